From an optimization exercise on the open Yosys and OpenROAD flow, aimed at small area; shortcuts taken in it are not production practice. At most, simulation tests tie the RTL to the original design; equivalence was not proved. Order is by start time. A run may have started before the one above it ended, and the first run may already hold edits. Some runs may be left out. An edit can pass the tests and still lose a function that they never use. Only the layout flow was run in runs 6 to 9; the RTL was not checked for function there. No driver is modelled on the clock port, so clocking that relies on it looks cheaper here than on a real chip.

===== flow/run.sh =====
#!/bin/bash
# synth_recipe.tcl (not shown) runs the flow's synth.tcl, then flattens the netlist and writes it again
# the make line also repeats each setting of config.mk as NAME=value (left out here)
make -C /OpenROAD-flow-scripts/flow DESIGN_CONFIG=/design/flow/config.mk WORK_HOME=/design/flow/orfs CLKGATE_MAP_FILE= SYNTH_SCRIPT=/design/flow/synth_recipe.tcl finish

===== flow/config.mk =====
export PLATFORM = sky130hd
export DESIGN_NAME = usb
export DESIGN_NICKNAME = usb
export VERILOG_FILES = /design/flow/design.v
export SDC_FILE = /design/flow/constraint.sdc
export NUM_CORES = 4
export LEC_CHECK = 0
export CAP_MARGIN = 20
export CORE_MARGIN = 2
export CORE_UTILIZATION = 40
export PLACE_DENSITY = 0.6
export SLEW_MARGIN = 20

===== flow/constraint.sdc =====
create_clock -name core_clock -period 20.8 [get_ports {clk_48}]
set_input_delay 4.1600 -clock core_clock [delete_from_list [all_inputs] [get_ports {clk_48}]]
set_output_delay 4.1600 -clock core_clock [all_outputs]
set_load 0.01 [all_outputs]

===== flow/design.v =====
module usb_crc5(
    input rst_n,
    input clk,
    input clken,
    input d,
    output valid
    );
reg[4:0] r;
reg[4:0] next;
wire top = r[4];
assign valid = (next == 5'b01100);
always @(*) begin
    if (top == d)
        next = { r[3], r[2], r[1], r[0], 1'b0 };
    else
        next = { r[3], r[2], !r[1], r[0], 1'b1 };
end
always @(posedge clk or negedge rst_n) begin
    if (!rst_n) begin
        r <= 5'b11111;
    end else if (clken) begin
        r <= next;
    end
end
endmodule
module usb_crc16(
    input rst_n,
    input clk,
    input clken,
    input d,
    input dump,
    output out,
    output valid
    );
reg[15:0] r;
reg[15:0] next;
assign out = r[15];
assign valid = (next == 16'b1000000000001101);
always @(*) begin
    if (dump || out == d)
        next = { r[14:0], 1'b0 };
    else
        next = { !r[14], r[13:2], !r[1], r[0], 1'b1 };
end
always @(posedge clk or negedge rst_n) begin
    if (!rst_n) begin
        r <= 16'hffff;
    end else if (clken) begin
        r <= next;
    end
end
endmodule
module usb_clk_recovery(
    input rst_n,
    input clk,
    input i,
    output strobe
    );
reg[1:0] cntr;
reg prev_i;
assign strobe = cntr == 2'b0;
always @(posedge clk or negedge rst_n) begin
    if (!rst_n) begin
        cntr <= 2'b0;
        prev_i <= 1'b0;
    end else begin
        if (i == prev_i) begin
            cntr <= cntr - 1'b1;
        end else begin
            cntr <= 2'b1;
        end
        prev_i <= i;
    end
end
endmodule
module usb_bit_destuff(
    input rst_n,
    input clk,
    input clken,
    input d,
    output strobe);
reg[6:0] data;
assign strobe = clken && (data != 7'b0111111);
always @(posedge clk or negedge rst_n) begin
    if (!rst_n) begin
        data <= 7'b0000000;
    end else if (clken) begin
        data <= { data[5:0], d };
    end
end
endmodule
module usb_sync_detect(
    input rst_n,
    input clk,
    input clken,
    input j,
    input se0,
    output sync);
reg[6:0] data;
assign sync = (data == 7'b0101010 && !j && !se0);
always @(posedge clk or negedge rst_n) begin
    if (!rst_n) begin
        data <= 7'd0;
    end else if (clken) begin
        data <= { data[5:0], j || se0 };
    end
end
endmodule
module usb_reset_detect(
    input rst_n,
    input clk,
    input se0,
    output usb_rst);
localparam cntr_rst_val = 19'd480000;
reg[18:0] cntr;
assign usb_rst = cntr == 19'b0;
always @(posedge clk or negedge rst_n) begin
    if (!rst_n) begin
        cntr <= cntr_rst_val;
    end else begin
        if (se0) begin
            if (!usb_rst)
                cntr <= cntr - 1'b1;
        end else begin
            cntr <= cntr_rst_val;
        end
    end
end
endmodule
module multisample3(
    input clk,
    input in,
    output reg out
    );
reg[2:0] r;
always @(r) begin
    case (r)
        3'b000: out = 1'b0;
        3'b001: out = 1'b0;
        3'b010: out = 1'b0;
        3'b011: out = 1'b1;
        3'b100: out = 1'b0;
        3'b101: out = 1'b1;
        3'b110: out = 1'b1;
        3'b111: out = 1'b1;
    endcase
end
always @(posedge clk) begin
    r <= { r[1:0], in };
end
endmodule
module multisample5(
    input clk,
    input in,
    output reg out
    );
reg[4:0] r;
always @(r) begin
    case (r)
        5'b00000: out = 1'b0;
        5'b00001: out = 1'b0;
        5'b00010: out = 1'b0;
        5'b00011: out = 1'b0;
        5'b00100: out = 1'b0;
        5'b00101: out = 1'b0;
        5'b00110: out = 1'b0;
        5'b00111: out = 1'b1;
        5'b01000: out = 1'b0;
        5'b01001: out = 1'b0;
        5'b01010: out = 1'b0;
        5'b01011: out = 1'b1;
        5'b01100: out = 1'b0;
        5'b01101: out = 1'b1;
        5'b01110: out = 1'b1;
        5'b01111: out = 1'b1;
        5'b10000: out = 1'b0;
        5'b10001: out = 1'b0;
        5'b10010: out = 1'b0;
        5'b10011: out = 1'b1;
        5'b10100: out = 1'b0;
        5'b10101: out = 1'b1;
        5'b10110: out = 1'b1;
        5'b10111: out = 1'b1;
        5'b11000: out = 1'b0;
        5'b11001: out = 1'b1;
        5'b11010: out = 1'b1;
        5'b11011: out = 1'b1;
        5'b11100: out = 1'b1;
        5'b11101: out = 1'b1;
        5'b11110: out = 1'b1;
        5'b11111: out = 1'b1;
    endcase
end
always @(posedge clk) begin
    r <= { r[3:0], in };
end
endmodule
module nrzi_decode(
    input clk,
    input clken,
    input i,
    output o
    );
reg prev_i;
assign o = (prev_i == i);
always @(posedge clk) begin
    if (clken) begin
        prev_i <= i;
    end
end
endmodule
module usb_recv_sm(
    input rst_n,
    input clk,
    input strobe,
    input din,
    input sync,
    input se0,
    output reg[3:0] xpid,
    output reg[7:0] xdata,
    output xpacket,
    output reg xdatastrobe,
    output reg xcrc5_ok,
    output reg xcrc16_ok
    );
reg clear_shift;
reg[7:0] shift_reg;
reg[8:0] next_shift;
always @(*) begin
    if (clear_shift)
        next_shift = { 8'b1, din };
    else
        next_shift = { shift_reg[7:0], din };
end
always @(posedge clk) begin
    if (strobe) begin
        shift_reg <= next_shift[7:0];
    end
end
localparam
    st_idle = 2'b00,
    st_done = 2'b10,
    st_pid = 2'b01,
    st_data = 2'b11;
reg[1:0] state;
wire crc5_valid;
usb_crc5 crc5(
    .rst_n(rst_n && xpacket),
    .clk(clk),
    .clken(strobe),
    .d(din),
    .valid(crc5_valid)
    );
wire crc16_valid;
usb_crc16 crc16(
    .rst_n(rst_n && xpacket),
    .clk(clk),
    .clken(strobe),
    .d(din),
    .dump(1'b0),
    .out(),
    .valid(crc16_valid)
    );
assign xpacket = (state == st_data);
always @(posedge clk or negedge rst_n) begin
    if (!rst_n) begin
        state <= st_idle;
        clear_shift <= 1'b0;
        xpid <= 4'b0;
        xdata <= 8'b0;
        xdatastrobe <= 1'b0;
        xcrc5_ok <= 1'b0;
        xcrc16_ok <= 1'b0;
    end else if (strobe) begin
        clear_shift <= 1'b0;
        xdatastrobe <= 1'b0;
        case (state)
            st_idle: begin
                if (sync && !se0) begin
                    state <= st_pid;
                    clear_shift <= 1'b1;
                end
            end
            st_pid: begin
                if (se0) begin
                    state <= st_idle;
                end else begin
                    if (next_shift[8]) begin
                        if (next_shift[7:4] == ~next_shift[3:0]) begin
                            clear_shift <= 1'b1;
                            xpid <= { next_shift[4], next_shift[5], next_shift[6], next_shift[7] };
                            state <= st_data;
                            xcrc5_ok <= 1'b0;
                            xcrc16_ok <= 1'b0;
                        end else begin
                            state <= st_done;
                        end
                    end else begin
                        clear_shift <= 1'b0;
                    end
                end
            end
            st_data: begin
                if (se0) begin
                    state <= st_idle;
                end else begin
                    clear_shift <= 1'b0;
                    if (next_shift[8]) begin
                        clear_shift <= 1'b1;
                        xdata <= {
                            next_shift[0], next_shift[1], next_shift[2], next_shift[3],
                            next_shift[4], next_shift[5], next_shift[6], next_shift[7] };
                        xdatastrobe <= 1'b1;
                        xcrc5_ok <= crc5_valid;
                        xcrc16_ok <= crc16_valid;
                    end
                end
            end
            default: begin
                if (se0)
                    state <= st_idle;
            end
        endcase
    end
end
endmodule
module usb_recv(
    input rst_n,
    input clk_48,
    input rx_j,
    input rx_se0,
    output short_idle,
    output usb_rst,
    output[3:0] xpid,
    output[7:0] xdata,
    output xpacket,
    output xdatastrobe,
    output xcrc5_ok,
    output xcrc16_ok
    );
wire j;
multisample3 d_filter(
    .clk(clk_48),
    .in(rx_j),
    .out(j));
wire se0;
multisample5 se0_filter(
    .clk(clk_48),
    .in(rx_se0),
    .out(se0));
reg[2:0] short_idle_counter;
assign short_idle = short_idle_counter == 3'b0;
always @(posedge clk_48) begin
    if (se0 || !j || xpacket)
        short_idle_counter <= 3'b111;
    else if (short_idle_counter != 3'b0)
        short_idle_counter <= short_idle_counter - 1'b1;
end
wire nrzi_strobe;
usb_clk_recovery clk_rcvr(
    .rst_n(rst_n),
    .clk(clk_48),
    .i(j),
    .strobe(nrzi_strobe)
    );
wire d;
nrzi_decode nrzi_decoder(
    .clk(clk_48),
    .clken(nrzi_strobe),
    .i(j),
    .o(d));
wire strobe;
usb_bit_destuff destuffer(
    .rst_n(rst_n),
    .clk(clk_48),
    .clken(nrzi_strobe),
    .d(d),
    .strobe(strobe)
    );
usb_reset_detect reset_detect(
    .rst_n(rst_n),
    .clk(clk_48),
    .se0(se0),
    .usb_rst(usb_rst));
wire sync_seq;
usb_sync_detect sync_detect(
    .rst_n(rst_n),
    .clk(clk_48),
    .clken(nrzi_strobe),
    .j(j),
    .se0(se0),
    .sync(sync_seq));
wire strobed_xdatastrobe;
assign xdatastrobe = strobed_xdatastrobe && strobe;
usb_recv_sm sm(
    .rst_n(rst_n),
    .clk(clk_48),
    .strobe(strobe),
    .din(d),
    .sync(sync_seq),
    .se0(se0),
    .xpid(xpid),
    .xdata(xdata),
    .xpacket(xpacket),
    .xdatastrobe(strobed_xdatastrobe),
    .xcrc5_ok(xcrc5_ok),
    .xcrc16_ok(xcrc16_ok)
    );
endmodule
module usb_tx(
    input rst_n,
    input clk_48,
    output tx_en,
    output tx_j,
    output tx_se0,
    input transmit,
    input[7:0] data,
    input update_crc16,
    input send_crc16,
    output data_strobe
    );
reg[1:0] tx_clock;
wire bit_strobe = tx_clock == 2'b00;
always @(posedge clk_48 or negedge rst_n) begin
    if (!rst_n) begin
        tx_clock <= 2'b00;
    end else begin
        tx_clock <= tx_clock + 1'b1;
    end
end
wire bit_stuff;
wire tx_strobe = bit_strobe && !bit_stuff;
reg[2:0] state;
localparam
    st_idle = 3'b000,
    st_sync = 3'b101,
    st_run  = 3'b001,
    st_eop1 = 3'b010,
    st_eop2 = 3'b011,
    st_eop3 = 3'b100,
    st_crc1 = 3'b110,
    st_crc2 = 3'b111;
assign tx_en = (state != st_idle);
reg[8:0] tx_data;
reg crc_enabled;
wire dump_crc = state == st_crc1 || state == st_crc2;
wire crc_out;
wire d = dump_crc? !crc_out: tx_data[0];
wire se0 = !bit_stuff && (state == st_eop1 || state == st_eop2);
wire tx_data_empty = (tx_data[8:2] == 7'b0);
assign data_strobe = transmit && tx_data_empty && tx_strobe;
always @(posedge clk_48 or negedge rst_n) begin
    if (!rst_n) begin
        state <= st_idle;
    end else if (tx_strobe) begin
        case (state)
            st_idle: begin
                if (transmit)
                    state <= st_run;
            end
            st_sync: begin
                if (tx_data_empty)
                    state <= st_run;
            end
            st_run: begin
                if (tx_data_empty && !transmit) begin
                    if (send_crc16)
                        state <= st_crc1;
                    else
                        state <= st_eop1;
                end
            end
            st_crc1: begin
                if (tx_data_empty)
                    state <= st_crc2;
            end
            st_crc2: begin
                if (tx_data_empty)
                    state <= st_eop1;
            end
            st_eop1: begin
                state <= st_eop2;
            end
            st_eop2: begin
                state <= st_eop3;
            end
            st_eop3: begin
                state <= st_idle;
            end
        endcase
    end
end
always @(posedge clk_48) begin
    if (tx_strobe) begin
        if (!tx_en) begin
            tx_data <= 9'b110000000;  
            crc_enabled <= 1'b0;
        end else if (tx_data_empty) begin
            tx_data <= { 1'b1, data };
            crc_enabled <= update_crc16;
        end else begin
            tx_data <= { 1'b0, tx_data[8:1] };
        end
    end
end
reg[2:0] bit_stuff_counter;
assign bit_stuff = bit_stuff_counter == 3'd6;
always @(posedge clk_48 or negedge rst_n) begin
    if (!rst_n) begin
        bit_stuff_counter <= 3'b0;
    end else if (bit_strobe) begin
        if (state == st_idle || !d || bit_stuff || se0)
            bit_stuff_counter <= 3'b0;
        else
            bit_stuff_counter <= bit_stuff_counter + 1'b1;
    end
end
reg last_j;
wire j = state == st_idle || state == st_eop3? 1'b1: ((bit_stuff || !d)? !last_j: last_j);
always @(posedge clk_48) begin
    if (bit_strobe)
        last_j <= tx_en? j: 1'b1;
end
assign tx_j = j;
assign tx_se0 = se0;
usb_crc16 tx_crc(
    .rst_n(rst_n && state != st_idle),
    .clk(clk_48),
    .clken(tx_strobe && (dump_crc || crc_enabled)),
    .d(d),
    .dump(dump_crc),
    .out(crc_out),
    .valid()
    );
endmodule
module usb(
    input rst_n,
    input clk_48,
    input rx_j,
    input rx_se0,
    output tx_en,
    output tx_j,
    output tx_se0,
    input[6:0] usb_address,
    output usb_rst,
    output reg transaction_active,
    output reg[3:0] endpoint,
    output reg direction_in,
    output reg setup,
    input data_toggle,
    input[1:0] handshake,
    output reg[7:0] data_out,
    input[7:0] data_in,
    input data_in_valid,
    output reg data_strobe,
    output reg success
    );
localparam
    hs_ack = 2'b00,
    hs_none = 2'b01,
    hs_nak = 2'b10,
    hs_stall = 2'b11;
wire[3:0] recv_pid;
wire[7:0] recv_data;
wire recv_packet;
wire recv_datastrobe;
wire recv_crc5_ok;
wire recv_crc16_ok;
wire recv_short_idle;
usb_recv recv(
    .rst_n(rst_n),
    .clk_48(clk_48),
    .rx_j(rx_j),
    .rx_se0(rx_se0),
    .short_idle(recv_short_idle),
    .usb_rst(usb_rst),
    .xpid(recv_pid),
    .xdata(recv_data),
    .xpacket(recv_packet),
    .xdatastrobe(recv_datastrobe),
    .xcrc5_ok(recv_crc5_ok),
    .xcrc16_ok(recv_crc16_ok)
    );
reg tx_transmit;
reg[7:0] tx_data;
wire tx_data_strobe;
reg tx_enable_crc16;
wire tx_send_crc16;
usb_tx tx(
    .rst_n(rst_n),
    .clk_48(clk_48),
    .tx_en(tx_en),
    .tx_j(tx_j),
    .tx_se0(tx_se0),
    .transmit(tx_transmit),
    .data(tx_data),
    .data_strobe(tx_data_strobe),
    .update_crc16(tx_enable_crc16),
    .send_crc16(tx_send_crc16)
    );
reg[7:0] recv_queue_0;
reg[7:0] recv_queue_1;
reg recv_queue_0_valid;
reg recv_queue_1_valid;
always @(posedge clk_48) begin
    if (!recv_packet) begin
        recv_queue_1_valid <= 1'b0;
        recv_queue_0_valid <= 1'b0;
    end else if (recv_datastrobe) begin
        data_out <= recv_queue_1;
        recv_queue_1 <= recv_queue_0;
        recv_queue_0 <= recv_data;
        recv_queue_1_valid <= recv_queue_0_valid;
        recv_queue_0_valid <= 1'b1;
    end
end
localparam
    st_idle = 3'b000,
    st_data = 3'b001,
    st_err = 3'b010,
    st_send_handshake = 3'b011,
    st_in = 3'b100,
    st_prep_recv_ack = 3'b101,
    st_recv_ack = 3'b110,
    st_send_ack = 3'b111;
reg[2:0] state;
assign tx_send_crc16 = state == st_prep_recv_ack;
localparam
    pt_special   = 2'b00,
    pt_token     = 2'b01,
    pt_handshake = 2'b10,
    pt_data      = 2'b11;
localparam
    tok_out   = 2'b00,
    tok_sof   = 2'b01,
    tok_in    = 2'b10,
    tok_setup = 2'b11;
reg[6:0] token_timeout;
wire token_active = token_timeout != 7'b0;
reg[1:0] handshake_latch;
always @(posedge clk_48 or negedge rst_n) begin
    if (!rst_n) begin
        success <= 1'b0;
        state <= st_idle;
        data_strobe <= 1'b0;
        endpoint <= 4'b0;
        direction_in <= 1'b0;
        setup <= 1'b0;
        transaction_active <= 1'b0;
        token_timeout <= 7'b0;
        tx_transmit <= 1'b0;
        tx_enable_crc16 <= 1'b0;
        handshake_latch <= 2'b00;
    end else begin
        if (token_timeout != 7'b0)
            token_timeout <= token_timeout - 1'b1;
        if (!transaction_active) begin
            endpoint <= 4'b0;
            direction_in <= 1'b0;
            setup <= 1'b0;
            handshake_latch <= 2'b00;
        end
        success <= 1'b0;
        data_strobe <= 1'b0;
        tx_transmit <= 1'b0;
        case (state)
            st_idle: begin
                if (!token_active)
                    transaction_active <= 1'b0;
                if (recv_packet) begin
                    if (recv_pid[1:0] == pt_token) begin
                        state <= st_data;
                    end else begin
                        if (recv_pid[1:0] == pt_data && !recv_pid[2] && token_active) begin
                            handshake_latch <= handshake;
                            state <= recv_pid[3] == data_toggle? st_data: st_send_ack;
                        end else begin
                            state <= st_err;
                        end
                    end
                end
            end
            st_data: begin
                if (!recv_packet) begin
                    state <= st_idle;
                    case (recv_pid[1:0])
                        pt_token: begin
                            if (recv_queue_1_valid && recv_crc5_ok && recv_queue_1[6:0] == usb_address && recv_pid[3:2] != tok_sof) begin
                                token_timeout <= 7'h7f;
                                transaction_active <= 1'b1;
                                endpoint <= { recv_queue_0[2:0], recv_queue_1[7] };
                                case (recv_pid[3:2])
                                    tok_in: begin
                                        direction_in <= 1'b1;
                                        setup <= 1'b0;
                                        state <= st_in;
                                    end
                                    tok_out: begin
                                        direction_in <= 1'b0;
                                        setup <= 1'b0;
                                    end
                                    tok_setup: begin
                                        direction_in <= 1'b0;
                                        setup <= 1'b1;
                                    end
                                endcase
                            end else begin
                                transaction_active <= 1'b0;
                                endpoint <= 4'b0;
                                direction_in <= 1'b0;
                                setup <= 1'b0;
                            end
                        end
                        pt_data: begin
                            if (recv_queue_1_valid && recv_crc16_ok) begin
                                if (handshake_latch == hs_ack || handshake_latch == hs_none)
                                    success <= 1'b1;
                                state <= st_send_handshake;
                            end
                        end
                        default: begin
                            endpoint <= 4'b0;
                            direction_in <= 1'b0;
                            setup <= 1'b0;
                        end
                    endcase
                end else if (recv_datastrobe) begin
                    case (recv_pid[1:0])
                        pt_token: begin
                            if (recv_queue_1_valid)
                                state <= st_err;
                        end
                        pt_data: begin
                            if (recv_queue_1_valid && (handshake_latch == hs_ack || handshake_latch == hs_none))
                                data_strobe <= 1'b1;
                        end
                        default: begin
                            state <= st_err;
                        end
                    endcase
                end
            end
            st_in: begin
                tx_transmit <= tx_transmit;
                if (!tx_transmit && recv_short_idle) begin
                    if (handshake != hs_ack && handshake != hs_none) begin
                        handshake_latch <= handshake;
                        state <= st_send_handshake;
                    end else begin
                        tx_data <= { !data_toggle, 3'b100, data_toggle, 3'b011 };
                        tx_transmit <= 1'b1;
                    end
                end
                if (tx_transmit && tx_data_strobe) begin
                    if (!data_in_valid) begin
                        if (handshake == hs_ack) begin
                            state <= st_prep_recv_ack;
                        end else begin
                            state <= st_err;
                            success <= 1'b1;
                            transaction_active <= 1'b0;
                        end
                        tx_enable_crc16 <= 1'b0;
                        tx_transmit <= 1'b0;
                    end else begin
                        tx_data <= data_in;
                        data_strobe <= 1'b1;
                        tx_enable_crc16 <= 1'b1;
                    end
                end
            end
            st_prep_recv_ack: begin
                token_timeout <= 7'h7f;
                if (!tx_en && !recv_packet)
                    state <= st_recv_ack;
            end
            st_recv_ack: begin
                if (recv_packet) begin
                    state <= st_err;
                    if (recv_pid == 4'b0010) begin
                        success <= 1'b1;
                        transaction_active <= 1'b0;
                    end
                end
                if (!token_active && !recv_packet)
                    state <= st_idle;
            end
            st_send_ack: begin
                tx_transmit <= tx_transmit;
                if (!tx_transmit && recv_short_idle) begin
                    tx_data <= 8'b11010010;  
                    tx_transmit <= 1'b1;
                end
                if (tx_transmit && tx_data_strobe) begin
                    tx_transmit <= 1'b0;
                    state <= st_err;
                end
            end
            st_send_handshake: begin
                tx_transmit <= tx_transmit;
                if (!tx_transmit && recv_short_idle) begin
                    case (handshake_latch)
                        hs_none: begin
                            state <= st_idle;
                        end
                        hs_ack: begin
                            tx_data <= 8'b11010010;
                            tx_transmit <= 1'b1;
                        end
                        hs_nak: begin
                            tx_data <= 8'b01011010;
                            tx_transmit <= 1'b1;
                        end
                        hs_stall: begin
                            tx_data <= 8'b00011110;
                            tx_transmit <= 1'b1;
                        end
                    endcase
                end
                if (tx_transmit && tx_data_strobe) begin
                    tx_transmit <= 1'b0;
                    state <= st_err;
                end
            end
            default: begin
                transaction_active <= 1'b0;
                if (!tx_en && !recv_packet)
                    state <= st_idle;
            end
        endcase
    end
end
endmodule

==> summary.txt, run 1 <==
Timing
  • Worst Clk Skew: about 14 ps
  • RSZ-0062 raised after global routing: no
  • Max-Slew Margin vs Limit: 0.3453
  • Least-Margin Pin Slew: between 900 and 1000 ps
  • Pins Over Slew Limit: 0
  • Setup TNS: 0 ps
  • Count of final hold-check violations: 0
  • Tmin final: just under 7000 ps
  • Final Worst Setup Slack: roughly 14000 ps
  • Fin crit share: 0.3288
  • Final setup fails: 0
  • FMAX: between 0.1 and 0.15 GHz

Die
  • Site row count: 52
  • Ports: 44
  • Core ar.: 20360 sq um
  • Die Wd: 148.6 um
  • Die area: approximately 22000 sq um
  • Die Ht: about 150 um
  • Starting density of the core: 0.4107

Synth
  • Mapped Nets: ~790
  • Mapped Cells: 750
  • Synthesized area: ~8400 sq um
  • Yosys Warn Count: 13
  • Post-synth top flop: dfrtp_1
  • #FFs+latches synth: 187
  • Fraction of registers with async set/reset: 0.6524
  • Mean area per synthesized cell: roughly 11 sq um
  • Yosys cell types: 67
  • Post-synthesis sequential area ratio: 0.5894
  • Post-synth EDFFs: between 50 and 60

Clock tree
  • CTS Buf Count: 17
  • Clock Latency Late Sink: roughly 430 ps
  • Cts-stage hold buffer count: 0
  • CTS tree: built
  • Depth of the CTS H-tree: 4
  • Root buffer cell: clkbuf_16
  • CTS Buffer Depth: 2
  • Post-CTS Resized: 0
  • CTS sink cnt: between 150 and 200
  • Clock slew at reported path FFs: ~70 ps
  • Post-CTS Setup Inserts: 0

Placed design
  • GPL Wtd Cong: about 0.85
  • I/O Buffers: 43
  • DP Worst Slack: 14440 ps
  • Post-detail-place hpwl: around 12000 um
  • Placed Area: slightly above 9000 sq um

Route
  • WL/cell: around 15 um
  • Post-Route WL: between 15000 and 20000 um
  • Via Count: between 5k and 6k
  • Drc violations: 0
  • 1st-pass router iterations: 5
  • Initial DRC Count: ~310
  • Antenna Nets Post-Route: 0
  • Vias per Instance: between 5 and 6

Cells and area
  • ANT cells: 0
  • Fraction of layout cells with a size suffix above 1: 0.1743
  • Biggest regs: recv.reset_detect.cntr x19, recv.sm.crc16.r x16, tx.tx_crc.r x16
  • Largest register FFs: 19
  • Area grow syn2layout: 14.99%
  • Final instance area: slightly below 10000 sq um
  • Nets: a little over 800
  • Most flop-heavy register: recv.reset_detect.cntr

Worst hold path
  • Worst hold path class: reg -> reg
  • Hold worst-path end: recv.d_filter.r[1]
  • Worst Hold Depth: 0
  • Hold Path Origin: recv.d_filter.r[0]

Setup path
  • CP Launch Point: recv.reset_detect.cntr[15]
  • CP Launch Type: flop
  • Data required time of the worst path: approximately 17000 ps
  • Worst path arrival time: ~2700 ps
  • R2R cell count: 7
  • Slack of the worst reg-to-reg path: 17300 ps
  • Worst R2R Start: recv.clk_rcvr.cntr[0]
  • Worst Setup End Kind: output pin
  • Highest net fanout along the worst path: 3
  • CP Class: reg -> out
  • Reg2reg end: recv.sm.xdata[1]

Global route
  • Number of global-route vias before repair: 5608
  • First-pass GRT wire length: 27980 um
  • GRT overflow: 0
  • Antenna violations before repair: 0
  • GRT Resource Usage Total: 0.1597
  • Largest net degree at the start of global routing: 47

Status
  • Outcome: finished clean

Run
  • Number of max-cap violations: 0
-- cells in the mapped netlist, drive strengths merged, types with 20 or more instances --
| cell type | number | area share |
|---|---|---|
| o21ai | 41 | 0.025 |
| xnor2 | 22 | 0.024 |
| clkbuf | 20 | 0.0090 |
| nand2 | 104 | 0.047 |
| dfstp | 44 | 0.14 |
| inv | 30 | 0.013 |
| nor3 | 28 | 0.017 |
| nor2 | 61 | 0.027 |
| edfxtp | 52 | 0.19 |
| xor2 | 24 | 0.025 |
| dfrtp | 78 | 0.23 |
| mux2 | 41 | 0.055 |
| a21oi | 30 | 0.018 |
-- per-layer routing --
layer  wire length (um)  global-route usage
met4                238             0.04905
met5                  0                   0
met1               7474              0.2128
met2               8084              0.2611
met3                661             0.03712
-- cells by family after synthesis --
family          synth area share
simple gates              0.1686
compound gates           0.08377
mux                      0.06118
buf+inv                  0.02618
fa+ha+maj                0.02184
flops                     0.5894
xor+xnor                 0.04907
-- through the flow --
step / utilization / cells / hold WS (ps)
final: 0.4723 / 1073 / 358.6
after detailed placement: 0.4451 / 1041 / 347.4
after global placement: 0.4451 / 1041 / 338.0
after global routing: 0.4723 / 1073 / 375.9
after floorplan: - / 750 / 331.5
after CTS: 0.4723 / 1073 / 360.1
-- layout by cell type (no fill, tap or decap), types with 5 or more instances in the layout --
cell type / count
dfxtp_1: 13
a21oi_1: 30
xor2_1: 24
clkbuf_16: 17
nand2b_1: 8
nand3_1: 13
nand2_1: 104
clkdlybuf4s50_1: 42
mux2i_1: 5
o21ai_0: 40
buf_4: 6
nor2_1: 60
or3_1: 10
dfstp_2: 44
nor4_1: 7
mux2_2: 41
dfrtp_1: 78
nor3_1: 27
edfxtp_1: 52
nand4_1: 5
ha_1: 13
nor2b_1: 13
nand3b_1: 5
inv_1: 29
xnor2_1: 21
-- layout make-up --
| class | instances | area, sq um |
|---|---|---|
| inverter | 30 | 112.6 |
| tap | 270 | 337.8 |
| clock inverter | 13 | 111.4 |
| sequential | 187 | 4930 |
| multi-input combinational | 506 | 3218 |
| fill | 1832 | 10750 |
| timing repair buffer | 48 | 465.4 |
| clock buffer | 19 | 442.9 |
-- worst max-delay path by stage --
stage / to / slack, ps / cells after the start
4_1_cts: usb_rst / 13950 / 4
2_1_floorplan: usb_rst / 15030 / 3
3_3_place_gp: usb_rst / 14460 / 4
3_5_place_dp: usb_rst / 14440 / 4
6_report: usb_rst / 13960 / 4
5_1_grt: usb_rst / 13840 / 4
-- critical path: stages, from the launching register on --
cell	delay (ps)
dfrtp_1	410
or4_1	590
or3_1	390
nor3_2	280
clkdlybuf4s50_1	580
Power of run 1 is not shown: the default activity estimate is doubtful for this run.
==> inputs of run 2 (changes only) <==
==> flow/design.v (replaced) <==
module usb(
    input rst_n,
    input clk_48,
    input rx_j,
    input rx_se0,
    output tx_en,
    output tx_j,
    output tx_se0,
    input[6:0] usb_address,
    output usb_rst,
    output reg transaction_active,
    output reg[3:0] endpoint,
    output reg direction_in,
    output reg setup,
    input data_toggle,
    input[1:0] handshake,
    output reg[7:0] data_out,
    input[7:0] data_in,
    input data_in_valid,
    output reg data_strobe,
    output reg success
    );
localparam
    hs_ack = 2'b00,
    hs_none = 2'b01,
    hs_nak = 2'b10,
    hs_stall = 2'b11;
reg[2:0] j_samples;
reg[4:0] se0_samples;
always @(posedge clk_48) begin
    j_samples <= { j_samples[1:0], rx_j };
    se0_samples <= { se0_samples[3:0], rx_se0 };
end
wire j = (j_samples[0] & j_samples[1]) | (j_samples[0] & j_samples[2]) | (j_samples[1] & j_samples[2]);
wire se0 = ({ 2'b0, se0_samples[0] } + se0_samples[1] + se0_samples[2] + se0_samples[3] + se0_samples[4]) >= 3'd3;
wire rx_packet;
reg[2:0] short_idle_counter;
wire short_idle = short_idle_counter == 3'b0;
always @(posedge clk_48) begin
    if (se0 || !j || rx_packet)
        short_idle_counter <= 3'b111;
    else if (short_idle_counter != 3'b0)
        short_idle_counter <= short_idle_counter - 1'b1;
end
reg[1:0] rcv_cntr;
reg rcv_prev;
wire nrzi_strobe = rcv_cntr == 2'b0;
always @(posedge clk_48 or negedge rst_n) begin
    if (!rst_n) begin
        rcv_cntr <= 2'b0;
        rcv_prev <= 1'b0;
    end else begin
        if (j == rcv_prev)
            rcv_cntr <= rcv_cntr - 1'b1;
        else
            rcv_cntr <= 2'b1;
        rcv_prev <= j;
    end
end
reg nrzi_prev;
always @(posedge clk_48) begin
    if (nrzi_strobe)
        nrzi_prev <= j;
end
wire d = (nrzi_prev == j);
reg[2:0] ones;
always @(posedge clk_48 or negedge rst_n) begin
    if (!rst_n)
        ones <= 3'd0;
    else if (nrzi_strobe)
        ones <= !d? 3'd0: (ones == 3'd7)? 3'd7: ones + 1'b1;
end
wire strobe = nrzi_strobe && (ones != 3'd6);
reg[2:0] sync_st;
wire sync_in = j || se0;
always @(posedge clk_48 or negedge rst_n) begin
    if (!rst_n)
        sync_st <= 3'd1;
    else if (nrzi_strobe) begin
        if (!sync_in)
            sync_st <= sync_st[0]? 3'd1: sync_st + 1'b1;
        else
            sync_st <= !sync_st[0]? 3'd0: (sync_st == 3'd7)? 3'd6: sync_st + 1'b1;
    end
end
wire sync = (sync_st == 3'd7) && !j && !se0;
localparam[18:0] reset_lfsr_start = 19'h2afdd;
reg[18:0] reset_lfsr;
wire reset_lfsr_low = &reset_lfsr[17:0];
assign usb_rst = reset_lfsr_low && reset_lfsr[18];
wire reset_lfsr_fb = !(reset_lfsr[18] ^ reset_lfsr[17] ^ reset_lfsr[16] ^ reset_lfsr[13]) || reset_lfsr_low;
always @(posedge clk_48 or negedge rst_n) begin
    if (!rst_n)
        reset_lfsr <= reset_lfsr_start;
    else if (!se0)
        reset_lfsr <= reset_lfsr_start;
    else
        reset_lfsr <= { reset_lfsr[17:0], reset_lfsr_fb };
end
localparam
    rs_idle = 2'b00,
    rs_done = 2'b10,
    rs_pid = 2'b01,
    rs_data = 2'b11;
reg[1:0] rx_state;
assign rx_packet = (rx_state == rs_data);
reg[3:0] rx_pid;
reg rx_crc_ok;
reg rx_byte_done;      
reg rx_byte_done2;     
reg rx_first_bit;      
reg[7:0] recv_queue_0;
reg[7:0] recv_queue_1;
reg recv_queue_0_valid;
reg recv_queue_1_valid;
wire rx_datastrobe = rx_byte_done && strobe;
wire[8:0] next_shift = { data_out, d };
reg[15:0] crc;
wire rx_token = (rx_pid[1:0] == 2'b01);
wire rx_crc_fb = (rx_token? crc[4]: crc[15]) ^ d;
wire[15:0] rx_crc_next = { crc[14] ^ rx_crc_fb, crc[13:2], crc[1] ^ rx_crc_fb, crc[0], rx_crc_fb };
wire rx_crc_valid = rx_token? (rx_crc_next[4:0] == 5'b01100): (rx_crc_next == 16'b1000000000001101);
always @(posedge clk_48 or negedge rst_n) begin
    if (!rst_n) begin
        rx_state <= rs_idle;
        rx_byte_done <= 1'b0;
        rx_byte_done2 <= 1'b0;
    end else if (strobe) begin
        rx_byte_done <= 1'b0;
        rx_byte_done2 <= rx_byte_done;
        case (rx_state)
            rs_idle: begin
                if (sync)
                    rx_state <= rs_pid;
            end
            rs_pid: begin
                if (se0) begin
                    rx_state <= rs_idle;
                end else if (next_shift[8]) begin
                    if (next_shift[7:4] == ~next_shift[3:0])
                        rx_state <= rs_data;
                    else
                        rx_state <= rs_done;
                end
            end
            rs_data: begin
                if (se0)
                    rx_state <= rs_idle;
                else if (!rx_byte_done && !rx_byte_done2 && next_shift[8])
                    rx_byte_done <= 1'b1;
            end
            default: begin
                if (se0)
                    rx_state <= rs_idle;
            end
        endcase
    end
end
always @(posedge clk_48) begin
    if (strobe) begin
        case (rx_state)
            rs_idle: begin
                if (sync)
                    data_out <= 8'b00000001;
            end
            rs_pid: begin
                if (!se0) begin
                    if (next_shift[8]) begin
                        rx_pid <= { next_shift[4], next_shift[5], next_shift[6], next_shift[7] };
                        rx_crc_ok <= 1'b0;
                        data_out <= 8'b00000001;
                    end else begin
                        data_out <= next_shift[7:0];
                    end
                end
            end
            rs_data: begin
                if (!se0) begin
                    if (rx_byte_done) begin
                        rx_first_bit <= d;
                    end else if (rx_byte_done2) begin
                        data_out <= { 6'b000001, rx_first_bit, d };
                    end else if (next_shift[8]) begin
                        recv_queue_0 <= {
                            next_shift[0], next_shift[1], next_shift[2], next_shift[3],
                            next_shift[4], next_shift[5], next_shift[6], next_shift[7] };
                        recv_queue_1 <= recv_queue_0;
                        data_out <= recv_queue_1;
                        rx_crc_ok <= rx_crc_valid;
                    end else begin
                        data_out <= next_shift[7:0];
                    end
                end
            end
            default: begin
            end
        endcase
    end
end
always @(posedge clk_48) begin
    if (!rx_packet) begin
        recv_queue_1_valid <= 1'b0;
        recv_queue_0_valid <= 1'b0;
    end else if (rx_datastrobe) begin
        recv_queue_1_valid <= recv_queue_0_valid;
        recv_queue_0_valid <= 1'b1;
    end
end
reg tx_transmit;
reg[7:0] tx_data;
reg tx_enable_crc16;
wire tx_send_crc16;
reg[1:0] tx_clock;
wire bit_strobe = tx_clock == 2'b00;
always @(posedge clk_48 or negedge rst_n) begin
    if (!rst_n)
        tx_clock <= 2'b00;
    else
        tx_clock <= tx_clock + 1'b1;
end
reg[2:0] bit_stuff_counter;
wire bit_stuff = bit_stuff_counter == 3'd6;
wire tx_strobe = bit_strobe && !bit_stuff;
reg[2:0] tx_state;
localparam
    ts_idle = 3'b000,
    ts_run  = 3'b001,
    ts_eop1 = 3'b010,
    ts_eop2 = 3'b011,
    ts_eop3 = 3'b100,
    ts_crc1 = 3'b110,
    ts_crc2 = 3'b111;
assign tx_en = (tx_state != ts_idle);
reg[8:0] tx_shift;
reg tx_crc_enabled;
wire dump_crc = tx_state == ts_crc1 || tx_state == ts_crc2;
wire txd = dump_crc? !crc[15]: tx_shift[0];
wire txse0 = !bit_stuff && (tx_state == ts_eop1 || tx_state == ts_eop2);
wire tx_shift_empty = (tx_shift[8:2] == 7'b0);
wire tx_data_strobe = tx_transmit && tx_shift_empty && tx_strobe;
always @(posedge clk_48 or negedge rst_n) begin
    if (!rst_n) begin
        tx_state <= ts_idle;
    end else if (tx_strobe) begin
        case (tx_state)
            ts_idle: begin
                if (tx_transmit)
                    tx_state <= ts_run;
            end
            ts_run: begin
                if (tx_shift_empty && !tx_transmit) begin
                    if (tx_send_crc16)
                        tx_state <= ts_crc1;
                    else
                        tx_state <= ts_eop1;
                end
            end
            ts_crc1: begin
                if (tx_shift_empty)
                    tx_state <= ts_crc2;
            end
            ts_crc2: begin
                if (tx_shift_empty)
                    tx_state <= ts_eop1;
            end
            ts_eop1: begin
                tx_state <= ts_eop2;
            end
            ts_eop2: begin
                tx_state <= ts_eop3;
            end
            ts_eop3: begin
                tx_state <= ts_idle;
            end
            default: begin
            end
        endcase
    end
end
always @(posedge clk_48) begin
    if (tx_strobe) begin
        if (!tx_en) begin
            tx_shift <= 9'b110000000;  
            tx_crc_enabled <= 1'b0;
        end else if (tx_shift_empty) begin
            tx_shift <= { 1'b1, tx_data };
            tx_crc_enabled <= tx_enable_crc16;
        end else begin
            tx_shift <= { 1'b0, tx_shift[8:1] };
        end
    end
end
always @(posedge clk_48 or negedge rst_n) begin
    if (!rst_n) begin
        bit_stuff_counter <= 3'b0;
    end else if (bit_strobe) begin
        if (tx_state == ts_idle || !txd || bit_stuff || txse0)
            bit_stuff_counter <= 3'b0;
        else
            bit_stuff_counter <= bit_stuff_counter + 1'b1;
    end
end
reg last_j;
wire txj = tx_state == ts_idle || tx_state == ts_eop3? 1'b1: ((bit_stuff || !txd)? !last_j: last_j);
always @(posedge clk_48) begin
    if (bit_strobe)
        last_j <= tx_en? txj: 1'b1;
end
assign tx_j = txj;
assign tx_se0 = txse0;
wire tx_crc_fb = !dump_crc && (crc[15] ^ txd);
wire[15:0] tx_crc_next = { crc[14] ^ tx_crc_fb, crc[13:2], crc[1] ^ tx_crc_fb, crc[0], tx_crc_fb };
always @(posedge clk_48 or negedge rst_n) begin
    if (!rst_n) begin
        crc <= 16'hffff;
    end else if (tx_en) begin
        if (!(dump_crc || tx_crc_enabled))
            crc <= 16'hffff;
        else if (tx_strobe)
            crc <= tx_crc_next;
    end else begin
        if (!rx_packet)
            crc <= 16'hffff;
        else if (strobe)
            crc <= rx_crc_next;
    end
end
localparam
    st_idle = 3'b000,
    st_data = 3'b001,
    st_err = 3'b010,
    st_send_handshake = 3'b011,
    st_in = 3'b100,
    st_prep_recv_ack = 3'b101,
    st_recv_ack = 3'b110,
    st_send_ack = 3'b111;
reg[2:0] state;
assign tx_send_crc16 = state == st_prep_recv_ack;
localparam
    pt_special   = 2'b00,
    pt_token     = 2'b01,
    pt_handshake = 2'b10,
    pt_data      = 2'b11;
localparam
    tok_out   = 2'b00,
    tok_sof   = 2'b01,
    tok_in    = 2'b10,
    tok_setup = 2'b11;
reg[6:0] token_timeout;
wire token_active = token_timeout != 7'b0;
wire token_fb = token_timeout[6]? (!token_timeout[5] && token_timeout[4:0] != 5'b0): token_timeout[5];
wire[6:0] token_next = { token_timeout[5:0], token_fb };
reg[1:0] handshake_latch;
always @(posedge clk_48 or negedge rst_n) begin
    if (!rst_n) begin
        success <= 1'b0;
        state <= st_idle;
        data_strobe <= 1'b0;
        endpoint <= 4'b0;
        direction_in <= 1'b0;
        setup <= 1'b0;
        transaction_active <= 1'b0;
        token_timeout <= 7'b0;
        tx_transmit <= 1'b0;
        tx_enable_crc16 <= 1'b0;
        handshake_latch <= 2'b00;
    end else begin
        token_timeout <= token_next;
        if (!transaction_active) begin
            endpoint <= 4'b0;
            direction_in <= 1'b0;
            setup <= 1'b0;
            handshake_latch <= 2'b00;
        end
        success <= 1'b0;
        data_strobe <= 1'b0;
        tx_transmit <= 1'b0;
        case (state)
            st_idle: begin
                if (!token_active)
                    transaction_active <= 1'b0;
                if (rx_packet) begin
                    if (rx_pid[1:0] == pt_token) begin
                        state <= st_data;
                    end else begin
                        if (rx_pid[1:0] == pt_data && !rx_pid[2] && token_active) begin
                            handshake_latch <= handshake;
                            state <= rx_pid[3] == data_toggle? st_data: st_send_ack;
                        end else begin
                            state <= st_err;
                        end
                    end
                end
            end
            st_data: begin
                if (!rx_packet) begin
                    state <= st_idle;
                    case (rx_pid[1:0])
                        pt_token: begin
                            if (recv_queue_1_valid && rx_crc_ok && recv_queue_1[6:0] == usb_address && rx_pid[3:2] != tok_sof) begin
                                token_timeout <= 7'b0000001;
                                transaction_active <= 1'b1;
                                endpoint <= { recv_queue_0[2:0], recv_queue_1[7] };
                                case (rx_pid[3:2])
                                    tok_in: begin
                                        direction_in <= 1'b1;
                                        setup <= 1'b0;
                                        state <= st_in;
                                    end
                                    tok_out: begin
                                        direction_in <= 1'b0;
                                        setup <= 1'b0;
                                    end
                                    tok_setup: begin
                                        direction_in <= 1'b0;
                                        setup <= 1'b1;
                                    end
                                    default: begin
                                    end
                                endcase
                            end else begin
                                transaction_active <= 1'b0;
                                endpoint <= 4'b0;
                                direction_in <= 1'b0;
                                setup <= 1'b0;
                            end
                        end
                        pt_data: begin
                            if (recv_queue_1_valid && rx_crc_ok) begin
                                if (handshake_latch == hs_ack || handshake_latch == hs_none)
                                    success <= 1'b1;
                                state <= st_send_handshake;
                            end
                        end
                        default: begin
                            endpoint <= 4'b0;
                            direction_in <= 1'b0;
                            setup <= 1'b0;
                        end
                    endcase
                end else if (rx_datastrobe) begin
                    case (rx_pid[1:0])
                        pt_token: begin
                            if (recv_queue_1_valid)
                                state <= st_err;
                        end
                        pt_data: begin
                            if (recv_queue_1_valid && (handshake_latch == hs_ack || handshake_latch == hs_none))
                                data_strobe <= 1'b1;
                        end
                        default: begin
                            state <= st_err;
                        end
                    endcase
                end
            end
            st_in: begin
                tx_transmit <= tx_transmit;
                if (!tx_transmit && short_idle) begin
                    if (handshake != hs_ack && handshake != hs_none) begin
                        handshake_latch <= handshake;
                        state <= st_send_handshake;
                    end else begin
                        tx_data <= { !data_toggle, 3'b100, data_toggle, 3'b011 };
                        tx_transmit <= 1'b1;
                    end
                end
                if (tx_transmit && tx_data_strobe) begin
                    if (!data_in_valid) begin
                        if (handshake == hs_ack) begin
                            state <= st_prep_recv_ack;
                        end else begin
                            state <= st_err;
                            success <= 1'b1;
                            transaction_active <= 1'b0;
                        end
                        tx_enable_crc16 <= 1'b0;
                        tx_transmit <= 1'b0;
                    end else begin
                        tx_data <= data_in;
                        data_strobe <= 1'b1;
                        tx_enable_crc16 <= 1'b1;
                    end
                end
            end
            st_prep_recv_ack: begin
                token_timeout <= 7'b0000001;
                if (!tx_en && !rx_packet)
                    state <= st_recv_ack;
            end
            st_recv_ack: begin
                if (rx_packet) begin
                    state <= st_err;
                    if (rx_pid == 4'b0010) begin
                        success <= 1'b1;
                        transaction_active <= 1'b0;
                    end
                end
                if (!token_active && !rx_packet)
                    state <= st_idle;
            end
            st_send_ack: begin
                tx_transmit <= tx_transmit;
                if (!tx_transmit && short_idle) begin
                    tx_data <= 8'b11010010;  
                    tx_transmit <= 1'b1;
                end
                if (tx_transmit && tx_data_strobe) begin
                    tx_transmit <= 1'b0;
                    state <= st_err;
                end
            end
            st_send_handshake: begin
                tx_transmit <= tx_transmit;
                if (!tx_transmit && short_idle) begin
                    case (handshake_latch)
                        hs_none: begin
                            state <= st_idle;
                        end
                        hs_ack: begin
                            tx_data <= 8'b11010010;
                            tx_transmit <= 1'b1;
                        end
                        hs_nak: begin
                            tx_data <= 8'b01011010;
                            tx_transmit <= 1'b1;
                        end
                        hs_stall: begin
                            tx_data <= 8'b00011110;
                            tx_transmit <= 1'b1;
                        end
                    endcase
                end
                if (tx_transmit && tx_data_strobe) begin
                    tx_transmit <= 1'b0;
                    state <= st_err;
                end
            end
            default: begin
                transaction_active <= 1'b0;
                if (!tx_en && !rx_packet)
                    state <= st_idle;
            end
        endcase
    end
end
endmodule
==> summary.txt, run 2 <==
Status
  • Outcome: finished clean

Clock tree
  • CTS Buffer Depth: 2 (unchanged)
  • Post-CTS Resized: 0 (unchanged)
  • Cts-stage hold buffer count: 0 (unchanged)
  • Clock Latency Late Sink: 420 ps (about the same)
  • Root buffer cell: clkbuf_16
  • Depth of the CTS H-tree: 4 (unchanged)
  • CTS Buf Count: 17 (unchanged)
  • Post-CTS Setup Inserts: 0 (unchanged)
  • CTS tree: built
  • Clock slew at reported path FFs: 60 ps (about the same)
  • CTS sink cnt: 142 (-24%)

Die
  • Die Ht: 134.6 um (-9.4%)
  • Site row count: 47 (-9.6%)
  • Core ar.: 16640 sq um (-18%)
  • Die Wd: 134.6 um (-9.4%)
  • Starting density of the core: 0.4100 (-0.0006831)
  • Die area: 18120 sq um (-18%)
  • Ports: 44 (unchanged)

Cells and area
  • Nets: 747 (-9.6%)
  • Register area: 3776 sq um (-23%)
  • Area grow syn2layout: 18.13%
  • Biggest regs: reset_lfsr x19, crc x16, tx_shift x9
  • Largest register FFs: 19 (unchanged)
  • Multi-input gate area: 2811 sq um (-13%)
  • ANT cells: 0 (unchanged)
  • Fraction of layout cells with a size suffix above 1: 0.1201 (-0.05423)
  • Most common cell after layout, fill and taps aside: nand2_1
  • Final core utilization: 0.4844 (+0.01211)
  • Final instance area: 8061 sq um (-16%)
  • Leading cell types in the layout, fill and taps excluded: nand2_1, nor2_1, edfxtp_1
  • Fill count: 1511 (-18%)
  • Most flop-heavy register: reset_lfsr

Synth
  • Synthesized area: 6824 sq um (-18%)
  • Most common cell in the netlist: nand2_1
  • Mapped Cells: 664 (-11%)
  • Mean area per synthesized cell: 10.28 sq um (-7.8%)
  • #FFs+latches synth: 142 (-24%)
  • Most area-hungry cell type in the Yosys netlist: edfxtp_1
  • Post-synth top flop: edfxtp_1
  • Top-area cell type share of the netlist area: 0.2200 (-0.01334)
  • Area contributors post-synth: edfxtp_1, dfrtp_1, dfstp_2, nand2_1, dfxtp_1
  • Post-synth top cells: nand2_1, nor2_1, edfxtp_1
  • Post-synth EDFFs: 50 (-3.8%)
  • Fraction of registers with async set/reset: 0.5563 (-0.09607)
  • Yosys Warn Count: 1 (-12)
  • Mapped Nets: 708 (-9.9%)
  • Yosys cell types: 72 (+7.5%)
  • Post-synthesis sequential area ratio: 0.5534 (-0.03602)

Setup path
  • Crit path buffers/inverters: 1 (unchanged)
  • Slowest CP cell: dfstp_2
  • CP peak stage delay: 540 ps (-50 ps)
  • R2R cell count: 7 (unchanged)
  • Data required time of the worst path: 16640 ps (about the same)
  • Worst Setup End Kind: output pin
  • Critical path, cell by cell: and4_1, nand3_1, or4_1, nor2_1, clkdlybuf4s50_1
  • Worst path depth: 5 (+1)
  • Highest net fanout along the worst path: 3 (unchanged)
  • CP Launch Type: flop
  • Crit path max-delay family: simple AND/OR/NAND/NOR gates
  • Slack of the worst reg-to-reg path: 17370 ps (+70 ps)
  • CP Class: reg -> out
  • Worst path arrival time: 2410 ps (-270 ps)

Timing
  • Least-Margin Pin Slew: 1075 ps (+92.96 ps)
  • Final setup fails: 0 (unchanged)
  • Count of final hold-check violations: 0 (unchanged)
  • Fin crit share: 0.3159 (-0.01296)
  • FMAX: 0.1522 GHz (+4.1%)
  • Max-Slew Margin vs Limit: 0.2819 (-0.06336)
  • RSZ-0062 raised after global routing: no
  • Worst Clk Skew: 6.690 ps (-7.541 ps)
  • Tmin final: 6570 ps (-269.5 ps)
  • Final Worst Setup Slack: 14230 ps (+269.5 ps)
  • Setup TNS: 0 ps (unchanged)
  • Pins Over Slew Limit: 0 (unchanged)

Global route
  • Antenna violations before repair: 0 (unchanged)
  • GRT Resource Usage Total: 0.1742 (+0.01448)
  • Largest net degree at the start of global routing: 61 (+30%)
  • GRT overflow: 0 (unchanged)
  • Number of global-route vias before repair: 4986 (-11%)
  • First-pass GRT wire length: 24820 um (-11%)

Placed design
  • I/O Buffers: 43 (unchanged)
  • Placed Area: 7481 sq um (-17%)
  • Post-detail-place hpwl: 10490 um (-10%)
  • GPL Wtd Cong: 0.8651 (+1.8%)
  • DP Worst Slack: 14350 ps (-88.60 ps)

Route
  • 1st-pass router iterations: 4 (-1)
  • Wire length on met1: 7136 um (-4.5%)
  • Via Count: 4978 (-11%)
  • Vias per Instance: 5.318 (+1.9%)
  • WL met2: 6875 um (-15%)
  • Antenna Nets Post-Route: 0 (unchanged)
  • Post-Route WL: 14920 um (-9.4%)
  • WL/cell: 15.94 um (+3.9%)
  • Initial DRC Count: 285 (-7.2%)
  • Met3 WL: 606 um (-8.3%)
  • Drc violations: 0 (unchanged)
  • Max layer used: met4

Worst hold path
  • Worst Hold Depth: 0 (unchanged)
  • Worst hold path class: reg -> reg

Run
  • Number of max-cap violations: 0 (unchanged)
## run 2: area by class of cell
| type | instances | share of cell area |
|---|---|---|
| inverters | 40 | 0.01862 |
| flip-flops and latches | 142 | 0.4684 |
| clock inverters | 15 | 0.01862 |
| well taps | 220 | 0.03415 |
| multi-input cells | 453 | 0.3488 |
| clock buffers | 17 | 0.05277 |
| repair buffers | 49 | 0.05867 |
## run 2: cells by family (layout without fill, tap and decap cells)
kind of cell               after synthesis  count (layout)  synth area share
buffers and inverters                   69             121           0.03832
and+or+nand+nor                        252             252            0.1848
muxes                                    9               9           0.01357
adders and majority gates               22              22           0.04217
xor gates and xnor gates                21              21           0.02695
DFF                                    142             142            0.5534
AOI/OAI and AO/OA                      149             149            0.1408
## run 2: per-layer routing
layer	vias up	GRT usage
li1	2434	-
met1	2428	0.2311
met2	97	0.2803
met3	19	0.03866
met4	0	0.06667
met5	-	0
## run 2: worst paths after layout
path,start,endpoint
max in group asynchronous,rst_n,data_strobe
worst max-delay path,reset_lfsr[13],usb_rst
min in group asynchronous,rst_n,reset_lfsr[5]
worst min register to register,se0_samples[1],se0_samples[2]
worst max register to register,se0_samples[0],data_out[2]
worst min-delay path,se0_samples[1],se0_samples[2]
## run 2: through the flow
step                instances  hold slack, ps
CTS                       936           351.5
global route              936           356.1
detailed placement        904           340.4
finish                    936           349.7
global placement          904           334.9
floorplan                 664           330.8
Power of run 2 is not shown: the default activity estimate is doubtful for this run.
==> inputs of run 3 (changes only) <==
--- a/flow/config.mk
+++ b/flow/config.mk
@@ -5,6 +5,7 @@
 export SDC_FILE = /design/flow/constraint.sdc
 export NUM_CORES = 4
 export LEC_CHECK = 0
+export ABC_AREA = 1
 export CAP_MARGIN = 20
 export CORE_MARGIN = 2
 export CORE_UTILIZATION = 40
==> summary.txt, run 3 <==
Cells and area
  • Final instance area: 8572 sq um (+6.3%)
  • Fraction of layout cells with a size suffix above 1: 0.1122 (-0.007932)
  • ANT cells: 0 (unchanged)
  • Nets: 967 (+29%)
  • Biggest regs: reset_lfsr x19, crc x16, tx_shift x9
  • Largest register FFs: 19 (unchanged)
  • Most common cell after layout, fill and taps aside: nand2_1
  • Most flop-heavy register: reset_lfsr
  • Area grow syn2layout: 16.67%
  • Leading cell types in the layout, fill and taps excluded: nand2_1, inv_1, nor2_1

Die
  • Starting density of the core: 0.4090 (-0.001045)
  • Ports: 44 (unchanged)
  • Die area: 19470 sq um (+7.4%)
  • Core ar.: 17960 sq um (+7.9%)
  • Die Wd: 139.5 um (+3.6%)
  • Site row count: 49 (+4.3%)
  • Die Ht: 139.5 um (+3.6%)

Clock tree
  • Clock Latency Late Sink: 430 ps (about the same)
  • Cts-stage hold buffer count: 0 (unchanged)
  • Depth of the CTS H-tree: 4 (unchanged)
  • CTS Buffer Depth: 2 (unchanged)
  • Root buffer cell: clkbuf_16
  • CTS Buf Count: 17 (unchanged)
  • Post-CTS Resized: 0 (unchanged)
  • Post-CTS Setup Inserts: 0 (unchanged)
  • CTS sink cnt: 142 (unchanged)
  • CTS tree: built
  • Clock slew at reported path FFs: 60 ps (about the same)

Synth
  • Fraction of registers with async set/reset: 0.5563 (unchanged)
  • Most area-hungry cell type in the Yosys netlist: edfxtp_1
  • XOR/XNOR Fraction of Synth Area: 0.01073 (-0.01622)
  • Mapped Cells: 872 (+31%)
  • Post-synth top flop: edfxtp_1
  • Post-synthesis mux area share: 0 (-0.01357)
  • Most common cell in the netlist: nand2_1
  • Post-synth EDFFs: 50 (unchanged)
  • Synth Area in Simple Gates: 0.2379 (+0.05309)
  • Largest family of logic cells by synthesized area: simple AND/OR/NAND/NOR gates
  • Top-area cell type share of the netlist area: 0.2044 (-0.01566)
  • Post-synthesis compound-gate area fraction: 0.1063 (-0.03455)
  • Mapped Nets: 916 (+29%)
  • Yosys cell types: 56 (-22%)
  • Area contributors post-synth: edfxtp_1, dfrtp_1, nand2_1, dfstp_2, inv_1
  • Post-synthesis adder-cell area fraction: 0.03781 (-0.004364)
  • Synthesized area: 7347 sq um (+7.7%)
  • Post-synthesis sequential area ratio: 0.5140 (-0.03939)
  • Mean area per synthesized cell: 8.426 sq um (-18%)
  • Post-synth top cells: nand2_1, inv_1, nor2_1
  • Yosys Warn Count: 1 (unchanged)
  • #FFs+latches synth: 142 (unchanged)

Route
  • Antenna Nets Post-Route: 0 (unchanged)
  • Drc violations: 0 (unchanged)
  • Initial DRC Count: 501 (+76%)
  • Vias per Instance: 4.848 (-8.8%)
  • 1st-pass router iterations: 5 (+1)
  • Post-Route WL: 15670 um (+5.0%)
  • Via Count: 5648 (+13%)
  • WL/cell: 13.45 um (-16%)

Worst hold path
  • Worst hold path class: reg -> reg

Setup path
  • CP Class: reg -> out
  • Data required time of the worst path: 16640 ps (about the same)
  • Highest net fanout along the worst path: 8 (+5)
  • CP Launch Type: flop
  • Worst Setup End Kind: output pin
  • Worst path arrival time: 2200 ps (-210 ps)

Placed design
  • DP Worst Slack: 14620 ps (+266.7 ps)
  • I/O Buffers: 43 (unchanged)
  • Placed Area: 7984 sq um (+6.7%)
  • GPL Wtd Cong: 0.8802 (+1.7%)
  • Post-detail-place hpwl: 11390 um (+8.5%)

Status
  • Outcome: finished clean

Timing
  • Hold WS: 350.2 ps (+0.5150 ps)
  • Fin crit share: 0.3058 (-0.01011)
  • Final setup fails: 0 (unchanged)
  • Max-Slew Margin vs Limit: 0.6035 (+0.3215)
  • Least-Margin Pin Slew: 579.8 ps (-495.2 ps)
  • Tmin final: 6360 ps (-210.3 ps)
  • RSZ-0062 raised after global routing: no
  • Final Worst Setup Slack: 14440 ps (+210.3 ps)
  • FMAX: 0.1572 GHz (+3.3%)
  • Count of final hold-check violations: 0 (unchanged)
  • Worst Clk Skew: 8.287 ps (+1.597 ps)
  • Pins Over Slew Limit: 0 (unchanged)
  • Setup TNS: 0 ps (unchanged)

Global route
  • GRT overflow: 0 (unchanged)
  • First-pass GRT wire length: 26280 um (+5.9%)
  • Antenna violations before repair: 0 (unchanged)
  • Largest net degree at the start of global routing: 43 (-30%)
  • Number of global-route vias before repair: 5491 (+10%)
  • GRT Resource Usage Total: 0.1686 (-0.005546)

Run
  • Number of max-cap violations: 0 (unchanged)
-- run 3: changes by cell type in the layout (fill, tap and decap cells not counted), sizes merged, moves of 6 or more --
| cell | change |
|---|---|
| nand3 | +25 |
| a21oi | -18 |
| inv | +110 |
| clkinv | +6 |
| o21ai | +42 |
| nor2 | +36 |
| nand2 | +150 |
| or2 | +6 |
| xnor2 | -13 |
| nand2b | -19 |
| mux2i | -7 |
| and2 | -19 |
| a22oi | -7 |
| nor2b | -11 |
-- run 3: final cells by class --
type / instances / area, sq um
multi-input cells: 561 / 2892
well taps: 229 / 286.5
inverters: 155 / 586.8
repair buffers: 46 / 447.9
clock inverters: 13 / 107.6
clock buffers: 19 / 475.5
flip-flops and latches: 142 / 3776
fillers: 1724 / 9392
-- run 3: final timing paths --
kind,startpoint,end,slack (ps),cells after the start
setup / recovery,tx_state[1],tx_j,14440,7
hold / removal,se0_samples[1],se0_samples[2],350,0
setup reg to reg,se0_samples[0],rx_pid[1],17380,12
hold reg to reg,se0_samples[1],se0_samples[2],350,0
max in group asynchronous,rst_n,reset_lfsr[7],16140,2
min in group asynchronous,rst_n,endpoint[2],3710,1
-- run 3: worst max-delay path, cell delays in order, from the launching register on --
cell	delay, ps
dfrtp_1	580
nand2_2	140
o21ai_0	180
nand2_1	70
inv_1	90
a21oi_1	80
o21ai_0	80
clkdlybuf4s50_1	550
-- run 3: logic make-up after synthesis --
group / count (synthesis)
buffers and inverters: 169
flip-flops: 142
adder cells (fa/ha/maj): 21
XOR/XNOR: 9
AND/OR/NAND/NOR: 398
AO/OA/AOI/OAI: 133
-- run 3: per-layer routing --
metal | share of wire | wire [um] | track usage
met2 | 0.46 | 7132 | 0.2642
met1 | 0.48 | 7533 | 0.2238
met4 | 0.021 | 329 | 0.06805
met3 | 0.043 | 670 | 0.04405
met5 | 0 | 0 | 0
-- run 3: through the flow --
| step | cells | utilization |
|---|---|---|
| 3_5_place_dp | 1132 | 0.4445 |
| 2_1_floorplan | 872 | - |
| 6_report | 1165 | 0.4772 |
| 3_3_place_gp | 1132 | 0.4445 |
| 4_1_cts | 1164 | 0.4769 |
| 5_1_grt | 1165 | 0.4772 |
Power of run 3 is not shown: the default activity estimate is doubtful for this run.
==> inputs of run 4 (changes only) <==
--- a/flow/design.v
+++ b/flow/design.v
@@ -181,10 +181,6 @@
                     end else if (rx_byte_done2) begin
                         data_out <= { 6'b000001, rx_first_bit, d };
                     end else if (next_shift[8]) begin
-                        recv_queue_0 <= {
-                            next_shift[0], next_shift[1], next_shift[2], next_shift[3],
-                            next_shift[4], next_shift[5], next_shift[6], next_shift[7] };
-                        recv_queue_1 <= recv_queue_0;
                         data_out <= recv_queue_1;
                         rx_crc_ok <= rx_crc_valid;
                     end else begin
@@ -207,7 +203,6 @@
     end
 end
 reg tx_transmit;
-reg[7:0] tx_data;
 reg tx_enable_crc16;
 wire tx_send_crc16;
 reg[1:0] tx_clock;
@@ -231,13 +226,14 @@
     ts_crc1 = 3'b110,
     ts_crc2 = 3'b111;
 assign tx_en = (tx_state != ts_idle);
-reg[8:0] tx_shift;
+reg tx_mark;
+wire[8:0] tx_shift = { tx_mark, recv_queue_1 };
 reg tx_crc_enabled;
 wire dump_crc = tx_state == ts_crc1 || tx_state == ts_crc2;
-wire txd = dump_crc? !crc[15]: tx_shift[0];
+wire txd = dump_crc? !crc[15]: recv_queue_1[0];
 wire txse0 = !bit_stuff && (tx_state == ts_eop1 || tx_state == ts_eop2);
 wire tx_shift_empty = (tx_shift[8:2] == 7'b0);
-wire tx_data_strobe = tx_transmit && tx_shift_empty && tx_strobe;
+wire tx_data_strobe = tx_transmit && tx_shift_empty && tx_strobe && tx_en;
 always @(posedge clk_48 or negedge rst_n) begin
     if (!rst_n) begin
         tx_state <= ts_idle;
@@ -280,16 +276,39 @@
 always @(posedge clk_48) begin
     if (tx_strobe) begin
         if (!tx_en) begin
-            tx_shift <= 9'b110000000;  
+            tx_mark <= 1'b1;
             tx_crc_enabled <= 1'b0;
         end else if (tx_shift_empty) begin
-            tx_shift <= { 1'b1, tx_data };
+            tx_mark <= 1'b1;
             tx_crc_enabled <= tx_enable_crc16;
         end else begin
-            tx_shift <= { 1'b0, tx_shift[8:1] };
+            tx_mark <= 1'b0;
         end
     end
 end
+wire rx_complete = strobe && rx_state == rs_data && !se0 && !rx_byte_done && !rx_byte_done2 && next_shift[8];
+reg tx_data_load;
+reg[7:0] tx_data_value;
+always @(posedge clk_48) begin
+    if (tx_data_load)
+        recv_queue_0 <= tx_data_value;
+    else if (rx_complete && !tx_en)
+        recv_queue_0 <= {
+            next_shift[0], next_shift[1], next_shift[2], next_shift[3],
+            next_shift[4], next_shift[5], next_shift[6], next_shift[7] };
+end
+always @(posedge clk_48) begin
+    if (tx_strobe && (tx_en || tx_transmit)) begin
+        if (!tx_en)
+            recv_queue_1 <= 8'b10000000;  
+        else if (tx_shift_empty)
+            recv_queue_1 <= recv_queue_0;
+        else
+            recv_queue_1 <= { tx_mark, recv_queue_1[7:1] };
+    end else if (rx_complete && !tx_en) begin
+        recv_queue_1 <= recv_queue_0;
+    end
+end
 always @(posedge clk_48 or negedge rst_n) begin
     if (!rst_n) begin
         bit_stuff_counter <= 3'b0;
@@ -351,6 +370,38 @@
 wire token_fb = token_timeout[6]? (!token_timeout[5] && token_timeout[4:0] != 5'b0): token_timeout[5];
 wire[6:0] token_next = { token_timeout[5:0], token_fb };
 reg[1:0] handshake_latch;
+always @(*) begin
+    tx_data_load = 1'b0;
+    tx_data_value = data_in;
+    case (state)
+        st_in: begin
+            if (!tx_transmit && short_idle && (handshake == hs_ack || handshake == hs_none)) begin
+                tx_data_load = 1'b1;
+                tx_data_value = { !data_toggle, 3'b100, data_toggle, 3'b011 };
+            end else if (tx_transmit && tx_data_strobe && data_in_valid) begin
+                tx_data_load = 1'b1;
+            end
+        end
+        st_send_ack: begin
+            if (!tx_transmit && short_idle) begin
+                tx_data_load = 1'b1;
+                tx_data_value = 8'b11010010;  
+            end
+        end
+        st_send_handshake: begin
+            if (!tx_transmit && short_idle && handshake_latch != hs_none) begin
+                tx_data_load = 1'b1;
+                case (handshake_latch)
+                    hs_nak: tx_data_value = 8'b01011010;
+                    hs_stall: tx_data_value = 8'b00011110;
+                    default: tx_data_value = 8'b11010010;
+                endcase
+            end
+        end
+        default: begin
+        end
+    endcase
+end
 always @(posedge clk_48 or negedge rst_n) begin
     if (!rst_n) begin
         success <= 1'b0;
@@ -461,7 +512,6 @@
                         handshake_latch <= handshake;
                         state <= st_send_handshake;
                     end else begin
-                        tx_data <= { !data_toggle, 3'b100, data_toggle, 3'b011 };
                         tx_transmit <= 1'b1;
                     end
                 end
@@ -477,7 +527,6 @@
                         tx_enable_crc16 <= 1'b0;
                         tx_transmit <= 1'b0;
                     end else begin
-                        tx_data <= data_in;
                         data_strobe <= 1'b1;
                         tx_enable_crc16 <= 1'b1;
                     end
@@ -502,7 +551,6 @@
             st_send_ack: begin
                 tx_transmit <= tx_transmit;
                 if (!tx_transmit && short_idle) begin
-                    tx_data <= 8'b11010010;  
                     tx_transmit <= 1'b1;
                 end
                 if (tx_transmit && tx_data_strobe) begin
@@ -518,15 +566,12 @@
                             state <= st_idle;
                         end
                         hs_ack: begin
-                            tx_data <= 8'b11010010;
                             tx_transmit <= 1'b1;
                         end
                         hs_nak: begin
-                            tx_data <= 8'b01011010;
                             tx_transmit <= 1'b1;
                         end
                         hs_stall: begin
-                            tx_data <= 8'b00011110;
                             tx_transmit <= 1'b1;
                         end
                     endcase
--- a/flow/config.mk
+++ b/flow/config.mk
@@ -5,7 +5,6 @@
 export SDC_FILE = /design/flow/constraint.sdc
 export NUM_CORES = 4
 export LEC_CHECK = 0
-export ABC_AREA = 1
 export CAP_MARGIN = 20
 export CORE_MARGIN = 2
 export CORE_UTILIZATION = 40
==> summary.txt, run 4 <==
Synth
  • Most area-hungry cell type in the Yosys netlist: dfrtp_1
  • Yosys Warn Count: 1 (unchanged)
  • Post-synth top flop: dfrtp_1
  • Synthesized area: 6565 sq um (-11%)
  • Area contributors post-synth: dfrtp_1, edfxtp_1, dfstp_2, nor2_1, dfxtp_1
  • Mean area per synthesized cell: 10.07 sq um (+20%)
  • Post-synth EDFFs: 34 (-32%)
  • Post-synth top cells: nor2_1, dfrtp_1, nand2_1
  • Mapped Nets: 691 (-25%)
  • Mapped Cells: 652 (-25%)
  • Post-synthesis sequential area ratio: 0.5020 (-0.01196)
  • #FFs+latches synth: 126 (-11%)
  • Most common cell in the netlist: nor2_1
  • Fraction of registers with async set/reset: 0.6270 (+0.07065)
  • Yosys cell types: 85 (+52%)
  • Top-area cell type share of the netlist area: 0.1868 (-0.01759)

Setup path
  • Worst Setup End Kind: output pin
  • Highest net fanout along the worst path: 2 (-6)
  • Data required time of the worst path: 16640 ps (about the same)
  • CP Launch Type: flop
  • Worst path arrival time: 2390 ps (+190 ps)
  • Slowest CP cell: clkdlybuf4s50_1
  • CP peak stage delay: 540 ps (-40 ps)
  • Critical path, cell by cell: and4_1, nand3_1, or4_1, nor2_1, clkdlybuf4s50_1
  • CP Class: reg -> out

Route
  • Antenna Nets Post-Route: 0 (unchanged)
  • WL/cell: 18.86 um (+40%)
  • Via Count: 5187 (-8.2%)
  • Initial DRC Count: 551 (+10%)
  • Vias per Instance: 5.638 (+16%)
  • 1st-pass router iterations: 5 (unchanged)
  • Drc violations: 0 (unchanged)
  • Post-Route WL: 17350 um (+11%)

Timing
  • Least-Margin Pin Slew: 955.5 ps (+375.7 ps)
  • Count of final hold-check violations: 0 (unchanged)
  • Final setup fails: 0 (unchanged)
  • Tmin final: 6547 ps (+187.3 ps)
  • Max-Slew Margin vs Limit: 0.3630 (-0.2405)
  • Worst Clk Skew: 5.789 ps (-2.497 ps)
  • RSZ-0062 raised after global routing: no
  • Fin crit share: 0.3148 (+0.009005)
  • Hold WS: 351.9 ps (+1.671 ps)
  • Setup TNS: 0 ps (unchanged)
  • FMAX: 0.1527 GHz (-2.9%)
  • Pins Over Slew Limit: 0 (unchanged)

Placed design
  • Cell Count Post-Placement: 888 (-22%)
  • GPL Wtd Cong: 0.9163 (+4.1%)
  • I/O Buffers: 43 (unchanged)
  • Post-detail-place hpwl: 12330 um (+8.3%)
  • Placed Area: 7156 sq um (-10%)

Die
  • Die area: 17450 sq um (-10%)
  • Site row count: 46 (-6.1%)
  • Die Wd: 132.1 um (-5.3%)
  • Starting density of the core: 0.4118 (+0.002789)
  • Ports: 44 (unchanged)
  • Core ar.: 15940 sq um (-11%)
  • Die Ht: 132.1 um (-5.3%)

Cells and area
  • Fraction of layout cells with a size suffix above 1: 0.1307 (+0.01850)
  • Biggest regs: reset_lfsr x19, crc x16
  • Largest register FFs: 19 (unchanged)
  • Most flop-heavy register: reset_lfsr
  • Post-Layout Cell Count: 920 (-21%)
  • Most common cell after layout, fill and taps aside: nor2_1
  • Area grow syn2layout: 18.60%
  • Final instance area: 7786 sq um (-9.2%)
  • ANT cells: 0 (unchanged)
  • Leading cell types in the layout, fill and taps excluded: nor2_1, dfrtp_1, nand2_1
  • Nets: 730 (-25%)

Worst hold path
  • Worst hold path class: reg -> reg

Global route
  • First-pass GRT wire length: 27620 um (+5.1%)
  • GRT overflow: 0 (unchanged)
  • Largest net degree at the start of global routing: 80 (+86%)
  • Antenna violations before repair: 0 (unchanged)
  • Number of global-route vias before repair: 4930 (-10%)
  • GRT Resource Usage Total: 0.2029 (+0.03427)

Clock tree
  • Depth of the CTS H-tree: 4 (unchanged)
  • CTS Buf Count: 17 (unchanged)
  • Clock Latency Late Sink: 420 ps (about the same)
  • CTS sink cnt: 126 (-11%)
  • Post-CTS Setup Inserts: 0 (unchanged)
  • Cts-stage hold buffer count: 0 (unchanged)
  • Root buffer cell: clkbuf_16
  • CTS Buffer Depth: 2 (unchanged)
  • CTS tree: built
  • Post-CTS Resized: 0 (unchanged)
  • Clock slew at reported path FFs: 50 ps (about the same)

Status
  • Outcome: finished clean

Run
  • Number of max-cap violations: 0 (unchanged)
-- run 4: changes by cell type in the layout (fill, tap and decap cells not counted), moves of 10 or more --
cell      before  now
a21oi_1       21   43
nand2_1      219   47
inv_1        148   30
and2_1         0   10
mux2i_1        0   15
nor2b_1        0   17
nand2b_1       0   21
nor2_1        80   70
o21ai_1       20    1
o21ai_0       59   26
nand3_1       45   23
edfxtp_1      50   34
-- run 4: worst max-delay path: cells and delay by family, from the launching register on --
family                 cells  cell delay (ps)
buffers and inverters      1              540
DFF                        1              530
and+or+nand+nor            4              900
-- run 4: metrics by stage --
stage | worst slack (ps) | util
after CTS | 14220 | 0.4881
after global placement | 14600 | 0.4488
after floorplan | 15190 | -
after detailed placement | 14520 | 0.4488
final | 14250 | 0.4884
after global routing | 14100 | 0.4884
-- run 4: final timing paths --
kind	start	to	slack, ps	cells after the start
worst min-delay path	se0_samples[3]	se0_samples[4]	350	0
worst max-delay path	reset_lfsr[8]	usb_rst	14250	5
max in group asynchronous	rst_n	bit_stuff_counter[1]	16490	1
worst max register to register	se0_samples[0]	data_out[5]	17350	9
min in group asynchronous	rst_n	token_timeout[2]	3770	1
worst min register to register	se0_samples[3]	se0_samples[4]	350	0
-- run 4: cells by family (layout without fill, tap and decap cells) --
group	after synthesis	after routing	share of synthesized area
mux	24	24	0.03888
flops	126	126	0.5020
buf+inv	60	112	0.04040
fa+ha+maj	17	17	0.03450
simple gates	261	261	0.2093
compound gates	140	140	0.1418
xor+xnor	24	24	0.03316
-- run 4: final cells by class --
class	count	area (sq um)
clock inverter	14	197.7
multi-input combinational	466	3004
fill	1500	8157
sequential	126	3296
timing repair buffer	48	469.2
tap	216	270.3
inverter	32	120.1
clock buffer	18	429.2
-- run 4: routing by layer --
layer  global-route usage  wire length (um)  up-vias
li1                     -                 -     2426
met1               0.2728              7769     2557
met2               0.3261              8261      178
met3              0.04460               973       26
met4              0.06703               345        0
met5                    0                 0        -
Power of run 4 is not shown: the default activity estimate is doubtful for this run.
==> inputs of run 5 (changes only) <==
--- a/flow/config.mk
+++ b/flow/config.mk
@@ -8,5 +8,8 @@
 export CAP_MARGIN = 20
 export CORE_MARGIN = 2
 export CORE_UTILIZATION = 40
+export CTS_BUF_LIST = sky130_fd_sc_hd__clkbuf_8
+export CTS_CLUSTER_DIAMETER = 100
+export CTS_CLUSTER_SIZE = 30
 export PLACE_DENSITY = 0.6
 export SLEW_MARGIN = 20
==> summary.txt, run 5 <==
Route
  • WL/cell: 18.79 um (-0.39%)
  • Vias per Instance: 5.683 (+0.79%)
  • Via Count: 5228 (+0.79%)
  • Drc violations: 0 (unchanged)
  • Initial DRC Count: 460 (-17%)
  • Antenna Nets Post-Route: 0 (unchanged)
  • Post-Route WL: 17280 um (-0.39%)
  • 1st-pass router iterations: 9 (+4)

Die
  • Core ar.: 15940 sq um (unchanged)
  • Starting density of the core: 0.4118 (unchanged)
  • Ports: 44 (unchanged)
  • Die Ht: 132.1 um (unchanged)
  • Die Wd: 132.1 um (unchanged)
  • Die area: 17450 sq um (unchanged)
  • Site row count: 46 (unchanged)

Setup path
  • Critical path, cell by cell: and4_1, nand3_1, or4_1, nor2_1, clkdlybuf4s50_1
  • CP Launch Type: flop
  • Crit path max-delay family: simple AND/OR/NAND/NOR gates
  • CP Class: reg -> out
  • Highest net fanout along the worst path: 2 (unchanged)
  • Slowest CP cell: dfstp_2
  • Worst Setup End Kind: output pin
  • Data required time of the worst path: 16640 ps (about the same)
  • Crit path buffers/inverters: 1 (unchanged)
  • CP peak stage delay: 540 ps (about the same)
  • Worst path arrival time: 2430 ps (+40 ps)

Cells and area
  • Nets: 730 (unchanged)
  • Biggest regs: reset_lfsr x19, crc x16
  • Largest register FFs: 19 (unchanged)
  • ANT cells: 0 (unchanged)
  • Leading cell types in the layout, fill and taps excluded: nor2_1, dfrtp_1, nand2_1
  • Fill count: 1522 (+1.5%)
  • Multi-input gate area: 3004 sq um (unchanged)
  • Area grow syn2layout: 15.69%
  • Most flop-heavy register: reset_lfsr
  • Fraction of layout cells with a size suffix above 1: 0.1307 (unchanged)
  • Register area: 3296 sq um (unchanged)
  • Most common cell after layout, fill and taps aside: nor2_1

Timing
  • Setup TNS: 0 ps (unchanged)
  • Count of final hold-check violations: 0 (unchanged)
  • Least-Margin Pin Slew: 954.8 ps (-0.7812 ps)
  • Final setup fails: 0 (unchanged)
  • FMAX: 0.1518 GHz (-0.58%)
  • Pins Over Slew Limit: 0 (unchanged)
  • RSZ-0062 raised after global routing: no
  • Tmin final: 6586 ps (+38.40 ps)
  • Worst Clk Skew: 10.07 ps (+4.280 ps)
  • Max-Slew Margin vs Limit: 0.3635 (+0.0005210)
  • Fin crit share: 0.3166 (+0.001846)

Clock tree
  • CTS Buffer Depth: 2 (unchanged)
  • Post-CTS Setup Inserts: 0 (unchanged)
  • Clock slew at reported path FFs: 70 ps (+20 ps)
  • Cts-stage hold buffer count: 0 (unchanged)
  • Root buffer cell: clkbuf_8
  • CTS tree: built
  • Clock Latency Late Sink: 440 ps (+20 ps)
  • Depth of the CTS H-tree: 4 (unchanged)
  • Post-CTS Resized: 0 (unchanged)
  • CTS sink cnt: 126 (unchanged)
  • CTS Buf Count: 17 (unchanged)

Status
  • Outcome: finished clean

Placed design
  • GPL Wtd Cong: 0.9163 (unchanged)
  • Post-detail-place hpwl: 12330 um (unchanged)
  • I/O Buffers: 43 (unchanged)

Synth
  • Yosys Warn Count: 1 (unchanged)
  • Post-synth top flop: dfrtp_1
  • Post-synth top cells: nor2_1, dfrtp_1, nand2_1
  • Most area-hungry cell type in the Yosys netlist: dfrtp_1
  • Mean area per synthesized cell: 10.07 sq um (unchanged)
  • Fraction of registers with async set/reset: 0.6270 (unchanged)
  • Mapped Cells: 652 (unchanged)
  • Post-synth EDFFs: 34 (unchanged)
  • Synthesized area: 6565 sq um (unchanged)
  • Yosys cell types: 85 (unchanged)
  • Top-area cell type share of the netlist area: 0.1868 (unchanged)
  • Area contributors post-synth: dfrtp_1, edfxtp_1, dfstp_2, nor2_1, dfxtp_1
  • Post-synthesis sequential area ratio: 0.5020 (unchanged)
  • Most common cell in the netlist: nor2_1
  • #FFs+latches synth: 126 (unchanged)
  • Mapped Nets: 691 (unchanged)

Global route
  • GRT Resource Usage Total: 0.2009 (-0.002010)
  • Largest net degree at the start of global routing: 80 (unchanged)
  • GRT overflow: 0 (unchanged)
  • Number of global-route vias before repair: 4909 (-0.43%)
  • First-pass GRT wire length: 27380 um (-0.87%)
  • Antenna violations before repair: 0 (unchanged)

Run
  • Number of max-cap violations: 0 (unchanged)

Worst hold path
  • Worst hold path class: reg -> reg
run 5: logic make-up (layout without fill, tap and decap cells):
logic type / Yosys count / count (layout) / synth area share
buffers and inverters: 60 / 112 / 0.04040
and+or+nand+nor: 261 / 261 / 0.2093
AOI/OAI and AO/OA: 140 / 140 / 0.1418
muxes: 24 / 24 / 0.03888
DFF: 126 / 126 / 0.5020
adders and majority gates: 17 / 17 / 0.03450
xor gates and xnor gates: 24 / 24 / 0.03316
run 5: cell type report:
type,instances,share of cell area
repair buffers,48,0.06178
clock buffers,17,0.03081
flip-flops and latches,126,0.4339
clock inverters,15,0.02652
multi-input cells,466,0.3956
inverters,32,0.01582
well taps,216,0.03558
run 5: layer usage:
metal | track usage | wire length, um
met1 | 0.2702 | 7616
met2 | 0.3247 | 8234
met3 | 0.04152 | 1089
met4 | 0.06643 | 343
met5 | 0 | 0
run 5: path summary, 6_finish.rpt:
path / startpoint / endpoint / slack [ps] / cells past startpoint
max reg2reg: se0_samples[0] / data_out[5] / 17360 / 9
min reg2reg: j_samples[1] / j_samples[2] / 350 / 0
min in group asynchronous: rst_n / token_timeout[2] / 3750 / 1
max: reset_lfsr[8] / usb_rst / 14210 / 5
max in group asynchronous: rst_n / tx_clock[0] / 16530 / 1
min: j_samples[1] / j_samples[2] / 350 / 0
run 5: per-stage QoR:
| step | cell area, sq um | setup WS (ps) | hold slack [ps] | instances | util |
|---|---|---|---|---|---|
| 5_1_grt | 7595 | 14060 | 358.9 | 920 | 0.4764 |
| 3_5_place_dp | 7156 | 14520 | 344.5 | 888 | 0.4488 |
| 3_3_place_gp | 7156 | 14600 | 334.8 | 888 | 0.4488 |
| 2_1_floorplan | 6565 | 15190 | 330.8 | 652 | - |
| 4_1_cts | 7591 | 14180 | 356.0 | 920 | 0.4761 |
| 6_report | 7595 | 14210 | 352.4 | 920 | 0.4764 |
Power of run 5 is not shown: the default activity estimate is doubtful for this run.
==> inputs of run 6 (changes only) <==
--- a/flow/design.v
+++ b/flow/design.v
@@ -32,28 +32,34 @@
     se0_samples <= { se0_samples[3:0], rx_se0 };
 end
 wire j = (j_samples[0] & j_samples[1]) | (j_samples[0] & j_samples[2]) | (j_samples[1] & j_samples[2]);
-wire se0 = ({ 2'b0, se0_samples[0] } + se0_samples[1] + se0_samples[2] + se0_samples[3] + se0_samples[4]) >= 3'd3;
+wire[4:0] ss = se0_samples;
+wire se0 = (ss[0] & ss[1] & ss[2]) | (ss[0] & ss[1] & ss[3]) | (ss[0] & ss[1] & ss[4]) | (ss[0] & ss[2] & ss[3]) |
+    (ss[0] & ss[2] & ss[4]) | (ss[0] & ss[3] & ss[4]) | (ss[1] & ss[2] & ss[3]) | (ss[1] & ss[2] & ss[4]) |
+    (ss[1] & ss[3] & ss[4]) | (ss[2] & ss[3] & ss[4]);
 wire rx_packet;
+function[2:0] seq_step(input[2:0] c);
+    seq_step = { c[1], c[0], c[1]? !c[2]: (c[2] && c[0]) };
+endfunction
 reg[2:0] short_idle_counter;
-wire short_idle = short_idle_counter == 3'b0;
+wire short_idle = short_idle_counter == 3'b000;
 always @(posedge clk_48) begin
     if (se0 || !j || rx_packet)
-        short_idle_counter <= 3'b111;
-    else if (short_idle_counter != 3'b0)
-        short_idle_counter <= short_idle_counter - 1'b1;
+        short_idle_counter <= 3'b001;
+    else
+        short_idle_counter <= seq_step(short_idle_counter);
 end
 reg[1:0] rcv_cntr;
 reg rcv_prev;
-wire nrzi_strobe = rcv_cntr == 2'b0;
+wire nrzi_strobe = rcv_cntr == 2'b00;
 always @(posedge clk_48 or negedge rst_n) begin
     if (!rst_n) begin
-        rcv_cntr <= 2'b0;
+        rcv_cntr <= 2'b00;
         rcv_prev <= 1'b0;
     end else begin
         if (j == rcv_prev)
-            rcv_cntr <= rcv_cntr - 1'b1;
+            rcv_cntr <= { !rcv_cntr[0], rcv_cntr[1] };
         else
-            rcv_cntr <= 2'b1;
+            rcv_cntr <= 2'b01;
         rcv_prev <= j;
     end
 end
@@ -66,24 +72,27 @@
 reg[2:0] ones;
 always @(posedge clk_48 or negedge rst_n) begin
     if (!rst_n)
-        ones <= 3'd0;
+        ones <= 3'b001;
     else if (nrzi_strobe)
-        ones <= !d? 3'd0: (ones == 3'd7)? 3'd7: ones + 1'b1;
+        ones <= !d? 3'b001: seq_step(ones);
 end
-wire strobe = nrzi_strobe && (ones != 3'd6);
-reg[2:0] sync_st;
+wire strobe = nrzi_strobe && (ones != 3'b100);
+reg[1:0] sync_m;
+reg sync_p;
 wire sync_in = j || se0;
 always @(posedge clk_48 or negedge rst_n) begin
-    if (!rst_n)
-        sync_st <= 3'd1;
-    else if (nrzi_strobe) begin
-        if (!sync_in)
-            sync_st <= sync_st[0]? 3'd1: sync_st + 1'b1;
-        else
-            sync_st <= !sync_st[0]? 3'd0: (sync_st == 3'd7)? 3'd6: sync_st + 1'b1;
+    if (!rst_n) begin
+        sync_m <= 2'b10;
+        sync_p <= 1'b1;
+    end else if (nrzi_strobe) begin
+        sync_p <= !sync_in;
+        if (sync_in)
+            sync_m <= sync_p? { sync_m[0], !sync_m[1] || sync_m[0] }: 2'b10;
+        else if (sync_p)
+            sync_m <= 2'b10;
     end
 end
-wire sync = (sync_st == 3'd7) && !j && !se0;
+wire sync = (sync_m == 2'b11) && sync_p && !j && !se0;
 localparam[18:0] reset_lfsr_start = 19'h2afdd;
 reg[18:0] reset_lfsr;
 wire reset_lfsr_low = &reset_lfsr[17:0];
@@ -211,10 +220,10 @@
     if (!rst_n)
         tx_clock <= 2'b00;
     else
-        tx_clock <= tx_clock + 1'b1;
+        tx_clock <= { tx_clock[0], !tx_clock[1] };
 end
 reg[2:0] bit_stuff_counter;
-wire bit_stuff = bit_stuff_counter == 3'd6;
+wire bit_stuff = bit_stuff_counter == 3'b100;
 wire tx_strobe = bit_strobe && !bit_stuff;
 reg[2:0] tx_state;
 localparam
@@ -311,12 +320,12 @@
 end
 always @(posedge clk_48 or negedge rst_n) begin
     if (!rst_n) begin
-        bit_stuff_counter <= 3'b0;
+        bit_stuff_counter <= 3'b001;
     end else if (bit_strobe) begin
         if (tx_state == ts_idle || !txd || bit_stuff || txse0)
-            bit_stuff_counter <= 3'b0;
+            bit_stuff_counter <= 3'b001;
         else
-            bit_stuff_counter <= bit_stuff_counter + 1'b1;
+            bit_stuff_counter <= seq_step(bit_stuff_counter);
     end
 end
 reg last_j;
==> flow/flow/run.sh (new file) <==
#!/bin/bash
set -euo pipefail
export BUFFER_PORTS_ARGS="-buffer_cell sky130_fd_sc_hd__buf_1"
export CTS_ARGS="-sink_clustering_enable -repair_clock_nets -dont_use_dummy_load -buf_list sky130_fd_sc_hd__clkbuf_8"
bash standard.sh > standard.log 2>&1
==> flow/standard.sh (new file) <==
#!/bin/bash
# synth_recipe.tcl (not shown) runs the flow's synth.tcl, then flattens the netlist and writes it again
# the make line also repeats each setting of config.mk as NAME=value (left out here)
make -C /OpenROAD-flow-scripts/flow DESIGN_CONFIG=/design/flow/config.mk WORK_HOME=/design/flow/orfs CLKGATE_MAP_FILE= SYNTH_SCRIPT=/design/flow/synth_recipe.tcl "${@:-finish}"
--- a/flow/config.mk
+++ b/flow/config.mk
@@ -8,8 +8,5 @@
 export CAP_MARGIN = 20
 export CORE_MARGIN = 2
 export CORE_UTILIZATION = 40
-export CTS_BUF_LIST = sky130_fd_sc_hd__clkbuf_8
-export CTS_CLUSTER_DIAMETER = 100
-export CTS_CLUSTER_SIZE = 30
 export PLACE_DENSITY = 0.6
 export SLEW_MARGIN = 20
removed: flow/run.sh
==> summary.txt, run 6 <==
Setup path
  • Data required time of the worst path: 16640 ps (about the same)
  • CP Launch Type: flop
  • CP peak stage delay: 550 ps (about the same)
  • Worst Setup End Kind: output pin
  • Critical path, cell by cell: and4_1, nand3_1, or4_1, nor2_1, buf_1
  • CP Class: reg -> out
  • Slowest CP cell: dfstp_2
  • Worst path arrival time: 2050 ps (-380 ps)
  • Highest net fanout along the worst path: 3 (+1)

Clock tree
  • CTS sink cnt: 126 (unchanged)
  • Post-CTS Resized: 0 (unchanged)
  • Cts-stage hold buffer count: 0 (unchanged)
  • Post-CTS Setup Inserts: 0 (unchanged)
  • Root buffer cell: clkbuf_8
  • CTS Buf Count: 17 (unchanged)
  • CTS Buffer Depth: 2 (unchanged)
  • Clock slew at reported path FFs: 60 ps (about the same)
  • Depth of the CTS H-tree: 4 (unchanged)
  • CTS tree: built
  • Clock Latency Late Sink: 440 ps (about the same)

Synth
  • Yosys Warn Count: 1 (unchanged)
  • Post-synthesis sequential area ratio: 0.5311 (+0.02912)
  • Mean area per synthesized cell: 9.737 sq um (-3.3%)
  • Top-area cell type share of the netlist area: 0.1853 (-0.001476)
  • Yosys cell types: 75 (-12%)
  • Post-synth top flop: dfrtp_1
  • Post-synth top cells: nand2_1, nor2_1, o21ai_0
  • Post-synth EDFFs: 34 (unchanged)
  • Mapped Nets: 661 (-4.3%)
  • Most area-hungry cell type in the Yosys netlist: dfrtp_1
  • Synthesized area: 6212 sq um (-5.4%)
  • Mapped Cells: 638 (-2.1%)
  • Most common cell in the netlist: nand2_1
  • Area contributors post-synth: dfrtp_1, edfxtp_1, dfstp_2, o21ai_0, dfxtp_1
  • Fraction of registers with async set/reset: 0.6270 (unchanged)
  • #FFs+latches synth: 126 (unchanged)

Route
  • Via Count: 4915 (-6.0%)
  • 1st-pass router iterations: 5 (-4)
  • Met3 WL: 1028 um (-5.6%)
  • Antenna Nets Post-Route: 0 (unchanged)
  • Post-Route WL: 15400 um (-11%)
  • Drc violations: 0 (unchanged)
  • Vias per Instance: 5.755 (+1.3%)
  • WL/cell: 18.04 um (-4.0%)
  • Max layer used: met4
  • Initial DRC Count: 355 (-23%)
  • Wire length on met1: 7184 um (-5.7%)
  • WL met2: 6963 um (-15%)

Placed design
  • I/O Buffers: 43 (unchanged)
  • Placed Area: 6471 sq um (-9.6%)
  • GPL Wtd Cong: 0.9183 (+0.22%)
  • Post-detail-place hpwl: 11130 um (-9.7%)
  • Cell Count Post-Placement: 836 (-5.9%)

Global route
  • Largest net degree at the start of global routing: 80 (unchanged)
  • Antenna violations before repair: 1 (+1)
  • GRT overflow: 0 (unchanged)
  • GRT Resource Usage Total: 0.1945 (-0.006380)
  • Number of global-route vias before repair: 4614 (-6.0%)
  • First-pass GRT wire length: 24510 um (-10%)

Timing
  • Pins Over Slew Limit: 0 (unchanged)
  • Count of final hold-check violations: 0 (unchanged)
  • Hold WS: 356.1 ps (+3.732 ps)
  • Fin crit share: 0.2984 (-0.01825)
  • Max-Slew Margin vs Limit: 0.3354 (-0.02814)
  • Final setup fails: 0 (unchanged)
  • FMAX: 0.1611 GHz (+6.1%)
  • Setup TNS: 0 ps (unchanged)
  • Worst Clk Skew: 19.73 ps (+9.657 ps)
  • RSZ-0062 raised after global routing: no
  • Least-Margin Pin Slew: 997.0 ps (+42.21 ps)
  • Tmin final: 6206 ps (-379.7 ps)

Cells and area
  • Leading cell types in the layout, fill and taps excluded: nand2_1, nor2_1, o21ai_0
  • Nets: 690 (-5.5%)
  • Biggest regs: reset_lfsr x19, crc x16
  • Largest register FFs: 19 (unchanged)
  • Area grow syn2layout: 7.976%
  • Final instance area: 6708 sq um (-12%)
  • Fraction of layout cells with a size suffix above 1: 0.1128 (-0.01790)
  • Most flop-heavy register: reset_lfsr
  • Post-Layout Cell Count: 854 (-7.2%)
  • Most common cell after layout, fill and taps aside: nand2_1

Die
  • Starting density of the core: 0.4086 (-0.003146)
  • Site row count: 45 (-2.2%)
  • Die area: 16540 sq um (-5.2%)
  • Die Ht: 128.6 um (-2.6%)
  • Die Wd: 128.6 um (-2.6%)
  • Core ar.: 15200 sq um (-4.6%)
  • Ports: 44 (unchanged)

Run
  • Number of max-cap violations: 0 (unchanged)

Status
  • Outcome: finished clean

Worst hold path
  • Worst hold path class: reg -> reg
==> run 6: worst paths after layout <==
check	start	endpoint	slack [ps]	cells past startpoint
worst max-delay path	reset_lfsr[13]	usb_rst	14590	5
worst min-delay path	j_samples[0]	j_samples[1]	360	0
worst max register to register	tx_state[2]	crc[2]	17500	7
worst min register to register	j_samples[0]	j_samples[1]	360	0
max in group asynchronous	rst_n	sync_m[0]	16160	2
min in group asynchronous	rst_n	bit_stuff_counter[2]	3970	2
==> run 6: area by class of cell <==
| cell class | instances | area (sq um) |
|---|---|---|
| clock buffer | 17 | 234.0 |
| multi-input combinational | 453 | 2666 |
| timing repair buffer | 45 | 180.2 |
| fill | 1460 | 8494 |
| inverter | 24 | 90.09 |
| antenna | 1 | 2.502 |
| tap | 188 | 235.2 |
| sequential | 126 | 3299 |
==> run 6: per-stage QoR <==
step | setup WS [ps] | utilization
final | 14590 | 0.4412
after global routing | 14490 | 0.4412
after CTS | 14560 | 0.4411
after detailed placement | 14540 | 0.4257
after global placement | 14680 | 0.4257
after floorplan | 14980 | -
==> run 6: kinds of logic after synthesis <==
group | synth area share
compound gates | 0.1736
xor+xnor | 0.02941
fa+ha+maj | 0.001611
buf+inv | 0.03968
flops | 0.5311
mux | 0.01148
simple gates | 0.2131
==> run 6: metal layers <==
| layer | vias up | GRT usage |
|---|---|---|
| li1 | 2347 | - |
| met1 | 2378 | 0.2737 |
| met2 | 169 | 0.2932 |
| met3 | 21 | 0.04782 |
| met4 | 0 | 0.07097 |
| met5 | - | 0 |
==> run 6: critical path, delay by kind of cell (launching register included) <==
family,cells,cell delay (ps)
AND/OR/NAND/NOR,4,910
flip-flops,1,550
buffers and inverters,1,150
Power of run 6 is not shown: the default activity estimate is doubtful for this run.
==> inputs of run 7 (changes only) <==
==> flow/run.sh (new file) <==
#!/bin/bash
# synth_recipe.tcl (not shown) runs the flow's synth.tcl, then flattens the netlist and writes it again
# the make line also repeats each setting of config.mk as NAME=value (left out here)
make -C /OpenROAD-flow-scripts/flow DESIGN_CONFIG=/design/flow/config.mk WORK_HOME=/design/flow/orfs CLKGATE_MAP_FILE= SYNTH_SCRIPT=/design/flow/synth_recipe.tcl finish
--- a/flow/config.mk
+++ b/flow/config.mk
@@ -8,5 +8,8 @@
 export CAP_MARGIN = 20
 export CORE_MARGIN = 2
 export CORE_UTILIZATION = 40
+export CTS_BUF_LIST = sky130_fd_sc_hd__clkbuf_8
+export CTS_CLUSTER_DIAMETER = 100
+export CTS_CLUSTER_SIZE = 30
 export PLACE_DENSITY = 0.6
 export SLEW_MARGIN = 20
removed: flow/flow/run.sh
removed: flow/standard.sh
==> summary.txt, run 7 <==
Cells and area
  • Leading cell types in the layout, fill and taps excluded: nand2_1, nor2_1, o21ai_0
  • Final instance area: 7056 sq um (+5.2%)
  • Post-Layout Cell Count: 867 (+1.5%)
  • Area grow syn2layout: 13.58%
  • ANT cells: 0 (-1)
  • Biggest regs: reset_lfsr x19, crc x16
  • Largest register FFs: 19 (unchanged)
  • Fraction of layout cells with a size suffix above 1: 0.1208 (+0.007984)
  • Fill count: 1456 (-0.27%)
  • Nets: 689 (-0.14%)
  • Most flop-heavy register: reset_lfsr
  • Most common cell after layout, fill and taps aside: nand2_1

Timing
  • Pins Over Slew Limit: 0 (unchanged)
  • Final setup fails: 0 (unchanged)
  • Count of final hold-check violations: 0 (unchanged)
  • RSZ-0062 raised after global routing: no
  • FMAX: 0.1519 GHz (-5.7%)
  • Tmin final: 6584 ps (+378.0 ps)
  • Worst Clk Skew: 15.60 ps (-4.127 ps)
  • Max-Slew Margin vs Limit: 0.3354 (about the same)
  • Least-Margin Pin Slew: 988.6 ps (-8.373 ps)
  • Setup TNS: 0 ps (unchanged)
  • Fin crit share: 0.3165 (+0.01817)

Synth
  • Post-synth top flop: dfrtp_1
  • Yosys cell types: 75 (unchanged)
  • Post-synthesis adder-cell area fraction: 0.001611 (unchanged)
  • Mean area per synthesized cell: 9.737 sq um (unchanged)
  • Post-synth EDFFs: 34 (unchanged)
  • Most area-hungry cell type in the Yosys netlist: dfrtp_1
  • Fraction of registers with async set/reset: 0.6270 (unchanged)
  • Post-synthesis sequential area ratio: 0.5311 (unchanged)
  • Synthesized area: 6212 sq um (unchanged)
  • Area contributors post-synth: dfrtp_1, edfxtp_1, dfstp_2, o21ai_0, dfxtp_1
  • Post-synthesis compound-gate area fraction: 0.1736 (unchanged)
  • Most common cell in the netlist: nand2_1
  • XOR/XNOR Fraction of Synth Area: 0.02941 (unchanged)
  • Post-synth top cells: nand2_1, nor2_1, o21ai_0
  • Mapped Cells: 638 (unchanged)
  • Yosys Warn Count: 1 (unchanged)
  • #FFs+latches synth: 126 (unchanged)
  • Top-area cell type share of the netlist area: 0.1853 (unchanged)
  • Largest family of logic cells by synthesized area: simple AND/OR/NAND/NOR gates
  • Synth Area in Simple Gates: 0.2131 (unchanged)
  • Mapped Nets: 661 (unchanged)
  • Post-synthesis mux area share: 0.01148 (unchanged)

Die
  • Die Ht: 128.6 um (unchanged)
  • Core ar.: 15200 sq um (unchanged)
  • Starting density of the core: 0.4086 (unchanged)
  • Ports: 44 (unchanged)
  • Die Wd: 128.6 um (unchanged)
  • Die area: 16540 sq um (unchanged)
  • Site row count: 45 (unchanged)

Run
  • Number of max-cap violations: 0 (unchanged)

Global route
  • GRT Resource Usage Total: 0.2000 (+0.005474)
  • GR Util met1: 0.2895 (+0.01573)
  • Antenna violations before repair: 0 (-1)
  • Number of global-route vias before repair: 4730 (+2.5%)
  • First-pass GRT wire length: 25340 um (+3.4%)
  • Largest net degree at the start of global routing: 80 (unchanged)
  • Global Route met3 Usage: 0.04449 (-0.003326)
  • Gr busiest metal: met2
  • Met2 GRT Util: 0.3004 (+0.007196)
  • GRT overflow: 0 (unchanged)

Placed design
  • GPL Wtd Cong: 0.9382 (+2.2%)
  • I/O Buffers: 43 (unchanged)
  • Post-detail-place hpwl: 11220 um (+0.79%)
  • Cell Count Post-Placement: 835 (-0.12%)
  • Placed Area: 6726 sq um (+3.9%)

Route
  • 1st-pass router iterations: 4 (-1)
  • WL/cell: 18.16 um (+0.67%)
  • Antenna Nets Post-Route: 0 (unchanged)
  • Via Count: 4966 (+1.0%)
  • Post-Route WL: 15740 um (+2.2%)
  • Initial DRC Count: 273 (-23%)
  • Vias per Instance: 5.728 (-0.48%)
  • Drc violations: 0 (unchanged)

Setup path
  • Crit path max-delay family: simple AND/OR/NAND/NOR gates
  • Crit path buffers/inverters: 1 (unchanged)
  • Critical path capture point: usb_rst
  • Data required time of the worst path: 16640 ps (about the same)
  • Worst R2R Start: tx_state[2]
  • Slack of the worst reg-to-reg path: 17530 ps (+30 ps)
  • Worst path arrival time: 2420 ps (+370 ps)
  • Reg2reg end: crc[15]
  • CP Launch Point: reset_lfsr[13]
  • Worst Setup End Kind: output pin
  • CP Class: reg -> out
  • CP Launch Type: flop
  • Highest net fanout along the worst path: 3 (unchanged)
  • Critical path, cell by cell: and4_1, nand3_1, or4_1, nor2_1, clkdlybuf4s50_1
  • R2R cell count: 7 (unchanged)
  • Worst path depth: 5 (unchanged)
  • Slowest CP cell: or4_1
  • CP peak stage delay: 550 ps (about the same)

Status
  • Outcome: finished clean

Worst hold path
  • Worst hold path class: reg -> reg

Clock tree
  • Cts-stage hold buffer count: 0 (unchanged)
  • Depth of the CTS H-tree: 4 (unchanged)
  • CTS sink cnt: 126 (unchanged)
  • CTS tree: built
  • Post-CTS Setup Inserts: 0 (unchanged)
  • Post-CTS Resized: 0 (unchanged)
  • Clock slew at reported path FFs: 70 ps (about the same)
  • CTS Buf Count: 17 (unchanged)
  • Root buffer cell: clkbuf_8
  • Clock Latency Late Sink: 440 ps (about the same)
  • CTS Buffer Depth: 2 (unchanged)
run 7: cell types whose count changed in the layout (fill, tap and decap cells not counted):
cell	delta
bufinv_16	+1
clkbuf_4	-1
clkinv_2	+5
clkinvlp_4	+1
diode_2	-1
clkdlybuf4s50_1	+42
inv_4	+1
inv_1	+7
buf_1	-42
run 7: worst min path at each step:
stage / startpoint / to / slack [ps] / cells past startpoint
2_1_floorplan: se0_samples[1] / se0_samples[2] / 330 / 0
3_3_place_gp: se0_samples[1] / se0_samples[2] / 340 / 0
3_5_place_dp: j_samples[0] / j_samples[1] / 350 / 0
4_1_cts: j_samples[1] / j_samples[2] / 360 / 0
5_1_grt: j_samples[0] / j_samples[1] / 370 / 0
6_report: j_samples[1] / j_samples[2] / 350 / 0
run 7: area by class of cell:
type,instances,area (sq um),share of cell area
inverter,24,90.09,0.01277
multi-input combinational,453,2666,0.3779
sequential,126,3299,0.4676
tap,188,235.2,0.03334
clock buffer,17,234.0,0.03316
clock inverter,15,95.09,0.01348
timing repair buffer,44,435.4,0.06171
run 7: logic make-up after synthesis:
group	after synthesis
AND/OR/NAND/NOR	260
AO/OA/AOI/OAI	166
flip-flops	126
buffers and inverters	59
XOR/XNOR	20
multiplexers	6
adder cells (fa/ha/maj)	1
run 7: metrics by stage:
| step | setup WS, ps | hold WS (ps) | utilization |
|---|---|---|---|
| after floorplan | 14980 | 331.4 | - |
| after global placement | 14310 | 338.4 | 0.4425 |
| after detailed placement | 14230 | 346.7 | 0.4425 |
| after CTS | 14170 | 356.7 | 0.4641 |
| after global routing | 14070 | 369.5 | 0.4641 |
| final | 14220 | 354.0 | 0.4641 |
run 7: metal layers:
metal / up-vias / part of all wire
met5: - / 0
met2: 163 / 0.44
li1: 2369 / -
met4: 0 / 0.016
met3: 18 / 0.059
met1: 2416 / 0.48
Power of run 7 is not shown: the default activity estimate is doubtful for this run.
==> inputs of run 8 (changes only) <==
--- a/flow/design.v
+++ b/flow/design.v
@@ -70,11 +70,11 @@
 end
 wire d = (nrzi_prev == j);
 reg[2:0] ones;
-always @(posedge clk_48 or negedge rst_n) begin
-    if (!rst_n)
+always @(posedge clk_48) begin
+    if (!rst_n || (nrzi_strobe && !d))
         ones <= 3'b001;
     else if (nrzi_strobe)
-        ones <= !d? 3'b001: seq_step(ones);
+        ones <= seq_step(ones);
 end
 wire strobe = nrzi_strobe && (ones != 3'b100);
 reg[1:0] sync_m;
@@ -96,12 +96,10 @@
 localparam[18:0] reset_lfsr_start = 19'h2afdd;
 reg[18:0] reset_lfsr;
 wire reset_lfsr_low = &reset_lfsr[17:0];
-assign usb_rst = reset_lfsr_low && reset_lfsr[18];
+assign usb_rst = reset_lfsr_low && reset_lfsr[18] && rst_n;
 wire reset_lfsr_fb = !(reset_lfsr[18] ^ reset_lfsr[17] ^ reset_lfsr[16] ^ reset_lfsr[13]) || reset_lfsr_low;
-always @(posedge clk_48 or negedge rst_n) begin
-    if (!rst_n)
-        reset_lfsr <= reset_lfsr_start;
-    else if (!se0)
+always @(posedge clk_48) begin
+    if (!se0 || !rst_n)
         reset_lfsr <= reset_lfsr_start;
     else
         reset_lfsr <= { reset_lfsr[17:0], reset_lfsr_fb };
@@ -123,20 +121,23 @@
 reg recv_queue_0_valid;
 reg recv_queue_1_valid;
 wire rx_datastrobe = rx_byte_done && strobe;
+wire rx_complete = strobe && rx_state == rs_data && !se0 && !rx_byte_done && !rx_byte_done2 && next_shift[8];
 wire[8:0] next_shift = { data_out, d };
 reg[15:0] crc;
 wire rx_token = (rx_pid[1:0] == 2'b01);
 wire rx_crc_fb = (rx_token? crc[4]: crc[15]) ^ d;
 wire[15:0] rx_crc_next = { crc[14] ^ rx_crc_fb, crc[13:2], crc[1] ^ rx_crc_fb, crc[0], rx_crc_fb };
 wire rx_crc_valid = rx_token? (rx_crc_next[4:0] == 5'b01100): (rx_crc_next == 16'b1000000000001101);
+always @(posedge clk_48) begin
+    if (strobe) begin
+        rx_byte_done <= rx_complete;
+        rx_byte_done2 <= rx_byte_done;
+    end
+end
 always @(posedge clk_48 or negedge rst_n) begin
     if (!rst_n) begin
         rx_state <= rs_idle;
-        rx_byte_done <= 1'b0;
-        rx_byte_done2 <= 1'b0;
     end else if (strobe) begin
-        rx_byte_done <= 1'b0;
-        rx_byte_done2 <= rx_byte_done;
         case (rx_state)
             rs_idle: begin
                 if (sync)
@@ -155,8 +156,6 @@
             rs_data: begin
                 if (se0)
                     rx_state <= rs_idle;
-                else if (!rx_byte_done && !rx_byte_done2 && next_shift[8])
-                    rx_byte_done <= 1'b1;
             end
             default: begin
                 if (se0)
@@ -295,7 +294,6 @@
         end
     end
 end
-wire rx_complete = strobe && rx_state == rs_data && !se0 && !rx_byte_done && !rx_byte_done2 && next_shift[8];
 reg tx_data_load;
 reg[7:0] tx_data_value;
 always @(posedge clk_48) begin
@@ -318,10 +316,8 @@
         recv_queue_1 <= recv_queue_0;
     end
 end
-always @(posedge clk_48 or negedge rst_n) begin
-    if (!rst_n) begin
-        bit_stuff_counter <= 3'b001;
-    end else if (bit_strobe) begin
+always @(posedge clk_48) begin
+    if (bit_strobe) begin
         if (tx_state == ts_idle || !txd || bit_stuff || txse0)
             bit_stuff_counter <= 3'b001;
         else
@@ -338,10 +334,8 @@
 assign tx_se0 = txse0;
 wire tx_crc_fb = !dump_crc && (crc[15] ^ txd);
 wire[15:0] tx_crc_next = { crc[14] ^ tx_crc_fb, crc[13:2], crc[1] ^ tx_crc_fb, crc[0], tx_crc_fb };
-always @(posedge clk_48 or negedge rst_n) begin
-    if (!rst_n) begin
-        crc <= 16'hffff;
-    end else if (tx_en) begin
+always @(posedge clk_48) begin
+    if (tx_en) begin
         if (!(dump_crc || tx_crc_enabled))
             crc <= 16'hffff;
         else if (tx_strobe)
==> flow/flow/run.sh (new file) <==
#!/bin/bash
set -euo pipefail
export BUFFER_PORTS_ARGS="-buffer_cell sky130_fd_sc_hd__buf_1"
export CTS_ARGS="-sink_clustering_enable -repair_clock_nets -dont_use_dummy_load -buf_list sky130_fd_sc_hd__clkbuf_8 -sink_clustering_size 40 -sink_clustering_max_diameter 200"
bash standard.sh > standard.log 2>&1
==> flow/standard.sh (new file) <==
#!/bin/bash
# synth_recipe.tcl (not shown) runs the flow's synth.tcl, then flattens the netlist and writes it again
# the make line also repeats each setting of config.mk as NAME=value (left out here)
make -C /OpenROAD-flow-scripts/flow DESIGN_CONFIG=/design/flow/config.mk WORK_HOME=/design/flow/orfs CLKGATE_MAP_FILE= SYNTH_SCRIPT=/design/flow/synth_recipe.tcl "${@:-finish}"
--- a/flow/config.mk
+++ b/flow/config.mk
@@ -8,8 +8,5 @@
 export CAP_MARGIN = 20
 export CORE_MARGIN = 2
 export CORE_UTILIZATION = 40
-export CTS_BUF_LIST = sky130_fd_sc_hd__clkbuf_8
-export CTS_CLUSTER_DIAMETER = 100
-export CTS_CLUSTER_SIZE = 30
 export PLACE_DENSITY = 0.6
 export SLEW_MARGIN = 20
removed: flow/run.sh
==> summary.txt, run 8 <==
Status
  • Outcome: finished clean

Timing
  • FMAX: 0.1080 GHz (-29%)
  • Fin crit share: 0.4451 (+0.1285)
  • Least-Margin Pin Slew: 876.2 ps (-112.4 ps)
  • Tmin final: 9258 ps (+2674 ps)
  • Setup TNS: 0 ps (unchanged)
  • Final setup fails: 0 (unchanged)
  • Count of final hold-check violations: 0 (unchanged)
  • RSZ-0062 raised after global routing: no
  • Pins Over Slew Limit: 0 (unchanged)
  • Max-Slew Margin vs Limit: 0.4127 (+0.07722)
  • Worst Clk Skew: 29.18 ps (+13.58 ps)

Synth
  • Mean area per synthesized cell: 10.09 sq um (+3.6%)
  • Yosys cell types: 76 (+1.3%)
  • Top-area cell type share of the netlist area: 0.2751 (+0.08976)
  • Post-synthesis adder-cell area fraction: 0.003542 (+0.001931)
  • Area contributors post-synth: edfxtp_1, dfrtp_1, dfxtp_1, nand2_1, o21ai_0
  • Synth Area in Simple Gates: 0.2136 (+0.0004945)
  • Post-synthesis mux area share: 0.01209 (+0.0006055)
  • Mapped Nets: 618 (-6.5%)
  • Most common cell in the netlist: nand2_1
  • Largest family of logic cells by synthesized area: simple AND/OR/NAND/NOR gates
  • XOR/XNOR Fraction of Synth Area: 0.02917 (-0.0002331)
  • Post-synthesis sequential area ratio: 0.5422 (+0.01108)
  • Mapped Cells: 595 (-6.7%)
  • Post-synthesis compound-gate area fraction: 0.1621 (-0.01150)
  • Post-synth top flop: edfxtp_1
  • Yosys Warn Count: 1 (unchanged)
  • Most area-hungry cell type in the Yosys netlist: edfxtp_1
  • Post-synth top cells: nand2_1, edfxtp_1, nor2_1, o21ai_0, dfxtp_1
  • Fraction of registers with async set/reset: 0.2857 (-0.3413)
  • #FFs+latches synth: 126 (unchanged)
  • Synthesized area: 6005 sq um (-3.3%)
  • Post-synth EDFFs: 55 (+62%)

Cells and area
  • Largest register FFs: 19 (unchanged)
  • Biggest regs: reset_lfsr x19, crc x16
  • Fraction of layout cells with a size suffix above 1: 0.08531 (-0.03546)
  • Most flop-heavy register: reset_lfsr
  • Fill count: 1360 (-6.6%)
  • Area grow syn2layout: 8.856%
  • Leading cell types in the layout, fill and taps excluded: nand2_1, edfxtp_1, nor2_1, o21ai_0, buf_1
  • ANT cells: 0 (unchanged)
  • Nets: 658 (-4.5%)
  • Most common cell after layout, fill and taps aside: nand2_1

Setup path
  • CP peak stage delay: 460 ps (-90 ps)
  • Slack of the worst reg-to-reg path: 17430 ps (-100 ps)
  • CP Class: in -> out
  • Highest net fanout along the worst path: 47 (+44)
  • Slowest CP cell: buf_4
  • Crit path buffers/inverters: 3 (+2)
  • Reg2reg end: recv_queue_0[0]
  • Worst Setup End Kind: output pin
  • Data required time of the worst path: 16640 ps (about the same)
  • Critical path, cell by cell: clkbuf_2, buf_4, nand2_1, nor2_1, buf_1
  • Crit path max-delay family: buffers and inverters
  • R2R cell count: 6 (-1)
  • CP Launch Type: input port
  • Worst path arrival time: 5100 ps (+2680 ps)
  • Worst R2R Start: tx_state[1]

Global route
  • GRT overflow: 0 (unchanged)
  • GRT Resource Usage Total: 0.1903 (-0.009691)
  • Number of global-route vias before repair: 4568 (-3.4%)
  • Antenna violations before repair: 0 (unchanged)
  • Largest net degree at the start of global routing: 48 (-40%)
  • First-pass GRT wire length: 24020 um (-5.2%)

Worst hold path
  • Hold Path Origin: j_samples[1]
  • Worst hold path class: reg -> reg
  • Hold worst-path end: j_samples[2]
  • Worst Hold Depth: 0 (unchanged)

Placed design
  • I/O Buffers: 43 (unchanged)
  • GPL Wtd Cong: 0.8747 (-6.8%)
  • Post-detail-place hpwl: 10490 um (-6.5%)

Route
  • Via Count: 4634 (-6.7%)
  • Initial DRC Count: 437 (+60%)
  • Drc violations: 0 (unchanged)
  • Vias per Instance: 5.672 (-0.97%)
  • Post-Route WL: 14640 um (-7.0%)
  • Antenna Nets Post-Route: 0 (unchanged)
  • WL/cell: 17.92 um (-1.3%)
  • 1st-pass router iterations: 5 (+1)

Clock tree
  • CTS Buf Count: 17 (unchanged)
  • CTS tree: built
  • Post-CTS Setup Inserts: 0 (unchanged)
  • Post-CTS Resized: 0 (unchanged)
  • Clock slew at reported path FFs: 70 ps (about the same)
  • CTS sink cnt: 126 (unchanged)
  • CTS Buffer Depth: 2 (unchanged)
  • Depth of the CTS H-tree: 4 (unchanged)
  • Cts-stage hold buffer count: 0 (unchanged)
  • Root buffer cell: clkbuf_8
  • Clock Latency Late Sink: 440 ps (about the same)

Die
  • Die Wd: 126.5 um (-1.6%)
  • Die area: 16010 sq um (-3.2%)
  • Site row count: 44 (-2.2%)
  • Die Ht: 126.5 um (-1.6%)
  • Starting density of the core: 0.4116 (+0.002936)
  • Core ar.: 14590 sq um (-4.0%)
  • Ports: 44 (unchanged)

Run
  • Number of max-cap violations: 0 (unchanged)
run 8: changes by cell type after synthesis, sizes merged, moves of 8 or more:
cell    before  now
dfstp       33    2
nor2        63   45
clkbuf      31   14
and3         2   10
edfxtp      34   55
or2          5   15
dfxtp       13   35
o21ai       58   47
dfrtp       46   34
run 8: metrics by stage:
step	setup slack [ps]	std cells	instance area (sq um)	utilization	hold slack [ps]
2_1_floorplan	12050	595	6005	-	331.5
3_3_place_gp	11530	800	6302	0.4320	336.1
3_5_place_dp	11490	800	6302	0.4320	337.3
4_1_cts	11490	817	6536	0.4480	341.1
5_1_grt	11390	817	6536	0.4480	355.6
6_report	11540	817	6536	0.4480	345.1
run 8: worst register-to-register path, cell delays in order, from the launching register on:
cell	delay, ps
dfrtp_1	550
nor3_2	780
inv_2	250
nand4b_2	250
nor2_1	150
a31oi_2	650
nand2_1	400
run 8: layout make-up:
class                   instances  area, sq um  area share
flip-flops and latches        126         3256      0.4981
multi-input cells             419         2525      0.3863
well taps                     184        230.2     0.03522
inverters                      25        106.4     0.01627
repair buffers                 46        185.2     0.02833
clock buffers                  17        234.0     0.03580
run 8: worst max-delay path by stage:
stage          cells after the start  startpoint       to  slack, ps
6_report                           5       rst_n  usb_rst      11540
5_1_grt                            5       rst_n  usb_rst      11390
4_1_cts                            5       rst_n  usb_rst      11490
3_5_place_dp                       5       rst_n  usb_rst      11490
3_3_place_gp                       5       rst_n  usb_rst      11530
2_1_floorplan                      3       rst_n  usb_rst      12050
run 8: kinds of logic after synthesis:
kind of cell | after synthesis
compound gates | 144
buf+inv | 50
fa+ha+maj | 2
simple gates | 246
xor+xnor | 20
mux | 7
flops | 126
run 8: layer usage:
metal	vias to the layer above	wire length [um]	share of wire	global-route usage
met5	-	0	0	0
met4	0	227	0.016	0.06464
met3	15	804	0.055	0.05061
met2	121	6914	0.47	0.2985
met1	2275	6694	0.46	0.2563
li1	2223	-	-	-
Power of run 8 is not shown: the default activity estimate is doubtful for this run.
==> inputs of run 9 (changes only) <==
==> flow/flow/run.sh (replaced) <==
#!/bin/bash
set -euo pipefail
export BUFFER_PORTS_ARGS="-buffer_cell sky130_fd_sc_hd__buf_1"
export CTS_ARGS="-sink_clustering_enable -repair_clock_nets -dont_use_dummy_load -buf_list sky130_fd_sc_hd__clkbuf_4 -sink_clustering_size 25 -sink_clustering_max_diameter 150"
bash standard.sh > standard.log 2>&1
==> summary.txt, run 9 <==
Die
  • Die Wd: 126.5 um (unchanged)
  • Die Ht: 126.5 um (unchanged)
  • Core ar.: 14590 sq um (unchanged)
  • Ports: 44 (unchanged)
  • Starting density of the core: 0.4116 (unchanged)
  • Site row count: 44 (unchanged)
  • Die area: 16010 sq um (unchanged)

Cells and area
  • Area grow syn2layout: 7.085%
  • Leading cell types in the layout, fill and taps excluded: nand2_1, edfxtp_1, nor2_1, o21ai_0, buf_1
  • Largest register FFs: 19 (unchanged)
  • Most common cell after layout, fill and taps aside: nand2_1
  • Post-Layout Cell Count: 817 (unchanged)
  • ANT cells: 0 (unchanged)
  • Most flop-heavy register: reset_lfsr
  • Fraction of layout cells with a size suffix above 1: 0.08531 (unchanged)
  • Nets: 658 (unchanged)
  • Biggest regs: reset_lfsr x19, crc x16

Synth
  • Post-synth top flop: edfxtp_1
  • Synthesized area: 6005 sq um (unchanged)
  • Post-synth top cells: nand2_1, edfxtp_1, nor2_1, o21ai_0, dfxtp_1
  • Mapped Cells: 595 (unchanged)
  • Area contributors post-synth: edfxtp_1, dfrtp_1, dfxtp_1, nand2_1, o21ai_0
  • Post-synthesis sequential area ratio: 0.5422 (unchanged)
  • Top-area cell type share of the netlist area: 0.2751 (unchanged)
  • Fraction of registers with async set/reset: 0.2857 (unchanged)
  • Most area-hungry cell type in the Yosys netlist: edfxtp_1
  • Mean area per synthesized cell: 10.09 sq um (unchanged)
  • Most common cell in the netlist: nand2_1
  • Post-synth EDFFs: 55 (unchanged)
  • #FFs+latches synth: 126 (unchanged)
  • Mapped Nets: 618 (unchanged)
  • Yosys cell types: 76 (unchanged)
  • Yosys Warn Count: 1 (unchanged)

Clock tree
  • CTS Buffer Depth: 2 (unchanged)
  • Post-CTS Setup Inserts: 0 (unchanged)
  • Clock Latency Late Sink: 530 ps (+90 ps)
  • Cts-stage hold buffer count: 0 (unchanged)
  • CTS tree: built
  • Root buffer cell: clkbuf_4
  • CTS Buf Count: 17 (unchanged)
  • Post-CTS Resized: 0 (unchanged)
  • Clock slew at reported path FFs: 110 ps (+40 ps)
  • CTS sink cnt: 126 (unchanged)
  • Depth of the CTS H-tree: 4 (unchanged)

Timing
  • Pins Over Slew Limit: 0 (unchanged)
  • Least-Margin Pin Slew: 882.9 ps (+6.630 ps)
  • Tmin final: 9260 ps (+2.500 ps)
  • Hold WS: 338.9 ps (-6.150 ps)
  • Worst Clk Skew: 45.27 ps (+16.09 ps)
  • Count of final hold-check violations: 0 (unchanged)
  • Max-Slew Margin vs Limit: 0.4082 (-0.004444)
  • Final Worst Setup Slack: 11540 ps (-2.500 ps)
  • Setup TNS: 0 ps (unchanged)
  • FMAX: 0.1080 GHz (about the same)
  • Final setup fails: 0 (unchanged)
  • RSZ-0062 raised after global routing: no
  • Fin crit share: 0.4452 (about the same)

Placed design
  • Post-detail-place hpwl: 10490 um (unchanged)
  • I/O Buffers: 43 (unchanged)
  • GPL Wtd Cong: 0.8747 (unchanged)
  • Cell Count Post-Placement: 800 (unchanged)
  • DP Worst Slack: 11490 ps (unchanged)

Global route
  • First-pass GRT wire length: 23960 um (-0.23%)
  • GR Util met1: 0.2560 (-0.0002715)
  • GRT overflow: 0 (unchanged)
  • Gr busiest metal: met2
  • Global Route met3 Usage: 0.05188 (+0.001265)
  • Number of global-route vias before repair: 4558 (-0.22%)
  • GRT Resource Usage Total: 0.1899 (-0.0004503)
  • Met2 GRT Util: 0.2973 (-0.001258)
  • Largest net degree at the start of global routing: 48 (unchanged)
  • Antenna violations before repair: 0 (unchanged)

Setup path
  • Worst Setup End Kind: output pin
  • Worst path arrival time: 5100 ps (about the same)
  • CP Class: in -> out
  • CP Launch Type: input port
  • Highest net fanout along the worst path: 47 (unchanged)
  • Data required time of the worst path: 16640 ps (about the same)

Run
  • Number of max-cap violations: 0 (unchanged)

Route
  • Antenna Nets Post-Route: 0 (unchanged)
  • Drc violations: 0 (unchanged)
  • Via Count: 4613 (-0.45%)
  • 1st-pass router iterations: 5 (unchanged)
  • Vias per Instance: 5.646 (-0.45%)
  • Post-Route WL: 14590 um (-0.38%)
  • Initial DRC Count: 475 (+8.7%)
  • WL/cell: 17.85 um (-0.38%)

Status
  • Outcome: finished clean

Worst hold path
  • Worst hold path class: reg -> reg
[run 9: changes by cell type in the layout (fill, tap and decap cells not counted)]
| cell | previous run | this run |
|---|---|---|
| clkbuf_4 | 0 | 17 |
| clkbuf_8 | 17 | 0 |
[run 9: path summary, 6_finish.rpt]
kind | cells after the start | to | slack, ps | startpoint
worst max register to register | 6 | recv_queue_0[0] | 17410 | tx_state[1]
min in group asynchronous | 2 | rx_state[0] | 3700 | rst_n
worst max-delay path | 5 | usb_rst | 11540 | rst_n
worst min-delay path | 0 | j_samples[2] | 340 | j_samples[1]
worst min register to register | 0 | j_samples[2] | 340 | j_samples[1]
max in group asynchronous | 2 | tx_enable_crc16 | 16670 | rst_n
[run 9: critical path, cell delays in order]
cell and delay [ps]:
clkbuf_2 70, buf_4 460, nand2_1 110, nor2_1 110, buf_1 160
[run 9: stage by stage]
stage	utilization	instance area [sq um]
2_1_floorplan	-	6005
3_3_place_gp	0.4320	6302
3_5_place_dp	0.4320	6302
4_1_cts	0.4407	6430
5_1_grt	0.4407	6430
6_report	0.4407	6430
[run 9: metal layers]
layer  up-vias  share of wire
met1      2225           0.45
li1       2229              -
met5         -              0
met3        21          0.062
met4         0          0.019
met2       138           0.47
[run 9: logic make-up after synthesis]
logic type,synth area share
AO/OA/AOI/OAI,0.1621
XOR/XNOR,0.02917
adder cells (fa/ha/maj),0.003542
buffers and inverters,0.03730
flip-flops,0.5422
multiplexers,0.01209
AND/OR/NAND/NOR,0.2136
[run 9: area by class of cell]
class,instances,area (sq um)
inverter,25,106.4
clock buffer,17,127.6
timing repair buffer,46,185.2
multi-input combinational,419,2525
fill,1379,8159
tap,184,230.2
sequential,126,3256
Power of run 9 is not shown: the default activity estimate is doubtful for this run.
==> inputs of run 10 (changes only) <==
--- a/flow/design.v
+++ b/flow/design.v
@@ -373,38 +373,33 @@
 wire token_fb = token_timeout[6]? (!token_timeout[5] && token_timeout[4:0] != 5'b0): token_timeout[5];
 wire[6:0] token_next = { token_timeout[5:0], token_fb };
 reg[1:0] handshake_latch;
+wire tx_pid_load = (state == st_in || state == st_send_ack || state == st_send_handshake) && !tx_transmit;
+wire[3:0] tx_pid = {
+    (state == st_in)? data_toggle: (state == st_send_handshake && handshake_latch[1]),
+    state == st_send_handshake && handshake_latch == hs_stall,
+    1'b1,
+    state == st_in };
+wire tx_byte_load = tx_data_strobe && state == st_in && data_in_valid;
 always @(*) begin
-    tx_data_load = 1'b0;
-    tx_data_value = data_in;
+    tx_data_load = tx_byte_load || tx_pid_load;
+    tx_data_value = tx_byte_load? data_in: { ~tx_pid, tx_pid };
+end
+always @(posedge clk_48) begin
     case (state)
-        st_in: begin
-            if (!tx_transmit && short_idle && (handshake == hs_ack || handshake == hs_none)) begin
-                tx_data_load = 1'b1;
-                tx_data_value = { !data_toggle, 3'b100, data_toggle, 3'b011 };
-            end else if (tx_transmit && tx_data_strobe && data_in_valid) begin
-                tx_data_load = 1'b1;
-            end
-        end
-        st_send_ack: begin
-            if (!tx_transmit && short_idle) begin
-                tx_data_load = 1'b1;
-                tx_data_value = 8'b11010010;  
-            end
-        end
-        st_send_handshake: begin
-            if (!tx_transmit && short_idle && handshake_latch != hs_none) begin
-                tx_data_load = 1'b1;
-                case (handshake_latch)
-                    hs_nak: tx_data_value = 8'b01011010;
-                    hs_stall: tx_data_value = 8'b00011110;
-                    default: tx_data_value = 8'b11010010;
-                endcase
-            end
-        end
-        default: begin
-        end
+        st_in: tx_transmit <= tx_transmit? !(tx_data_strobe && !data_in_valid): (short_idle && (handshake == hs_ack || handshake == hs_none));
+        st_send_ack: tx_transmit <= tx_transmit? !tx_data_strobe: short_idle;
+        st_send_handshake: tx_transmit <= tx_transmit? !tx_data_strobe: (short_idle && handshake_latch != hs_none);
+        default: tx_transmit <= 1'b0;
     endcase
 end
+always @(posedge clk_48) begin
+    if (state == st_idle && rx_packet && rx_pid[1:0] == pt_data && !rx_pid[2] && token_active)
+        handshake_latch <= handshake;
+    else if (state == st_in && !tx_transmit && short_idle && handshake != hs_ack && handshake != hs_none)
+        handshake_latch <= handshake;
+    else if (!transaction_active)
+        handshake_latch <= 2'b00;
+end
 always @(posedge clk_48 or negedge rst_n) begin
     if (!rst_n) begin
         success <= 1'b0;
@@ -415,20 +410,16 @@
         setup <= 1'b0;
         transaction_active <= 1'b0;
         token_timeout <= 7'b0;
-        tx_transmit <= 1'b0;
         tx_enable_crc16 <= 1'b0;
-        handshake_latch <= 2'b00;
     end else begin
         token_timeout <= token_next;
         if (!transaction_active) begin
             endpoint <= 4'b0;
             direction_in <= 1'b0;
             setup <= 1'b0;
-            handshake_latch <= 2'b00;
         end
         success <= 1'b0;
         data_strobe <= 1'b0;
-        tx_transmit <= 1'b0;
         case (state)
             st_idle: begin
                 if (!token_active)
@@ -438,7 +429,6 @@
                         state <= st_data;
                     end else begin
                         if (rx_pid[1:0] == pt_data && !rx_pid[2] && token_active) begin
-                            handshake_latch <= handshake;
                             state <= rx_pid[3] == data_toggle? st_data: st_send_ack;
                         end else begin
                             state <= st_err;
@@ -509,13 +499,10 @@
                 end
             end
             st_in: begin
-                tx_transmit <= tx_transmit;
                 if (!tx_transmit && short_idle) begin
                     if (handshake != hs_ack && handshake != hs_none) begin
-                        handshake_latch <= handshake;
                         state <= st_send_handshake;
                     end else begin
-                        tx_transmit <= 1'b1;
                     end
                 end
                 if (tx_transmit && tx_data_strobe) begin
@@ -528,7 +515,6 @@
                             transaction_active <= 1'b0;
                         end
                         tx_enable_crc16 <= 1'b0;
-                        tx_transmit <= 1'b0;
                     end else begin
                         data_strobe <= 1'b1;
                         tx_enable_crc16 <= 1'b1;
@@ -552,35 +538,27 @@
                     state <= st_idle;
             end
             st_send_ack: begin
-                tx_transmit <= tx_transmit;
                 if (!tx_transmit && short_idle) begin
-                    tx_transmit <= 1'b1;
                 end
                 if (tx_transmit && tx_data_strobe) begin
-                    tx_transmit <= 1'b0;
                     state <= st_err;
                 end
             end
             st_send_handshake: begin
-                tx_transmit <= tx_transmit;
                 if (!tx_transmit && short_idle) begin
                     case (handshake_latch)
                         hs_none: begin
                             state <= st_idle;
                         end
                         hs_ack: begin
-                            tx_transmit <= 1'b1;
                         end
                         hs_nak: begin
-                            tx_transmit <= 1'b1;
                         end
                         hs_stall: begin
-                            tx_transmit <= 1'b1;
                         end
                     endcase
                 end
                 if (tx_transmit && tx_data_strobe) begin
-                    tx_transmit <= 1'b0;
                     state <= st_err;
                 end
             end
==> flow/flow/run.sh (replaced) <==
#!/bin/bash
set -euo pipefail
export BUFFER_PORTS_ARGS="-buffer_cell sky130_fd_sc_hd__buf_1"
export CTS_ARGS="-sink_clustering_enable -repair_clock_nets -dont_use_dummy_load -buf_list sky130_fd_sc_hd__clkbuf_8 -sink_clustering_size 40 -sink_clustering_max_diameter 200"
bash standard.sh > standard.log 2>&1
==> summary.txt, run 10 <==
Synth
  • Post-synth EDFFs: 57 (+3.6%)
  • Area contributors post-synth: edfxtp_1, dfrtp_1, dfxtp_1, nand2_1, nand2b_1
  • Post-synthesis adder-cell area fraction: 0.01404 (+0.01050)
  • Synthesized area: 5969 sq um (-0.58%)
  • Yosys Warn Count: 1 (unchanged)
  • XOR/XNOR Fraction of Synth Area: 0.03249 (+0.003315)
  • #FFs+latches synth: 126 (unchanged)
  • Yosys cell types: 80 (+5.3%)
  • Fraction of registers with async set/reset: 0.2619 (-0.02381)
  • Mapped Nets: 596 (-3.6%)
  • Top-area cell type share of the netlist area: 0.2867 (+0.01168)
  • Most area-hungry cell type in the Yosys netlist: edfxtp_1
  • Most common cell in the netlist: nand2_1
  • Post-synth top cells: nand2_1, edfxtp_1, dfxtp_1
  • Mapped Cells: 568 (-4.5%)
  • Synth Area in Simple Gates: 0.2123 (-0.001262)
  • Largest family of logic cells by synthesized area: simple AND/OR/NAND/NOR gates
  • Post-synthesis mux area share: 0.01530 (+0.003215)
  • Post-synthesis sequential area ratio: 0.5462 (+0.004020)
  • Post-synth top flop: edfxtp_1
  • Post-synthesis compound-gate area fraction: 0.1455 (-0.01665)
  • Mean area per synthesized cell: 10.51 sq um (+4.1%)

Route
  • Drc violations: 0 (unchanged)
  • Vias per Instance: 5.686 (+0.71%)
  • 1st-pass router iterations: 5 (unchanged)
  • Antenna Nets Post-Route: 0 (unchanged)
  • Post-Route WL: 13780 um (-5.5%)
  • Initial DRC Count: 301 (-37%)
  • WL/cell: 17.45 um (-2.3%)
  • Via Count: 4492 (-2.6%)

Timing
  • Final setup fails: 0 (unchanged)
  • Worst Clk Skew: 21.27 ps (-24.00 ps)
  • Tmin final: 9393 ps (+132.7 ps)
  • Least-Margin Pin Slew: 1038 ps (+155.6 ps)
  • Count of final hold-check violations: 0 (unchanged)
  • Setup TNS: 0 ps (unchanged)
  • Fin crit share: 0.4516 (+0.006380)
  • Pins Over Slew Limit: 0 (unchanged)
  • Final Worst Setup Slack: 11410 ps (-132.7 ps)
  • Max-Slew Margin vs Limit: 0.3045 (-0.1038)
  • FMAX: 0.1065 GHz (-1.4%)
  • RSZ-0062 raised after global routing: no

Setup path
  • Slack of the worst reg-to-reg path: 17910 ps (+500 ps)
  • Data required time of the worst path: 16640 ps (about the same)
  • Critical path capture point: usb_rst
  • Worst path arrival time: 5230 ps (+130 ps)
  • R2R cell count: 6 (unchanged)
  • Highest net fanout along the worst path: 41 (-13%)
  • CP Launch Type: input port
  • Worst Setup End Kind: output pin
  • CP Class: in -> out
  • CP Launch Point: rst_n
  • Worst R2R Start: se0_samples[2]
  • Reg2reg end: data_out[0]

Global route
  • Gr busiest metal: met2
  • First-pass GRT wire length: 22360 um (-6.7%)
  • Met2 GRT Util: 0.2802 (-0.01706)
  • Number of global-route vias before repair: 4412 (-3.2%)
  • Antenna violations before repair: 0 (unchanged)
  • GRT Resource Usage Total: 0.1802 (-0.009696)
  • GR Util met1: 0.2365 (-0.01959)
  • GRT overflow: 0 (unchanged)
  • Largest net degree at the start of global routing: 42 (-13%)
  • Global Route met3 Usage: 0.05225 (+0.0003746)

Die
  • Site row count: 44 (unchanged)
  • Core ar.: 14530 sq um (-0.38%)
  • Die Ht: 126.2 um (-0.28%)
  • Die Wd: 126.2 um (-0.28%)
  • Ports: 44 (unchanged)
  • Die area: 15920 sq um (-0.57%)
  • Starting density of the core: 0.4107 (-0.0008515)

Cells and area
  • ANT cells: 0 (unchanged)
  • Nets: 636 (-3.3%)
  • Fill count: 1432 (+3.8%)
  • Biggest regs: reset_lfsr x19, crc x16
  • Most flop-heavy register: reset_lfsr
  • Largest register FFs: 19 (unchanged)
  • Most common cell after layout, fill and taps aside: nand2_1
  • Multi-input gate area: 2505 sq um (-0.79%)
  • Area grow syn2layout: 8.887%
  • Leading cell types in the layout, fill and taps excluded: nand2_1, edfxtp_1, buf_1
  • Fraction of layout cells with a size suffix above 1: 0.08911 (+0.003801)
  • Register area: 3261 sq um (+0.15%)

Worst hold path
  • Worst hold path class: reg -> reg

Run
  • Number of max-cap violations: 0 (unchanged)

Clock tree
  • Depth of the CTS H-tree: 4 (unchanged)
  • Clock slew at reported path FFs: 70 ps (-40 ps)
  • Cts-stage hold buffer count: 0 (unchanged)
  • CTS tree: built
  • CTS sink cnt: 126 (unchanged)
  • Post-CTS Setup Inserts: 0 (unchanged)
  • Clock Latency Late Sink: 440 ps (-90 ps)
  • Root buffer cell: clkbuf_8
  • Post-CTS Resized: 0 (unchanged)
  • CTS Buffer Depth: 2 (unchanged)
  • CTS Buf Count: 17 (unchanged)

Placed design
  • I/O Buffers: 43 (unchanged)
  • GPL Wtd Cong: 0.8620 (-1.5%)
  • Post-detail-place hpwl: 10090 um (-3.9%)
  • DP Worst Slack: 11280 ps (-214.9 ps)

Status
  • Outcome: finished clean
## run 10: worst min-delay path by stage
stage | slack [ps] | cells after the start | end | start
after CTS | 360 | 0 | se0_samples[2] | se0_samples[1]
after detailed placement | 340 | 0 | se0_samples[2] | se0_samples[1]
final | 350 | 0 | se0_samples[2] | se0_samples[1]
after floorplan | 330 | 0 | se0_samples[2] | se0_samples[1]
after global placement | 340 | 0 | se0_samples[2] | se0_samples[1]
after global routing | 360 | 0 | se0_samples[2] | se0_samples[1]
## run 10: cell families after synthesis
| family | Yosys count |
|---|---|
| simple gates | 230 |
| buf+inv | 48 |
| xor+xnor | 20 |
| mux | 9 |
| compound gates | 128 |
| flops | 126 |
| fa+ha+maj | 7 |
## run 10: final cells by class
| class | instances | share of cell area |
|---|---|---|
| flip-flops and latches | 126 | 0.5016 |
| multi-input cells | 394 | 0.3854 |
| clock buffers | 17 | 0.03600 |
| well taps | 184 | 0.03542 |
| repair buffers | 45 | 0.02733 |
| inverters | 24 | 0.01424 |
## run 10: worst max-delay path: stages
cell,delay [ps]
buf_2,680
nand2_1,110
nor2_1,110
buf_1,160
## run 10: metal layers
metal	part of all wire	vias to the layer above
li1	-	2141
met1	0.45	2182
met2	0.46	138
met3	0.063	31
met4	0.025	0
met5	0	-
## run 10: through the flow
stage | util | instances | instance area, sq um | hold slack (ps)
2_1_floorplan | - | 568 | 5969 | 327.6
3_3_place_gp | 0.4311 | 773 | 6266 | 335.2
3_5_place_dp | 0.4311 | 773 | 6266 | 337.7
4_1_cts | 0.4472 | 790 | 6500 | 355.0
5_1_grt | 0.4472 | 790 | 6500 | 358.1
6_report | 0.4472 | 790 | 6500 | 353.8
Power of run 10 is not shown: the default activity estimate is doubtful for this run.
==> inputs of run 11 (changes only) <==
==> flow/flow/run.sh (replaced) <==
#!/bin/bash
set -euo pipefail
export BUFFER_PORTS_ARGS="-buffer_cell sky130_fd_sc_hd__buf_1"
export CTS_ARGS="-sink_clustering_enable -repair_clock_nets -dont_use_dummy_load -buf_list sky130_fd_sc_hd__clkbuf_4"
bash standard.sh > standard.log 2>&1
--- a/flow/config.mk
+++ b/flow/config.mk
@@ -7,6 +7,6 @@
 export LEC_CHECK = 0
 export CAP_MARGIN = 20
 export CORE_MARGIN = 2
-export CORE_UTILIZATION = 40
-export PLACE_DENSITY = 0.6
+export CORE_UTILIZATION = 65
+export PLACE_DENSITY = 0.75
 export SLEW_MARGIN = 20
==> summary.txt, run 11 <==
Status
  • Outcome: finished clean

Worst hold path
  • Hold worst-path end: se0_samples[2]
  • Worst Hold Depth: 0 (unchanged)
  • Hold Path Origin: se0_samples[1]
  • Worst hold path class: reg -> reg

Setup path
  • CP Launch Type: input port
  • Worst path arrival time: 4990 ps (-240 ps)
  • CP Class: in -> out
  • Slowest CP cell: buf_4
  • Critical path, cell by cell: clkbuf_2, buf_4, nand2_1, nor2_1, buf_1
  • Data required time of the worst path: 16640 ps (about the same)
  • Slack of the worst reg-to-reg path: 17890 ps (-20 ps)
  • Worst Setup End Kind: output pin
  • Highest net fanout along the worst path: 41 (unchanged)
  • Crit path buffers/inverters: 3 (+1)
  • Reg2reg end: data_out[3]
  • Crit path max-delay family: buffers and inverters
  • Worst R2R Start: se0_samples[2]
  • CP peak stage delay: 400 ps (-280 ps)
  • R2R cell count: 6 (unchanged)

Die
  • Die Ht: 99.83 um (-21%)
  • Die area: 9966 sq um (-37%)
  • Core ar.: 8806 sq um (-39%)
  • Starting density of the core: 0.6779 (+0.2672)
  • Die Wd: 99.83 um (-21%)
  • Ports: 44 (unchanged)
  • Site row count: 34 (-23%)

Clock tree
  • Root buffer cell: clkbuf_4
  • CTS Buffer Depth: 2 (unchanged)
  • CTS tree: built
  • CTS sink cnt: 126 (unchanged)
  • Depth of the CTS H-tree: 4 (unchanged)
  • Post-CTS Setup Inserts: 0 (unchanged)
  • Cts-stage hold buffer count: 0 (unchanged)
  • Clock slew at reported path FFs: 110 ps (+40 ps)
  • Clock Latency Late Sink: 490 ps (+50 ps)
  • CTS Buf Count: 17 (unchanged)
  • Post-CTS Resized: 0 (unchanged)

Cells and area
  • Register area: 3261 sq um (unchanged)
  • Biggest regs: reset_lfsr x19, crc x16
  • Multi-input gate area: 2511 sq um (+0.25%)
  • Fill count: 673 (-53%)
  • Largest register FFs: 19 (unchanged)
  • ANT cells: 0 (unchanged)
  • Most flop-heavy register: reset_lfsr
  • Nets: 637 (+0.16%)
  • Most common cell after layout, fill and taps aside: nand2_1
  • Area grow syn2layout: 5.743%
  • Fraction of layout cells with a size suffix above 1: 0.09226 (+0.003148)
  • Leading cell types in the layout, fill and taps excluded: nand2_1, edfxtp_1, buf_1

Synth
  • Most area-hungry cell type in the Yosys netlist: edfxtp_1
  • Post-synth top cells: nand2_1, edfxtp_1, dfxtp_1
  • Post-synthesis sequential area ratio: 0.5462 (unchanged)
  • Synthesized area: 5969 sq um (unchanged)
  • Mapped Nets: 596 (unchanged)
  • Post-synth top flop: edfxtp_1
  • Top-area cell type share of the netlist area: 0.2867 (unchanged)
  • Mapped Cells: 568 (unchanged)
  • Area contributors post-synth: edfxtp_1, dfrtp_1, dfxtp_1, nand2_1, nand2b_1
  • Most common cell in the netlist: nand2_1
  • Mean area per synthesized cell: 10.51 sq um (unchanged)
  • Yosys Warn Count: 1 (unchanged)
  • #FFs+latches synth: 126 (unchanged)
  • Fraction of registers with async set/reset: 0.2619 (unchanged)
  • Yosys cell types: 80 (unchanged)
  • Post-synth EDFFs: 57 (unchanged)

Run
  • Number of max-cap violations: 0 (unchanged)

Timing
  • Setup TNS: 0 ps (unchanged)
  • Final setup fails: 0 (unchanged)
  • RSZ-0062 raised after global routing: no
  • Max-Slew Margin vs Limit: 0.3271 (+0.02266)
  • Least-Margin Pin Slew: 1000 ps (-38.36 ps)
  • Tmin final: 9148 ps (-244.7 ps)
  • Fin crit share: 0.4398 (-0.01176)
  • FMAX: 0.1093 GHz (+2.7%)
  • Worst Clk Skew: 42.05 ps (+20.77 ps)
  • Hold WS: 359.4 ps (+5.563 ps)
  • Count of final hold-check violations: 0 (unchanged)
  • Pins Over Slew Limit: 0 (unchanged)

Route
  • Initial DRC Count: 343 (+14%)
  • Antenna Nets Post-Route: 0 (unchanged)
  • 1st-pass router iterations: 5 (unchanged)
  • WL/cell: 18.57 um (+6.4%)
  • Post-Route WL: 13280 um (-3.7%)
  • Drc violations: 0 (unchanged)
  • Vias per Instance: 6.350 (+12%)
  • Via Count: 4540 (+1.1%)

Global route
  • First-pass GRT wire length: 21840 um (-2.3%)
  • Antenna violations before repair: 0 (unchanged)
  • Largest net degree at the start of global routing: 42 (unchanged)
  • Number of global-route vias before repair: 4448 (+0.82%)
  • GRT overflow: 0 (unchanged)
  • GRT Resource Usage Total: 0.2832 (+0.1030)

Placed design
  • Post-detail-place hpwl: 9707 um (-3.8%)
  • GPL Wtd Cong: 0.9117 (+5.8%)
  • I/O Buffers: 43 (unchanged)
-- run 11: cell counts after synthesis --
No cell type changed its count.
-- run 11: layout make-up --
type,count,area share
well taps,108,0.02141
inverters,24,0.01467
flip-flops and latches,126,0.5166
repair buffers,46,0.02934
clock buffers,17,0.02022
multi-input cells,394,0.3978
-- run 11: worst max path at each step --
stage,start,to,slack (ps),cells after the start
2_1_floorplan,rst_n,usb_rst,12280,2
3_3_place_gp,rst_n,usb_rst,11620,5
3_5_place_dp,rst_n,usb_rst,11620,5
4_1_cts,rst_n,usb_rst,11610,5
5_1_grt,rst_n,usb_rst,11470,5
6_report,rst_n,usb_rst,11650,5
-- run 11: per-stage QoR --
stage / std cells / utilization / worst slack [ps] / instance area [sq um]
4_1_cts: 715 / 0.7161 / 11610 / 6306
2_1_floorplan: 568 / - / 12280 / 5969
3_3_place_gp: 698 / 0.7016 / 11620 / 6178
6_report: 715 / 0.7168 / 11650 / 6312
5_1_grt: 715 / 0.7168 / 11470 / 6312
3_5_place_dp: 698 / 0.7016 / 11620 / 6178
-- run 11: logic make-up after synthesis --
logic type | synth area share
xor gates and xnor gates | 0.03249
adders and majority gates | 0.01404
AOI/OAI and AO/OA | 0.1455
and+or+nand+nor | 0.2123
muxes | 0.01530
DFF | 0.5462
buffers and inverters | 0.03417
-- run 11: layer usage --
metal | vias to the layer above | global-route usage | wire, um
met1 | 2161 | 0.3832 | 5717
met3 | 36 | 0.07591 | 960
li1 | 2144 | - | -
met2 | 199 | 0.4465 | 6221
met5 | - | 0 | 0
met4 | 0 | 0.1001 | 376
Power of run 11 is not shown: the default activity estimate is doubtful for this run.
==> inputs of run 12 (changes only) <==
--- a/flow/design.v
+++ b/flow/design.v
@@ -93,16 +93,18 @@
     end
 end
 wire sync = (sync_m == 2'b11) && sync_p && !j && !se0;
-localparam[18:0] reset_lfsr_start = 19'h2afdd;
-reg[18:0] reset_lfsr;
-wire reset_lfsr_low = &reset_lfsr[17:0];
-assign usb_rst = reset_lfsr_low && reset_lfsr[18] && rst_n;
-wire reset_lfsr_fb = !(reset_lfsr[18] ^ reset_lfsr[17] ^ reset_lfsr[16] ^ reset_lfsr[13]) || reset_lfsr_low;
+reg[3:0] reset_pre;
+reg reset_long;
+wire reset_wrap = se0 && reset_pre == 4'b1000;
+wire reset_count = se0 && (reset_long || reset_wrap);
+wire reset_end;
+assign usb_rst = reset_long && reset_end && rst_n;
 always @(posedge clk_48) begin
     if (!se0 || !rst_n)
-        reset_lfsr <= reset_lfsr_start;
+        reset_pre <= 4'b0001;
     else
-        reset_lfsr <= { reset_lfsr[17:0], reset_lfsr_fb };
+        reset_pre <= { reset_pre[2:0], reset_pre[3] ^ reset_pre[2] };
+    reset_long <= rst_n && reset_count;
 end
 localparam
     rs_idle = 2'b00,
@@ -334,8 +336,15 @@
 assign tx_se0 = txse0;
 wire tx_crc_fb = !dump_crc && (crc[15] ^ txd);
 wire[15:0] tx_crc_next = { crc[14] ^ tx_crc_fb, crc[13:2], crc[1] ^ tx_crc_fb, crc[0], tx_crc_fb };
+assign reset_end = crc == 16'hb973;
+wire[15:0] reset_crc_next = { crc[14] ^ crc[15], crc[13:2], crc[1] ^ crc[15], crc[0], crc[15] };
 always @(posedge clk_48) begin
-    if (tx_en) begin
+    if (reset_count) begin
+        if (!reset_long)
+            crc <= 16'hffff;
+        else if (reset_wrap && !reset_end)
+            crc <= reset_crc_next;
+    end else if (tx_en) begin
         if (!(dump_crc || tx_crc_enabled))
             crc <= 16'hffff;
         else if (tx_strobe)
@@ -439,8 +448,8 @@
             st_data: begin
                 if (!rx_packet) begin
                     state <= st_idle;
-                    case (rx_pid[1:0])
-                        pt_token: begin
+                    case (rx_pid[1])
+                        1'b0: begin
                             if (recv_queue_1_valid && rx_crc_ok && recv_queue_1[6:0] == usb_address && rx_pid[3:2] != tok_sof) begin
                                 token_timeout <= 7'b0000001;
                                 transaction_active <= 1'b1;
@@ -469,33 +478,19 @@
                                 setup <= 1'b0;
                             end
                         end
-                        pt_data: begin
+                        default: begin
                             if (recv_queue_1_valid && rx_crc_ok) begin
-                                if (handshake_latch == hs_ack || handshake_latch == hs_none)
+                                if (!handshake_latch[1])
                                     success <= 1'b1;
                                 state <= st_send_handshake;
                             end
                         end
-                        default: begin
-                            endpoint <= 4'b0;
-                            direction_in <= 1'b0;
-                            setup <= 1'b0;
-                        end
-                    endcase
-                end else if (rx_datastrobe) begin
-                    case (rx_pid[1:0])
-                        pt_token: begin
-                            if (recv_queue_1_valid)
-                                state <= st_err;
-                        end
-                        pt_data: begin
-                            if (recv_queue_1_valid && (handshake_latch == hs_ack || handshake_latch == hs_none))
-                                data_strobe <= 1'b1;
-                        end
-                        default: begin
-                            state <= st_err;
-                        end
                     endcase
+                end else if (rx_datastrobe && recv_queue_1_valid) begin
+                    if (!rx_pid[1])
+                        state <= st_err;
+                    else if (!handshake_latch[1])
+                        data_strobe <= 1'b1;
                 end
             end
             st_in: begin
==> flow/flow/run.sh (replaced) <==
#!/bin/bash
set -euo pipefail
export BUFFER_PORTS_ARGS="-buffer_cell sky130_fd_sc_hd__buf_1"
export CTS_ARGS="-sink_clustering_enable -repair_clock_nets -dont_use_dummy_load -buf_list sky130_fd_sc_hd__clkbuf_8 -sink_clustering_size 40 -sink_clustering_max_diameter 200"
bash standard.sh > standard.log 2>&1
--- a/flow/config.mk
+++ b/flow/config.mk
@@ -7,6 +7,6 @@
 export LEC_CHECK = 0
 export CAP_MARGIN = 20
 export CORE_MARGIN = 2
-export CORE_UTILIZATION = 65
-export PLACE_DENSITY = 0.75
+export CORE_UTILIZATION = 40
+export PLACE_DENSITY = 0.6
 export SLEW_MARGIN = 20
==> summary.txt, run 12 <==
Timing
  • Worst Clk Skew: 32.16 ps (-9.886 ps)
  • Least-Margin Pin Slew: 1072 ps (+71.58 ps)
  • Fin crit share: 0.4459 (+0.006029)
  • Setup TNS: 0 ps (unchanged)
  • Pins Over Slew Limit: 0 (unchanged)
  • FMAX: 0.1078 GHz (-1.4%)
  • Final setup fails: 0 (unchanged)
  • Tmin final: 9274 ps (+125.4 ps)
  • Count of final hold-check violations: 0 (unchanged)
  • Final Worst Setup Slack: 11530 ps (-125.4 ps)
  • RSZ-0062 raised after global routing: no
  • Max-Slew Margin vs Limit: 0.2780 (-0.04912)

Setup path
  • Worst Setup End Kind: output pin
  • Worst path arrival time: 5110 ps (+120 ps)
  • Highest net fanout along the worst path: 42 (+2.4%)
  • CP Class: in -> out
  • CP Launch Type: input port
  • Data required time of the worst path: 16640 ps (about the same)

Placed design
  • I/O Buffers: 43 (unchanged)
  • Post-detail-place hpwl: 9801 um (+0.97%)
  • DP Worst Slack: 11470 ps (-149.7 ps)
  • GPL Wtd Cong: 0.8803 (-3.4%)
  • Placed Area: 5966 sq um (-3.4%)

Synth
  • Yosys Warn Count: 1 (unchanged)
  • Post-synth EDFFs: 57 (unchanged)
  • Mapped Cells: 554 (-2.5%)
  • Yosys cell types: 75 (-6.3%)
  • Synthesized area: 5674 sq um (-4.9%)
  • #FFs+latches synth: 112 (-11%)
  • Most area-hungry cell type in the Yosys netlist: edfxtp_1
  • Mean area per synthesized cell: 10.24 sq um (-2.5%)
  • Fraction of registers with async set/reset: 0.2946 (+0.03274)
  • Top-area cell type share of the netlist area: 0.3017 (+0.01492)
  • Mapped Nets: 584 (-2.0%)
  • Most common cell in the netlist: edfxtp_1
  • Post-synth top flop: edfxtp_1
  • Post-synthesis sequential area ratio: 0.5252 (-0.02097)
  • Post-synth top cells: edfxtp_1, nor2_1, nand2_1
  • Area contributors post-synth: edfxtp_1, dfrtp_1, dfxtp_1, nor2_1, o21ai_0

Cells and area
  • ANT cells: 0 (unchanged)
  • Largest register FFs: 16 (-3)
  • Area grow syn2layout: 7.321%
  • Most flop-heavy register: crc
  • Most common cell after layout, fill and taps aside: edfxtp_1
  • Fraction of layout cells with a size suffix above 1: 0.06003 (-0.03222)
  • Final instance area: 6090 sq um (-3.5%)
  • Nets: 615 (-3.5%)
  • Leading cell types in the layout, fill and taps excluded: edfxtp_1, nor2_1, nand2_1, buf_1, o21ai_0

Clock tree
  • CTS tree: built
  • Clock slew at reported path FFs: 90 ps (-20 ps)
  • Clock Latency Late Sink: 390 ps (-100 ps)
  • Root buffer cell: clkbuf_8
  • Post-CTS Resized: 0 (unchanged)
  • CTS sink cnt: 112 (-11%)
  • CTS Buf Count: 9 (-8)
  • Depth of the CTS H-tree: 3 (-1)
  • Post-CTS Setup Inserts: 0 (unchanged)
  • CTS Buffer Depth: 2 (unchanged)
  • Cts-stage hold buffer count: 0 (unchanged)

Die
  • Ports: 44 (unchanged)
  • Die Ht: 123.1 um (+23%)
  • Die area: 15150 sq um (+52%)
  • Site row count: 43 (+26%)
  • Core ar.: 13880 sq um (+58%)
  • Die Wd: 123.1 um (+23%)
  • Starting density of the core: 0.4088 (-0.2691)

Global route
  • Number of global-route vias before repair: 4128 (-7.2%)
  • GRT overflow: 0 (unchanged)
  • GRT Resource Usage Total: 0.1851 (-0.09813)
  • Gr busiest metal: met2
  • Antenna violations before repair: 0 (unchanged)
  • Global Route met3 Usage: 0.04935 (-0.02655)
  • Met2 GRT Util: 0.2852 (-0.1612)
  • GR Util met1: 0.2559 (-0.1273)
  • First-pass GRT wire length: 21290 um (-2.5%)
  • Largest net degree at the start of global routing: 43 (+2.4%)

Route
  • Post-Route WL: 13560 um (+2.1%)
  • Vias per Instance: 5.847 (-7.9%)
  • Initial DRC Count: 356 (+3.8%)
  • Drc violations: 0 (unchanged)
  • WL/cell: 17.77 um (-4.3%)
  • Via Count: 4461 (-1.7%)
  • Antenna Nets Post-Route: 0 (unchanged)
  • 1st-pass router iterations: 5 (unchanged)

Worst hold path
  • Worst hold path class: reg -> reg

Run
  • Number of max-cap violations: 0 (unchanged)

Status
  • Outcome: finished clean
run 12: changes by cell type after synthesis, sizes merged, moves of 5 or more:
| cell | change |
|---|---|
| or2 | -14 |
| nor2b | +8 |
| dfxtp | -14 |
| a21oi | +10 |
| a211oi | -6 |
| xnor2 | -11 |
| nor2 | +15 |
| xor2 | +9 |
| o21ai | -5 |
| nand2 | -18 |
| nand3 | +7 |
run 12: cell type report:
type                       count  area (sq um)
clock buffer                   9         123.9
fill                        1337          7791
inverter                      23         86.33
multi-input combinational    394          2496
sequential                   112          2980
tap                          180         225.2
timing repair buffer          45         177.7
run 12: final timing paths:
path | startpoint | endpoint | slack [ps] | cells past startpoint
min reg2reg | se0_samples[1] | se0_samples[2] | 360 | 0
max in group asynchronous | rst_n | tx_state[0] | 16560 | 2
min in group asynchronous | rst_n | rx_state[1] | 3810 | 2
min | se0_samples[1] | se0_samples[2] | 360 | 0
max reg2reg | se0_samples[2] | recv_queue_0[1] | 17720 | 7
max | rst_n | usb_rst | 11530 | 4
run 12: cells by family (layout without fill, tap and decap cells):
family / Yosys count / count (layout) / share of synthesized area
and+or+nand+nor: 223 / 223 / 0.2132
adders and majority gates: 9 / 9 / 0.01962
buffers and inverters: 48 / 77 / 0.03638
AOI/OAI and AO/OA: 138 / 138 / 0.1621
muxes: 6 / 6 / 0.01103
xor gates and xnor gates: 18 / 18 / 0.03242
DFF: 112 / 112 / 0.5252
run 12: stage by stage:
step | instances | utilization | hold slack, ps
after CTS | 763 | 0.4387 | 357.1
after global placement | 754 | 0.4298 | 333.4
final | 763 | 0.4387 | 355.4
after global routing | 763 | 0.4387 | 368.4
after detailed placement | 754 | 0.4298 | 340.1
after floorplan | 554 | - | 331.5
run 12: worst max-delay path, stage by stage:
cell and delay, ps:
clkbuf_2 70, buf_4 440, and3_1 260, buf_1 160
run 12: layer usage:
layer / up-vias / wire, um
li1: 2093 / -
met1: 2191 / 6261
met2: 161 / 6238
met3: 16 / 878
met4: 0 / 179
met5: - / 0
Power of run 12 is not shown: the default activity estimate is doubtful for this run.
==> inputs of run 13 (changes only) <==
--- a/flow/design.v
+++ b/flow/design.v
@@ -129,7 +129,7 @@
 wire rx_token = (rx_pid[1:0] == 2'b01);
 wire rx_crc_fb = (rx_token? crc[4]: crc[15]) ^ d;
 wire[15:0] rx_crc_next = { crc[14] ^ rx_crc_fb, crc[13:2], crc[1] ^ rx_crc_fb, crc[0], rx_crc_fb };
-wire rx_crc_valid = rx_token? (rx_crc_next[4:0] == 5'b01100): (rx_crc_next == 16'b1000000000001101);
+wire rx_crc_match = rx_token? (crc[4:0] == 5'b01100): (crc == 16'b1000000000001101);
 always @(posedge clk_48) begin
     if (strobe) begin
         rx_byte_done <= rx_complete;
@@ -170,8 +170,7 @@
     if (strobe) begin
         case (rx_state)
             rs_idle: begin
-                if (sync)
-                    data_out <= 8'b00000001;
+                data_out <= 8'b00000001;
             end
             rs_pid: begin
                 if (!se0) begin
@@ -192,7 +191,6 @@
                         data_out <= { 6'b000001, rx_first_bit, d };
                     end else if (next_shift[8]) begin
                         data_out <= recv_queue_1;
-                        rx_crc_ok <= rx_crc_valid;
                     end else begin
                         data_out <= next_shift[7:0];
                     end
@@ -201,6 +199,8 @@
             default: begin
             end
         endcase
+        if (rx_byte_done)
+            rx_crc_ok <= rx_crc_match;
     end
 end
 always @(posedge clk_48) begin
@@ -299,26 +299,6 @@
 reg tx_data_load;
 reg[7:0] tx_data_value;
 always @(posedge clk_48) begin
-    if (tx_data_load)
-        recv_queue_0 <= tx_data_value;
-    else if (rx_complete && !tx_en)
-        recv_queue_0 <= {
-            next_shift[0], next_shift[1], next_shift[2], next_shift[3],
-            next_shift[4], next_shift[5], next_shift[6], next_shift[7] };
-end
-always @(posedge clk_48) begin
-    if (tx_strobe && (tx_en || tx_transmit)) begin
-        if (!tx_en)
-            recv_queue_1 <= 8'b10000000;  
-        else if (tx_shift_empty)
-            recv_queue_1 <= recv_queue_0;
-        else
-            recv_queue_1 <= { tx_mark, recv_queue_1[7:1] };
-    end else if (rx_complete && !tx_en) begin
-        recv_queue_1 <= recv_queue_0;
-    end
-end
-always @(posedge clk_48) begin
     if (bit_strobe) begin
         if (tx_state == ts_idle || !txd || bit_stuff || txse0)
             bit_stuff_counter <= 3'b001;
@@ -565,4 +545,24 @@
         endcase
     end
 end
+always @(posedge clk_48) begin
+    if (tx_data_load)
+        recv_queue_0 <= tx_data_value;
+    else if (rx_complete && !tx_en)
+        recv_queue_0 <= {
+            next_shift[0], next_shift[1], next_shift[2], next_shift[3],
+            next_shift[4], next_shift[5], next_shift[6], next_shift[7] };
+end
+always @(posedge clk_48) begin
+    if (tx_pid_load) begin
+        recv_queue_1 <= 8'b10000000;  
+    end else if (tx_strobe && tx_en) begin
+        if (tx_shift_empty)
+            recv_queue_1 <= recv_queue_0;
+        else
+            recv_queue_1 <= { tx_mark, recv_queue_1[7:1] };
+    end else if (rx_complete && !tx_en) begin
+        recv_queue_1 <= recv_queue_0;
+    end
+end
 endmodule
==> flow/flow/run.sh (replaced) <==
#!/bin/bash
# The standard layout (standard.sh), with
#  - synthesis mapped by an area-oriented ABC script (flow/synth.tcl),
#  - one buf_1 per port instead of the default port buffer,
#  - a clock tree of clkbuf_8 without dummy loads.
# Each tool's output goes to a log file in this folder.
set -euo pipefail
W=$(pwd)
export OWN_ABC_SCRIPT="$W/flow/abc_area.script"
export FLOW_SYNTH_TCL="$W/synth_recipe.tcl"
export BUFFER_PORTS_ARGS="-buffer_cell sky130_fd_sc_hd__buf_1"
export CTS_ARGS="-sink_clustering_enable -repair_clock_nets -dont_use_dummy_load -buf_list sky130_fd_sc_hd__clkbuf_8"
sed "s#SYNTH_SCRIPT=[^ ]*synth_recipe.tcl#SYNTH_SCRIPT=$W/flow/synth.tcl#" standard.sh > own_standard.sh
grep -q "SYNTH_SCRIPT=$W/flow/synth.tcl" own_standard.sh
bash own_standard.sh > standard.log 2>&1
==> flow/flow/abc_area.script (new file) <==
strash
&get -n
&fraig -x
&put
dc2
strash
&get -n
&dch -f
&nf
&put
==> flow/flow/synth.tcl (new file) <==
# The standard synthesis script, with the technology mapping done by an
# area-oriented ABC script (flow/abc_area.script) instead of ORFS's speed
# script. Everything else, the flip-flop mapping included, is unchanged.
proc abc {args} {
  set out {}
  for {set i 0} {$i < [llength $args]} {incr i} {
    set a [lindex $args $i]
    if {$a eq "-script"} {
      incr i
      lappend out -script $::env(OWN_ABC_SCRIPT)
      continue
    }
    lappend out $a
  }
  yosys abc {*}$out
}
source $::env(FLOW_SYNTH_TCL)
==> summary.txt, run 13 <==
Setup path
  • Highest net fanout along the worst path: 40 (-4.8%)
  • R2R cell count: 6 (-1)
  • CP Launch Type: input port
  • Worst path arrival time: 5050 ps (-60 ps)
  • Worst Setup End Kind: output pin
  • Crit path max-delay family: buffers and inverters
  • Worst R2R Start: tx_transmit
  • CP peak stage delay: 420 ps (-20 ps)
  • Crit path buffers/inverters: 3 (unchanged)
  • Critical path, cell by cell: clkbuf_2, buf_4, nand2_1, nor2_1, buf_1
  • Slowest CP cell: buf_4
  • CP Class: in -> out
  • Data required time of the worst path: 16640 ps (about the same)
  • Reg2reg end: state[2]
  • Slack of the worst reg-to-reg path: 17850 ps (+130 ps)

Timing
  • Fin crit share: 0.4426 (-0.003216)
  • Setup TNS: 0 ps (unchanged)
  • Count of final hold-check violations: 0 (unchanged)
  • Tmin final: 9207 ps (-66.90 ps)
  • Worst Clk Skew: 34.26 ps (+2.098 ps)
  • Least-Margin Pin Slew: 987.0 ps (-84.68 ps)
  • FMAX: 0.1086 GHz (+0.73%)
  • RSZ-0062 raised after global routing: no
  • Final setup fails: 0 (unchanged)
  • Max-Slew Margin vs Limit: 0.3359 (+0.05794)
  • Pins Over Slew Limit: 0 (unchanged)

Clock tree
  • CTS sink cnt: 112 (unchanged)
  • Clock Latency Late Sink: 400 ps (about the same)
  • CTS Buf Count: 9 (unchanged)
  • Post-CTS Resized: 0 (unchanged)
  • CTS Buffer Depth: 2 (unchanged)
  • Post-CTS Setup Inserts: 0 (unchanged)
  • Root buffer cell: clkbuf_8
  • Cts-stage hold buffer count: 0 (unchanged)
  • Depth of the CTS H-tree: 3 (unchanged)
  • Clock slew at reported path FFs: 90 ps (about the same)
  • CTS tree: built

Synth
  • Area contributors post-synth: edfxtp_1, dfrtp_1, dfxtp_1, nand2_1, a21oi_1
  • Yosys Warn Count: 1 (unchanged)
  • #FFs+latches synth: 112 (unchanged)
  • Most area-hungry cell type in the Yosys netlist: edfxtp_1
  • Synthesized area: 5284 sq um (-6.9%)
  • Post-synthesis sequential area ratio: 0.5489 (+0.02365)
  • Post-synth EDFFs: 49 (-14%)
  • Post-synth top flop: edfxtp_1
  • Top-area cell type share of the netlist area: 0.2785 (-0.02318)
  • Fraction of registers with async set/reset: 0.2946 (unchanged)
  • Mapped Nets: 542 (-7.2%)
  • Most common cell in the netlist: nand2_1
  • Post-synth top cells: nand2_1, edfxtp_1, nor2_1
  • Yosys cell types: 57 (-24%)
  • Mean area per synthesized cell: 10.32 sq um (+0.76%)
  • Mapped Cells: 512 (-7.6%)

Die
  • Core ar.: 12770 sq um (-8.0%)
  • Die area: 14140 sq um (-6.7%)
  • Site row count: 41 (-4.7%)
  • Ports: 44 (unchanged)
  • Starting density of the core: 0.4137 (+0.004875)
  • Die Ht: 118.9 um (-3.4%)
  • Die Wd: 118.9 um (-3.4%)

Placed design
  • Post-detail-place hpwl: 9661 um (-1.4%)
  • Cell Count Post-Placement: 733 (-2.8%)
  • GPL Wtd Cong: 0.9485 (+7.7%)
  • Placed Area: 5710 sq um (-4.3%)
  • I/O Buffers: 43 (unchanged)

Route
  • Vias per Instance: 5.689 (-2.7%)
  • Antenna Nets Post-Route: 0 (unchanged)
  • Post-Route WL: 13100 um (-3.4%)
  • WL/cell: 17.65 um (-0.66%)
  • Drc violations: 0 (unchanged)
  • Via Count: 4221 (-5.4%)
  • Initial DRC Count: 295 (-17%)
  • 1st-pass router iterations: 5 (unchanged)

Cells and area
  • Most flop-heavy register: crc
  • Area grow syn2layout: 10.68%
  • Register area: 2900 sq um (-2.7%)
  • Leading cell types in the layout, fill and taps excluded: nand2_1, edfxtp_1, buf_1
  • Largest register FFs: 16 (unchanged)
  • ANT cells: 0 (unchanged)
  • Nets: 602 (-2.1%)
  • Most common cell after layout, fill and taps aside: nand2_1
  • Final instance area: 5848 sq um (-4.0%)
  • Fraction of layout cells with a size suffix above 1: 0.03684 (-0.02319)
  • Fill count: 1252 (-6.4%)
  • Multi-input gate area: 2332 sq um (-6.6%)
  • Post-Layout Cell Count: 742 (-2.8%)

Run
  • Number of max-cap violations: 0 (unchanged)

Worst hold path
  • Hold Path Origin: j_samples[1]
  • Hold worst-path end: j_samples[2]
  • Worst hold path class: reg -> reg
  • Worst Hold Depth: 0 (unchanged)

Global route
  • First-pass GRT wire length: 21250 um (-0.16%)
  • GRT Resource Usage Total: 0.1906 (+0.005513)
  • Antenna violations before repair: 0 (unchanged)
  • Largest net degree at the start of global routing: 41 (-4.7%)
  • GRT overflow: 0 (unchanged)
  • Number of global-route vias before repair: 4180 (+1.3%)

Status
  • Outcome: finished clean
[run 13: layout make-up]
cell class	count	area share
clock buffers	9	0.02118
well taps	172	0.03680
flip-flops and latches	112	0.4959
inverters	19	0.01220
multi-input cells	381	0.3988
repair buffers	49	0.03509
[run 13: routing by layer]
layer,global-route usage,up-vias,part of all wire,wire length [um]
met5,0,-,0,0
met4,0.06696,0,0.024,310
met3,0.04310,25,0.055,716
met2,0.3103,132,0.47,6159
met1,0.2498,2049,0.45,5912
li1,-,2015,-,-
[run 13: stage by stage]
stage | util | hold WS, ps | worst slack (ps)
2_1_floorplan | - | 333.0 | 12280
3_5_place_dp | 0.4471 | 340.2 | 11550
3_3_place_gp | 0.4467 | 342.7 | 11580
5_1_grt | 0.4578 | 361.1 | 11430
4_1_cts | 0.4568 | 358.0 | 11540
6_report | 0.4578 | 355.3 | 11590
[run 13: kinds of logic (layout without fill, tap and decap cells)]
| logic type | after synthesis | in the layout | synth area share |
|---|---|---|---|
| simple gates | 225 | 225 | 0.2202 |
| compound gates | 121 | 121 | 0.1518 |
| flops | 112 | 112 | 0.5489 |
| buf+inv | 19 | 77 | 0.01350 |
| xor+xnor | 18 | 18 | 0.02984 |
| fa+ha+maj | 9 | 9 | 0.02036 |
| mux | 8 | 8 | 0.01539 |
[run 13: worst register-to-register path, delay by kind of cell, from the launching register on]
family          cells  cell delay (ps)
simple gates        3             1730
compound gates      3              640
flops               1              460
[run 13: worst max path at each step]
stage               slack (ps)   from       to  depth (start not counted)
floorplan                12280  rst_n  usb_rst                          2
global placement         11580  rst_n  usb_rst                          5
detailed placement       11550  rst_n  usb_rst                          5
CTS                      11540  rst_n  usb_rst                          5
global route             11430  rst_n  usb_rst                          5
finish                   11590  rst_n  usb_rst                          5
Power of run 13 is not shown: the default activity estimate is doubtful for this run.
==> inputs of run 14 (changes only) <==
==> flow/flow/abc_area.script (replaced) <==
strash
&get -n
&fraig -x
&put
dc2
strash
&get -n
&dch -f
&nf -R 1000
&put
strash
&get -n
&dch -f
&nf -R 1000
&put
==> summary.txt, run 14 <==
Timing
  • Fin crit share: 0.4425 (about the same)
  • Max-Slew Margin vs Limit: 0.3179 (-0.01799)
  • Pins Over Slew Limit: 0 (unchanged)
  • Worst Clk Skew: 29.59 ps (-4.674 ps)
  • FMAX: 0.1087 GHz (about the same)
  • Final Worst Setup Slack: 11600 ps (+3.700 ps)
  • Final setup fails: 0 (unchanged)
  • Setup TNS: 0 ps (unchanged)
  • Tmin final: 9203 ps (-3.700 ps)
  • Count of final hold-check violations: 0 (unchanged)
  • Least-Margin Pin Slew: 1015 ps (+28.28 ps)
  • RSZ-0062 raised after global routing: no

Route
  • Antenna Nets Post-Route: 0 (unchanged)
  • WL met2: 5758 um (-6.5%)
  • Met3 WL: 736 um (+2.8%)
  • Wire length on met1: 5754 um (-2.7%)
  • Post-Route WL: 12540 um (-4.3%)
  • Via Count: 4133 (-2.1%)
  • Initial DRC Count: 410 (+39%)
  • Drc violations: 0 (unchanged)
  • Max layer used: met4
  • Vias per Instance: 5.570 (-2.1%)
  • 1st-pass router iterations: 5 (unchanged)
  • WL/cell: 16.89 um (-4.3%)

Die
  • Ports: 44 (unchanged)
  • Die area: 13850 sq um (-2.1%)
  • Core ar.: 12620 sq um (-1.2%)
  • Die Ht: 117.7 um (-1.0%)
  • Starting density of the core: 0.4098 (-0.003879)
  • Die Wd: 117.7 um (-1.0%)
  • Site row count: 41 (unchanged)

Placed design
  • GPL Wtd Cong: 0.8685 (-8.4%)
  • DP Worst Slack: 11550 ps (+7.000 ps)
  • Post-detail-place hpwl: 9195 um (-4.8%)
  • I/O Buffers: 43 (unchanged)
  • Placed Area: 5564 sq um (-2.6%)

Cells and area
  • ANT cells: 0 (unchanged)
  • Most flop-heavy register: crc
  • Final core utilization: 0.4507 (-0.007107)
  • Leading cell types in the layout, fill and taps excluded: nand2_1, nor2_1, edfxtp_1
  • Multi-input gate area: 2196 sq um (-5.8%)
  • Final instance area: 5688 sq um (-2.7%)
  • Nets: 602 (unchanged)
  • Fraction of layout cells with a size suffix above 1: 0.02456 (-0.01228)
  • Largest register FFs: 16 (unchanged)
  • Fill count: 1222 (-2.4%)
  • Area grow syn2layout: 9.993%
  • Register area: 2900 sq um (unchanged)

Synth
  • Mapped Cells: 516 (+0.78%)
  • Synthesized area: 5171 sq um (-2.1%)
  • Mapped Nets: 546 (+0.74%)
  • Largest family of logic cells by synthesized area: simple AND/OR/NAND/NOR gates
  • Synth Area in Simple Gates: 0.2149 (-0.005367)
  • XOR/XNOR Fraction of Synth Area: 0.02710 (-0.002738)
  • Area contributors post-synth: edfxtp_1, dfrtp_1, dfxtp_1, o21ai_0, nand2_1
  • Fraction of registers with async set/reset: 0.2946 (unchanged)
  • Mean area per synthesized cell: 10.02 sq um (-2.9%)
  • Post-synthesis mux area share: 0.01161 (-0.003778)
  • Post-synth top cells: nand2_1, nor2_1, edfxtp_1
  • Post-synthesis compound-gate area fraction: 0.1503 (-0.001534)
  • Most area-hungry cell type in the Yosys netlist: edfxtp_1
  • Yosys Warn Count: 1 (unchanged)
  • Post-synth top flop: edfxtp_1
  • Yosys cell types: 45 (-21%)
  • Top-area cell type share of the netlist area: 0.2845 (+0.006064)
  • Post-synth EDFFs: 49 (unchanged)
  • Post-synthesis sequential area ratio: 0.5609 (+0.01195)
  • Post-synthesis adder-cell area fraction: 0.02081 (+0.0004435)
  • #FFs+latches synth: 112 (unchanged)

Setup path
  • CP peak stage delay: 420 ps (about the same)
  • Critical path, cell by cell: clkbuf_2, buf_4, and3_1, buf_1
  • Worst path arrival time: 5040 ps (about the same)
  • Slowest CP cell: buf_4
  • CP Class: in -> out
  • Data required time of the worst path: 16640 ps (about the same)
  • CP Launch Type: input port
  • CP Launch Point: rst_n
  • Worst R2R Start: recv_queue_1[2]
  • Highest net fanout along the worst path: 40 (unchanged)
  • Worst Setup End Kind: output pin

Clock tree
  • CTS Buf Count: 9 (unchanged)
  • CTS tree: built
  • Root buffer cell: clkbuf_8
  • Cts-stage hold buffer count: 0 (unchanged)
  • Depth of the CTS H-tree: 3 (unchanged)
  • Clock slew at reported path FFs: 100 ps (about the same)
  • Clock Latency Late Sink: 390 ps (about the same)
  • Post-CTS Setup Inserts: 0 (unchanged)
  • Post-CTS Resized: 0 (unchanged)
  • CTS Buffer Depth: 2 (unchanged)
  • CTS sink cnt: 112 (unchanged)

Global route
  • First-pass GRT wire length: 20240 um (-4.7%)
  • GRT overflow: 0 (unchanged)
  • Number of global-route vias before repair: 3843 (-8.1%)
  • Largest net degree at the start of global routing: 41 (unchanged)
  • Antenna violations before repair: 0 (unchanged)
  • GRT Resource Usage Total: 0.1859 (-0.004665)

Worst hold path
  • Worst hold path class: reg -> reg
  • Hold Path Origin: j_samples[1]

Status
  • Outcome: finished clean

Run
  • Number of max-cap violations: 0 (unchanged)
## run 14: cell count changes after synthesis, moves of 4 or more
cell,before,now
nand3b_1,7,1
o22a_1,1,8
o2111ai_1,1,5
nand2_1,52,56
xnor2_1,13,8
nor2_1,38,56
a31oi_1,8,2
a21o_1,4,0
nand2b_1,24,18
o21ai_0,25,43
## run 14: critical path, delay by kind of cell
family	cells	cell delay, ps
buffers and inverters	3	640
and+or+nand+nor	1	230
## run 14: metrics by stage
stage	cells	hold slack, ps
floorplan	516	333.0
global route	742	373.1
detailed placement	733	348.2
global placement	733	340.3
CTS	742	364.7
finish	742	359.7
## run 14: cell families after synthesis
| logic type | after synthesis |
|---|---|
| mux | 6 |
| fa+ha+maj | 9 |
| simple gates | 229 |
| xor+xnor | 16 |
| buf+inv | 20 |
| compound gates | 124 |
| flops | 112 |
## run 14: layout make-up
class | instances | share of cell area
sequential | 112 | 0.5099
multi-input combinational | 384 | 0.3861
tap | 172 | 0.03784
timing repair buffer | 45 | 0.03124
clock buffer | 9 | 0.02178
inverter | 20 | 0.01320
## run 14: layer usage
| metal | GRT usage | vias up |
|---|---|---|
| met1 | 0.2572 | 1972 |
| met3 | 0.03634 | 21 |
| met2 | 0.2856 | 148 |
| met5 | 0 | - |
| li1 | - | 1992 |
| met4 | 0.07756 | 0 |
## run 14: worst paths after layout
kind / slack (ps) / to / cells after the start
max in group asynchronous: 16600 / endpoint[1] / 2
hold reg to reg: 360 / j_samples[2] / 0
min in group asynchronous: 3800 / tx_state[0] / 2
setup / recovery: 11600 / usb_rst / 4
setup reg to reg: 17470 / state[2] / 7
hold / removal: 360 / j_samples[2] / 0
Power of run 14 is not shown: the default activity estimate is doubtful for this run.
==> inputs of run 15 (changes only) <==
--- a/flow/design.v
+++ b/flow/design.v
@@ -338,13 +338,13 @@
 end
 localparam
     st_idle = 3'b000,
-    st_data = 3'b001,
-    st_err = 3'b010,
-    st_send_handshake = 3'b011,
-    st_in = 3'b100,
-    st_prep_recv_ack = 3'b101,
-    st_recv_ack = 3'b110,
-    st_send_ack = 3'b111;
+    st_data = 3'b101,
+    st_err = 3'b001,
+    st_send_handshake = 3'b111,
+    st_in = 3'b010,
+    st_prep_recv_ack = 3'b110,
+    st_recv_ack = 3'b011,
+    st_send_ack = 3'b100;
 reg[2:0] state;
 assign tx_send_crc16 = state == st_prep_recv_ack;
 localparam
==> flow/flow/run.sh (replaced) <==
#!/bin/bash
# The standard layout (standard.sh), with
#  - synthesis mapped by an area-oriented ABC script (flow/synth.tcl),
#  - one buf_1 per port instead of the default port buffer,
#  - a clock tree of clkbuf_8 without dummy loads, whose buffers are upsized
#    where the clock slew is high (flow/post_cts.tcl).
# Each tool's output goes to a log file in this folder.
set -euo pipefail
W=$(pwd)
export OWN_ABC_SCRIPT="$W/flow/abc_area.script"
export FLOW_SYNTH_TCL="$W/synth_recipe.tcl"
export BUFFER_PORTS_ARGS="-buffer_cell sky130_fd_sc_hd__buf_1"
export POST_CTS_TCL="$W/flow/post_cts.tcl"
export CTS_ARGS="-sink_clustering_enable -repair_clock_nets -dont_use_dummy_load -buf_list sky130_fd_sc_hd__clkbuf_8"
sed "s#SYNTH_SCRIPT=[^ ]*synth_recipe.tcl#SYNTH_SCRIPT=$W/flow/synth.tcl#" standard.sh > own_standard.sh
grep -q "SYNTH_SCRIPT=$W/flow/synth.tcl" own_standard.sh
bash own_standard.sh > standard.log 2>&1
==> flow/flow/post_cts.tcl (new file) <==
# After clock tree synthesis: upsize clock buffers (clkbuf_8 -> clkbuf_16)
# whose flip-flop clock pins see an estimated slew above 95 ps, one step per
# pass, then legalize the placement again.
proc upsize_clock_buffers {limit} {
  set order {sky130_fd_sc_hd__clkbuf_4 sky130_fd_sc_hd__clkbuf_8 sky130_fd_sc_hd__clkbuf_16}
  for {set pass 0} {$pass < 4} {incr pass} {
    estimate_parasitics -placement
    set todo [dict create]
    foreach pin [get_pins -hierarchical */CLK] {
      if {[get_property $pin slew_max] <= $limit} continue
      set net [get_nets -of_objects $pin]
      foreach drv [get_pins -of_objects $net -filter "direction == output"] {
        set inst [get_cells -of_objects $drv]
        dict set todo [get_full_name $inst] $inst
      }
    }
    set changed 0
    dict for {name inst} $todo {
      set m [get_property $inst ref_name]
      set k [lsearch $order $m]
      if {$k >= 0 && $k < [llength $order] - 1} {
        puts "upsize_clock_buffers: $name $m -> [lindex $order [expr {$k + 1}]]"
        replace_cell $inst [lindex $order [expr {$k + 1}]]
        incr changed
      }
    }
    puts "upsize_clock_buffers: pass $pass changed $changed"
    if {$changed == 0} break
  }
}
upsize_clock_buffers 0.095
detailed_placement
check_placement -verbose
estimate_parasitics -placement
==> summary.txt, run 15 <==
Die
  • Die Ht: 116.1 um (-1.4%)
  • Die area: 13480 sq um (-2.7%)
  • Ports: 44 (unchanged)
  • Site row count: 40 (-2.4%)
  • Core ar.: 12160 sq um (-3.6%)
  • Die Wd: 116.1 um (-1.4%)
  • Starting density of the core: 0.4133 (+0.003496)

Global route
  • GR Util met1: 0.2468 (-0.01042)
  • GRT Resource Usage Total: 0.1868 (+0.0008983)
  • Antenna violations before repair: 0 (unchanged)
  • Largest net degree at the start of global routing: 41 (unchanged)
  • Global Route met3 Usage: 0.05241 (+0.01608)
  • Gr busiest metal: met2
  • First-pass GRT wire length: 19270 um (-4.8%)
  • GRT overflow: 0 (unchanged)
  • Met2 GRT Util: 0.2963 (+0.01069)
  • Number of global-route vias before repair: 3846 (+0.078%)

Status
  • Outcome: finished clean

Setup path
  • Data required time of the worst path: 16640 ps (about the same)
  • CP Launch Type: input port
  • Slowest CP cell: buf_4
  • Critical path, cell by cell: clkbuf_2, buf_4, and3_1, buf_1
  • CP Class: in -> out
  • Slack of the worst reg-to-reg path: 17460 ps (about the same)
  • Highest net fanout along the worst path: 40 (unchanged)
  • Worst path arrival time: 5040 ps (about the same)
  • Worst Setup End Kind: output pin
  • CP peak stage delay: 410 ps (about the same)

Synth
  • #FFs+latches synth: 112 (unchanged)
  • Top-area cell type share of the netlist area: 0.2928 (+0.008217)
  • Area contributors post-synth: edfxtp_1, dfrtp_1, dfxtp_1, nor2_1, nand2_1
  • Post-synthesis sequential area ratio: 0.5770 (+0.01620)
  • Post-synth top flop: edfxtp_1
  • Mapped Cells: 492 (-4.7%)
  • Mapped Nets: 517 (-5.3%)
  • Fraction of registers with async set/reset: 0.2946 (unchanged)
  • Post-synth EDFFs: 49 (unchanged)
  • Yosys Warn Count: 1 (unchanged)
  • Most common cell in the netlist: nor2_1
  • Synthesized area: 5026 sq um (-2.8%)
  • Mean area per synthesized cell: 10.22 sq um (+1.9%)
  • Yosys cell types: 46 (+2.2%)
  • Most area-hungry cell type in the Yosys netlist: edfxtp_1
  • Post-synth top cells: nor2_1, nand2_1, edfxtp_1

Cells and area
  • Leading cell types in the layout, fill and taps excluded: nor2_1, nand2_1, edfxtp_1
  • Most flop-heavy register: crc
  • Fraction of layout cells with a size suffix above 1: 0.02920 (+0.004636)
  • Largest register FFs: 16 (unchanged)
  • Nets: 575 (-4.5%)
  • Area grow syn2layout: 11.33%
  • ANT cells: 0 (unchanged)
  • Fill count: 1164 (-4.7%)
  • Most common cell after layout, fill and taps aside: nor2_1

Timing
  • Count of final hold-check violations: 0 (unchanged)
  • FMAX: 0.1087 GHz (about the same)
  • Final setup fails: 0 (unchanged)
  • Tmin final: 9200 ps (-3.600 ps)
  • Least-Margin Pin Slew: 815.9 ps (-199.4 ps)
  • Fin crit share: 0.4423 (about the same)
  • Max-Slew Margin vs Limit: 0.4561 (+0.1381)
  • Pins Over Slew Limit: 0 (unchanged)
  • Worst Clk Skew: 11.45 ps (-18.13 ps)
  • RSZ-0062 raised after global routing: no
  • Setup TNS: 0 ps (unchanged)

Route
  • Vias per Instance: 5.447 (-2.2%)
  • 1st-pass router iterations: 5 (unchanged)
  • Via Count: 3900 (-5.6%)
  • Post-Route WL: 11820 um (-5.7%)
  • WL/cell: 16.51 um (-2.3%)
  • Antenna Nets Post-Route: 0 (unchanged)
  • Initial DRC Count: 373 (-9.0%)
  • Drc violations: 0 (unchanged)

Run
  • Number of max-cap violations: 0 (unchanged)

Clock tree
  • CTS sink cnt: 112 (unchanged)
  • CTS tree: built
  • Clock slew at reported path FFs: 70 ps (-30 ps)
  • Clock Latency Late Sink: 400 ps (about the same)

Placed design
  • Post-detail-place hpwl: 8752 um (-4.8%)
  • I/O Buffers: 43 (unchanged)
  • GPL Wtd Cong: 0.9258 (+6.6%)

Worst hold path
  • Worst hold path class: reg -> reg
## run 15: final timing paths
kind / startpoint / cells past startpoint / to
hold reg to reg: j_samples[1] / 0 / j_samples[2]
setup / recovery: rst_n / 4 / usb_rst
max in group asynchronous: rst_n / 2 / sync_p
min in group asynchronous: rst_n / 2 / token_timeout[2]
setup reg to reg: tx_clock[1] / 10 / token_timeout[6]
hold / removal: j_samples[1] / 0 / j_samples[2]
## run 15: kinds of logic (layout without fill, tap and decap cells)
group / Yosys count / after routing / share of synthesized area
muxes: 7 / 7 / 0.01394
xor gates and xnor gates: 17 / 17 / 0.02962
and+or+nand+nor: 226 / 226 / 0.2166
adders and majority gates: 4 / 4 / 0.008961
buffers and inverters: 16 / 72 / 0.01195
DFF: 112 / 112 / 0.5770
AOI/OAI and AO/OA: 110 / 110 / 0.1419
## run 15: per-stage QoR
step / setup WS (ps) / hold WS, ps / cells / util / cell area, sq um
after global routing: 11490 / 366.8 / 716 / 0.4601 / 5595
after detailed placement: 11550 / 346.3 / 707 / 0.4462 / 5426
after global placement: 11570 / 338.5 / 706 / 0.4458 / 5421
after floorplan: 12300 / 333.0 / 492 / - / 5026
final: 11600 / 360.2 / 716 / 0.4601 / 5595
## run 15: layout make-up
class / instances / area [sq um] / area share
flip-flops and latches: 112 / 2900 / 0.5183
clock buffers: 9 / 168.9 / 0.03019
repair buffers: 47 / 190.2 / 0.03399
well taps: 168 / 210.2 / 0.03757
multi-input cells: 364 / 2066 / 0.3692
inverters: 16 / 60.06 / 0.01073
## run 15: worst max-delay path: cells and delay by family
kind          cells  cell delay, ps
buf+inv           3             630
simple gates      1             240
## run 15: layer usage
metal	part of all wire	vias up
li1	-	1915
met1	0.46	1850
met2	0.46	120
met3	0.064	15
met4	0.018	0
met5	0	-
Power of run 15 is not shown: the default activity estimate is doubtful for this run.
==> inputs of run 16 (changes only) <==
--- a/flow/design.v
+++ b/flow/design.v
@@ -116,8 +116,8 @@
 reg[3:0] rx_pid;
 reg rx_crc_ok;
 reg rx_byte_done;      
-reg rx_byte_done2;     
-reg rx_first_bit;      
+wire rx_byte_done2;
+wire rx_first_bit;
 reg[7:0] recv_queue_0;
 reg[7:0] recv_queue_1;
 reg recv_queue_0_valid;
@@ -133,7 +133,6 @@
 always @(posedge clk_48) begin
     if (strobe) begin
         rx_byte_done <= rx_complete;
-        rx_byte_done2 <= rx_byte_done;
     end
 end
 always @(posedge clk_48 or negedge rst_n) begin
@@ -186,7 +185,6 @@
             rs_data: begin
                 if (!se0) begin
                     if (rx_byte_done) begin
-                        rx_first_bit <= d;
                     end else if (rx_byte_done2) begin
                         data_out <= { 6'b000001, rx_first_bit, d };
                     end else if (next_shift[8]) begin
@@ -239,6 +237,8 @@
 reg tx_mark;
 wire[8:0] tx_shift = { tx_mark, recv_queue_1 };
 reg tx_crc_enabled;
+assign rx_byte_done2 = tx_crc_enabled;
+assign rx_first_bit = tx_mark;
 wire dump_crc = tx_state == ts_crc1 || tx_state == ts_crc2;
 wire txd = dump_crc? !crc[15]: recv_queue_1[0];
 wire txse0 = !bit_stuff && (tx_state == ts_eop1 || tx_state == ts_eop2);
@@ -284,16 +284,20 @@
     end
 end
 always @(posedge clk_48) begin
-    if (tx_strobe) begin
-        if (!tx_en) begin
-            tx_mark <= 1'b1;
-            tx_crc_enabled <= 1'b0;
-        end else if (tx_shift_empty) begin
+    if (tx_strobe && tx_en) begin
+        if (tx_shift_empty) begin
             tx_mark <= 1'b1;
             tx_crc_enabled <= tx_enable_crc16;
         end else begin
             tx_mark <= 1'b0;
         end
+    end else if (tx_strobe && tx_transmit) begin
+        tx_mark <= 1'b1;
+        tx_crc_enabled <= 1'b0;
+    end else if (!tx_en && strobe) begin
+        tx_crc_enabled <= rx_byte_done;
+        if (rx_byte_done && rx_state == rs_data && !se0)
+            tx_mark <= d;
     end
 end
 reg tx_data_load;
==> summary.txt, run 16 <==
Cells and area
  • Most common cell after layout, fill and taps aside: nand2_1
  • Most flop-heavy register: crc
  • Leading cell types in the layout, fill and taps excluded: nand2_1, nor2_1, edfxtp_1
  • Area grow syn2layout: 11.59%
  • Fill count: 1203 (+3.4%)
  • Fraction of layout cells with a size suffix above 1: 0.03393 (+0.004731)
  • ANT cells: 0 (unchanged)
  • Nets: 587 (+2.1%)
  • Largest register FFs: 16 (unchanged)

Route
  • Via Count: 3992 (+2.4%)
  • 1st-pass router iterations: 5 (unchanged)
  • WL/cell: 16.61 um (+0.57%)
  • Post-Route WL: 12090 um (+2.3%)
  • Drc violations: 0 (unchanged)
  • Antenna Nets Post-Route: 0 (unchanged)
  • Vias per Instance: 5.484 (+0.67%)
  • Initial DRC Count: 352 (-5.6%)

Synth
  • Post-synth EDFFs: 47 (-4.1%)
  • Post-synthesis adder-cell area fraction: 0.008975 (+0.00001341)
  • Most common cell in the netlist: nand2_1
  • Synth Area in Simple Gates: 0.2069 (-0.009649)
  • Post-synth top flop: edfxtp_1
  • Yosys Warn Count: 1 (unchanged)
  • Synthesized area: 5019 sq um (-0.15%)
  • Yosys cell types: 50 (+8.7%)
  • #FFs+latches synth: 110 (-1.8%)
  • Post-synth top cells: nand2_1, nor2_1, edfxtp_1
  • Post-synthesis sequential area ratio: 0.5659 (-0.01110)
  • Top-area cell type share of the netlist area: 0.2812 (-0.01153)
  • Mapped Nets: 527 (+1.9%)
  • Post-synthesis mux area share: 0.01197 (-0.001974)
  • Area contributors post-synth: edfxtp_1, dfrtp_1, dfxtp_1, nand2_1, o21ai_0
  • Most area-hungry cell type in the Yosys netlist: edfxtp_1
  • Mapped Cells: 502 (+2.0%)
  • XOR/XNOR Fraction of Synth Area: 0.02792 (-0.001701)
  • Fraction of registers with async set/reset: 0.3000 (+0.005357)
  • Largest family of logic cells by synthesized area: simple AND/OR/NAND/NOR gates
  • Mean area per synthesized cell: 9.997 sq um (-2.1%)
  • Post-synthesis compound-gate area fraction: 0.1618 (+0.01991)

Worst hold path
  • Worst Hold Depth: 0 (unchanged)
  • Worst hold path class: reg -> reg

Setup path
  • Worst R2R Start: recv_queue_1[7]
  • CP Launch Point: rst_n
  • Critical path capture point: usb_rst
  • Slack of the worst reg-to-reg path: 17640 ps (+180 ps)
  • CP Launch Type: input port
  • R2R cell count: 6 (-4)
  • Highest net fanout along the worst path: 40 (unchanged)
  • Worst path arrival time: 5070 ps (+30 ps)
  • Data required time of the worst path: 16640 ps (about the same)
  • CP Class: in -> out
  • Reg2reg end: recv_queue_0[2]
  • Worst Setup End Kind: output pin

Timing
  • RSZ-0062 raised after global routing: no
  • Setup TNS: 0 ps (unchanged)
  • Pins Over Slew Limit: 0 (unchanged)
  • FMAX: 0.1083 GHz (-0.38%)
  • Least-Margin Pin Slew: 971.8 ps (+156.0 ps)
  • Tmin final: 9235 ps (+35.00 ps)
  • Final Worst Setup Slack: 11570 ps (-35.00 ps)
  • Count of final hold-check violations: 0 (unchanged)
  • Fin crit share: 0.4440 (+0.001683)
  • Worst Clk Skew: 16.07 ps (+4.621 ps)
  • Final setup fails: 0 (unchanged)
  • Max-Slew Margin vs Limit: 0.3461 (-0.1099)

Global route
  • Number of global-route vias before repair: 3904 (+1.5%)
  • GRT overflow: 0 (unchanged)
  • First-pass GRT wire length: 19820 um (+2.8%)
  • Antenna violations before repair: 0 (unchanged)
  • Largest net degree at the start of global routing: 41 (unchanged)
  • GRT Resource Usage Total: 0.1917 (+0.004893)

Die
  • Core ar.: 12110 sq um (-0.41%)
  • Die Ht: 116.0 um (about the same)
  • Die Wd: 116.0 um (about the same)
  • Ports: 44 (unchanged)
  • Site row count: 40 (unchanged)
  • Die area: 13460 sq um (-0.15%)
  • Starting density of the core: 0.4144 (+0.001088)

Clock tree
  • Clock slew at reported path FFs: 70 ps (about the same)
  • Clock Latency Late Sink: 390 ps (about the same)
  • CTS sink cnt: 110 (-1.8%)
  • CTS tree: built

Placed design
  • I/O Buffers: 43 (unchanged)
  • Post-detail-place hpwl: 8881 um (+1.5%)
  • DP Worst Slack: 11520 ps (-25.90 ps)
  • GPL Wtd Cong: 0.9294 (+0.39%)

Status
  • Outcome: finished clean

Run
  • Number of max-cap violations: 0 (unchanged)
run 16: cell count changes after synthesis, sizes merged, moves of 3 or more:
cell	previous run	this run
nor2	62	50
a222oi	6	2
clkinv	16	22
o22a	5	2
nand3	19	13
o21ai	34	39
or3	3	6
nand2	54	66
o22ai	3	7
nand2b	21	18
a22oi	3	7
o31ai	0	5
o211ai	1	4
a21oi	26	29
run 16: worst min-delay path by stage:
stage | startpoint | endpoint | slack [ps]
6_report | j_samples[1] | j_samples[2] | 360
5_1_grt | j_samples[1] | j_samples[2] | 370
3_5_place_dp | j_samples[1] | j_samples[2] | 350
3_3_place_gp | j_samples[1] | j_samples[2] | 340
2_1_floorplan | j_samples[0] | j_samples[1] | 330
run 16: final cells by class:
cell class / instances / area (sq um) / share of cell area
well taps: 168 / 210.2 / 0.03753
inverters: 22 / 82.58 / 0.01475
repair buffers: 49 / 207.7 / 0.03709
clock buffers: 9 / 157.7 / 0.02815
flip-flops and latches: 110 / 2840 / 0.5071
multi-input cells: 370 / 2102 / 0.3753
run 16: stage by stage:
| stage | hold slack [ps] | cell area (sq um) | util | cells |
|---|---|---|---|---|
| floorplan | 333.0 | 5019 | - | 502 |
| global placement | 340.4 | 5443 | 0.4494 | 719 |
| detailed placement | 346.1 | 5443 | 0.4494 | 719 |
| global route | 371.9 | 5600 | 0.4624 | 728 |
| finish | 355.5 | 5600 | 0.4624 | 728 |
run 16: layer usage:
layer	wire length [um]	share of wire	global-route usage	vias to the layer above
met5	0	0	0	-
met4	211	0.017	0.06111	0
met3	613	0.051	0.04393	13
met2	5640	0.47	0.3021	112
met1	5624	0.47	0.2640	1920
li1	-	-	-	1947
run 16: worst max-delay path: stages:
cell and delay (ps):
clkbuf_2 70, buf_4 430, and3_1 250, buf_1 150
run 16: kinds of logic after synthesis:
kind of cell | after synthesis
AND/OR/NAND/NOR | 216
AO/OA/AOI/OAI | 128
flip-flops | 110
buffers and inverters | 22
XOR/XNOR | 16
multiplexers | 6
adder cells (fa/ha/maj) | 4
Power of run 16 is not shown: the default activity estimate is doubtful for this run.
==> inputs of run 17 (changes only) <==
--- a/flow/design.v
+++ b/flow/design.v
@@ -174,7 +174,6 @@
             rs_pid: begin
                 if (!se0) begin
                     if (next_shift[8]) begin
-                        rx_pid <= { next_shift[4], next_shift[5], next_shift[6], next_shift[7] };
                         rx_crc_ok <= 1'b0;
                         data_out <= 8'b00000001;
                     end else begin
@@ -221,8 +220,8 @@
     else
         tx_clock <= { tx_clock[0], !tx_clock[1] };
 end
-reg[2:0] bit_stuff_counter;
-wire bit_stuff = bit_stuff_counter == 3'b100;
+wire[2:0] bit_stuff_counter = rx_pid[2:0];
+wire bit_stuff = tx_en && bit_stuff_counter == 3'b100;
 wire tx_strobe = bit_strobe && !bit_stuff;
 reg[2:0] tx_state;
 localparam
@@ -302,19 +301,22 @@
 end
 reg tx_data_load;
 reg[7:0] tx_data_value;
-always @(posedge clk_48) begin
-    if (bit_strobe) begin
-        if (tx_state == ts_idle || !txd || bit_stuff || txse0)
-            bit_stuff_counter <= 3'b001;
-        else
-            bit_stuff_counter <= seq_step(bit_stuff_counter);
-    end
-end
-reg last_j;
+wire last_j = rx_pid[3];
 wire txj = tx_state == ts_idle || tx_state == ts_eop3? 1'b1: ((bit_stuff || !txd)? !last_j: last_j);
 always @(posedge clk_48) begin
-    if (bit_strobe)
-        last_j <= tx_en? txj: 1'b1;
+    if (tx_en) begin
+        if (bit_strobe) begin
+            if (!txd || bit_stuff || txse0)
+                rx_pid[2:0] <= 3'b001;
+            else
+                rx_pid[2:0] <= seq_step(bit_stuff_counter);
+            rx_pid[3] <= txj;
+        end
+    end else if (tx_strobe && tx_transmit) begin
+        rx_pid <= 4'b1001;
+    end else if (strobe && rx_state == rs_pid && !se0 && next_shift[8]) begin
+        rx_pid <= { next_shift[4], next_shift[5], next_shift[6], next_shift[7] };
+    end
 end
 assign tx_j = txj;
 assign tx_se0 = txse0;
==> summary.txt, run 17 <==
Status
  • Outcome: finished clean

Setup path
  • CP Launch Type: input port
  • Highest net fanout along the worst path: 40 (unchanged)
  • Worst path arrival time: 5080 ps (about the same)
  • Critical path, cell by cell: clkbuf_2, buf_4, and3_1, buf_1
  • Worst Setup End Kind: output pin
  • Data required time of the worst path: 16640 ps (about the same)
  • Worst R2R Start: recv_queue_1[3]
  • CP Class: in -> out
  • CP Launch Point: rst_n
  • Slowest CP cell: buf_4
  • Slack of the worst reg-to-reg path: 16980 ps (-660 ps)
  • CP peak stage delay: 420 ps (about the same)

Synth
  • XOR/XNOR Fraction of Synth Area: 0.02857 (+0.0006482)
  • Mapped Nets: 520 (-1.3%)
  • Top-area cell type share of the netlist area: 0.2633 (-0.01796)
  • Post-synthesis adder-cell area fraction: 0.009184 (+0.0002084)
  • Post-synth top flop: edfxtp_1
  • #FFs+latches synth: 106 (-3.6%)
  • Mean area per synthesized cell: 9.908 sq um (-0.89%)
  • Yosys cell types: 50 (unchanged)
  • Post-synthesis mux area share: 0.01429 (+0.002319)
  • Fraction of registers with async set/reset: 0.3113 (+0.01132)
  • Area contributors post-synth: edfxtp_1, dfrtp_1, dfxtp_1, nand2_1, nor2_1
  • Largest family of logic cells by synthesized area: simple AND/OR/NAND/NOR gates
  • Synth Area in Simple Gates: 0.2186 (+0.01169)
  • Most common cell in the netlist: nand2_1
  • Post-synth EDFFs: 43 (-8.5%)
  • Most area-hungry cell type in the Yosys netlist: edfxtp_1
  • Mapped Cells: 495 (-1.4%)
  • Post-synth top cells: nand2_1, nor2_1, edfxtp_1
  • Synthesized area: 4905 sq um (-2.3%)
  • Yosys Warn Count: 1 (unchanged)
  • Post-synthesis compound-gate area fraction: 0.1602 (-0.001601)
  • Post-synthesis sequential area ratio: 0.5546 (-0.01135)

Timing
  • Fin crit share: 0.4442 (about the same)
  • Tmin final: 9240 ps (+5.600 ps)
  • Setup TNS: 0 ps (unchanged)
  • Worst Clk Skew: 19.31 ps (+3.238 ps)
  • Count of final hold-check violations: 0 (unchanged)
  • Least-Margin Pin Slew: 971.7 ps (-0.1620 ps)
  • RSZ-0062 raised after global routing: no
  • Max-Slew Margin vs Limit: 0.3522 (+0.006082)
  • FMAX: 0.1082 GHz (about the same)
  • Pins Over Slew Limit: 0 (unchanged)
  • Final setup fails: 0 (unchanged)

Global route
  • GR Util met1: 0.2636 (-0.0004552)
  • GRT overflow: 0 (unchanged)
  • Antenna violations before repair: 0 (unchanged)
  • GRT Resource Usage Total: 0.1964 (+0.004727)
  • Number of global-route vias before repair: 3763 (-3.6%)
  • Largest net degree at the start of global routing: 41 (unchanged)
  • Global Route met3 Usage: 0.05219 (+0.008255)
  • Met2 GRT Util: 0.3108 (+0.008704)
  • Gr busiest metal: met2
  • First-pass GRT wire length: 19910 um (+0.49%)

Die
  • Starting density of the core: 0.4083 (-0.006026)
  • Die area: 13160 sq um (-2.2%)
  • Core ar.: 12010 sq um (-0.83%)
  • Die Ht: 114.7 um (-1.1%)
  • Die Wd: 114.7 um (-1.1%)
  • Ports: 44 (unchanged)
  • Site row count: 40 (unchanged)

Clock tree
  • Clock slew at reported path FFs: 70 ps (about the same)
  • CTS tree: built
  • Clock Latency Late Sink: 400 ps (about the same)
  • CTS sink cnt: 106 (-3.6%)

Worst hold path
  • Hold Path Origin: j_samples[0]
  • Worst hold path class: reg -> reg

Placed design
  • I/O Buffers: 43 (unchanged)
  • Post-detail-place hpwl: 9032 um (+1.7%)
  • GPL Wtd Cong: 0.9021 (-2.9%)

Cells and area
  • Nets: 580 (-1.2%)
  • ANT cells: 0 (unchanged)
  • Leading cell types in the layout, fill and taps excluded: nand2_1, nor2_1, edfxtp_1
  • Most common cell after layout, fill and taps aside: nand2_1
  • Largest register FFs: 16 (unchanged)
  • Fill count: 1179 (-2.0%)
  • Area grow syn2layout: 11.15%
  • Most flop-heavy register: crc
  • Fraction of layout cells with a size suffix above 1: 0.03255 (-0.001379)

Route
  • Vias per Instance: 5.734 (+4.6%)
  • Via Count: 4014 (+0.55%)
  • Antenna Nets Post-Route: 0 (unchanged)
  • Drc violations: 0 (unchanged)
  • 1st-pass router iterations: 5 (unchanged)
  • Initial DRC Count: 334 (-5.1%)
  • Post-Route WL: 12240 um (+1.2%)
  • WL/cell: 17.48 um (+5.3%)

Run
  • Number of max-cap violations: 0 (unchanged)
run 17: cell types whose count changed after synthesis, moves of 4 or more:
| cell | change |
|---|---|
| a222oi_1 | +4 |
| nand2_1 | -6 |
| nor3_1 | -4 |
| a21oi_1 | +6 |
| nor2_1 | +6 |
| edfxtp_1 | -4 |
| nand3_1 | +5 |
| o21ai_0 | -7 |
run 17: final timing paths:
kind | to | depth (start not counted)
worst max register to register | token_timeout[6] | 8
worst max-delay path | usb_rst | 4
worst min-delay path | j_samples[1] | 0
min in group asynchronous | tx_enable_crc16 | 2
worst min register to register | j_samples[1] | 0
max in group asynchronous | sync_p | 2
run 17: cell families after synthesis:
logic type / after synthesis
simple gates: 221
fa+ha+maj: 4
flops: 106
mux: 7
xor+xnor: 16
compound gates: 122
buf+inv: 19
run 17: routing by layer:
metal  wire (um)  up-vias
li1            -     1939
met1        5507     1924
met2        5806      133
met3         705       18
met4         219        0
met5           0        -
run 17: cell type report:
| cell class | count | area, sq um | share of cell area |
|---|---|---|---|
| Inverter | 19 | 71.32 | 0.01308 |
| Clock buffer | 9 | 157.7 | 0.02892 |
| Sequential cell | 106 | 2720 | 0.4990 |
| Tap cell | 147 | 183.9 | 0.03374 |
| Timing Repair Buffer | 49 | 205.2 | 0.03764 |
| Multi-Input combinational cell | 370 | 2113 | 0.3877 |
run 17: per-stage QoR:
stage	setup WS, ps	instance area [sq um]	cells	util	hold slack (ps)
after floorplan	12300	4905	495	-	333.0
after global placement	11550	5289	690	0.4403	340.6
after detailed placement	11520	5289	690	0.4403	345.4
after global routing	11410	5451	700	0.4539	366.6
final	11560	5451	700	0.4539	355.8
run 17: worst max-delay path, delay by kind of cell:
| family | cells | cell delay (ps) |
|---|---|---|
| buffers and inverters | 3 | 640 |
| AND/OR/NAND/NOR | 1 | 260 |
Power of run 17 is not shown: the default activity estimate is doubtful for this run.
==> inputs of run 18 (changes only) <==
--- a/flow/config.mk
+++ b/flow/config.mk
@@ -8,5 +8,6 @@
 export CAP_MARGIN = 20
 export CORE_MARGIN = 2
 export CORE_UTILIZATION = 40
+export GPL_TIMING_DRIVEN = 0
 export PLACE_DENSITY = 0.6
 export SLEW_MARGIN = 20
==> summary.txt, run 18 <==
Synth
  • Post-synthesis adder-cell area fraction: 0.009184 (unchanged)
  • Yosys Warn Count: 1 (unchanged)
  • Fraction of registers with async set/reset: 0.3113 (unchanged)
  • Mean area per synthesized cell: 9.908 sq um (unchanged)
  • Area contributors post-synth: edfxtp_1, dfrtp_1, dfxtp_1, nand2_1, nor2_1
  • Post-synth top cells: nand2_1, nor2_1, edfxtp_1
  • Mapped Cells: 495 (unchanged)
  • Post-synth top flop: edfxtp_1
  • Post-synthesis compound-gate area fraction: 0.1602 (unchanged)
  • Post-synth EDFFs: 43 (unchanged)
  • XOR/XNOR Fraction of Synth Area: 0.02857 (unchanged)
  • Most common cell in the netlist: nand2_1
  • #FFs+latches synth: 106 (unchanged)
  • Top-area cell type share of the netlist area: 0.2633 (unchanged)
  • Largest family of logic cells by synthesized area: simple AND/OR/NAND/NOR gates
  • Mapped Nets: 520 (unchanged)
  • Synth Area in Simple Gates: 0.2186 (unchanged)
  • Synthesized area: 4905 sq um (unchanged)
  • Yosys cell types: 50 (unchanged)
  • Post-synthesis mux area share: 0.01429 (unchanged)
  • Most area-hungry cell type in the Yosys netlist: edfxtp_1
  • Post-synthesis sequential area ratio: 0.5546 (unchanged)

Timing
  • Tmin final: 9253 ps (+13.30 ps)
  • Max-Slew Margin vs Limit: 0.3210 (-0.03125)
  • Pins Over Slew Limit: 0 (unchanged)
  • Count of final hold-check violations: 0 (unchanged)
  • RSZ-0062 raised after global routing: no
  • Worst Clk Skew: 12.79 ps (-6.520 ps)
  • Final setup fails: 0 (unchanged)
  • Setup TNS: 0 ps (unchanged)
  • Fin crit share: 0.4449 (+0.0006394)
  • FMAX: 0.1081 GHz (-0.14%)
  • Least-Margin Pin Slew: 1019 ps (+46.88 ps)

Global route
  • Antenna violations before repair: 0 (unchanged)
  • Number of global-route vias before repair: 3849 (+2.3%)
  • GRT overflow: 0 (unchanged)
  • Largest net degree at the start of global routing: 26 (-37%)
  • GRT Resource Usage Total: 0.1882 (-0.008231)
  • First-pass GRT wire length: 19370 um (-2.7%)

Cells and area
  • Fill count: 1178 (-0.085%)
  • Register area: 2720 sq um (unchanged)
  • Area grow syn2layout: 11.35%
  • Post-Layout Cell Count: 698 (-0.29%)
  • ANT cells: 0 (unchanged)
  • Final core utilization: 0.4547 (+0.0008340)
  • Most common cell after layout, fill and taps aside: nand2_1
  • Nets: 578 (-0.34%)
  • Leading cell types in the layout, fill and taps excluded: nand2_1, nor2_1, edfxtp_1
  • Final instance area: 5461 sq um (+0.18%)
  • Multi-input gate area: 2128 sq um (+0.71%)
  • Fraction of layout cells with a size suffix above 1: 0.03448 (+0.001933)
  • Most flop-heavy register: crc
  • Largest register FFs: 16 (unchanged)

Route
  • 1st-pass router iterations: 5 (unchanged)
  • Via Count: 3981 (-0.82%)
  • Drc violations: 0 (unchanged)
  • WL/cell: 16.99 um (-2.8%)
  • Post-Route WL: 11860 um (-3.1%)
  • Antenna Nets Post-Route: 0 (unchanged)
  • Vias per Instance: 5.703 (-0.54%)
  • Initial DRC Count: 316 (-5.4%)

Placed design
  • Placed Area: 5305 sq um (+0.31%)
  • Cell Count Post-Placement: 688 (-0.29%)
  • GPL Wtd Cong: 0.9121 (+1.1%)
  • I/O Buffers: 43 (unchanged)
  • Post-detail-place hpwl: 8825 um (-2.3%)

Die
  • Die Wd: 114.7 um (unchanged)
  • Die area: 13160 sq um (unchanged)
  • Die Ht: 114.7 um (unchanged)
  • Ports: 44 (unchanged)
  • Core ar.: 12010 sq um (unchanged)
  • Starting density of the core: 0.4083 (unchanged)
  • Site row count: 40 (unchanged)

Worst hold path
  • Worst hold path class: reg -> reg
  • Hold Path Origin: j_samples[1]

Setup path
  • CP Launch Point: rst_n
  • CP Class: in -> out
  • Slowest CP cell: buf_2
  • Crit path max-delay family: buffers and inverters
  • Slack of the worst reg-to-reg path: 16960 ps (-20 ps)
  • CP peak stage delay: 350 ps (-70 ps)
  • Worst Setup End Kind: output pin
  • Data required time of the worst path: 16640 ps (about the same)
  • Crit path buffers/inverters: 3 (unchanged)
  • CP Launch Type: input port
  • Worst path arrival time: 5090 ps (about the same)
  • Critical path, cell by cell: buf_2, buf_16, and3_1, buf_1
  • Worst R2R Start: recv_queue_1[3]
  • Highest net fanout along the worst path: 25 (-38%)

Clock tree
  • CTS sink cnt: 106 (unchanged)
  • CTS tree: built
  • Clock slew at reported path FFs: 80 ps (about the same)
  • Clock Latency Late Sink: 380 ps (-20 ps)

Run
  • Number of max-cap violations: 0 (unchanged)

Status
  • Outcome: finished clean
-- run 18: cell counts after synthesis --
Identical to the previous run, type by type.
-- run 18: final cells by class --
| class | instances | area share |
|---|---|---|
| tap | 147 | 0.03368 |
| timing repair buffer | 47 | 0.03872 |
| inverter | 19 | 0.01306 |
| sequential | 106 | 0.4981 |
| clock buffer | 9 | 0.02680 |
| multi-input combinational | 370 | 0.3897 |
-- run 18: routing by layer --
metal,vias to the layer above,share of wire,GRT usage
met5,-,0,0
met4,0,0.018,0.06747
met3,20,0.056,0.03848
met2,134,0.46,0.3026
met1,1891,0.47,0.2544
li1,1936,-,-
-- run 18: cells by family after synthesis --
logic type	count (synthesis)
AO/OA/AOI/OAI	122
flip-flops	106
adder cells (fa/ha/maj)	4
buffers and inverters	19
XOR/XNOR	16
multiplexers	7
AND/OR/NAND/NOR	221
-- run 18: worst paths after layout --
path,end,cells past startpoint
max,usb_rst,4
min,j_samples[2],0
max reg2reg,token_timeout[3],8
min reg2reg,j_samples[2],0
max in group asynchronous,sync_p,2
min in group asynchronous,tx_enable_crc16,1
-- run 18: worst reg2reg max path, stage by stage (launching register included) --
cell	delay, ps
dfxtp_1	390
or4_1	530
nor4_1	670
nand3_1	440
o31ai_1	450
nand3_1	190
nor3_1	590
nor2_1	250
and2_0	230
-- run 18: per-stage QoR --
stage / hold WS [ps] / setup WS (ps)
after global routing: 369.8 / 11400
after global placement: 341.6 / 10380
after detailed placement: 343.4 / 11510
after floorplan: 333.0 / 12300
final: 355.7 / 11550
Power of run 18 is not shown: the default activity estimate is doubtful for this run.
==> inputs of run 19 (changes only) <==
--- a/flow/config.mk
+++ b/flow/config.mk
@@ -7,7 +7,6 @@
 export LEC_CHECK = 0
 export CAP_MARGIN = 20
 export CORE_MARGIN = 2
-export CORE_UTILIZATION = 40
-export GPL_TIMING_DRIVEN = 0
-export PLACE_DENSITY = 0.6
+export CORE_UTILIZATION = 55
+export PLACE_DENSITY = 0.7
 export SLEW_MARGIN = 20
==> summary.txt, run 19 <==
Synth
  • Top-area cell type share of the netlist area: 0.2633 (unchanged)
  • Synthesized area: 4905 sq um (unchanged)
  • Post-synth top cells: nand2_1, nor2_1, edfxtp_1
  • Most area-hungry cell type in the Yosys netlist: edfxtp_1
  • Mapped Cells: 495 (unchanged)
  • Post-synth EDFFs: 43 (unchanged)
  • Yosys Warn Count: 1 (unchanged)
  • Most common cell in the netlist: nand2_1
  • #FFs+latches synth: 106 (unchanged)
  • Fraction of registers with async set/reset: 0.3113 (unchanged)
  • Yosys cell types: 50 (unchanged)
  • Post-synth top flop: edfxtp_1
  • Mean area per synthesized cell: 9.908 sq um (unchanged)
  • Area contributors post-synth: edfxtp_1, dfrtp_1, dfxtp_1, nand2_1, nor2_1
  • Mapped Nets: 520 (unchanged)
  • Post-synthesis sequential area ratio: 0.5546 (unchanged)

Global route
  • First-pass GRT wire length: 18840 um (-2.7%)
  • GRT Resource Usage Total: 0.2442 (+0.05596)
  • Antenna violations before repair: 0 (unchanged)
  • GRT overflow: 0 (unchanged)
  • Number of global-route vias before repair: 3768 (-2.1%)
  • Largest net degree at the start of global routing: 41 (+58%)

Die
  • Core ar.: 8678 sq um (-28%)
  • Ports: 44 (unchanged)
  • Site row count: 34 (-15%)
  • Die Ht: 98.44 um (-14%)
  • Die area: 9689 sq um (-26%)
  • Die Wd: 98.44 um (-14%)
  • Starting density of the core: 0.5652 (+0.1568)

Setup path
  • CP Launch Type: input port
  • Slowest CP cell: buf_4
  • Data required time of the worst path: 16640 ps (about the same)
  • Worst Setup End Kind: output pin
  • CP peak stage delay: 410 ps (+60 ps)
  • Worst path arrival time: 5080 ps (about the same)
  • Highest net fanout along the worst path: 40 (+60%)
  • Critical path, cell by cell: clkbuf_2, buf_4, and3_1, buf_1
  • CP Class: in -> out

Route
  • WL/cell: 17.14 um (+0.88%)
  • Post-Route WL: 11320 um (-4.6%)
  • Via Count: 3958 (-0.58%)
  • 1st-pass router iterations: 6 (+1)
  • Antenna Nets Post-Route: 0 (unchanged)
  • Initial DRC Count: 262 (-17%)
  • Drc violations: 0 (unchanged)
  • Vias per Instance: 5.997 (+5.1%)

Cells and area
  • Fill count: 751 (-36%)
  • Post-Layout Cell Count: 660 (-5.4%)
  • Final instance area: 5393 sq um (-1.3%)
  • Nets: 579 (+0.17%)
  • Most flop-heavy register: crc
  • Most common cell after layout, fill and taps aside: nand2_1
  • ANT cells: 0 (unchanged)
  • Largest register FFs: 16 (unchanged)
  • Fraction of layout cells with a size suffix above 1: 0.03261 (-0.001874)
  • Leading cell types in the layout, fill and taps excluded: nand2_1, nor2_1, edfxtp_1
  • Area grow syn2layout: 9.949%

Timing
  • Count of final hold-check violations: 0 (unchanged)
  • Tmin final: 9241 ps (-12.30 ps)
  • Max-Slew Margin vs Limit: 0.3804 (+0.05938)
  • Final setup fails: 0 (unchanged)
  • Hold WS: 361.4 ps (+5.706 ps)
  • RSZ-0062 raised after global routing: no
  • Least-Margin Pin Slew: 921.0 ps (-97.57 ps)
  • Worst Clk Skew: 24.08 ps (+11.29 ps)
  • Fin crit share: 0.4443 (-0.0005913)
  • FMAX: 0.1082 GHz (+0.13%)
  • Setup TNS: 0 ps (unchanged)
  • Pins Over Slew Limit: 0 (unchanged)

Placed design
  • Cell Count Post-Placement: 651 (-5.4%)
  • I/O Buffers: 43 (unchanged)
  • Placed Area: 5240 sq um (-1.2%)
  • Post-detail-place hpwl: 8329 um (-5.6%)
  • GPL Wtd Cong: 0.9160 (+0.43%)

Clock tree
  • Clock slew at reported path FFs: 80 ps (about the same)
  • Clock Latency Late Sink: 380 ps (about the same)
  • CTS sink cnt: 106 (unchanged)
  • CTS tree: built

Run
  • Number of max-cap violations: 0 (unchanged)

Status
  • Outcome: finished clean

Worst hold path
  • Worst hold path class: reg -> reg
## run 19: cell counts after synthesis
No cell type changed its count.
## run 19: worst paths after layout
path	startpoint	end	slack, ps	cells after the start
min in group asynchronous	rst_n	endpoint[0]	3830	2
max reg2reg	recv_queue_1[4]	token_timeout[6]	16920	8
min	j_samples[0]	j_samples[1]	360	0
min reg2reg	j_samples[0]	j_samples[1]	360	0
max in group asynchronous	rst_n	sync_m[1]	16600	2
max	rst_n	usb_rst	11560	4
## run 19: area by class of cell
| cell class | count | area (sq um) | share of cell area |
|---|---|---|---|
| multi-input combinational | 370 | 2120 | 0.3930 |
| timing repair buffer | 48 | 200.2 | 0.03712 |
| clock buffer | 9 | 146.4 | 0.02715 |
| tap | 108 | 135.1 | 0.02506 |
| sequential | 106 | 2720 | 0.5044 |
| inverter | 19 | 71.32 | 0.01323 |
## run 19: cell families after synthesis
group,count (synthesis),share of synthesized area
simple gates,221,0.2186
compound gates,122,0.1602
flops,106,0.5546
buf+inv,19,0.01454
xor+xnor,16,0.02857
mux,7,0.01429
fa+ha+maj,4,0.009183
## run 19: layer usage
layer,GRT usage,wire length [um],vias to the layer above
met2,0.3830,5372,134
met5,0,0,-
met4,0.08430,201,0
met3,0.04681,620,20
met1,0.3442,5121,1872
li1,-,-,1932
## run 19: critical path: cells and delay by family
family                 cells  cell delay (ps)
AND/OR/NAND/NOR            1              250
buffers and inverters      3              640
## run 19: per-stage QoR
step / utilization / setup WS [ps]
after detailed placement: 0.6038 / 11540
after global routing: 0.6214 / 11450
after global placement: 0.6038 / 11580
final: 0.6214 / 11560
after floorplan: - / 12300
Power of run 19 is not shown: the default activity estimate is doubtful for this run.
==> inputs of run 20 (changes only) <==
==> flow/config.mk (replaced) <==
export PLATFORM = sky130hd
export DESIGN_NAME = usb
export DESIGN_NICKNAME = usb
export VERILOG_FILES = /design/flow/design.v
export SDC_FILE = /design/flow/constraint.sdc
export NUM_CORES = 4
export LEC_CHECK = 0
export CAP_MARGIN = 5
export CORE_MARGIN = 2
export CORE_UTILIZATION = 40
export PLACE_DENSITY = 0.6
export SLEW_MARGIN = 5
==> summary.txt, run 20 <==
Worst hold path
  • Worst hold path class: reg -> reg
  • Hold worst-path end: j_samples[1]
  • Hold Path Origin: j_samples[0]
  • Worst Hold Depth: 0 (unchanged)

Route
  • Initial DRC Count: 357 (+36%)
  • Drc violations: 0 (unchanged)
  • Antenna Nets Post-Route: 0 (unchanged)
  • WL/cell: 17.52 um (+2.2%)
  • Post-Route WL: 12250 um (+8.2%)
  • Via Count: 3993 (+0.88%)
  • Vias per Instance: 5.712 (-4.7%)
  • 1st-pass router iterations: 7 (+1)

Clock tree
  • Clock slew at reported path FFs: 70 ps (about the same)
  • CTS tree: built
  • CTS sink cnt: 106 (unchanged)
  • Clock Latency Late Sink: 400 ps (+20 ps)

Global route
  • GRT Resource Usage Total: 0.1964 (-0.04773)
  • First-pass GRT wire length: 19910 um (+5.7%)
  • Largest net degree at the start of global routing: 41 (unchanged)
  • GRT overflow: 0 (unchanged)
  • Number of global-route vias before repair: 3763 (-0.13%)
  • Antenna violations before repair: 0 (unchanged)

Die
  • Site row count: 40 (+18%)
  • Die Ht: 114.7 um (+17%)
  • Ports: 44 (unchanged)
  • Starting density of the core: 0.4083 (-0.1568)
  • Core ar.: 12010 sq um (+38%)
  • Die area: 13160 sq um (+36%)
  • Die Wd: 114.7 um (+17%)

Run
  • Number of max-cap violations: 0 (unchanged)

Synth
  • Post-synthesis sequential area ratio: 0.5546 (unchanged)
  • Yosys Warn Count: 1 (unchanged)
  • Mapped Cells: 495 (unchanged)
  • Post-synth EDFFs: 43 (unchanged)
  • Most area-hungry cell type in the Yosys netlist: edfxtp_1
  • Most common cell in the netlist: nand2_1
  • Synthesized area: 4905 sq um (unchanged)
  • Mean area per synthesized cell: 9.908 sq um (unchanged)
  • Yosys cell types: 50 (unchanged)
  • Area contributors post-synth: edfxtp_1, dfrtp_1, dfxtp_1, nand2_1, nor2_1
  • Post-synth top flop: edfxtp_1
  • Mapped Nets: 520 (unchanged)
  • Post-synth top cells: nand2_1, nor2_1, edfxtp_1
  • Fraction of registers with async set/reset: 0.3113 (unchanged)
  • #FFs+latches synth: 106 (unchanged)
  • Top-area cell type share of the netlist area: 0.2633 (unchanged)

Cells and area
  • Fill count: 1178 (+57%)
  • Most common cell after layout, fill and taps aside: nand2_1
  • Register area: 2720 sq um (unchanged)
  • ANT cells: 0 (unchanged)
  • Final instance area: 5446 sq um (+1.0%)
  • Multi-input gate area: 2113 sq um (-0.29%)
  • Most flop-heavy register: crc
  • Post-Layout Cell Count: 699 (+5.9%)
  • Area grow syn2layout: 11.05%
  • Largest register FFs: 16 (unchanged)
  • Leading cell types in the layout, fill and taps excluded: nand2_1, nor2_1, edfxtp_1
  • Nets: 579 (unchanged)
  • Fraction of layout cells with a size suffix above 1: 0.03080 (-0.001812)

Timing
  • Fin crit share: 0.4442 (about the same)
  • Count of final hold-check violations: 0 (unchanged)
  • Max-Slew Margin vs Limit: 0.1502 (-0.2302)
  • Least-Margin Pin Slew: 1275 ps (+353.8 ps)
  • RSZ-0062 raised after global routing: no
  • Pins Over Slew Limit: 0 (unchanged)
  • Setup TNS: 0 ps (unchanged)
  • Final setup fails: 0 (unchanged)
  • Worst Clk Skew: 18.03 ps (-6.044 ps)
  • FMAX: 0.1082 GHz (about the same)
  • Tmin final: 9240 ps (-0.9000 ps)

Setup path
  • Reg2reg end: token_timeout[6]
  • CP peak stage delay: 420 ps (about the same)
  • Data required time of the worst path: 16640 ps (about the same)
  • Worst Setup End Kind: output pin
  • Slack of the worst reg-to-reg path: 16960 ps (+40 ps)
  • CP Launch Type: input port
  • Slowest CP cell: buf_4
  • Highest net fanout along the worst path: 40 (unchanged)
  • CP Class: in -> out
  • R2R cell count: 8 (unchanged)
  • Worst R2R Start: recv_queue_1[3]
  • Critical path, cell by cell: clkbuf_2, buf_4, and3_1, buf_1
  • Worst path arrival time: 5080 ps (about the same)

Placed design
  • Post-detail-place hpwl: 9032 um (+8.4%)
  • Cell Count Post-Placement: 690 (+6.0%)
  • I/O Buffers: 43 (unchanged)
  • Placed Area: 5289 sq um (+0.93%)
  • GPL Wtd Cong: 0.9021 (-1.5%)

Status
  • Outcome: finished clean
run 20: logic make-up (layout without fill, tap and decap cells):
kind of cell,after synthesis,in the layout,synth area share
buffers and inverters,19,76,0.01454
xor gates and xnor gates,16,16,0.02857
and+or+nand+nor,221,221,0.2186
AOI/OAI and AO/OA,122,122,0.1602
adders and majority gates,4,4,0.009183
DFF,106,106,0.5546
muxes,7,7,0.01429
run 20: layout make-up:
class	instances	share of cell area
flip-flops and latches	106	0.4994
multi-input cells	370	0.3880
inverters	19	0.01309
well taps	147	0.03377
clock buffers	9	0.02895
repair buffers	48	0.03676
run 20: worst max path at each step:
| stage | slack, ps | startpoint | to |
|---|---|---|---|
| final | 11560 | rst_n | usb_rst |
| after global routing | 11410 | rst_n | usb_rst |
| after detailed placement | 11520 | rst_n | usb_rst |
| after global placement | 11550 | rst_n | usb_rst |
| after floorplan | 12300 | rst_n | usb_rst |
run 20: worst max-delay path: cells and delay by family:
kind          cells  cell delay, ps
simple gates      1             260
buf+inv           3             640
run 20: stage by stage:
step / hold WS (ps) / worst slack, ps / util
2_1_floorplan: 333.0 / 12300 / -
3_3_place_gp: 340.6 / 11550 / 0.4403
3_5_place_dp: 345.4 / 11520 / 0.4403
5_1_grt: 366.6 / 11410 / 0.4534
6_report: 355.8 / 11560 / 0.4534
run 20: routing by layer:
metal	vias up	global-route usage	share of wire
met4	0	0.06667	0.017
li1	1942	-	-
met1	1912	0.2636	0.46
met2	119	0.3108	0.47
met5	-	0	0
met3	20	0.05219	0.053
Power of run 20 is not shown: the default activity estimate is doubtful for this run.

afterwards: timing with drivers on the ports:
How much do the figures lean on ideal ports? The routed layouts below were timed once more, with nothing changed but the port constraints.
Step 1: set_driving_cell puts a clkbuf_16 on clk_48 and a buf_2 on each other input, an assumption about the parent block.
Step 2 moves the port delays by t, midway between the first and last clock arrival at a register: inputs arrive t later, outputs are due t later. That takes back most of the time a late clock gives input paths.
Slacks: no drivers / after step 1 / after step 2; pairs: no drivers / after step 1.
run | shift t [ns] | setup slack, ns | latest minus earliest clock arrival (ns)
run 1 | 0.470 | 13.960 / 13.918 / 14.387 | 0.015 / 0.015
run 2 | 0.459 | 14.230 / 14.188 / 14.356 | 0.010 / 0.010
run 3 | 0.465 | 14.440 / 14.397 / 14.862 | 0.008 / 0.008
run 4 | 0.451 | 14.253 / 14.213 / 14.501 | 0.006 / 0.006
run 5 | 0.476 | 14.214 / 14.178 / 14.495 | 0.012 / 0.012
run 6 | 0.470 | 14.594 / 14.558 / 14.514 | 0.019 / 0.020
run 7 | 0.470 | 14.216 / 14.179 / 14.185 | 0.017 / 0.017
run 8 | 0.466 | 11.542 / 11.520 / 11.520 | 0.030 / 0.029
run 9 | 0.541 | 11.540 / 11.518 / 11.518 | 0.045 / 0.045
run 10 | 0.465 | 11.407 / 11.384 / 11.384 | 0.022 / 0.022
run 11 | 0.502 | 11.652 / 11.628 / 11.628 | 0.044 / 0.043
run 12 | 0.412 | 11.526 / 11.503 / 11.503 | 0.033 / 0.032
run 13 | 0.419 | 11.593 / 11.570 / 11.570 | 0.034 / 0.034
run 14 | 0.412 | 11.597 / 11.568 / 11.568 | 0.029 / 0.030
run 15 | 0.427 | 11.600 / 11.576 / 11.576 | 0.011 / 0.012
run 16 | 0.418 | 11.565 / 11.540 / 11.540 | 0.016 / 0.016
run 17 | 0.424 | 11.560 / 11.534 / 11.534 | 0.019 / 0.019
run 18 | 0.403 | 11.547 / 11.523 / 11.523 | 0.013 / 0.013
run 19 | 0.398 | 11.559 / 11.537 / 11.537 | 0.024 / 0.024
run 20 | 0.423 | 11.560 / 11.534 / 11.534 | 0.018 / 0.018
After both steps setup and hold are still met in every run listed. The setup slack of run 6, which loses most, moves by -0.036 ns with the drivers and by -0.080 ns with both steps.
